This design comes from an exercise in tuning for small area on the open sky130 flow, not from production work.
Where RTL was checked, it was by simulation tests only, not by an equivalence proof against the original.
The runs stand in the order in which they began. Some may have run side by side, so a run need not build on the results above it, and the first need not be the original design.
The series may have gaps, and a smaller design here may also do less where the tests do not look.
For runs 3, 4 and 13, only the layout was checked, not whether the RTL still works.
Power figures rest on the tool's default switching activity, not on a simulated workload.

==> flow/design.v <==
module debounce(
	input wire clk,          
	input wire rst,
    input wire Btn,
    output reg Btn_pulse);
localparam INIT = 3'b000, WQ = 3'b001, SCEN_St = 3'b010, CCR = 3'b011, WFCR = 3'b100;
reg[2:0] state;
localparam max_i = 2000;  
reg[13:0] I;
always @(posedge clk)
begin
	if (rst) begin
		Btn_pulse <= 0;
		state <= INIT;
		I <= 0;
	end
	else begin
		case (state)
			INIT:
			begin
				if (Btn) state <= WQ;
				I <= 0;
			end
			WQ:
			begin
				if (!Btn) state <= INIT;
				else if (I == max_i) begin 
					state <= SCEN_St;
					Btn_pulse <= 1;
				end
				I <= I + 1;
			end
			SCEN_St:
			begin
				state <= CCR;
				Btn_pulse <= 0;
				I <= 0;
			end
			CCR:
			begin
				if (!Btn) state <= WFCR;
				I <= 0;
			end
			WFCR:
			begin
				if (Btn) state <= CCR;
				else if (I == max_i) state <= INIT;
				I <= I + 1;
			end
		endcase
	end
end
endmodule
`timescale 1 ns / 1 ps
module vga_timing (
                input  wire clk,
                input  wire rst,
                output wire [9:0] vcount,
                output wire vsync,  
                output wire [9:0] hcount,
                output wire hsync,
                output reg inDisplayArea   
        );
        localparam HOR_TOTAL_TIME = 799;
        localparam VER_TOTAL_TIME = 524;
        localparam HOR_BLANK_START = 639;
        localparam VER_BLANK_START = 479;
        localparam HOR_SYNC_START = 655;
        localparam VER_SYNC_START = 489;
        localparam HOR_SYNC_TIME = 96;
        localparam VER_SYNC_TIME = 2;
        reg [11:0] horizontal_counter;
        reg [11:0] vertical_counter;
        reg horizontal_sync;
        reg vertical_sync;
        reg [11:0] horizontal_counter_nxt;
        reg [11:0] vertical_counter_nxt;
        reg horizontal_sync_nxt ; 
        reg vertical_sync_nxt ;
        always @(posedge clk)
                if(rst)
                        inDisplayArea <= 1'b0;
                else
                        inDisplayArea <= (horizontal_counter < 640) && (vertical_counter < 480);
        always @(posedge clk) begin
                if(rst) begin
                        horizontal_sync    <=  1'b0;
                        vertical_sync      <=  1'b0;
                        vertical_counter   <=  12'b0;
                        horizontal_counter <=  12'b0;
                end else begin
                        horizontal_sync    <= horizontal_sync_nxt;
                        vertical_sync      <= vertical_sync_nxt;
                        horizontal_counter <= horizontal_counter_nxt;
                        vertical_counter   <= vertical_counter_nxt;
                end
        end
        always @* begin 
        if (horizontal_counter == HOR_TOTAL_TIME) begin
                horizontal_counter_nxt = 0;
                if (vertical_counter == VER_TOTAL_TIME)
                        vertical_counter_nxt = 0;
                else
                        vertical_counter_nxt = vertical_counter + 1;
                if (vertical_counter >= VER_SYNC_START && vertical_counter < (VER_SYNC_START + VER_SYNC_TIME))
                        vertical_sync_nxt  = 1'b1;
                else
                        vertical_sync_nxt  = 1'b0;
        end else begin
                horizontal_counter_nxt = horizontal_counter + 1;
                vertical_counter_nxt   = vertical_counter;
                vertical_sync_nxt      = vertical_sync;
        end
        if (horizontal_counter >= HOR_SYNC_START && horizontal_counter < (HOR_SYNC_START + HOR_SYNC_TIME ))
                horizontal_sync_nxt  = 1'b1;
        else
                horizontal_sync_nxt  = 1'b0;
        end
        assign   hcount = horizontal_counter;
        assign   vcount = vertical_counter;
        assign   hsync  = horizontal_sync;
        assign   vsync  = vertical_sync;
endmodule
`timescale 1ns / 1ps
module logic_unit( 
    clk, rst,
    board_input,
    board_out_addr,
    board_out_piece,
	 board_change_en_wire,
    BtnL,  
    BtnU,
    BtnR,
    BtnD,
    BtnC,
    cursor_addr,
    selected_addr,
    hilite_selected_square,
	 state, move_is_legal, is_in_initial_state
    );
input wire clk, rst;
input wire BtnL, BtnU, BtnR, BtnD, BtnC;
input wire [255:0] board_input;
wire [3:0] board[63:0];
genvar i;
generate for (i=0; i<64; i=i+1) begin: BOARD
	assign board[i] = board_input[i*4+3 : i*4];
end
endgenerate
output reg[5:0] board_out_addr;
output reg[3:0] board_out_piece;
reg board_change_enable;  
output wire board_change_en_wire;
assign board_change_en_wire = board_change_enable;
output reg[5:0] cursor_addr;
output reg[5:0] selected_addr;
output wire hilite_selected_square;
localparam INITIAL = 3'b000,
    PIECE_SEL = 3'b001, PIECE_MOVE= 3'b010,
    WRITE_NEW_PIECE = 3'b011, ERASE_OLD_PIECE = 3'b100;
output wire is_in_initial_state;
assign is_in_initial_state = (state == INITIAL);
wire[3:0] cursor_contents, selected_contents;
assign cursor_contents = board[cursor_addr];  
assign selected_contents = board[selected_addr];  
localparam PIECE_NONE   = 3'b000;
localparam PIECE_PAWN   = 3'b001;
localparam PIECE_KNIGHT = 3'b010;
localparam PIECE_BISHOP = 3'b011;
localparam PIECE_ROOK   = 3'b100;
localparam PIECE_QUEEN  = 3'b101;
localparam PIECE_KING   = 3'b110;
localparam COLOR_WHITE  = 0;
localparam COLOR_BLACK  = 1;
reg player_to_move;
output reg move_is_legal;  
reg move_is_legal_nxt;  
output reg[2:0] state;
assign hilite_selected_square = (state == PIECE_MOVE);
always @ (posedge clk) begin
    if (rst) begin
        state <= INITIAL;
        player_to_move <= COLOR_WHITE;
        cursor_addr <= 6'b110_100;  
        selected_addr <= 6'bXXXXXX;
        board_out_addr <= 6'b000000;
        board_out_piece <= 4'b0000;
        board_change_enable <= 0;
        move_is_legal <= 1'b0;
    end
    else begin
        move_is_legal <= move_is_legal_nxt;
        case (state)
            INITIAL :
            begin
                state <= PIECE_SEL;  
            end
            PIECE_SEL:
            begin
                if (BtnC 
                    && cursor_contents[3] == player_to_move
                    && cursor_contents[2:0] != PIECE_NONE) 
						  begin
                        state <= PIECE_MOVE;
								selected_addr <= cursor_addr;
						  end
            end
            PIECE_MOVE:
            begin
                if (BtnC) begin
                    if (      (cursor_contents[3] != player_to_move
                            || cursor_contents[2:0] == PIECE_NONE)
                            && move_is_legal)
                    begin
								state <= WRITE_NEW_PIECE; 
                        board_out_addr <= cursor_addr;
                        board_out_piece <= selected_contents;
                        board_change_enable <= 1;
                    end
                    else if (cursor_contents[3] == player_to_move
                        && cursor_contents[2:0] != PIECE_NONE)
                    begin
                        selected_addr <= cursor_addr;
                    end
						  else begin
								state <= PIECE_SEL;
						  end
					end
            end
            WRITE_NEW_PIECE:
            begin
                state <= ERASE_OLD_PIECE;
                board_change_enable <= 1;  
                board_out_addr <= selected_addr;
                board_out_piece <= 4'b0000;  
            end
            ERASE_OLD_PIECE:
            begin
                state <= PIECE_SEL;
                board_change_enable <= 0;
                board_out_addr <= 6'bXXXXXX;
                board_out_piece <= 4'bXXXX;
                player_to_move <= ~player_to_move;
            end
			endcase
		 if      (BtnL && cursor_addr[2:0] != 3'b000) cursor_addr <= cursor_addr - 6'b000_001;
		 else if (BtnR && cursor_addr[2:0] != 3'b111) cursor_addr <= cursor_addr + 6'b000_001;
		 else if (BtnU && cursor_addr[5:3] != 3'b000) cursor_addr <= cursor_addr - 6'b001_000;
		 else if (BtnD && cursor_addr[5:3] != 3'b111) cursor_addr <= cursor_addr + 6'b001_000;
    end
end
reg[3:0] h_delta;
reg[3:0] v_delta;
always @(*) begin
	if (cursor_addr[2:0] >= selected_addr[2:0]) h_delta = cursor_addr[2:0] - selected_addr[2:0];
	else													  h_delta = selected_addr[2:0] - cursor_addr[2:0];
	if (cursor_addr[5:3] >= selected_addr[5:3]) v_delta = cursor_addr[5:3] - selected_addr[5:3];
	else													  v_delta = selected_addr[5:3] - cursor_addr[5:3];
end
always @(*) begin
    move_is_legal_nxt = move_is_legal;
    if(selected_contents[2:0] == PIECE_PAWN)
        begin
            if (player_to_move == COLOR_WHITE) begin  
                if (v_delta == 2  
                    && h_delta == 0  
                    && selected_addr[5:3] == 3'b110  
                    && cursor_contents[2:0] == PIECE_NONE  
                    && board[selected_addr - 6'b001_000][2:0] == PIECE_NONE  
						  && cursor_addr[5:3] < selected_addr[5:3] )
                    move_is_legal_nxt = 1;  
                else if(v_delta == 1  
                    && h_delta == 0
                    && cursor_contents[2:0] == PIECE_NONE
						  && cursor_addr[5:3] < selected_addr[5:3] )
                    move_is_legal_nxt = 1;
                else if(v_delta == 1
                    && (h_delta == 1)  
                    && cursor_contents[3] == COLOR_BLACK  
                    && cursor_contents[2:0] != PIECE_NONE  
						  && cursor_addr[5:3] < selected_addr[5:3] )
                    move_is_legal_nxt = 1;
                else move_is_legal_nxt = 0;
            end
            else if (player_to_move == COLOR_BLACK) begin
                if (v_delta == 2  
                    && h_delta == 0  
                    && selected_addr[5:3] == 3'b001  
                    && cursor_contents[2:0] == PIECE_NONE  
                    && board[selected_addr + 6'b001_000][2:0] == PIECE_NONE  
						  && cursor_addr[5:3] > selected_addr[5:3] )
                    move_is_legal_nxt = 1;  
                else if(v_delta == 1  
                    && h_delta == 0
                    && cursor_contents[2:0] == PIECE_NONE
						  && cursor_addr[5:3] > selected_addr[5:3] )
                    move_is_legal_nxt = 1;
                else if(v_delta == 1
                    && (h_delta==1)  
                    && cursor_contents[3] == COLOR_WHITE  
                    && cursor_contents[2:0] != PIECE_NONE  
						  && cursor_addr[5:3] > selected_addr[5:3] )
                    move_is_legal_nxt = 1;
                else move_is_legal_nxt = 0;
            end
        end
    else if(selected_contents[2:0] == PIECE_ROOK)
        begin
            move_is_legal_nxt = (h_delta==0 || v_delta==0);
        end
    else if(selected_contents[2:0] == PIECE_QUEEN)
        begin
            move_is_legal_nxt =
                (  h_delta==0 || v_delta==0   
                || h_delta == v_delta );      
        end
    else if(selected_contents[2:0] == PIECE_KING)
        begin
            move_is_legal_nxt =
                ( h_delta == 0 || h_delta == 1)
				 && ( v_delta == 0 || v_delta == 1);
        end
    else if(selected_contents[2:0] == PIECE_BISHOP)
        begin
            move_is_legal_nxt =
                (  h_delta == v_delta );
        end
    else if(selected_contents[2:0] == PIECE_KNIGHT)
        begin
            move_is_legal_nxt =
                (   h_delta==2 && v_delta==1 
                ||  v_delta==2 && h_delta==1 );
        end
	 else move_is_legal_nxt = 0;
end 
endmodule
`timescale 1ns / 1ps
module display_unit(
    input wire clk,
	input wire rst,
	input wire [255:0] board_in,
	input wire [5:0] cursor_addr,
	input wire [5:0] select_addr,
	input wire select_en,
	output wire hsync,
	output wire vsync,
	output wire [2:0] r,
	output wire [2:0] g,
	output wire [1:0] b
    );
reg [7:0] output_color;
wire inDisplayArea;
wire[3:0] board[63:0];
genvar i;
generate for (i=0; i<64; i=i+1) begin: REWIRE_BOARD
	assign board[i] = board_in[i*4+3 : i*4];
end
endgenerate
wire [9:0] CounterX;
wire [9:0] CounterY;
vga_timing syncgen(.clk(clk), .rst(rst),
	.hsync(hsync), 
	.vsync(vsync), 
	.inDisplayArea(inDisplayArea), 
	.hcount(CounterX), 
	.vcount(CounterY));
localparam PIECE_NONE   = 3'b000;
localparam PIECE_PAWN   = 3'b001;
localparam PIECE_KNIGHT = 3'b010;
localparam PIECE_BISHOP = 3'b011;
localparam PIECE_ROOK   = 3'b100;
localparam PIECE_QUEEN  = 3'b101;
localparam PIECE_KING   = 3'b110;
localparam COLOR_WHITE  = 0;
localparam COLOR_BLACK  = 1;
reg [0:7] pawnArt [0:7];
reg [0:7] bishopArt [0:7];
reg [0:7] knightArt [0:7];
reg [0:7] queenArt [0:7];
reg [0:7] kingArt [0:7];
reg [0:7] rookArt [0:7];
initial $readmemb("_pawn_art.mem", 	pawnArt);
initial $readmemb("_bishop_art.mem",bishopArt);
initial $readmemb("_knight_art.mem",knightArt);
initial $readmemb("_queen_art.mem", queenArt);
initial $readmemb("_king_art.mem", 	kingArt);
initial $readmemb("_rook_art.mem", 	rookArt);
localparam RGB_OUTSIDE = 8'b000_000_00;   
localparam RGB_DARK_SQ = 8'b101_000_00;   
localparam RGB_LIGHT_SQ = 8'b111_110_10;  
localparam RGB_BLACK_PIECE = 8'b001_001_01;  
localparam RGB_WHITE_PIECE = 8'b111_111_11;  
localparam RGB_CURSOR = 8'b000_000_11;  
localparam RGB_SELECTED = 8'b111_000_00;  
reg [2:0] counter_row;  
reg [2:0] counter_col;
reg [6:0] square_x;  
reg [6:0] square_y;
reg [4:0] art_x;  
reg [4:0] art_y; 
wire in_square_border;
wire in_board;
wire dark_square;  
always @(CounterX) begin
	if 	    (CounterX <= 170) begin counter_col <= 0; square_x <= CounterX - 120; end
	else if (CounterX <= 220) begin counter_col <= 1; square_x <= CounterX - 170; end
	else if (CounterX <= 270) begin counter_col <= 2; square_x <= CounterX - 220; end
	else if (CounterX <= 320) begin counter_col <= 3; square_x <= CounterX - 270; end
	else if (CounterX <= 370) begin counter_col <= 4; square_x <= CounterX - 320; end
	else if (CounterX <= 420) begin counter_col <= 5; square_x <= CounterX - 370; end
	else if (CounterX <= 470) begin counter_col <= 6; square_x <= CounterX - 420; end
	else 				      begin counter_col <= 7; square_x <= CounterX - 470; end
end
always @(CounterY) begin
	if 	    (CounterY <=  90) begin counter_row <= 0; square_y <= CounterY - 40; end
	else if (CounterY <= 140) begin counter_row <= 1; square_y <= CounterY - 90; end
	else if (CounterY <= 190) begin counter_row <= 2; square_y <= CounterY - 140; end
	else if (CounterY <= 240) begin counter_row <= 3; square_y <= CounterY - 190; end
	else if (CounterY <= 290) begin counter_row <= 4; square_y <= CounterY - 240; end
	else if (CounterY <= 340) begin counter_row <= 5; square_y <= CounterY - 290; end
	else if (CounterY <= 390) begin counter_row <= 6; square_y <= CounterY - 340; end
	else 					  begin counter_row <= 7; square_y <= CounterY - 390; end
end
always @(square_x) begin
	if 	    (square_x <= 10) art_x <= 0;
	else if (square_x <= 15) art_x <= 1;
	else if (square_x <= 20) art_x <= 2;
	else if (square_x <= 25) art_x <= 3;
	else if (square_x <= 30) art_x <= 4;
	else if (square_x <= 35) art_x <= 5;
	else if (square_x <= 40) art_x <= 6;
	else 				     art_x <= 7;	
end
always @(square_y) begin
	if 	    (square_y <= 10) art_y <= 0;
	else if (square_y <= 15) art_y <= 1;
	else if (square_y <= 20) art_y <= 2;
	else if (square_y <= 25) art_y <= 3;
	else if (square_y <= 30) art_y <= 4;
	else if (square_y <= 35) art_y <= 5;
	else if (square_y <= 40) art_y <= 6;
	else 				     art_y <= 7;	
end
assign in_square_border = (   square_x <= 5 
						   || square_x >= 45
						   || square_y <= 5 
						   || square_y >= 45	);
assign in_board = (CounterX >= 120 && CounterX < 520)
					 &&(CounterY >= 40  && CounterY < 440);
assign dark_square = counter_row[0] ^ counter_col[0];  
always @(posedge clk) begin
	if (!in_board) output_color <= RGB_OUTSIDE;
	else begin
		if (in_square_border) begin
			if (cursor_addr == { counter_row, counter_col }) 
				output_color <= RGB_CURSOR;
			else if (in_square_border && select_addr == { counter_row, counter_col } && select_en)
				output_color <= RGB_SELECTED;
			else if (dark_square) 
				output_color <= RGB_DARK_SQ;
			else
				output_color <= RGB_LIGHT_SQ;
		end
		else begin
			case (board[{counter_row, counter_col}][2:0])
				PIECE_NONE  : begin
					if (dark_square) 
						output_color <= RGB_DARK_SQ;
					else
						output_color <= RGB_LIGHT_SQ;
				end
				PIECE_PAWN  : begin
					if (pawnArt[art_y][art_x]) begin
						if(board[{counter_row, counter_col}][3] == COLOR_BLACK)
							output_color <= RGB_BLACK_PIECE;
						else
							output_color <= RGB_WHITE_PIECE;
					end
					else begin
						if (dark_square) 
							output_color <= RGB_DARK_SQ;
						else
							output_color <= RGB_LIGHT_SQ;
					end
				end
				PIECE_KNIGHT: begin
					if (knightArt[art_y][art_x]) begin
						if(board[{counter_row, counter_col}][3] == COLOR_BLACK)
							output_color <= RGB_BLACK_PIECE;
						else
							output_color <= RGB_WHITE_PIECE;
					end
					else begin
						if (dark_square) 
							output_color <= RGB_DARK_SQ;
						else
							output_color <= RGB_LIGHT_SQ;
					end
				end
				PIECE_BISHOP: begin
					if (bishopArt[art_y][art_x]) begin
						if(board[{counter_row, counter_col}][3] == COLOR_BLACK)
							output_color <= RGB_BLACK_PIECE;
						else
							output_color <= RGB_WHITE_PIECE;
					end
					else begin
						if (dark_square) 
							output_color <= RGB_DARK_SQ;
						else
							output_color <= RGB_LIGHT_SQ;
					end
				end
				PIECE_ROOK  : begin
					if (rookArt[art_y][art_x]) begin
						if(board[{counter_row, counter_col}][3] == COLOR_BLACK)
							output_color <= RGB_BLACK_PIECE;
						else
							output_color <= RGB_WHITE_PIECE;
					end
					else begin
						if (dark_square) 
							output_color <= RGB_DARK_SQ;
						else
							output_color <= RGB_LIGHT_SQ;
					end
				end
				PIECE_QUEEN : begin
					if (queenArt[art_y][art_x]) begin
						if(board[{counter_row, counter_col}][3] == COLOR_BLACK)
							output_color <= RGB_BLACK_PIECE;
						else
							output_color <= RGB_WHITE_PIECE;
					end
					else begin
						if (dark_square) 
							output_color <= RGB_DARK_SQ;
						else
							output_color <= RGB_LIGHT_SQ;
					end
				end
				PIECE_KING  : begin
					if (kingArt[art_y][art_x]) begin
						if(board[{counter_row, counter_col}][3] == COLOR_BLACK)
							output_color <= RGB_BLACK_PIECE;
						else
							output_color <= RGB_WHITE_PIECE;
					end
					else begin
						if (dark_square) 
							output_color <= RGB_DARK_SQ;
						else
							output_color <= RGB_LIGHT_SQ;
					end
				end
				default: output_color <= RGB_OUTSIDE;
			endcase
		end
	end
end
assign r = {output_color[7] & inDisplayArea,output_color[6] & inDisplayArea,output_color[5] & inDisplayArea};
assign g = {output_color[4] & inDisplayArea,output_color[3] & inDisplayArea,output_color[2] & inDisplayArea};
assign b = {output_color[1] & inDisplayArea,output_color[0] & inDisplayArea};
endmodule
`timescale 1ns / 1ps
module chess(
      	input wire clk,
		input wire rst,  
		input wire [4:0] btn,
		output wire vga_hsync,
		output wire vga_vsync, 
		output wire [2:0] vga_r,
		output wire [2:0] vga_g,
		output wire [1:0] vga_b
    );
wire clk_25MHz = clk;
wire Reset = rst;
genvar i;
wire [4:0] Btn_pulse;
generate for (i = 0;i < 5;i = i + 1) begin
	debounce u_debounce(
	.clk(clk_25MHz), .rst(Reset),
	.Btn(btn[i]), .Btn_pulse(Btn_pulse[i]));
end
endgenerate
reg [3:0] board[63:0];
wire [255:0] passable_board;
generate for (i=0; i<64; i=i+1) begin: BOARD
	assign passable_board[i*4+3 : i*4] = board[i];
end
endgenerate
wire[5:0] board_change_addr;
wire[3:0] board_change_piece;
wire[5:0] cursor_addr;
wire[5:0] selected_piece_addr;
wire hilite_selected_square;
wire board_change_en_wire;
wire is_in_initial_state;
logic_unit u_logic_unit (
	.clk(clk_25MHz), 
	.rst(Reset),
	.board_input(passable_board),
	.board_out_addr(board_change_addr),
	.board_out_piece(board_change_piece),
	.board_change_en_wire(board_change_en_wire),
	.cursor_addr(cursor_addr),
	.selected_addr(selected_piece_addr),
	.hilite_selected_square(hilite_selected_square),
	.BtnU(Btn_pulse[1]), .BtnL(Btn_pulse[2]), .BtnC(Btn_pulse[0]),
	.BtnR(Btn_pulse[3]), .BtnD(Btn_pulse[4]),
	.state(), .move_is_legal(), .is_in_initial_state(is_in_initial_state)
	);
always @(posedge clk_25MHz)
begin 
	if (Reset != 1) begin 
		if (board_change_en_wire == 1)  
		begin
			board[board_change_addr] <= board_change_piece;
		end
	end
	if (is_in_initial_state)
	begin
		board[6'b111_000] <= { 1'b0, 3'b100 };
		board[6'b111_001] <= { 1'b0, 3'b010 };
		board[6'b111_010] <= { 1'b0, 3'b011 };
		board[6'b111_011] <= { 1'b0, 3'b101 };
		board[6'b111_100] <= { 1'b0, 3'b110 };
		board[6'b111_101] <= { 1'b0, 3'b011 };
		board[6'b111_110] <= { 1'b0, 3'b010 };
		board[6'b111_111] <= { 1'b0, 3'b100 };
		board[6'b110_000] <= { 1'b0, 3'b001 };
		board[6'b110_001] <= { 1'b0, 3'b001 };
		board[6'b110_010] <= { 1'b0, 3'b001 };
		board[6'b110_011] <= { 1'b0, 3'b001 };
		board[6'b110_100] <= { 1'b0, 3'b001 };
		board[6'b110_101] <= { 1'b0, 3'b001 };
		board[6'b110_110] <= { 1'b0, 3'b001 };
		board[6'b110_111] <= { 1'b0, 3'b001 };
		board[6'b101_000] <= { 1'b0, 3'b000 };
		board[6'b101_001] <= { 1'b0, 3'b000 };
		board[6'b101_010] <= { 1'b0, 3'b000 };
		board[6'b101_011] <= { 1'b0, 3'b000 };
		board[6'b101_100] <= { 1'b0, 3'b000 };
		board[6'b101_101] <= { 1'b0, 3'b000 };
		board[6'b101_110] <= { 1'b0, 3'b000 };
		board[6'b101_111] <= { 1'b0, 3'b000 };
		board[6'b100_000] <= { 1'b0, 3'b000 };
		board[6'b100_001] <= { 1'b0, 3'b000 };
		board[6'b100_010] <= { 1'b0, 3'b000 };
		board[6'b100_011] <= { 1'b0, 3'b000 };
		board[6'b100_100] <= { 1'b0, 3'b000 };
		board[6'b100_101] <= { 1'b0, 3'b000 };
		board[6'b100_110] <= { 1'b0, 3'b000 };
		board[6'b100_111] <= { 1'b0, 3'b000 };
		board[6'b011_000] <= { 1'b0, 3'b000 };
		board[6'b011_001] <= { 1'b0, 3'b000 };
		board[6'b011_010] <= { 1'b0, 3'b000 };
		board[6'b011_011] <= { 1'b0, 3'b000 };
		board[6'b011_100] <= { 1'b0, 3'b000 };
		board[6'b011_101] <= { 1'b0, 3'b000 };
		board[6'b011_110] <= { 1'b0, 3'b000 };
		board[6'b011_111] <= { 1'b0, 3'b000 };
		board[6'b010_000] <= { 1'b0, 3'b000 };
		board[6'b010_001] <= { 1'b0, 3'b000 };
		board[6'b010_010] <= { 1'b0, 3'b000 };
		board[6'b010_011] <= { 1'b0, 3'b000 };
		board[6'b010_100] <= { 1'b0, 3'b000 };
		board[6'b010_101] <= { 1'b0, 3'b000 };
		board[6'b010_110] <= { 1'b0, 3'b000 };
		board[6'b010_111] <= { 1'b0, 3'b000 };
		board[6'b001_000] <= { 1'b1, 3'b001 };
		board[6'b001_001] <= { 1'b1, 3'b001 };
		board[6'b001_010] <= { 1'b1, 3'b001 };
		board[6'b001_011] <= { 1'b1, 3'b001 };
		board[6'b001_100] <= { 1'b1, 3'b001 };
		board[6'b001_101] <= { 1'b1, 3'b001 };
		board[6'b001_110] <= { 1'b1, 3'b001 };
		board[6'b001_111] <= { 1'b1, 3'b001 };
		board[6'b000_000] <= { 1'b1, 3'b100 };
		board[6'b000_001] <= { 1'b1, 3'b010 };
		board[6'b000_010] <= { 1'b1, 3'b011 };
		board[6'b000_011] <= { 1'b1, 3'b101 };
		board[6'b000_100] <= { 1'b1, 3'b110 };
		board[6'b000_101] <= { 1'b1, 3'b011 };
		board[6'b000_110] <= { 1'b1, 3'b010 };
		board[6'b000_111] <= { 1'b1, 3'b100 };
	end
end
display_unit u_display_unit (
	.clk(clk_25MHz), 
	.rst(Reset),
	.hsync(vga_hsync),  
	.vsync(vga_vsync),
	.r(vga_r),
	.g(vga_g),
	.b(vga_b),
	.board_in(passable_board),  
	.cursor_addr(cursor_addr),  
	.select_addr(selected_piece_addr),  
	.select_en(hilite_selected_square));  
endmodule
==> flow/_bishop_art.mem <==
00000000
00011000
00111100
00111100
00011000
00011000
00111100
11100111
==> flow/_king_art.mem <==
00011000
01111110
00011000
00011000
00111100
01111110
01111110
00111100
==> flow/_knight_art.mem <==
00011000
01111100
11111110
11101111
00000111
00011111
00111111
01111110
==> flow/_pawn_art.mem <==
00000000
00000000
00000000
00000000
00011000
00111100
01111110
01111110
==> flow/_queen_art.mem <==
00000000
01010101
01010101
01010101
01010101
01111111
01111111
01111111
==> flow/_rook_art.mem <==
00000000
01011010
01111110
00111100
00011000
00011000
00111100
01111110
==> flow/run.sh <==
#!/bin/bash
# synth_recipe.tcl (not shown) runs the flow's synth.tcl, then flattens the netlist and writes it again
# the make line also repeats each setting of config.mk as NAME=value (left out here)
make -C /OpenROAD-flow-scripts/flow DESIGN_CONFIG=/design/flow/config.mk WORK_HOME=/design/flow/orfs CLKGATE_MAP_FILE= SYNTH_SCRIPT=/design/flow/synth_recipe.tcl finish
==> flow/config.mk <==
export PLATFORM = sky130hd
export DESIGN_NAME = chess
export DESIGN_NICKNAME = chess
export VERILOG_FILES = /design/flow/design.v
export SDC_FILE = /design/flow/constraint.sdc
export NUM_CORES = 4
export LEC_CHECK = 0
export CAP_MARGIN = 20
export CELL_PAD_IN_SITES_DETAIL_PLACEMENT = 2
export CELL_PAD_IN_SITES_GLOBAL_PLACEMENT = 4
export CORE_MARGIN = 2
export CORE_UTILIZATION = 20
export PLACE_DENSITY = 0.3
export SLEW_MARGIN = 20
==> flow/constraint.sdc <==
create_clock -name core_clock -period 40.0 [get_ports {clk}]
set_input_delay 8.0000 -clock core_clock [delete_from_list [all_inputs] [get_ports {clk}]]
set_output_delay 8.0000 -clock core_clock [all_outputs]
set_load 0.01 [all_outputs]
==> results by group, run 1 <==
STA
  – Hold slack: 0.477 ns
  – Final min period: 10.11 ns
  – Setup violations, final: 0
  – Final Hold Fails: 0
  – Crit share post-route: 25.3%
  – Slew margin rel.: 17.7%
  – Slew Limit Fails: 0
  – RSZ-0062 raised after global routing: false
  – Setup TNS Final: 0 ns
  – Least-Margin Pin Slew: 1.23 ns
  – Fmax: 0.0990 GHz
  – Final clock skew: 0.0246 ns

Worst setup path
  – Reg-to-reg slack, setup: 32.91 ns
  – Crit path launch type: primary input
  – Critical Path AT: 10.61 ns
  – Crit-path max FO: 30
  – CP endpoint kind: register
  – Worst EP required: 40.51 ns
  – Setup CP Type: primary input to register

Die
  – Core area: 150000 µm²
  – Io pins: 17
  – Die Wd: 394 µm
  – Die H: 394 µm
  – Initial core utilization: 20.2%
  – Row count: 142
  – DIE AREA: 155000 µm²

Routing
  – Post-DRT Antenna Nets: 0
  – WL final: 246 mm
  – Via count: 37100
  – Remaining DRCs: 0
  – Drt wl/cell: 39.9 µm
  – Initial drt markers: 4243
  – Vias per cell: 6.02
  – Total iterations of the first detailed-routing run: 10

Hold path
  – Hold WC Path Type: register to register

Flow run
  – Max-Cap Viols: 0

Clock tree
  – CTS Hold Bufs: 0
  – Clock Path Buffers: 3
  – Clock sink count: 408
  – CTS buffer count: 56
  – Post-cts repair resize count: 0
  – Root buf cell: clkbuf_16
  – H-tree depth: 2
  – Worst-Skew Late Latency: 0.69 ns
  – # Post-CTS Setup Buffers: 0
  – Worst-path clk slew: 0.06 ns
  – TritonCTS clock tree: built

Global routing
  – Initial antenna violation count: 36
  – Gr usage total: 30.5%
  – Vias in the first global route: 37200
  – First-pass GRT wire length: 333 mm
  – Grt ovf: 0
  – Largest net degree at the start of global routing: 144

Layout
  – Share of layout cells above drive strength 1: 11.1%
  – Final Util: 23.7%
  – Final nets: 4180
  – Area delta synth->final: 17.5%

Outcome
  – Outcome: timing/DRC/antenna clean

Synth
  – Dominant synthesized flop cell: dfxtp_1
  – Cell variety after synth: 115
  – Post-synth ARST share: 0%
  – Top cells by count, synth: 521 x nand2_1, 402 x dfxtp_1, 360 x nor2_1, 341 x a21oi_1, 333 x nand3_1
  – Synth area leaders: dfxtp_1 27%, nand2_1 6.4%, a21oi_1 5.6%
  – Register area share after synthesis: 27.1%
  – Number of flops mapped to enable cells by yosys: 6
  – Synth area leader: dfxtp_1
  – Syn. warnings: 5
  – FF+latch count, synth: 408
  – Gate Count Post-Synth: 4135
  – Count leader, synth: nand2_1
  – Synth Net Count: 4224
  – Mean Syn Cell Area: 7.34 µm²
  – Share of the synthesized area in the top cell type: 26.5%
  – Synth Cell Area: 30300 µm²

Pwr
  – P_sw: 270 µW
  – Clock Power Share: 54.1%
  – Sw Ratio: 26.2%
  – Sequential share of power: 40.3%
  – PD cells: 28.8 nW/µm²
  – Pint: 759 µW
  – Leakage: 0.0119 µW
  – Maximum vdd drop: 0.0331 mV
  – Gate power share: 5.7%

Placed design
  – Post-DP HPWL: 181 mm
  – GPL Wtd Cong: 1.05
  – PortBufs: 16
power groups by stage:
stage / clock (µW) / combinational [µW] / sequential [µW]
finish: 556 / 58.2 / 414
global placement: 0 / 55.7 / 423
detailed placement: 0 / 57.4 / 423
floorplan: 0 / 36.4 / 420
global route: 590 / 62.4 / 415
CTS: 577 / 57.7 / 414
worst max-delay path, stage by stage:
cell and delay (ns):
buf_4 0.20, nor3b_1 0.55, nor3b_2 0.71, buf_4 0.55, nand2_1 0.24, nand2_1 0.14
a21oi_1 0.09
kinds of logic after synthesis:
group | synth area share (%)
flops | 27.1
xor+xnor | 3.52
fa+ha+maj | 3.56
mux | 4.73
compound gates | 28.9
buf+inv | 5.59
simple gates | 26.6
through the flow:
| step | instances | cell area [µm²] | power (µW) | setup slack (ns) |
|---|---|---|---|---|
| 6_report | 6161 | 35700 | 1030 | 29.89 |
| 5_1_grt | 6154 | 35700 | 1070 | 29.74 |
| 4_1_cts | 6153 | 35600 | 1050 | 29.98 |
| 3_5_place_dp | 6048 | 33600 | 481 | 29.27 |
| 3_3_place_gp | 6048 | 33600 | 479 | 29.48 |
| 2_1_floorplan | 4135 | 30300 | 457 | 30.57 |
path summary, 6_finish.rpt:
check,cells past startpoint,startpoint,to
setup reg to reg,21,u_display_unit.syncgen.vertical_counter[4],u_display_unit.output_color[4]
setup / recovery,7,rst,board[36][2]
hold reg to reg,2,genblk1[1].u_debounce.Btn_pulse,genblk1[1].u_debounce.Btn_pulse
hold / removal,2,genblk1[1].u_debounce.Btn_pulse,genblk1[1].u_debounce.Btn_pulse
cell type report:
cell class	instances	area [µm²]
fill	17600	115000
multi-input combinational	3303	20700
sequential	408	8240
tap	2016	2520
timing repair buffer	239	1850
clock buffer	83	1690
clock inverter	22	329
inverter	83	312
antenna	7	17.5
sequential cells by signal, summed over array words and instances (netlist names):
name and cells:
u_logic_unit.board_out_piece 4, genblk1.u_debounce.state 15, u_logic_unit.move_is_legal 1, genblk1.u_debounce.I 70, board 256, u_logic_unit.board_out_addr 6
u_logic_unit.selected_addr 6, genblk1.u_debounce.Btn_pulse 5, u_display_unit.syncgen.horizontal_counter 12, u_display_unit.syncgen.horizontal_sync 1, u_logic_unit.cursor_addr 6, u_logic_unit.state 3
u_display_unit.syncgen.vertical_counter 12, u_display_unit.syncgen.inDisplayArea 1, u_display_unit.syncgen.vertical_sync 1, u_logic_unit.board_change_enable 1, u_display_unit.output_color 7, u_logic_unit.player_to_move 1
layer usage:
metal  up-vias  track usage (%)  part of all wire, %
li1      15400                -                    -
met1     19400             41.0                   44
met2      1828             45.6                   42
met3       486             7.64                  8.3
met4        26             13.5                  5.3
met5         -            0.985                 0.15
layout by cell type (no fill, tap or decap), drive strengths merged, types with 18 or more instances in the layout:
master   synthesis  routed
nor3            65      65
o22ai           25      25
nor2b           19      19
buf             92     223
a211oi          52      52
a22o            41      41
and2            29      29
clkbuf         249      84
inv             80      80
mux2i          112     112
nand2          521     521
nand3          333     333
a32oi           19      19
nand2b          32      32
a22oi          130     130
nor4            29      29
and3            52      52
o21ai          261     261
a221oi          68      68
o211ai          29      29
a31oi           63      63
nor2           362     362
a222oi          44      44
dfxtp          402     402
mux2            18      18
xnor2           65      65
a21oi          343     343
ha              76      76
xor2            57      57
o2111ai         19      19
or3             26      26
nand4           92      92
==> run 2, diff against run 1 <==
==> flow/design.v (replaced) <==
module debounce(
    input  wire clk,
    input  wire rst,
    input  wire btn,
    output reg  pulse,       
    output wire pulse_next   
);
    localparam [10:0] TERM = 11'b100_1110_1001;
    reg        a;
    reg [10:0] s;
    wire x    = btn ^ a;           
    wire idle = (s == 11'd0);
    wire term = (s == TERM);
    wire adv  = x & ~term;         
    wire fin  = x & term;          
    assign pulse_next = fin & ~a & ~rst;
    always @(posedge clk) begin
        if (rst) begin
            a     <= 1'b0;
            pulse <= 1'b0;
            s     <= 11'd0;
        end else begin
            pulse <= fin & ~a;
            if (fin) a <= ~a;
            s <= adv ? {s[9:0], (s[10] ^ s[8]) | (idle & ~pulse)} : 11'd0;
        end
    end
endmodule
module chess(
    input  wire       clk,
    input  wire       rst,
    input  wire [4:0] btn,
    output wire       vga_hsync,
    output wire       vga_vsync,
    output wire [2:0] vga_r,
    output wire [2:0] vga_g,
    output wire [1:0] vga_b
);
    genvar i;
    wire [4:0] bp;
    wire [4:0] bnext;
    generate for (i = 0; i < 5; i = i + 1) begin : DB
        debounce u_db(.clk(clk), .rst(rst), .btn(btn[i]),
                      .pulse(bp[i]), .pulse_next(bnext[i]));
    end endgenerate
    wire btn_c = bp[0], btn_u = bp[1], btn_l = bp[2], btn_r = bp[3], btn_d = bp[4];
    wire steal = bp[0] | bnext[0];
    reg [2:0] hb;  reg [3:0] ha;  reg [3:0] hk;
    reg [2:0] vb;  reg [3:0] va;  reg [3:0] vk;
    wire hb4  = (hb == 3'd4);
    wire hend = (hk == 4'd13) & (ha == 4'd4) & (hb == 3'd3);    
    wire vb4  = (vb == 3'd4);
    wire vwrap = (vk == 4'd10) & (va == 4'd3) & vb4;           
    always @(posedge clk) begin
        if (rst) begin
            hb <= 3'd4; ha <= 4'd4; hk <= 4'd13;
            vb <= 3'd4; va <= 4'd5; vk <= 4'd9;
        end else begin
            hb <= hb4 ? 3'd0 : hb + 3'd1;
            if (hb4) begin
                ha <= (ha == 4'd9) ? 4'd0 : ha + 4'd1;
                if (ha == 4'd8) hk <= hk + 4'd1;
            end
            if (hend) begin
                if (vwrap) begin
                    vb <= 3'd0; va <= 4'd9; vk <= 4'd0;
                end else begin
                    vb <= vb4 ? 3'd0 : vb + 3'd1;
                    if (vb4) begin
                        va <= (va == 4'd9) ? 4'd0 : va + 4'd1;
                        if (va == 4'd8) vk <= vk + 4'd1;
                    end
                end
            end
        end
    end
    assign vga_hsync = ((hk == 4'd10) & (ha >= 4'd6) & (ha <= 4'd8))
                     | (hk == 4'd11)
                     | ((hk == 4'd12) & ((ha == 4'd9) | (ha <= 4'd4) | ((ha == 4'd5) & (hb == 3'd0))));
    assign vga_vsync = ((vk == 4'd8) & (va == 4'd8) & vb4)
                     | ((vk == 4'd9) & (va == 4'd9) & (vb == 3'd0));
    wire hpre = (hk == 4'd15) & (ha == 4'd8) & hb4;    
    wire vpre = vwrap;                                 
    wire in_x = (~hk[3] & ~((hk == 4'd7) & (ha == 4'd8) & hb4)) | hpre;
    wire in_y = (~vk[3] & ~((vk == 4'd7) & (va == 4'd8) & vb4)) | vpre;
    wire [2:0] col = hpre ? 3'd0 : hk[2:0];
    wire [2:0] row = vpre ? 3'd0 : vk[2:0];
    wire bord = ha[3] | ((ha == 4'd7) & hb4) | hpre
              | va[3] | ((va == 4'd7) & vb4) | vpre;
    wire [2:0] art_x = ha[2:0];
    wire [2:0] art_y = va[2:0];
    localparam S_SEL = 2'd0, S_MOVE = 2'd1, S_WRITE = 2'd2, S_ERASE = 2'd3;
    reg [1:0] state;
    reg       player;
    reg [5:0] cursor;
    reg [5:0] sel;
    reg [2:0] sel_type;
    reg [5:0] cprev;
    reg       legal;
    function [3:0] init_sq(input integer k);
        begin
            case (k / 8)
                0: init_sq = {1'b1, (k%8 == 0 || k%8 == 7) ? 3'd4 :
                                    (k%8 == 1 || k%8 == 6) ? 3'd2 :
                                    (k%8 == 2 || k%8 == 5) ? 3'd3 :
                                    (k%8 == 3) ? 3'd5 : 3'd6};
                1: init_sq = 4'b1001;
                6: init_sq = 4'b0001;
                7: init_sq = {1'b0, (k%8 == 0 || k%8 == 7) ? 3'd4 :
                                    (k%8 == 1 || k%8 == 6) ? 3'd2 :
                                    (k%8 == 2 || k%8 == 5) ? 3'd3 :
                                    (k%8 == 3) ? 3'd5 : 3'd6};
                default: init_sq = 4'b0000;
            endcase
        end
    endfunction
    reg [255:0] bq;
    wire       wen = state[1];
    wire [5:0] wa  = state[0] ? sel : cprev;
    wire [3:0] wd  = state[0] ? 4'b0000 : {player, sel_type};
    wire [7:0] rsel, csel;
    generate for (i = 0; i < 8; i = i + 1) begin : DEC
        assign rsel[i] = rst | (wen & (wa[5:3] == i));
        assign csel[i] = rst | (wen & (wa[2:0] == i));
    end endgenerate
    generate for (i = 0; i < 64; i = i + 1) begin : SQ
        always @(posedge clk)
            if (rsel[i/8] & csel[i%8])
                bq[4*i +: 4] <= rst ? init_sq(i) : wd;
    end endgenerate
    wire [5:0] ra = steal ? cursor : {row, col};
    wire [3:0] port = bq[{ra, 2'b00} +: 4];
    reg [3:0] dcopy;
    always @(posedge clk)
        if (!steal) dcopy <= port;
    wire [3:0] dsq = steal ? dcopy : port;
    wire c_occ   = |port[2:0];
    wire c_col   = port[3];
    wire c_own   = c_occ & (c_col == player);
    wire c_opp   = c_occ & (c_col != player);
    wire c_empty = ~c_occ;
    wire [7:0] empty2, empty5;
    generate for (i = 0; i < 8; i = i + 1) begin : PASS
        assign empty2[i] = ~|bq[4*(16+i) +: 3];
        assign empty5[i] = ~|bq[4*(40+i) +: 3];
    end endgenerate
    wire pass_empty = player ? empty2[sel[2:0]] : empty5[sel[2:0]];
    wire [2:0] cc = cursor[2:0], cr = cursor[5:3];
    wire [2:0] sc = sel[2:0],    sr = sel[5:3];
    wire [2:0] dh = (cc >= sc) ? cc - sc : sc - cc;
    wire [2:0] dv = (cr >= sr) ? cr - sr : sr - cr;
    wire fwd  = player ? (cr > sr) : (cr < sr);
    wire home = player ? (sr == 3'd1) : (sr == 3'd6);
    wire h0 = (dh == 3'd0), h1 = (dh == 3'd1), h2 = (dh == 3'd2);
    wire v0 = (dv == 3'd0), v1 = (dv == 3'd1), v2 = (dv == 3'd2);
    reg legal_n;
    always @(*) begin
        case (sel_type)
            3'd1: legal_n = fwd & ((v1 & h0 & c_empty) | (v1 & h1 & c_opp)
                                 | (v2 & h0 & home & c_empty & pass_empty));
            3'd2: legal_n = (h2 & v1) | (h1 & v2);
            3'd3: legal_n = (dh == dv);
            3'd4: legal_n = h0 | v0;
            3'd5: legal_n = h0 | v0 | (dh == dv);
            3'd6: legal_n = (h0 | h1) & (v0 | v1);
            default: legal_n = 1'b0;
        endcase
    end
    always @(posedge clk) begin
        legal <= legal_n;
        cprev <= cursor;
        if (rst) begin
            state  <= S_SEL;
            player <= 1'b0;
            cursor <= 6'd52;
        end else begin
            case (state)
                S_SEL:
                    if (btn_c & c_own) begin
                        state    <= S_MOVE;
                        sel      <= cursor;
                        sel_type <= port[2:0];
                    end
                S_MOVE:
                    if (btn_c) begin
                        if (~c_own & legal)
                            state <= S_WRITE;
                        else if (c_own) begin
                            sel      <= cursor;
                            sel_type <= port[2:0];
                        end else
                            state <= S_SEL;
                    end
                S_WRITE: state <= S_ERASE;
                S_ERASE: begin
                    state  <= S_SEL;
                    player <= ~player;
                end
            endcase
            if      (btn_l && cc != 3'd0) cursor <= cursor - 6'd1;
            else if (btn_r && cc != 3'd7) cursor <= cursor + 6'd1;
            else if (btn_u && cr != 3'd0) cursor <= cursor - 6'd8;
            else if (btn_d && cr != 3'd7) cursor <= cursor + 6'd8;
        end
    end
    localparam [63:0] ART_PAWN   = {8'b00000000, 8'b00000000, 8'b00000000, 8'b00000000,
                                    8'b00011000, 8'b00111100, 8'b01111110, 8'b01111110};
    localparam [63:0] ART_KNIGHT = {8'b00011000, 8'b01111100, 8'b11111110, 8'b11101111,
                                    8'b00000111, 8'b00011111, 8'b00111111, 8'b01111110};
    localparam [63:0] ART_BISHOP = {8'b00000000, 8'b00011000, 8'b00111100, 8'b00111100,
                                    8'b00011000, 8'b00011000, 8'b00111100, 8'b11100111};
    localparam [63:0] ART_ROOK   = {8'b00000000, 8'b01011010, 8'b01111110, 8'b00111100,
                                    8'b00011000, 8'b00011000, 8'b00111100, 8'b01111110};
    localparam [63:0] ART_QUEEN  = {8'b00000000, 8'b01010101, 8'b01010101, 8'b01010101,
                                    8'b01010101, 8'b01111111, 8'b01111111, 8'b01111111};
    localparam [63:0] ART_KING   = {8'b00011000, 8'b01111110, 8'b00011000, 8'b00011000,
                                    8'b00111100, 8'b01111110, 8'b01111110, 8'b00111100};
    wire [5:0] art_i = 6'd63 - {art_y, art_x};
    reg art;
    always @(*) begin
        case (dsq[2:0])
            3'd1: art = ART_PAWN[art_i];
            3'd2: art = ART_KNIGHT[art_i];
            3'd3: art = ART_BISHOP[art_i];
            3'd4: art = ART_ROOK[art_i];
            3'd5: art = ART_QUEEN[art_i];
            3'd6: art = ART_KING[art_i];
            default: art = 1'b0;
        endcase
    end
    wire [5:0] sq = {row, col};
    wire is_cur = (cursor == sq);
    wire is_sel = (state == S_MOVE) & (sel == sq);
    wire dark   = row[0] ^ col[0];
    reg [2:0] code;
    always @(posedge clk) begin
        if (rst | ~(in_x & in_y))
            code <= 3'b000;
        else if (bord)
            code <= is_cur ? 3'b001 : is_sel ? 3'b010 : dark ? 3'b100 : 3'b110;
        else if (art)
            code <= dsq[3] ? 3'b101 : 3'b011;
        else
            code <= dark ? 3'b100 : 3'b110;
    end
    assign vga_r = {code[1] | (code[2] & ~code[0]), code[1], code[2] | code[1]};
    assign vga_g = {code[1] & (code[2] | code[0]), code[1] & (code[2] | code[0]),
                    code[0] & (code[2] | code[1])};
    assign vga_b = {code[2] ? code[1] : code[0], code[0]};
endmodule
removed: flow/_bishop_art.mem
removed: flow/_king_art.mem
removed: flow/_knight_art.mem
removed: flow/_pawn_art.mem
removed: flow/_queen_art.mem
removed: flow/_rook_art.mem
==> results by group, run 2 <==
Outcome
  – Outcome: timing/DRC/antenna clean

Clock tree
  – Post-cts repair resize count: 0
  – Clock sink count: 375
  – Clock Path Buffers: 3
  – CTS Hold Bufs: 0
  – H-tree depth: 2
  – # Post-CTS Setup Buffers: 0
  – Root buf cell: clkbuf_16
  – Worst-Skew Late Latency: 0.62 ns
  – TritonCTS clock tree: built
  – Worst-path clk slew: 0.06 ns
  – CTS buffer count: 51

Synth
  – Mean Syn Cell Area: 11.0 µm²
  – Number of flops mapped to enable cells by yosys: 265
  – Count leader, synth: edfxtp_1
  – Synth area leader: edfxtp_1
  – FF+latch count, synth: 375
  – Synth area leaders: edfxtp_1 45%, dfxtp_1 12%, nand2_1 4.3%
  – Post-synth ARST share: 0%
  – Top cells by count, synth: 265 x edfxtp_1, 202 x nand2_1, 124 x nor2_1, 110 x dfxtp_1, 87 x a21oi_1
  – Cell variety after synth: 87
  – Dominant synthesized flop cell: edfxtp_1
  – Gate Count Post-Synth: 1610
  – Synth Net Count: 1649
  – Register area share after synthesis: 57.2%
  – Synth Cell Area: 17800 µm²
  – Syn. warnings: 2
  – Share of the synthesized area in the top cell type: 44.8%

STA
  – Final min period: 15.20 ns
  – Final clock skew: 0.0391 ns
  – Final Hold Fails: 0
  – Fmax: 0.0658 GHz
  – Least-Margin Pin Slew: 1.14 ns
  – Setup TNS Final: 0 ns
  – Crit share post-route: 38.0%
  – RSZ-0062 raised after global routing: false
  – Slew Limit Fails: 0
  – Slew margin rel.: 23.4%
  – Setup violations, final: 0

Worst setup path
  – Crit-path max FO: 55
  – Critical Path AT: 15.67 ns
  – CP endpoint kind: register
  – Crit path launch type: primary input
  – Setup CP Type: primary input to register
  – Worst EP required: 40.47 ns

Flow run
  – Max-Cap Viols: 0

Pwr
  – PD cells: 45.8 nW/µm²
  – Maximum vdd drop: 0.0268 mV
  – Leakage: 0.00719 µW

Placed design
  – PortBufs: 16
  – Area of placed instances: 19300 µm²
  – Post-DP HPWL: 54.9 mm
  – GPL Wtd Cong: 0.722

Layout
  – Design Area, Final: 20900 µm²
  – Final nets: 1659
  – Most frequent cells in the layout: 265 x edfxtp_1, 202 x nand2_1, 124 x nor2_1, 109 x dfxtp_1, 77 x a21oi_1
  – Number of fill cells: 9712
  – Max FFs per register: 256
  – Share of layout cells above drive strength 1: 10.0%
  – Most flops, register: bq
  – Largest registers: bq (256), DB.u_db.s (55)
  – Most common cell after layout, fill and taps aside: edfxtp_1
  – Area delta synth->final: 17.9%

Routing
  – Total iterations of the first detailed-routing run: 5
  – Via count: 13300
  – WL final: 79.2 mm
  – Initial drt markers: 725
  – Vias per cell: 4.70
  – Remaining DRCs: 0
  – Drt wl/cell: 28.0 µm
  – Post-DRT Antenna Nets: 0

Global routing
  – Initial antenna violation count: 1
  – Gr usage total: 17.5%
  – Grt ovf: 0
  – Largest net degree at the start of global routing: 69
  – First-pass GRT wire length: 114 mm
  – Vias in the first global route: 14500

Die
  – Initial core utilization: 20.1%
  – Row count: 109
  – Core area: 88200 µm²
  – Die Wd: 302 µm
  – DIE AREA: 91200 µm²
  – Io pins: 17
  – Die H: 302 µm

Hold path
  – Hold WC Path Type: register to register
[run 2: changes by cell type in the layout (fill, tap and decap cells not counted), sizes merged, moves of 77 or more]
cell | before | now
nand2 | 521 | 202
nand3 | 333 | 38
dfxtp | 402 | 110
edfxtp | 6 | 265
a21oi | 343 | 87
nor2 | 362 | 124
o21ai | 261 | 33
buf | 223 | 38
a22oi | 130 | 28
mux2i | 112 | 35
[run 2: report_power, final]
part           switching (µW)  internal (µW)  leakage, µW  total [µW]
combinational            48.0           16.4      0.00299        64.4
sequential               5.80            427      0.00340         433
clock                     189            272     0.000804         461
total                     243            716      0.00719         959
[run 2: path summary, 6_finish.rpt]
path,from,endpoint,slack [ns],cells past startpoint
setup reg to reg,hk[2],code[1],32.09,19
hold / removal,DB[4].u_db.s[1],DB[4].u_db.s[2],0.45,1
hold reg to reg,DB[4].u_db.s[1],DB[4].u_db.s[2],0.45,1
setup / recovery,rst,code[1],24.80,21
[run 2: critical path, cell delays in order]
cell,delay [ns]
buf_2,0.56
nor3b_2,0.23
a41oi_4,0.25
buf_4,0.45
mux2_4,0.48
buf_4,0.64
nand2_1,0.12
a31oi_1,0.23
o22ai_1,0.10
o21ai_0,0.88
o31a_1,0.75
clkinv_1,0.70
ha_1,0.56
nand2_1,0.10
mux2i_1,0.07
o21ai_0,0.18
o211ai_1,0.12
a2111o_1,0.44
a221oi_2,0.38
mux2i_1,0.23
a21oi_1,0.08
[run 2: layout make-up]
cell class | count | area [µm²] | share of cell area [%]
inverter | 42 | 158 | 0.753
timing repair buffer | 53 | 433 | 2.07
multi-input combinational | 1097 | 7070 | 33.8
clock buffer | 64 | 1360 | 6.48
sequential | 375 | 10200 | 48.5
clock inverter | 27 | 293 | 1.40
antenna | 3 | 7.51 | 0.0359
tap | 1165 | 1460 | 6.96
[run 2: cells by family (layout without fill, tap and decap cells)]
family                   Yosys count  in the layout  synth area share (%)
AND/OR/NAND/NOR                  611            611                  17.1
flip-flops                       375            375                  57.2
AO/OA/AOI/OAI                    359            359                  14.3
buffers and inverters            138            186                  3.41
multiplexers                      55             55                  3.49
XOR/XNOR                          39             39                  1.92
adder cells (fa/ha/maj)           33             33                  2.52
other                              0              3                     0
[run 2: routing by layer]
metal	share of wire [%]	vias up	global-route usage, %
met3	2.1	82	1.77
met2	45	156	28.2
li1	-	6098	-
met1	50	6958	25.2
met5	0	-	0
met4	2.1	0	3.94
[run 2: through the flow]
stage,total power (µW),setup WS (ns),cells,hold WS (ns),utilization (%)
6_report,959,24.80,2826,0.449,23.7
5_1_grt,999,24.18,2823,0.485,23.7
2_1_floorplan,478,27.71,1610,0.363,-
3_5_place_dp,508,24.17,2732,0.443,21.8
3_3_place_gp,509,24.18,2732,0.439,21.8
4_1_cts,978,24.77,2823,0.457,23.7
==> run 3, diff against run 2 <==
==> flow/design.v (replaced) <==
module debounce(
    input  wire clk,
    input  wire rst,
    input  wire btn,
    output reg  pulse,         
    output wire pulse_next,    
    output wire pulse_next2    
);
    localparam [10:0] TERM  = 11'b100_1110_1001;    
    localparam [10:0] TERM1 = 11'b110_0111_0100;    
    localparam [10:0] INV   = 11'b010_1010_1010;
    reg        a;
    reg [10:0] f;
    wire [10:0] s = f ^ INV;
    wire x    = btn ^ a;           
    wire idle = (s == 11'd0);
    wire term = (s == TERM);
    wire adv  = x & ~term;         
    wire fin  = x & term;          
    assign pulse_next  = ~a & term;
    assign pulse_next2 = ~a & (s == TERM1);
    wire [10:0] sn = adv ? {s[9:0], (s[10] ^ s[8]) | (idle & ~pulse)} : 11'd0;
    always @(posedge clk) begin
        if (rst) begin
            a     <= 1'b0;
            pulse <= 1'b0;
            f     <= INV;
        end else begin
            pulse <= fin & ~a;
            if (fin) a <= ~a;
            f <= sn ^ INV;
        end
    end
endmodule
module chess(
    input  wire       clk,
    input  wire       rst,
    input  wire [4:0] btn,
    output wire       vga_hsync,
    output wire       vga_vsync,
    output wire [2:0] vga_r,
    output wire [2:0] vga_g,
    output wire [1:0] vga_b
);
    genvar i;
    localparam [2:0] P_PAWN = 3'd6, P_KNIGHT = 3'd1, P_BISHOP = 3'd7,
                     P_ROOK = 3'd2, P_QUEEN  = 3'd3,  P_KING   = 3'd5;
    wire [4:0] bp, bn1, bn2;
    generate for (i = 0; i < 5; i = i + 1) begin : DB
        debounce u_db(.clk(clk), .rst(rst), .btn(btn[i]), .pulse(bp[i]),
                      .pulse_next(bn1[i]), .pulse_next2(bn2[i]));
    end endgenerate
    wire btn_c = bp[0], btn_u = bp[1], btn_l = bp[2], btn_r = bp[3], btn_d = bp[4];
    wire rd_pass = bn2[0];                  
    wire rd_cur  = bn1[0] | bp[0];          
    wire steal   = rd_pass | rd_cur;
    reg [2:0] hb;  reg [3:0] ha;  reg [3:0] hk;
    reg [2:0] vb;  reg [3:0] va;  reg [3:0] vk;
    wire hb4 = hb[2] & ~hb[1];
    wire hb3 = hb[2] & hb[1];
    wire hb0 = ~(hb[2] | hb[0]);
    wire vb4 = vb[2] & ~vb[1];
    wire vb0 = ~(vb[2] | vb[0]);
    wire hend  = (hk == 4'd13) & (ha == 4'd4) & hb3;      
    wire vwrap = (vk == 4'd10) & (va == 4'd3) & vb4;      
    always @(posedge clk) begin
        if (rst) begin
            hb <= 3'b100; ha <= 4'd4; hk <= 4'd13;
            vb <= 3'b100; va <= 4'd5; vk <= 4'd9;
        end else begin
            hb <= {hb[1:0], ~(hb[2] | hb[1])};
            if (hb4) begin
                ha <= (ha == 4'd9) ? 4'd0 : ha + 4'd1;
                if (ha == 4'd8) hk <= hk + 4'd1;
            end
            if (hend) begin
                if (vwrap) begin
                    vb <= 3'b000; va <= 4'd9; vk <= 4'd0;
                end else begin
                    vb <= {vb[1:0], ~(vb[2] | vb[1])};
                    if (vb4) begin
                        va <= (va == 4'd9) ? 4'd0 : va + 4'd1;
                        if (va == 4'd8) vk <= vk + 4'd1;
                    end
                end
            end
        end
    end
    assign vga_hsync = ((hk == 4'd10) & (ha >= 4'd6) & (ha <= 4'd8))
                     | (hk == 4'd11)
                     | ((hk == 4'd12) & ((ha == 4'd9) | (ha <= 4'd4) | ((ha == 4'd5) & hb0)));
    assign vga_vsync = ((vk == 4'd8) & (va == 4'd8) & vb4)
                     | ((vk == 4'd9) & (va == 4'd9) & vb0);
    wire hpre = (hk == 4'd15) & (ha == 4'd8) & hb4;     
    wire vpre = vwrap;                                  
    wire in_x = (~hk[3] & ~((hk == 4'd7) & (ha == 4'd8) & hb4)) | hpre;
    wire in_y = (~vk[3] & ~((vk == 4'd7) & (va == 4'd8) & vb4)) | vpre;
    wire [2:0] col = hpre ? 3'd0 : hk[2:0];
    wire [2:0] row = vpre ? 3'd0 : vk[2:0];
    wire bord = ha[3] | ((ha == 4'd7) & hb4) | hpre
              | va[3] | ((va == 4'd7) & vb4) | vpre;
    localparam S_SEL = 2'd0, S_MOVE = 2'd1, S_WRITE = 2'd2, S_ERASE = 2'd3;
    reg [1:0] state;
    reg       player;
    reg [2:0] cr, cc;           
    reg [5:0] sel;
    reg [2:0] sel_type;
    reg [5:0] cprev;            
    reg       legal;
    reg       pass_empty;
    wire [5:0] cursor = {cr, cc};
    function [2:0] back_rank(input integer c);
        back_rank = (c == 0 || c == 7) ? P_ROOK :
                    (c == 1 || c == 6) ? P_KNIGHT :
                    (c == 2 || c == 5) ? P_BISHOP :
                    (c == 3) ? P_QUEEN : P_KING;
    endfunction
    function [3:0] init_sq(input integer k);
        case (k / 8)
            0: init_sq = {1'b1, back_rank(k % 8)};
            1: init_sq = {1'b1, P_PAWN};
            6: init_sq = {1'b0, P_PAWN};
            7: init_sq = {1'b0, back_rank(k % 8)};
            default: init_sq = 4'b0000;
        endcase
    endfunction
    reg [255:0] bq;
    wire       wen = state[1];
    wire [5:0] wa  = state[0] ? sel : cprev;
    wire [3:0] wd  = state[0] ? 4'b0000 : {player, sel_type};
    wire [7:0] rsel, csel;
    generate for (i = 0; i < 8; i = i + 1) begin : DEC
        assign rsel[i] = rst | (wen & (wa[5:3] == i));
        assign csel[i] = rst | (wen & (wa[2:0] == i));
    end endgenerate
    generate for (i = 0; i < 64; i = i + 1) begin : SQ
        always @(posedge clk)
            if (rsel[i/8] & csel[i%8])
                bq[4*i +: 4] <= rst ? init_sq(i) : wd;
    end endgenerate
    wire [5:0] ra = rd_pass ? {player ? 3'd2 : 3'd5, sel[2:0]} :
                    rd_cur  ? cursor : {row, col};
    wire [3:0] port = bq[{ra, 2'b00} +: 4];
    reg [3:0] dcopy;
    always @(posedge clk)
        if (!steal) dcopy <= port;
    wire [3:0] dsq = steal ? dcopy : port;
    wire c_occ   = |port[2:0];
    wire c_own   = c_occ & (port[3] == player);
    wire c_opp   = c_occ & (port[3] != player);
    wire c_empty = ~c_occ;
    wire [2:0] sc = sel[2:0], sr = sel[5:3];
    wire [2:0] dh = (cc >= sc) ? cc - sc : sc - cc;
    wire [2:0] dv = (cr >= sr) ? cr - sr : sr - cr;
    wire fwd  = player ? (cr > sr) : (cr < sr);
    wire home = player ? (sr == 3'd1) : (sr == 3'd6);
    wire h0 = (dh == 3'd0), h1 = (dh == 3'd1), h2 = (dh == 3'd2);
    wire v0 = (dv == 3'd0), v1 = (dv == 3'd1), v2 = (dv == 3'd2);
    reg legal_n;
    always @(*) begin
        case (sel_type)
            P_PAWN:   legal_n = fwd & ((v1 & h0 & c_empty) | (v1 & h1 & c_opp)
                                     | (v2 & h0 & home & c_empty & pass_empty));
            P_KNIGHT: legal_n = (h2 & v1) | (h1 & v2);
            P_BISHOP: legal_n = (dh == dv);
            P_ROOK:   legal_n = h0 | v0;
            P_QUEEN:  legal_n = h0 | v0 | (dh == dv);
            P_KING:   legal_n = (h0 | h1) & (v0 | v1);
            default:  legal_n = 1'b0;
        endcase
    end
    always @(posedge clk) begin
        legal <= legal_n;
        cprev <= cursor;
        if (rd_pass) pass_empty <= ~|port[2:0];
        if (rst) begin
            state  <= S_SEL;
            player <= 1'b0;
            cr     <= 3'd6;
            cc     <= 3'd4;
        end else begin
            case (state)
                S_SEL:
                    if (btn_c & c_own) begin
                        state    <= S_MOVE;
                        sel      <= cursor;
                        sel_type <= port[2:0];
                    end
                S_MOVE:
                    if (btn_c) begin
                        if (~c_own & legal)
                            state <= S_WRITE;
                        else if (c_own) begin
                            sel      <= cursor;
                            sel_type <= port[2:0];
                        end else
                            state <= S_SEL;
                    end
                S_WRITE: state <= S_ERASE;
                S_ERASE: begin
                    state  <= S_SEL;
                    player <= ~player;
                end
            endcase
            if      (btn_l && cc != 3'd0) cc <= cc - 3'd1;
            else if (btn_r && cc != 3'd7) cc <= cc + 3'd1;
            else if (btn_u && cr != 3'd0) cr <= cr - 3'd1;
            else if (btn_d && cr != 3'd7) cr <= cr + 3'd1;
        end
    end
    reg art;
    always @(*) begin
        case ({dsq[2:0], va[2:0], ha[2:0]})
            9'd67: art = 1'b1;
            9'd68: art = 1'b1;
            9'd73: art = 1'b1;
            9'd74: art = 1'b1;
            9'd75: art = 1'b1;
            9'd76: art = 1'b1;
            9'd77: art = 1'b1;
            9'd80: art = 1'b1;
            9'd81: art = 1'b1;
            9'd82: art = 1'b1;
            9'd83: art = 1'b1;
            9'd84: art = 1'b1;
            9'd85: art = 1'b1;
            9'd86: art = 1'b1;
            9'd88: art = 1'b1;
            9'd89: art = 1'b1;
            9'd90: art = 1'b1;
            9'd92: art = 1'b1;
            9'd93: art = 1'b1;
            9'd94: art = 1'b1;
            9'd95: art = 1'b1;
            9'd101: art = 1'b1;
            9'd102: art = 1'b1;
            9'd103: art = 1'b1;
            9'd107: art = 1'b1;
            9'd108: art = 1'b1;
            9'd109: art = 1'b1;
            9'd110: art = 1'b1;
            9'd111: art = 1'b1;
            9'd114: art = 1'b1;
            9'd115: art = 1'b1;
            9'd116: art = 1'b1;
            9'd117: art = 1'b1;
            9'd118: art = 1'b1;
            9'd119: art = 1'b1;
            9'd121: art = 1'b1;
            9'd122: art = 1'b1;
            9'd123: art = 1'b1;
            9'd124: art = 1'b1;
            9'd125: art = 1'b1;
            9'd126: art = 1'b1;
            9'd137: art = 1'b1;
            9'd139: art = 1'b1;
            9'd140: art = 1'b1;
            9'd142: art = 1'b1;
            9'd145: art = 1'b1;
            9'd146: art = 1'b1;
            9'd147: art = 1'b1;
            9'd148: art = 1'b1;
            9'd149: art = 1'b1;
            9'd150: art = 1'b1;
            9'd154: art = 1'b1;
            9'd155: art = 1'b1;
            9'd156: art = 1'b1;
            9'd157: art = 1'b1;
            9'd163: art = 1'b1;
            9'd164: art = 1'b1;
            9'd171: art = 1'b1;
            9'd172: art = 1'b1;
            9'd178: art = 1'b1;
            9'd179: art = 1'b1;
            9'd180: art = 1'b1;
            9'd181: art = 1'b1;
            9'd185: art = 1'b1;
            9'd186: art = 1'b1;
            9'd187: art = 1'b1;
            9'd188: art = 1'b1;
            9'd189: art = 1'b1;
            9'd190: art = 1'b1;
            9'd201: art = 1'b1;
            9'd203: art = 1'b1;
            9'd205: art = 1'b1;
            9'd207: art = 1'b1;
            9'd209: art = 1'b1;
            9'd211: art = 1'b1;
            9'd213: art = 1'b1;
            9'd215: art = 1'b1;
            9'd217: art = 1'b1;
            9'd219: art = 1'b1;
            9'd221: art = 1'b1;
            9'd223: art = 1'b1;
            9'd225: art = 1'b1;
            9'd227: art = 1'b1;
            9'd229: art = 1'b1;
            9'd231: art = 1'b1;
            9'd233: art = 1'b1;
            9'd234: art = 1'b1;
            9'd235: art = 1'b1;
            9'd236: art = 1'b1;
            9'd237: art = 1'b1;
            9'd238: art = 1'b1;
            9'd239: art = 1'b1;
            9'd241: art = 1'b1;
            9'd242: art = 1'b1;
            9'd243: art = 1'b1;
            9'd244: art = 1'b1;
            9'd245: art = 1'b1;
            9'd246: art = 1'b1;
            9'd247: art = 1'b1;
            9'd249: art = 1'b1;
            9'd250: art = 1'b1;
            9'd251: art = 1'b1;
            9'd252: art = 1'b1;
            9'd253: art = 1'b1;
            9'd254: art = 1'b1;
            9'd255: art = 1'b1;
            9'd323: art = 1'b1;
            9'd324: art = 1'b1;
            9'd329: art = 1'b1;
            9'd330: art = 1'b1;
            9'd331: art = 1'b1;
            9'd332: art = 1'b1;
            9'd333: art = 1'b1;
            9'd334: art = 1'b1;
            9'd339: art = 1'b1;
            9'd340: art = 1'b1;
            9'd347: art = 1'b1;
            9'd348: art = 1'b1;
            9'd354: art = 1'b1;
            9'd355: art = 1'b1;
            9'd356: art = 1'b1;
            9'd357: art = 1'b1;
            9'd361: art = 1'b1;
            9'd362: art = 1'b1;
            9'd363: art = 1'b1;
            9'd364: art = 1'b1;
            9'd365: art = 1'b1;
            9'd366: art = 1'b1;
            9'd369: art = 1'b1;
            9'd370: art = 1'b1;
            9'd371: art = 1'b1;
            9'd372: art = 1'b1;
            9'd373: art = 1'b1;
            9'd374: art = 1'b1;
            9'd378: art = 1'b1;
            9'd379: art = 1'b1;
            9'd380: art = 1'b1;
            9'd381: art = 1'b1;
            9'd419: art = 1'b1;
            9'd420: art = 1'b1;
            9'd426: art = 1'b1;
            9'd427: art = 1'b1;
            9'd428: art = 1'b1;
            9'd429: art = 1'b1;
            9'd433: art = 1'b1;
            9'd434: art = 1'b1;
            9'd435: art = 1'b1;
            9'd436: art = 1'b1;
            9'd437: art = 1'b1;
            9'd438: art = 1'b1;
            9'd441: art = 1'b1;
            9'd442: art = 1'b1;
            9'd443: art = 1'b1;
            9'd444: art = 1'b1;
            9'd445: art = 1'b1;
            9'd446: art = 1'b1;
            9'd459: art = 1'b1;
            9'd460: art = 1'b1;
            9'd466: art = 1'b1;
            9'd467: art = 1'b1;
            9'd468: art = 1'b1;
            9'd469: art = 1'b1;
            9'd474: art = 1'b1;
            9'd475: art = 1'b1;
            9'd476: art = 1'b1;
            9'd477: art = 1'b1;
            9'd483: art = 1'b1;
            9'd484: art = 1'b1;
            9'd491: art = 1'b1;
            9'd492: art = 1'b1;
            9'd498: art = 1'b1;
            9'd499: art = 1'b1;
            9'd500: art = 1'b1;
            9'd501: art = 1'b1;
            9'd504: art = 1'b1;
            9'd505: art = 1'b1;
            9'd506: art = 1'b1;
            9'd509: art = 1'b1;
            9'd510: art = 1'b1;
            9'd511: art = 1'b1;
            default: art = 1'b0;
        endcase
    end
    wire is_cur = (cursor == {row, col});
    wire is_sel = (state == S_MOVE) & (sel == {row, col});
    wire dark   = row[0] ^ col[0];
    reg [2:0] code;
    always @(posedge clk) begin
        if (rst | ~(in_x & in_y))
            code <= 3'b000;
        else if (bord)
            code <= is_cur ? 3'b001 : is_sel ? 3'b010 : dark ? 3'b100 : 3'b110;
        else if (art)
            code <= dsq[3] ? 3'b101 : 3'b011;
        else
            code <= dark ? 3'b100 : 3'b110;
    end
    assign vga_r = {code[1] | (code[2] & ~code[0]), code[1], code[2] | code[1]};
    assign vga_g = {code[1] & (code[2] | code[0]), code[1] & (code[2] | code[0]),
                    code[0] & (code[2] | code[1])};
    assign vga_b = {code[2] ? code[1] : code[0], code[0]};
endmodule
==> flow/config.mk (replaced) <==
export PLATFORM = sky130hd
export DESIGN_NAME = chess
export DESIGN_NICKNAME = chess
export VERILOG_FILES = /design/flow/design.v
export SDC_FILE = /design/flow/constraint.sdc
export NUM_CORES = 4
export LEC_CHECK = 0
export CAP_MARGIN = 20
export CELL_PAD_IN_SITES_DETAIL_PLACEMENT = 0
export CELL_PAD_IN_SITES_GLOBAL_PLACEMENT = 0
export CORE_MARGIN = 2
export CORE_UTILIZATION = 50
export PLACE_DENSITY = 0.6
export SLEW_MARGIN = 20
==> results by group, run 3 <==
Global routing
  – Grt ovf: 0
  – Gr usage total: 28.2%
  – First-pass GRT wire length: 76.5 mm
  – Largest net degree at the start of global routing: 66
  – Initial antenna violation count: 0
  – Vias in the first global route: 12100

Die
  – Row count: 68
  – DIE AREA: 36400 µm²
  – Initial core utilization: 50.6%
  – Io pins: 17
  – Die H: 191 µm
  – Die Wd: 191 µm
  – Core area: 34500 µm²

Synth
  – Dominant synthesized flop cell: edfxtp_1
  – Cell variety after synth: 91
  – Number of flops mapped to enable cells by yosys: 266
  – Syn. warnings: 2
  – FF+latch count, synth: 376
  – Synth area leaders: edfxtp_1 46%, dfxtp_1 13%, nor2_1 3.3%
  – Gate Count Post-Synth: 1538
  – Synth Net Count: 1574
  – Register area share after synthesis: 58.4%
  – Count leader, synth: edfxtp_1
  – Synth Cell Area: 17400 µm²
  – Top cells by count, synth: 266 x edfxtp_1, 155 x nor2_1, 134 x nand2_1, 110 x dfxtp_1, 59 x a21oi_1
  – Share of the synthesized area in the top cell type: 45.8%
  – Synth area leader: edfxtp_1
  – Mean Syn Cell Area: 11.3 µm²
  – Post-synth ARST share: 0%

Routing
  – WL final: 51.3 mm
  – Total iterations of the first detailed-routing run: 6
  – Post-DRT Antenna Nets: 0
  – Vias per cell: 6.40
  – Via count: 12900
  – Drt wl/cell: 25.4 µm
  – Initial drt markers: 1210
  – Remaining DRCs: 0

Pwr
  – PD cells: 43.2 nW/µm²
  – Maximum vdd drop: 0.0300 mV
  – Leakage: 0.00683 µW

Layout
  – Final nets: 1565
  – Design Area, Final: 19200 µm²
  – Most frequent cells in the layout: 266 x edfxtp_1, 155 x nor2_1, 134 x nand2_1, 110 x dfxtp_1, 58 x nand3_1
  – Largest registers: bq (256), DB.u_db.f (55)
  – Share of layout cells above drive strength 1: 9.10%
  – Most common cell after layout, fill and taps aside: edfxtp_1
  – Most flops, register: bq
  – Area delta synth->final: 10.2%
  – Max FFs per register: 256
  – Post-route insts no fill: 2016
  – Antenna fix cells: 0

Worst setup path
  – Worst r2r dst: sel[4]
  – Reg-to-reg slack, setup: 33.62 ns
  – FF-to-FF Start: DB[0].u_db.f[8]
  – Cell count of the worst reg-to-reg path: 14
  – Crit path launch type: register
  – Critical Path AT: 2.81 ns
  – Setup CP Type: register to primary output
  – Crit-path max FO: 12
  – Worst EP required: 32.00 ns
  – CP endpoint kind: primary output

STA
  – Final clock skew: 0.0185 ns
  – Final min period: 10.81 ns
  – Setup TNS Final: 0 ns
  – RSZ-0062 raised after global routing: false
  – Least-Margin Pin Slew: 1.17 ns
  – Slew Limit Fails: 0
  – Crit share post-route: 27.0%
  – Setup violations, final: 0
  – Fmax: 0.0925 GHz
  – Slew margin rel.: 21.8%
  – Final Hold Fails: 0

Flow run
  – Max-Cap Viols: 0

Clock tree
  – Post-cts repair resize count: 0
  – H-tree depth: 2
  – Clock Path Buffers: 3
  – TritonCTS clock tree: built
  – Worst-Skew Late Latency: 0.57 ns
  – Clock sink count: 376
  – Root buf cell: clkbuf_16
  – # Post-CTS Setup Buffers: 0
  – Worst-path clk slew: 0.06 ns
  – CTS buffer count: 40
  – CTS Hold Bufs: 0

Hold path
  – WHS Path Cells: 1
  – Hold WC Path Type: register to register
  – Hold path startpoint: DB[2].u_db.f[4]
  – Hold Path Sink: DB[2].u_db.f[5]

Placed design
  – Dpl cells: 1942
  – GPL Wtd Cong: 0.890
  – Post-DP HPWL: 33.5 mm
  – Area of placed instances: 17900 µm²
  – PortBufs: 16

Outcome
  – Outcome: timing/DRC/antenna clean
run 3: worst max path at each step:
stage / endpoint / slack (ns) / startpoint / depth (start not counted)
2_1_floorplan: sel[0] / 30.25 / rst / 3
3_3_place_gp: vga_hsync / 29.82 / ha[2] / 8
3_5_place_dp: vga_hsync / 29.80 / ha[2] / 8
4_1_cts: vga_hsync / 29.18 / ha[2] / 8
5_1_grt: vga_hsync / 28.98 / ha[2] / 8
6_report: vga_hsync / 29.19 / ha[2] / 8
run 3: report_power, final:
part / internal [µW] / switching [µW] / leakage (µW)
registers: 427 / 4.63 / 0.00340
logic: 9.33 / 22.2 / 0.00280
clock network: 210 / 158 / 0.000640
total: 646 / 185 / 0.00683
run 3: stage by stage:
| step | hold slack, ns | total power, µW | utilization (%) | setup slack (ns) |
|---|---|---|---|---|
| finish | 0.377 | 831 | 55.8 | 29.19 |
| global route | 0.386 | 855 | 55.8 | 28.98 |
| CTS | 0.384 | 835 | 55.8 | 29.18 |
| detailed placement | 0.370 | 471 | 52.0 | 29.80 |
| global placement | 0.364 | 470 | 52.0 | 29.82 |
| floorplan | 0.358 | 459 | - | 30.25 |
run 3: worst max-delay path, cell delays in order, from the launching register on:
cell	delay [ns]
dfxtp_1	0.56
inv_1	0.24
ha_1	0.26
nand3b_1	0.15
o21ai_0	0.15
a21oi_1	0.17
o22ai_1	0.08
and2_1	0.17
clkdlybuf4s50_1	0.47
run 3: layer usage:
layer,global-route usage [%],vias up,wire length [µm]
met3,6.83,128,4900
met2,41.9,632,22300
met4,10.0,0,1760
met5,0,-,0
li1,-,5807,-
met1,40.4,6343,22300
run 3: area by class of cell:
type	count	area [µm²]
fill	3011	15200
sequential	376	10200
multi-input combinational	1028	6660
clock buffer	48	1090
tap	455	569
timing repair buffer	40	335
clock inverter	26	211
inverter	43	163
run 3: logic make-up (layout without fill, tap and decap cells):
family                   count (synthesis)  after routing  synth area share [%]
AND/OR/NAND/NOR                        557            557                  15.8
flip-flops                             376            376                  58.4
AO/OA/AOI/OAI                          358            358                  15.1
buffers and inverters                  134            157                  3.62
multiplexers                            51             51                  3.08
XOR/XNOR                                33             33                  1.66
adder cells (fa/ha/maj)                 29             29                  2.34
==> run 4, diff against run 3 <==
--- a/flow/config.mk
+++ b/flow/config.mk
@@ -11,4 +11,5 @@
 export CORE_MARGIN = 2
 export CORE_UTILIZATION = 50
+export CTS_BUF_LIST = sky130_fd_sc_hd__clkbuf_4
 export PLACE_DENSITY = 0.6
 export SLEW_MARGIN = 20
==> results by group, run 4 <==
Outcome
  – Outcome: timing/DRC/antenna clean

Die
  – Row count: 68
  – Die Wd: 191 µm
  – Core area: 34500 µm²
  – Io pins: 17
  – Die H: 191 µm
  – Initial core utilization: 50.6%
  – DIE AREA: 36400 µm²

STA
  – Hold slack: 0.377 ns
  – Crit share post-route: 27.6%
  – Fmax: 0.0907 GHz
  – Setup TNS Final: 0 ns
  – Setup violations, final: 0
  – Least-Margin Pin Slew: 1.16 ns
  – Slew Limit Fails: 0
  – RSZ-0062 raised after global routing: false
  – Final min period: 11.02 ns
  – Slack of the critical path: 28.98 ns
  – Slew margin rel.: 22.8%
  – Final Hold Fails: 0
  – Final clock skew: 0.0629 ns

Routing
  – WL final: 51.6 mm
  – Total iterations of the first detailed-routing run: 9
  – Via count: 13300
  – Drt wl/cell: 24.4 µm
  – Vias per cell: 6.29
  – Initial drt markers: 1525
  – Remaining DRCs: 0
  – Post-DRT Antenna Nets: 0

Worst setup path
  – Critical Path AT: 3.02 ns
  – Setup crit start: ha[2]
  – Worst r2r dst: sel[3]
  – Crit path launch type: register
  – Worst path cell trace: inv_1, ha_1, nand3b_1, o21ai_0, a21oi_1, o22ai_1, and2_1, clkdlybuf4s50_1
  – Crit path largest cell delay: 0.56 ns
  – CP endpoint kind: primary output
  – Worst setup endpoint: vga_hsync
  – Cell at the slowest stage of the critical path: dfxtp_1
  – Setup CP Type: register to primary output
  – Cell count of the worst reg-to-reg path: 14
  – FF-to-FF Start: DB[0].u_db.f[8]
  – Worst EP required: 32.00 ns
  – Reg-to-reg slack, setup: 33.51 ns
  – Crit-path max FO: 12

Synth
  – Top cells by count, synth: 266 x edfxtp_1, 155 x nor2_1, 134 x nand2_1, 110 x dfxtp_1, 59 x a21oi_1
  – Syn. warnings: 2
  – Synth area leaders: edfxtp_1 46%, dfxtp_1 13%, nor2_1 3.3%
  – Gate Count Post-Synth: 1538
  – Synth area leader: edfxtp_1
  – Number of flops mapped to enable cells by yosys: 266
  – Dominant synthesized flop cell: edfxtp_1
  – Synth Net Count: 1574
  – Share of the synthesized area in the top cell type: 45.8%
  – Synth Cell Area: 17400 µm²
  – Post-synth ARST share: 0%
  – Register area share after synthesis: 58.4%
  – FF+latch count, synth: 376
  – Mean Syn Cell Area: 11.3 µm²
  – Cell variety after synth: 91
  – Count leader, synth: edfxtp_1

Clock tree
  – CTS buffer count: 97
  – TritonCTS clock tree: built
  – Post-cts repair resize count: 0
  – H-tree depth: 3
  – Root buf cell: clkbuf_4
  – # Post-CTS Setup Buffers: 0
  – Worst-Skew Late Latency: 0.83 ns
  – CTS Hold Bufs: 0
  – Clock sink count: 376
  – Clock Path Buffers: 3
  – Worst-path clk slew: 0.06 ns

Placed design
  – Post-DP HPWL: 33.5 mm
  – Dpl cells: 1942
  – PortBufs: 16
  – Pre-CTS setup slack: 29.80 ns
  – GPL Wtd Cong: 0.890

Pwr
  – PD cells: 41.7 nW/µm²
  – Leakage: 0.00693 µW
  – Maximum vdd drop: 0.0247 mV

Layout
  – Most common cell after layout, fill and taps aside: edfxtp_1
  – Share of layout cells above drive strength 1: 13.2%
  – Area delta synth->final: 10.1%
  – Most frequent cells in the layout: 266 x edfxtp_1, 155 x nor2_1, 134 x nand2_1, 131 x clkbuf_4, 110 x dfxtp_1
  – Final nets: 1622
  – Post-route insts no fill: 2119
  – Final Util: 55.7%
  – Most flops, register: bq
  – Largest registers: bq (256), DB.u_db.f (55)
  – Max FFs per register: 256

Flow run
  – Max-Cap Viols: 0

Global routing
  – Grt ovf: 0
  – Largest net degree at the start of global routing: 66
  – First-pass GRT wire length: 77.1 mm
  – Vias in the first global route: 12600
  – Initial antenna violation count: 1
  – Gr usage total: 28.6%

Hold path
  – Hold WC Path Type: register to register
run 4: cell counts after synthesis:
No cell type changed its count.
run 4: where the power goes:
group,switching [µW],internal [µW],leakage [µW]
logic,22.2,9.33,0.00280
clock network,160,179,0.000740
registers,4.63,427,0.00340
total,186,615,0.00693
run 4: cell families after synthesis:
logic type	Yosys count	share of synthesized area, %
AO/OA/AOI/OAI	358	15.1
XOR/XNOR	33	1.66
adder cells (fa/ha/maj)	29	2.34
buffers and inverters	134	3.62
flip-flops	376	58.4
multiplexers	51	3.08
AND/OR/NAND/NOR	557	15.8
run 4: per-stage QoR:
stage                     power (µW)  area (µm²)
after global routing             830       19200
final                            801       19200
after detailed placement         471       17900
after floorplan                  459       17400
after global placement           470       17900
after CTS                        807       19200
run 4: worst min-delay path by stage:
stage | startpoint | to | slack, ns | cells past startpoint
3_3_place_gp | DB[2].u_db.f[2] | DB[2].u_db.f[3] | 0.36 | 1
3_5_place_dp | DB[1].u_db.f[4] | DB[1].u_db.f[5] | 0.37 | 1
2_1_floorplan | DB[1].u_db.f[4] | DB[1].u_db.f[5] | 0.36 | 1
4_1_cts | DB[1].u_db.f[2] | DB[1].u_db.f[3] | 0.38 | 1
5_1_grt | DB[1].u_db.f[2] | DB[1].u_db.f[3] | 0.39 | 1
6_report | DB[1].u_db.f[2] | DB[1].u_db.f[3] | 0.38 | 1
run 4: worst max-delay path: cells and delay by family (launching register included):
| family | cells | cell delay, ns |
|---|---|---|
| buffers and inverters | 2 | 0.71 |
| flip-flops | 1 | 0.56 |
| AO/OA/AOI/OAI | 3 | 0.41 |
| AND/OR/NAND/NOR | 2 | 0.32 |
| adder cells (fa/ha/maj) | 1 | 0.26 |
run 4: area by class of cell:
type,instances,area (µm²)
clock buffer,131,983
timing repair buffer,40,335
fill,3039,15300
tap,455,569
clock inverter,45,287
inverter,43,163
sequential,376,10200
antenna,1,2.50
multi-input combinational,1028,6660
run 4: metal layers:
layer	vias to the layer above	wire length (µm)	global-route usage [%]
met4	0	2100	13.2
li1	5987	-	-
met3	154	5320	7.58
met1	6507	22200	40.1
met2	689	22000	41.4
met5	-	0	0
==> run 5, diff against run 4 <==
--- a/flow/design.v
+++ b/flow/design.v
@@ -44,6 +44,6 @@
 );
     genvar i;
-    localparam [2:0] P_PAWN = 3'd6, P_KNIGHT = 3'd1, P_BISHOP = 3'd7,
-                     P_ROOK = 3'd2, P_QUEEN  = 3'd3,  P_KING   = 3'd5;
+    localparam [2:0] P_PAWN = 3'd1, P_KNIGHT = 3'd2, P_BISHOP = 3'd3,
+                     P_ROOK = 3'd4, P_QUEEN  = 3'd5,  P_KING   = 3'd6;
     wire [4:0] bp, bn1, bn2;
     generate for (i = 0; i < 5; i = i + 1) begin : DB
@@ -101,5 +101,6 @@
               | va[3] | ((va == 4'd7) & vb4) | vpre;
     localparam S_SEL = 2'd0, S_MOVE = 2'd1, S_WRITE = 2'd2, S_ERASE = 2'd3;
-    reg [1:0] state;
+    reg       st_hi, st_lo;     
+    wire [1:0] state = {st_hi, st_lo};
     reg       player;
     reg [2:0] cr, cc;           
@@ -141,5 +142,14 @@
     wire [5:0] ra = rd_pass ? {player ? 3'd2 : 3'd5, sel[2:0]} :
                     rd_cur  ? cursor : {row, col};
-    wire [3:0] port = bq[{ra, 2'b00} +: 4];
+    reg [31:0] prow;                       
+    always @(*) begin
+        case (ra[5:3])
+            3'd0: prow = bq[31:0];    3'd1: prow = bq[63:32];
+            3'd2: prow = bq[95:64];   3'd3: prow = bq[127:96];
+            3'd4: prow = bq[159:128]; 3'd5: prow = bq[191:160];
+            3'd6: prow = bq[223:192]; default: prow = bq[255:224];
+        endcase
+    end
+    wire [3:0] port = prow[{ra[2:0], 2'b00} +: 4];
     reg [3:0] dcopy;
     always @(posedge clk)
@@ -175,5 +185,5 @@
         if (rd_pass) pass_empty <= ~|port[2:0];
         if (rst) begin
-            state  <= S_SEL;
+            {st_hi, st_lo} <= S_SEL;
             player <= 1'b0;
             cr     <= 3'd6;
@@ -183,5 +193,5 @@
                 S_SEL:
                     if (btn_c & c_own) begin
-                        state    <= S_MOVE;
+                        {st_hi, st_lo} <= S_MOVE;
                         sel      <= cursor;
                         sel_type <= port[2:0];
@@ -190,14 +200,14 @@
                     if (btn_c) begin
                         if (~c_own & legal)
-                            state <= S_WRITE;
+                            {st_hi, st_lo} <= S_WRITE;
                         else if (c_own) begin
                             sel      <= cursor;
                             sel_type <= port[2:0];
                         end else
-                            state <= S_SEL;
+                            {st_hi, st_lo} <= S_SEL;
                     end
-                S_WRITE: state <= S_ERASE;
+                S_WRITE: {st_hi, st_lo} <= S_ERASE;
                 S_ERASE: begin
-                    state  <= S_SEL;
+                    {st_hi, st_lo} <= S_SEL;
                     player <= ~player;
                 end
@@ -212,33 +222,11 @@
     always @(*) begin
         case ({dsq[2:0], va[2:0], ha[2:0]})
-            9'd67: art = 1'b1;
-            9'd68: art = 1'b1;
-            9'd73: art = 1'b1;
-            9'd74: art = 1'b1;
-            9'd75: art = 1'b1;
-            9'd76: art = 1'b1;
-            9'd77: art = 1'b1;
-            9'd80: art = 1'b1;
-            9'd81: art = 1'b1;
-            9'd82: art = 1'b1;
-            9'd83: art = 1'b1;
-            9'd84: art = 1'b1;
-            9'd85: art = 1'b1;
-            9'd86: art = 1'b1;
-            9'd88: art = 1'b1;
-            9'd89: art = 1'b1;
-            9'd90: art = 1'b1;
-            9'd92: art = 1'b1;
-            9'd93: art = 1'b1;
-            9'd94: art = 1'b1;
-            9'd95: art = 1'b1;
-            9'd101: art = 1'b1;
-            9'd102: art = 1'b1;
-            9'd103: art = 1'b1;
+            9'd99: art = 1'b1;
+            9'd100: art = 1'b1;
+            9'd106: art = 1'b1;
             9'd107: art = 1'b1;
             9'd108: art = 1'b1;
             9'd109: art = 1'b1;
-            9'd110: art = 1'b1;
-            9'd111: art = 1'b1;
+            9'd113: art = 1'b1;
             9'd114: art = 1'b1;
             9'd115: art = 1'b1;
@@ -246,5 +234,4 @@
             9'd117: art = 1'b1;
             9'd118: art = 1'b1;
-            9'd119: art = 1'b1;
             9'd121: art = 1'b1;
             9'd122: art = 1'b1;
@@ -253,8 +240,12 @@
             9'd125: art = 1'b1;
             9'd126: art = 1'b1;
+            9'd131: art = 1'b1;
+            9'd132: art = 1'b1;
             9'd137: art = 1'b1;
+            9'd138: art = 1'b1;
             9'd139: art = 1'b1;
             9'd140: art = 1'b1;
-            9'd142: art = 1'b1;
+            9'd141: art = 1'b1;
+            9'd144: art = 1'b1;
             9'd145: art = 1'b1;
             9'd146: art = 1'b1;
@@ -263,16 +254,25 @@
             9'd149: art = 1'b1;
             9'd150: art = 1'b1;
+            9'd152: art = 1'b1;
+            9'd153: art = 1'b1;
             9'd154: art = 1'b1;
-            9'd155: art = 1'b1;
             9'd156: art = 1'b1;
             9'd157: art = 1'b1;
-            9'd163: art = 1'b1;
-            9'd164: art = 1'b1;
+            9'd158: art = 1'b1;
+            9'd159: art = 1'b1;
+            9'd165: art = 1'b1;
+            9'd166: art = 1'b1;
+            9'd167: art = 1'b1;
             9'd171: art = 1'b1;
             9'd172: art = 1'b1;
+            9'd173: art = 1'b1;
+            9'd174: art = 1'b1;
+            9'd175: art = 1'b1;
             9'd178: art = 1'b1;
             9'd179: art = 1'b1;
             9'd180: art = 1'b1;
             9'd181: art = 1'b1;
+            9'd182: art = 1'b1;
+            9'd183: art = 1'b1;
             9'd185: art = 1'b1;
             9'd186: art = 1'b1;
@@ -281,57 +281,72 @@
             9'd189: art = 1'b1;
             9'd190: art = 1'b1;
-            9'd201: art = 1'b1;
             9'd203: art = 1'b1;
-            9'd205: art = 1'b1;
-            9'd207: art = 1'b1;
-            9'd209: art = 1'b1;
+            9'd204: art = 1'b1;
+            9'd210: art = 1'b1;
             9'd211: art = 1'b1;
+            9'd212: art = 1'b1;
             9'd213: art = 1'b1;
-            9'd215: art = 1'b1;
-            9'd217: art = 1'b1;
+            9'd218: art = 1'b1;
             9'd219: art = 1'b1;
+            9'd220: art = 1'b1;
             9'd221: art = 1'b1;
-            9'd223: art = 1'b1;
-            9'd225: art = 1'b1;
             9'd227: art = 1'b1;
-            9'd229: art = 1'b1;
-            9'd231: art = 1'b1;
-            9'd233: art = 1'b1;
-            9'd234: art = 1'b1;
+            9'd228: art = 1'b1;
             9'd235: art = 1'b1;
             9'd236: art = 1'b1;
-            9'd237: art = 1'b1;
-            9'd238: art = 1'b1;
-            9'd239: art = 1'b1;
-            9'd241: art = 1'b1;
             9'd242: art = 1'b1;
             9'd243: art = 1'b1;
             9'd244: art = 1'b1;
             9'd245: art = 1'b1;
-            9'd246: art = 1'b1;
-            9'd247: art = 1'b1;
+            9'd248: art = 1'b1;
             9'd249: art = 1'b1;
             9'd250: art = 1'b1;
-            9'd251: art = 1'b1;
-            9'd252: art = 1'b1;
             9'd253: art = 1'b1;
             9'd254: art = 1'b1;
             9'd255: art = 1'b1;
-            9'd323: art = 1'b1;
-            9'd324: art = 1'b1;
+            9'd265: art = 1'b1;
+            9'd267: art = 1'b1;
+            9'd268: art = 1'b1;
+            9'd270: art = 1'b1;
+            9'd273: art = 1'b1;
+            9'd274: art = 1'b1;
+            9'd275: art = 1'b1;
+            9'd276: art = 1'b1;
+            9'd277: art = 1'b1;
+            9'd278: art = 1'b1;
+            9'd282: art = 1'b1;
+            9'd283: art = 1'b1;
+            9'd284: art = 1'b1;
+            9'd285: art = 1'b1;
+            9'd291: art = 1'b1;
+            9'd292: art = 1'b1;
+            9'd299: art = 1'b1;
+            9'd300: art = 1'b1;
+            9'd306: art = 1'b1;
+            9'd307: art = 1'b1;
+            9'd308: art = 1'b1;
+            9'd309: art = 1'b1;
+            9'd313: art = 1'b1;
+            9'd314: art = 1'b1;
+            9'd315: art = 1'b1;
+            9'd316: art = 1'b1;
+            9'd317: art = 1'b1;
+            9'd318: art = 1'b1;
             9'd329: art = 1'b1;
-            9'd330: art = 1'b1;
             9'd331: art = 1'b1;
-            9'd332: art = 1'b1;
             9'd333: art = 1'b1;
-            9'd334: art = 1'b1;
+            9'd335: art = 1'b1;
+            9'd337: art = 1'b1;
             9'd339: art = 1'b1;
-            9'd340: art = 1'b1;
+            9'd341: art = 1'b1;
+            9'd343: art = 1'b1;
+            9'd345: art = 1'b1;
             9'd347: art = 1'b1;
-            9'd348: art = 1'b1;
-            9'd354: art = 1'b1;
+            9'd349: art = 1'b1;
+            9'd351: art = 1'b1;
+            9'd353: art = 1'b1;
             9'd355: art = 1'b1;
-            9'd356: art = 1'b1;
             9'd357: art = 1'b1;
+            9'd359: art = 1'b1;
             9'd361: art = 1'b1;
             9'd362: art = 1'b1;
@@ -340,4 +355,5 @@
             9'd365: art = 1'b1;
             9'd366: art = 1'b1;
+            9'd367: art = 1'b1;
             9'd369: art = 1'b1;
             9'd370: art = 1'b1;
@@ -346,14 +362,34 @@
             9'd373: art = 1'b1;
             9'd374: art = 1'b1;
+            9'd375: art = 1'b1;
+            9'd377: art = 1'b1;
             9'd378: art = 1'b1;
             9'd379: art = 1'b1;
             9'd380: art = 1'b1;
             9'd381: art = 1'b1;
+            9'd382: art = 1'b1;
+            9'd383: art = 1'b1;
+            9'd387: art = 1'b1;
+            9'd388: art = 1'b1;
+            9'd393: art = 1'b1;
+            9'd394: art = 1'b1;
+            9'd395: art = 1'b1;
+            9'd396: art = 1'b1;
+            9'd397: art = 1'b1;
+            9'd398: art = 1'b1;
+            9'd403: art = 1'b1;
+            9'd404: art = 1'b1;
+            9'd411: art = 1'b1;
+            9'd412: art = 1'b1;
+            9'd418: art = 1'b1;
             9'd419: art = 1'b1;
             9'd420: art = 1'b1;
+            9'd421: art = 1'b1;
+            9'd425: art = 1'b1;
             9'd426: art = 1'b1;
             9'd427: art = 1'b1;
             9'd428: art = 1'b1;
             9'd429: art = 1'b1;
+            9'd430: art = 1'b1;
             9'd433: art = 1'b1;
             9'd434: art = 1'b1;
@@ -362,34 +398,8 @@
             9'd437: art = 1'b1;
             9'd438: art = 1'b1;
-            9'd441: art = 1'b1;
             9'd442: art = 1'b1;
             9'd443: art = 1'b1;
             9'd444: art = 1'b1;
             9'd445: art = 1'b1;
-            9'd446: art = 1'b1;
-            9'd459: art = 1'b1;
-            9'd460: art = 1'b1;
-            9'd466: art = 1'b1;
-            9'd467: art = 1'b1;
-            9'd468: art = 1'b1;
-            9'd469: art = 1'b1;
-            9'd474: art = 1'b1;
-            9'd475: art = 1'b1;
-            9'd476: art = 1'b1;
-            9'd477: art = 1'b1;
-            9'd483: art = 1'b1;
-            9'd484: art = 1'b1;
-            9'd491: art = 1'b1;
-            9'd492: art = 1'b1;
-            9'd498: art = 1'b1;
-            9'd499: art = 1'b1;
-            9'd500: art = 1'b1;
-            9'd501: art = 1'b1;
-            9'd504: art = 1'b1;
-            9'd505: art = 1'b1;
-            9'd506: art = 1'b1;
-            9'd509: art = 1'b1;
-            9'd510: art = 1'b1;
-            9'd511: art = 1'b1;
             default: art = 1'b0;
         endcase
==> flow/flow/run.sh (new file) <==
#!/bin/bash
# Layout flow: the standard ORFS flow (standard.sh) with two changes.
#  1. Synthesis maps the logic with an area-oriented ABC script
#     (flow/abc_area.script: no buffering or gate upsizing; the resizer
#     repairs slew and capacitance after placement). Everything else in
#     synthesis, flip-flop mapping and naming included, is the standard one.
#  2. Clock tree synthesis uses small clock buffers and no dummy loads.
# Each make step writes its tool's full log under orfs/logs/; the make
# output goes to flow_make.log in this folder.
set -euo pipefail
W=$PWD
rm -rf "$W/scripts_area"
cp -r "$FLOW_HOME/scripts" "$W/scripts_area"
cp "$W/flow/abc_area.script" "$W/scripts_area/abc_speed.script"
CTS="-sink_clustering_enable -repair_clock_nets -dont_use_dummy_load -buf_list {sky130_fd_sc_hd__clkbuf_16} -sink_clustering_size 30 -sink_clustering_max_diameter 80"
bash standard.sh "SCRIPTS_DIR=$W/scripts_area" "CTS_ARGS=$CTS" "BUFFER_PORTS_ARGS=-inputs -outputs -buffer_cell sky130_fd_sc_hd__buf_1" finish > "$W/flow_make.log" 2>&1
==> flow/flow/abc_area.script (new file) <==
&get -n
&st
&dch -f
&nf -R 1000
&st
&dch -f
&nf -R 1000
&st
&dch -f
&nf -R 1000
&put
==> flow/standard.sh (new file) <==
#!/bin/bash
# synth_recipe.tcl (not shown) runs the flow's synth.tcl, then flattens the netlist and writes it again
# the make line also repeats each setting of config.mk as NAME=value (left out here)
make -C /OpenROAD-flow-scripts/flow DESIGN_CONFIG=/design/flow/config.mk WORK_HOME=/design/flow/orfs CLKGATE_MAP_FILE= SYNTH_SCRIPT=/design/flow/synth_recipe.tcl "${@:-finish}"
--- a/flow/config.mk
+++ b/flow/config.mk
@@ -11,5 +11,4 @@
 export CORE_MARGIN = 2
 export CORE_UTILIZATION = 50
-export CTS_BUF_LIST = sky130_fd_sc_hd__clkbuf_4
 export PLACE_DENSITY = 0.6
 export SLEW_MARGIN = 20
removed: flow/run.sh
==> results by group, run 5 <==
Outcome
  – Outcome: timing/DRC/antenna clean

Worst setup path
  – Crit-path max FO: 15
  – Setup CP Type: register to primary output
  – Cell at the slowest stage of the critical path: dfxtp_1
  – Critical Path AT: 2.38 ns
  – Worst EP required: 32.00 ns
  – Crit path launch type: register
  – Worst path cell trace: nor2b_1, nand3b_1, nor4b_1, a31oi_1, nor2_1, buf_1
  – CP endpoint kind: primary output
  – Crit path largest cell delay: 0.62 ns
  – Cell count of the worst reg-to-reg path: 22

Layout
  – Most flops, register: bq
  – Number of fill cells: 2622
  – Max FFs per register: 256
  – Post-route insts no fill: 1669
  – Most frequent cells in the layout: 266 x edfxtp_1, 169 x nor2_1, 110 x dfxtp_1, 102 x nand2_1, 65 x a21oi_1
  – Area delta synth->final: 7.61%
  – Antenna fix cells: 0
  – Share of layout cells above drive strength 1: 4.16%
  – Final nets: 1315
  – Most common cell after layout, fill and taps aside: edfxtp_1
  – Largest registers: bq (256), DB.u_db.f (55)

Pwr
  – Clock Power Share: 27.4%
  – Sequential share of power: 65.2%
  – Gate power share: 7.4%
  – Leakage: 0.00551 µW
  – PD cells: 41.7 nW/µm²
  – Maximum vdd drop: 0.0360 mV
  – P_sw: 159 µW
  – Pint: 530 µW
  – Sw Ratio: 23.1%

Clock tree
  – TritonCTS clock tree: built
  – Post-cts repair resize count: 0
  – Worst-Skew Late Latency: 0.53 ns
  – CTS Hold Bufs: 0
  – Clock Path Buffers: 3
  – CTS buffer count: 17
  – H-tree depth: 1
  – Root buf cell: clkbuf_16
  – Clock sink count: 376
  – # Post-CTS Setup Buffers: 0
  – Worst-path clk slew: 0.10 ns

Die
  – Die H: 179 µm
  – Initial core utilization: 50.5%
  – Core area: 30300 µm²
  – Die Wd: 179 µm
  – DIE AREA: 32100 µm²
  – Io pins: 17
  – Row count: 64

Placed design
  – Dpl cells: 1652
  – GPL Wtd Cong: 0.810
  – Post-DP HPWL: 24.4 mm
  – PortBufs: 16

Synth
  – FF+latch count, synth: 376
  – Synth area leader: edfxtp_1
  – Top cells by count, synth: 266 x edfxtp_1, 176 x nor2_1, 110 x dfxtp_1, 102 x nand2_1, 71 x a21oi_1
  – Register area share after synthesis: 66.5%
  – Number of flops mapped to enable cells by yosys: 266
  – Dominant synthesized flop cell: edfxtp_1
  – Synth Area in Compound Gates: 14.2%
  – Post-synthesis mux area share: 1.00%
  – Share of the synthesized area in the top cell type: 52.1%
  – Adder-Cell Fraction of Synth Area: 2.99%
  – Post-synth ARST share: 0%
  – Syn. warnings: 2
  – Synth Cell Area: 15300 µm²
  – Synth Net Count: 1266
  – Largest family of logic cells by synthesized area: compound AO/OA/AOI/OAI gates
  – Synth area leaders: edfxtp_1 52%, dfxtp_1 14%, nor2_1 4.3%
  – Count leader, synth: edfxtp_1
  – Cell variety after synth: 58
  – Mean Syn Cell Area: 12.5 µm²
  – Synth Area in XOR/XNOR: 1.43%
  – Post-synthesis simple-gate area fraction: 12.9%
  – Gate Count Post-Synth: 1226

Routing
  – Vias per cell: 6.17
  – Post-DRT Antenna Nets: 0
  – Initial drt markers: 1098
  – Via count: 10300
  – WL final: 38.0 mm
  – Total iterations of the first detailed-routing run: 6
  – Drt wl/cell: 22.8 µm
  – Remaining DRCs: 0

STA
  – Final min period: 10.38 ns
  – Setup TNS Final: 0 ns
  – Slew Limit Fails: 0
  – Crit share post-route: 26.0%
  – Least-Margin Pin Slew: 1.02 ns
  – Final Hold Fails: 0
  – Setup violations, final: 0
  – Final clock skew: 0.0401 ns
  – RSZ-0062 raised after global routing: false
  – Slew margin rel.: 31.0%
  – Fmax: 0.0963 GHz

Global routing
  – Vias in the first global route: 10100
  – Gr usage total: 24.3%
  – First-pass GRT wire length: 58.7 mm
  – Initial antenna violation count: 0
  – Grt ovf: 0
  – Largest net degree at the start of global routing: 57

Hold path
  – Hold WC Path Type: register to register
  – WHS Path Cells: 1

Flow run
  – Max-Cap Viols: 0
[run 5: cell count changes in the layout (fill, tap and decap cells not counted), sizes merged, moves of 27 or more]
cell	before	now
clkbuf	131	18
and3	55	6
inv	42	0
a22oi	3	41
a211oi	44	8
nand2	136	102
a222oi	1	30
mux2i	41	12
nand3	58	31
[run 5: cell type report]
cell class	count	area, µm²	area share [%]
Clock buffer	17	425	2.58
Inverter	33	124	0.751
Multi-Input combinational cell	814	5070	30.7
Sequential cell	376	10200	61.8
Tap cell	396	495	3.00
Timing Repair Buffer	33	189	1.15
[run 5: path summary, 6_finish.rpt]
| check | to | slack (ns) | start |
|---|---|---|---|
| setup / recovery | vga_vsync | 29.62 | va[0] |
| hold reg to reg | DB[2].u_db.f[3] | 0.40 | DB[2].u_db.f[2] |
| setup reg to reg | st_lo | 34.03 | DB[0].u_db.f[5] |
| hold / removal | DB[2].u_db.f[3] | 0.40 | DB[2].u_db.f[2] |
[run 5: cell families (layout without fill, tap and decap cells)]
| logic type | Yosys count | in the layout |
|---|---|---|
| mux | 15 | 15 |
| xor+xnor | 25 | 25 |
| flops | 376 | 376 |
| fa+ha+maj | 33 | 33 |
| compound gates | 313 | 313 |
| buf+inv | 36 | 83 |
| simple gates | 428 | 428 |
[run 5: worst max-delay path: cells and delay by family (launching register included)]
family	cells	cell delay (ns)
buffers and inverters	1	0.17
AND/OR/NAND/NOR	4	1.03
flip-flops	1	0.62
AO/OA/AOI/OAI	1	0.07
[run 5: per-stage QoR]
stage               instance area [µm²]  setup WS [ns]  power (µW)  hold WS, ns  util (%)
global route                      16500          29.45         713        0.419      54.3
global placement                  16100          29.88         508        0.378      52.9
floorplan                         15300          30.22         486        0.366         -
finish                            16500          29.62         688        0.402      54.3
detailed placement                16100          29.82         508        0.379      52.9
CTS                               16500          29.62         693        0.404      54.3
[run 5: power by group through the flow]
stage / registers, µW / clock network, µW / logic, µW
floorplan: 454 / 0 / 31.9
global placement: 458 / 0 / 50.3
detailed placement: 458 / 0 / 50.6
CTS: 449 / 193 / 50.7
global route: 451 / 206 / 56.3
finish: 449 / 189 / 50.8
[run 5: per-layer routing]
metal | vias up | track usage (%) | share of wire, %
met2 | 347 | 41.4 | 49
met3 | 60 | 2.84 | 5.8
met5 | - | 0 | 0
met4 | 0 | 6.92 | 3.3
met1 | 5054 | 33.1 | 42
li1 | 4836 | - | -
==> run 6, diff against run 5 <==
--- a/flow/flow/run.sh
+++ b/flow/flow/run.sh
@@ -13,4 +13,4 @@
 cp -r "$FLOW_HOME/scripts" "$W/scripts_area"
 cp "$W/flow/abc_area.script" "$W/scripts_area/abc_speed.script"
-CTS="-sink_clustering_enable -repair_clock_nets -dont_use_dummy_load -buf_list {sky130_fd_sc_hd__clkbuf_16} -sink_clustering_size 30 -sink_clustering_max_diameter 80"
+CTS="-sink_clustering_enable -repair_clock_nets -dont_use_dummy_load -buf_list {sky130_fd_sc_hd__clkbuf_8} -sink_clustering_size 20 -sink_clustering_max_diameter 60"
 bash standard.sh "SCRIPTS_DIR=$W/scripts_area" "CTS_ARGS=$CTS" "BUFFER_PORTS_ARGS=-inputs -outputs -buffer_cell sky130_fd_sc_hd__buf_1" finish > "$W/flow_make.log" 2>&1
--- a/flow/config.mk
+++ b/flow/config.mk
@@ -10,5 +10,5 @@
 export CELL_PAD_IN_SITES_GLOBAL_PLACEMENT = 0
 export CORE_MARGIN = 2
-export CORE_UTILIZATION = 50
-export PLACE_DENSITY = 0.6
+export CORE_UTILIZATION = 65
+export PLACE_DENSITY = 0.75
 export SLEW_MARGIN = 20
==> results by group, run 6 <==
Worst setup path
  – Worst EP required: 32.00 ns
  – Crit path launch type: register
  – CP endpoint kind: primary output
  – FF-to-FF Start: DB[0].u_db.f[5]
  – Crit-path max FO: 15
  – Top delay family on crit path: simple AND/OR/NAND/NOR gates
  – Crit path largest cell delay: 0.63 ns
  – CP Depth: 6
  – Setup crit start: va[0]
  – Cell at the slowest stage of the critical path: dfxtp_1
  – Crit path buffers/inverters: 1
  – Critical Path AT: 2.45 ns
  – Worst path cell trace: nor2b_1, nand3b_1, nor4b_1, a31oi_1, nor2_1, buf_1
  – Setup CP Type: register to primary output
  – Cell count of the worst reg-to-reg path: 22

Clock tree
  – H-tree depth: 1
  – # Post-CTS Setup Buffers: 0
  – CTS Hold Bufs: 0
  – Worst-path clk slew: 0.11 ns
  – Clock Path Buffers: 3
  – Root buf cell: clkbuf_8
  – TritonCTS clock tree: built
  – Post-cts repair resize count: 0
  – CTS buffer count: 27
  – Clock sink count: 376
  – Worst-Skew Late Latency: 0.58 ns

Global routing
  – Gr usage total: 29.3%
  – Initial antenna violation count: 0
  – Grt ovf: 0
  – Largest net degree at the start of global routing: 57
  – Vias in the first global route: 10200
  – First-pass GRT wire length: 55.3 mm

STA
  – Setup TNS Final: 0 ns
  – Final clock skew: 0.0504 ns
  – Slew Limit Fails: 0
  – RSZ-0062 raised after global routing: false
  – Final Hold Fails: 0
  – Slew margin rel.: 22.7%
  – Final min period: 10.45 ns
  – Crit share post-route: 26.1%
  – Fmax: 0.0957 GHz
  – Least-Margin Pin Slew: 1.16 ns
  – Hold slack: 0.367 ns
  – Setup violations, final: 0
  – Slack of the critical path: 29.55 ns

Routing
  – WL met2: 17.2 mm
  – Metal-1 WL: 14.1 mm
  – Max Used Layer: met4
  – WL final: 35.7 mm
  – Vias per cell: 6.58
  – Initial drt markers: 1202
  – WL met3: 2.96 mm
  – Drt wl/cell: 22.3 µm
  – Post-DRT Antenna Nets: 0
  – Total iterations of the first detailed-routing run: 6
  – Remaining DRCs: 0
  – Via count: 10600

Synth
  – Top cells by count, synth: 266 x edfxtp_1, 176 x nor2_1, 110 x dfxtp_1, 102 x nand2_1, 71 x a21oi_1
  – Register area share after synthesis: 66.5%
  – Synth area leader: edfxtp_1
  – Post-synthesis mux area share: 1.00%
  – Syn. warnings: 2
  – Dominant synthesized flop cell: edfxtp_1
  – Cell variety after synth: 58
  – Mean Syn Cell Area: 12.5 µm²
  – Number of flops mapped to enable cells by yosys: 266
  – Count leader, synth: edfxtp_1
  – Adder-Cell Fraction of Synth Area: 2.99%
  – Largest family of logic cells by synthesized area: compound AO/OA/AOI/OAI gates
  – Synth area leaders: edfxtp_1 52%, dfxtp_1 14%, nor2_1 4.3%
  – Synth Area in Compound Gates: 14.2%
  – Post-synth ARST share: 0%
  – Synth Cell Area: 15300 µm²
  – Synth Net Count: 1266
  – FF+latch count, synth: 376
  – Post-synthesis simple-gate area fraction: 12.9%
  – Gate Count Post-Synth: 1226
  – Share of the synthesized area in the top cell type: 52.1%
  – Synth Area in XOR/XNOR: 1.43%

Layout
  – Area delta synth->final: 6.66%
  – Most common cell after layout, fill and taps aside: edfxtp_1
  – Most frequent cells in the layout: 266 x edfxtp_1, 169 x nor2_1, 110 x dfxtp_1, 102 x nand2_1, 68 x a21oi_1
  – Largest registers: bq (256), DB.u_db.f (55)
  – Share of layout cells above drive strength 1: 4.82%
  – Most flops, register: bq
  – Final nets: 1328
  – Max FFs per register: 256
  – Post-route insts no fill: 1606

Placed design
  – GPL Wtd Cong: 0.858
  – Post-DP HPWL: 23.0 mm
  – PortBufs: 16
  – Dpl cells: 1578
  – Pre-CTS setup slack: 29.93 ns

Hold path
  – WHS Path Cells: 1
  – Hold WC Path Type: register to register
  – Hold path startpoint: DB[0].u_db.f[8]

Pwr
  – Leakage: 0.00551 µW
  – PD cells: 40.9 nW/µm²
  – Maximum vdd drop: 0.0286 mV

Die
  – Die Wd: 158 µm
  – Die H: 158 µm
  – Initial core utilization: 65.7%
  – Core area: 23300 µm²
  – Io pins: 17
  – DIE AREA: 24800 µm²
  – Row count: 56

Flow run
  – Max-Cap Viols: 0

Outcome
  – Outcome: timing/DRC/antenna clean
[run 6: logic make-up after synthesis]
logic type / after synthesis
XOR/XNOR: 25
multiplexers: 15
AO/OA/AOI/OAI: 313
AND/OR/NAND/NOR: 428
flip-flops: 376
adder cells (fa/ha/maj): 33
buffers and inverters: 36
[run 6: through the flow]
step / power [µW] / util, % / instance area (µm²)
CTS: 670 / 70.0 / 16300
detailed placement: 507 / 68.5 / 16000
global route: 691 / 70.1 / 16300
finish: 669 / 70.1 / 16300
global placement: 506 / 68.4 / 16000
floorplan: 486 / - / 15300
[run 6: layout make-up]
type	instances	area [µm²]
fill	1679	6980
clock buffer	27	372
multi-input combinational	814	5050
timing repair buffer	36	211
antenna	1	2.50
sequential	376	10200
tap	319	399
inverter	33	124
[run 6: final timing paths]
| check | endpoint | slack [ns] |
|---|---|---|
| min | DB[0].u_db.f[9] | 0.37 |
| min reg2reg | DB[0].u_db.f[9] | 0.37 |
| max | vga_vsync | 29.55 |
| max reg2reg | st_lo | 33.98 |
[run 6: per-layer routing]
layer	vias up	GRT usage (%)
met2	514	48.8
met5	-	0
met4	0	12.2
met1	5074	38.7
li1	4871	-
met3	101	4.71
[run 6: where the power goes]
| group | internal [µW] | total, µW | switching (µW) |
|---|---|---|---|
| clock network | 60.2 | 169 | 109 |
| registers | 440 | 449 | 8.70 |
| logic | 12.7 | 50.5 | 37.8 |
| total | 513 | 669 | 156 |
==> run 7, diff against run 6 <==
--- a/flow/flow/run.sh
+++ b/flow/flow/run.sh
@@ -13,4 +13,4 @@
 cp -r "$FLOW_HOME/scripts" "$W/scripts_area"
 cp "$W/flow/abc_area.script" "$W/scripts_area/abc_speed.script"
-CTS="-sink_clustering_enable -repair_clock_nets -dont_use_dummy_load -buf_list {sky130_fd_sc_hd__clkbuf_8} -sink_clustering_size 20 -sink_clustering_max_diameter 60"
+CTS="-sink_clustering_enable -repair_clock_nets -dont_use_dummy_load -buf_list {sky130_fd_sc_hd__clkbuf_16} -sink_clustering_size 30 -sink_clustering_max_diameter 50"
 bash standard.sh "SCRIPTS_DIR=$W/scripts_area" "CTS_ARGS=$CTS" "BUFFER_PORTS_ARGS=-inputs -outputs -buffer_cell sky130_fd_sc_hd__buf_1" finish > "$W/flow_make.log" 2>&1
==> results by group, run 7 <==
Clock tree
  – Clock sink count: 376
  – # Post-CTS Setup Buffers: 0
  – CTS Hold Bufs: 0
  – Root buf cell: clkbuf_16
  – CTS buffer count: 36
  – TritonCTS clock tree: built
  – Clock Path Buffers: 3
  – H-tree depth: 2
  – Worst-path clk slew: 0.06 ns
  – Worst-Skew Late Latency: 0.52 ns
  – Post-cts repair resize count: 0

STA
  – Slew Limit Fails: 0
  – Setup violations, final: 0
  – Final clock skew: 0.0457 ns
  – Slew margin rel.: 28.0%
  – Final min period: 10.34 ns
  – RSZ-0062 raised after global routing: false
  – Crit share post-route: 25.8%
  – Setup TNS Final: 0 ns
  – Least-Margin Pin Slew: 1.08 ns
  – Final Hold Fails: 0
  – Fmax: 0.0967 GHz

Global routing
  – Largest net degree at the start of global routing: 57
  – Met2 GRT Util: 49.0%
  – First-pass GRT wire length: 55.8 mm
  – Gr usage total: 29.7%
  – Met1 Use GR: 39.0%
  – Vias in the first global route: 10200
  – Grt ovf: 0
  – Global route hottest layer: met2
  – Initial antenna violation count: 0
  – Met3 GRT Util: 5.40%

Synth
  – Synth area leaders: edfxtp_1 52%, dfxtp_1 14%, nor2_1 4.3%
  – Post-synth ARST share: 0%
  – Top cells by count, synth: 266 x edfxtp_1, 176 x nor2_1, 110 x dfxtp_1, 102 x nand2_1, 71 x a21oi_1
  – Synth area leader: edfxtp_1
  – FF+latch count, synth: 376
  – Register area share after synthesis: 66.5%
  – Share of the synthesized area in the top cell type: 52.1%
  – Cell variety after synth: 58
  – Count leader, synth: edfxtp_1
  – Synth Net Count: 1266
  – Gate Count Post-Synth: 1226
  – Syn. warnings: 2
  – Synth Cell Area: 15300 µm²
  – Number of flops mapped to enable cells by yosys: 266
  – Mean Syn Cell Area: 12.5 µm²
  – Dominant synthesized flop cell: edfxtp_1

Worst setup path
  – Crit-path max FO: 15
  – Crit path largest cell delay: 0.62 ns
  – CP endpoint kind: primary output
  – Critical Path AT: 2.34 ns
  – Crit path launch type: register
  – Cell at the slowest stage of the critical path: dfxtp_1
  – Setup CP Type: register to primary output
  – Worst EP required: 32.00 ns
  – Top delay family on crit path: simple AND/OR/NAND/NOR gates
  – Crit path buffers/inverters: 1
  – Worst path cell trace: nor2b_1, nand3b_1, nor4b_1, a31oi_1, nor2_1, buf_1

Die
  – Initial core utilization: 65.7%
  – Die Wd: 158 µm
  – DIE AREA: 24800 µm²
  – Core area: 23300 µm²
  – Io pins: 17
  – Row count: 56
  – Die H: 158 µm

Routing
  – Drt wl/cell: 22.3 µm
  – Initial drt markers: 1341
  – Remaining DRCs: 0
  – Post-DRT Antenna Nets: 0
  – WL final: 36.1 mm
  – Vias per cell: 6.57
  – Via count: 10600
  – Total iterations of the first detailed-routing run: 7

Pwr
  – Maximum vdd drop: 0.0439 mV
  – PD cells: 46.4 nW/µm²
  – Leakage: 0.00576 µW
  – Design Power: 783 µW

Flow run
  – Max-Cap Viols: 0

Layout
  – Max FFs per register: 256
  – Most common cell after layout, fill and taps aside: edfxtp_1
  – Final nets: 1337
  – Share of layout cells above drive strength 1: 5.48%
  – Most frequent cells in the layout: 266 x edfxtp_1, 169 x nor2_1, 110 x dfxtp_1, 102 x nand2_1, 68 x a21oi_1
  – Most flops, register: bq
  – Area delta synth->final: 10.1%
  – Largest registers: bq (256), DB.u_db.f (55)
  – Number of fill cells: 1618

Outcome
  – Outcome: timing/DRC/antenna clean

Hold path
  – Hold WC Path Type: register to register

Placed design
  – Post-DP HPWL: 23.0 mm
  – PortBufs: 16
  – GPL Wtd Cong: 0.858
[run 7: area by class of cell]
class / instances / area, µm² / area share, %
flip-flops and latches: 376 / 10200 / 60.4
clock buffers: 36 / 901 / 5.34
multi-input cells: 814 / 5050 / 29.9
diodes: 1 / 2.50 / 0.0148
inverters: 33 / 124 / 0.734
repair buffers: 36 / 211 / 1.25
well taps: 319 / 399 / 2.36
[run 7: through the flow]
| step | utilization [%] | hold WS [ns] | instances | worst slack [ns] | area [µm²] |
|---|---|---|---|---|---|
| floorplan | - | 0.366 | 1226 | 30.22 | 15300 |
| global route | 72.3 | 0.382 | 1614 | 29.46 | 16900 |
| detailed placement | 68.5 | 0.382 | 1578 | 29.93 | 16000 |
| finish | 72.3 | 0.371 | 1615 | 29.66 | 16900 |
| global placement | 68.4 | 0.370 | 1578 | 29.93 | 16000 |
| CTS | 72.3 | 0.371 | 1614 | 29.67 | 16900 |
[run 7: cell families after synthesis]
group / share of synthesized area, %
multiplexers: 1.00
flip-flops: 66.5
XOR/XNOR: 1.43
AO/OA/AOI/OAI: 14.2
adder cells (fa/ha/maj): 2.99
buffers and inverters: 0.955
AND/OR/NAND/NOR: 12.9
[run 7: metal layers]
metal,part of all wire (%),up-vias
met1,39,5074
li1,-,4895
met2,48,545
met5,0,-
met3,9.0,96
met4,3.7,0
[run 7: power by group]
group	internal [µW]	switching (µW)
sequential	441	8.79
clock	158	125
combinational	12.7	37.8
total	611	172
[run 7: final timing paths]
| path | cells after the start | end | slack, ns | startpoint |
|---|---|---|---|---|
| hold / removal | 1 | DB[3].u_db.f[3] | 0.37 | DB[3].u_db.f[2] |
| setup / recovery | 6 | vga_vsync | 29.66 | va[0] |
| hold reg to reg | 1 | DB[3].u_db.f[3] | 0.37 | DB[3].u_db.f[2] |
| setup reg to reg | 22 | st_lo | 34.00 | DB[0].u_db.f[5] |
[run 7: worst reg2reg max path, stage by stage, from the launching register on]
cell and delay, ns:
dfxtp_1 0.34, nor2_1 0.13, nand3_1 0.11, nor3_1 0.23, nand4b_1 0.55, o211ai_1 0.51
o21ai_0 0.36, nand2_1 0.21, nor2_2 0.04, buf_4 0.27, a222oi_1 0.45, nand3_1 0.16
a211oi_1 0.28, a21oi_1 0.07, o22ai_1 0.17, o21ai_0 0.32, nor3_1 0.55, nand2b_1 0.25
clkinv_1 0.11, a211oi_1 0.40, o21ai_0 0.15, o21ai_0 0.11, nor2_1 0.06
==> run 8, diff against run 7 <==
--- a/flow/flow/run.sh
+++ b/flow/flow/run.sh
@@ -13,4 +13,4 @@
 cp -r "$FLOW_HOME/scripts" "$W/scripts_area"
 cp "$W/flow/abc_area.script" "$W/scripts_area/abc_speed.script"
-CTS="-sink_clustering_enable -repair_clock_nets -dont_use_dummy_load -buf_list {sky130_fd_sc_hd__clkbuf_16} -sink_clustering_size 30 -sink_clustering_max_diameter 50"
+CTS="-sink_clustering_enable -repair_clock_nets -dont_use_dummy_load -buf_list {sky130_fd_sc_hd__clkbuf_8} -sink_clustering_size 20 -sink_clustering_max_diameter 60"
 bash standard.sh "SCRIPTS_DIR=$W/scripts_area" "CTS_ARGS=$CTS" "BUFFER_PORTS_ARGS=-inputs -outputs -buffer_cell sky130_fd_sc_hd__buf_1" finish > "$W/flow_make.log" 2>&1
==> flow/flow/abc_area.script (replaced) <==
&get -n
&st
&deepsyn -T 60
&st
&dch -f
&nf -R 1000
&st
&dch -f
&nf -R 1000
&st
&dch -f
&nf -R 1000
&put
==> results by group, run 8 <==
Synth
  – FF+latch count, synth: 376
  – Post-synthesis simple-gate area fraction: 13.1%
  – Adder-Cell Fraction of Synth Area: 3.02%
  – Gate Count Post-Synth: 1217
  – Synth Cell Area: 15200 µm²
  – Synth Area in XOR/XNOR: 1.38%
  – Top cells by count, synth: 266 x edfxtp_1, 168 x nor2_1, 127 x nand2_1, 110 x dfxtp_1, 86 x a21oi_1
  – Syn. warnings: 2
  – Dominant synthesized flop cell: edfxtp_1
  – Register area share after synthesis: 67.1%
  – Post-synth ARST share: 0%
  – Share of the synthesized area in the top cell type: 52.6%
  – Cell variety after synth: 55
  – Synth Area in Compound Gates: 13.6%
  – Count leader, synth: edfxtp_1
  – Synth area leader: edfxtp_1
  – Mean Syn Cell Area: 12.5 µm²
  – Synth area leaders: edfxtp_1 53%, dfxtp_1 15%, nor2_1 4.2%
  – Synth Net Count: 1257
  – Number of flops mapped to enable cells by yosys: 266
  – Post-synthesis mux area share: 0.684%
  – Largest family of logic cells by synthesized area: compound AO/OA/AOI/OAI gates

Die
  – DIE AREA: 24600 µm²
  – Core area: 22800 µm²
  – Io pins: 17
  – Die Wd: 157 µm
  – Initial core utilization: 66.7%
  – Die H: 157 µm
  – Row count: 55

Worst setup path
  – Worst r2r dst: code[1]
  – Setup CP Type: register to primary output
  – Worst EP required: 32.00 ns
  – Crit path buffers/inverters: 2
  – Cell count of the worst reg-to-reg path: 26
  – Top delay family on crit path: flip-flops
  – Reg-to-reg slack, setup: 33.76 ns
  – Crit path launch type: register
  – Crit-path max FO: 8
  – FF-to-FF Start: vk[0]
  – Critical Path AT: 2.18 ns
  – Crit path largest cell delay: 0.50 ns
  – Cell at the slowest stage of the critical path: dfxtp_1
  – CP endpoint kind: primary output
  – Setup crit start: ha[2]
  – Worst path cell trace: clkinv_1, ha_1, nand3b_1, o21ai_0, a21oi_1, o32ai_1, buf_1

Pwr
  – Pint: 491 µW
  – Gate power share: 4.4%
  – Maximum vdd drop: 0.0265 mV
  – Sw Ratio: 21.4%
  – Sequential share of power: 69.1%
  – Design Power: 625 µW
  – Leakage: 0.00560 µW
  – P_sw: 134 µW
  – Clock Power Share: 26.4%
  – PD cells: 38.6 nW/µm²

STA
  – Slew Limit Fails: 0
  – Crit share post-route: 25.4%
  – RSZ-0062 raised after global routing: false
  – Setup violations, final: 0
  – Least-Margin Pin Slew: 1.10 ns
  – Setup TNS Final: 0 ns
  – Final Hold Fails: 0
  – Fmax: 0.0983 GHz
  – Slew margin rel.: 26.6%
  – Final min period: 10.18 ns
  – Final clock skew: 0.0728 ns
  – Hold slack: 0.379 ns

Routing
  – Remaining DRCs: 0
  – Via count: 10400
  – Post-DRT Antenna Nets: 0
  – Total iterations of the first detailed-routing run: 7
  – Initial drt markers: 1186
  – WL final: 36.1 mm
  – Drt wl/cell: 22.7 µm
  – Vias per cell: 6.52

Global routing
  – Initial antenna violation count: 0
  – Largest net degree at the start of global routing: 59
  – Vias in the first global route: 9939
  – Gr usage total: 29.9%
  – Grt ovf: 0
  – First-pass GRT wire length: 55.3 mm

Clock tree
  – CTS Hold Bufs: 0
  – # Post-CTS Setup Buffers: 0
  – Root buf cell: clkbuf_8
  – Clock sink count: 376
  – CTS buffer count: 25
  – Worst-path clk slew: 0.11 ns
  – Clock Path Buffers: 3
  – H-tree depth: 1
  – TritonCTS clock tree: built
  – Post-cts repair resize count: 0
  – Worst-Skew Late Latency: 0.59 ns

Layout
  – Sequential cell area: 10200 µm²
  – Area delta synth->final: 6.53%
  – Number of fill cells: 1640
  – Design Area, Final: 16200 µm²
  – Share of layout cells above drive strength 1: 4.78%
  – Most frequent cells in the layout: 266 x edfxtp_1, 163 x nor2_1, 127 x nand2_1, 110 x dfxtp_1, 85 x a21oi_1
  – Max FFs per register: 256
  – Multi-input logic area: 4890 µm²
  – Most flops, register: bq
  – Most common cell after layout, fill and taps aside: edfxtp_1
  – Antenna fix cells: 0
  – Largest registers: bq (256), DB.u_db.f (55)
  – Final nets: 1318

Flow run
  – Max-Cap Viols: 0

Placed design
  – GPL Wtd Cong: 0.876
  – PortBufs: 16
  – Area of placed instances: 15800 µm²
  – Post-DP HPWL: 23.5 mm

Hold path
  – Hold WC Path Type: register to register
  – WHS Path Cells: 1
  – Hold path startpoint: DB[1].u_db.f[4]
  – Hold Path Sink: DB[1].u_db.f[5]

Outcome
  – Outcome: timing/DRC/antenna clean
-- run 8: power by group through the flow --
stage / Clock (µW) / Combinational (µW) / Sequential (µW)
final: 165 / 27.7 / 432
after global routing: 181 / 30.4 / 433
after CTS: 167 / 27.2 / 432
after detailed placement: 0 / 27.1 / 441
after global placement: 0 / 26.3 / 441
after floorplan: 0 / 17.7 / 439
-- run 8: per-stage QoR --
step,utilization [%],instances,setup WS [ns]
after floorplan,-,1217,29.95
final,71.0,1589,29.82
after detailed placement,69.4,1563,29.48
after global routing,71.0,1589,29.69
after global placement,69.4,1562,29.51
after CTS,70.9,1588,29.78
-- run 8: worst register-to-register path, stage by stage, from the launching register on --
cell      delay [ns]
dfxtp_1         0.49
clkinv_1        0.17
ha_1            0.22
nor3b_1         0.13
nor2_1          0.08
nor3_1          0.09
nand2b_1        0.24
nand2_1         0.23
o21ai_0         0.64
and2_0          0.22
buf_4           0.28
nor2b_2         0.59
buf_4           0.33
a22oi_1         0.11
nand2_1         0.10
a221oi_1        0.05
nand2_1         0.10
nand2_1         0.05
a21oi_1         0.28
a211oi_1        0.17
o21ai_0         0.59
nor4_1          0.14
a311oi_1        0.39
a31o_1          0.22
a21oi_1         0.04
nor2_1          0.09
nor2_1          0.05
-- run 8: final cells by class --
type                            instances  share of cell area [%]
Clock buffer                           25                    2.13
Inverter                               37                   0.859
Multi-Input combinational cell        801                    30.2
Sequential cell                       376                    63.0
Tap cell                              313                    2.42
Timing Repair Buffer                   37                    1.38
-- run 8: how the worst max path moves through the flow --
stage / to / slack [ns] / depth (start not counted)
6_report: vga_hsync / 29.82 / 7
5_1_grt: vga_hsync / 29.69 / 7
4_1_cts: vga_hsync / 29.78 / 7
3_5_place_dp: bq[23] / 29.48 / 6
3_3_place_gp: bq[23] / 29.51 / 6
2_1_floorplan: bq[0] / 29.95 / 1
-- run 8: layer usage --
metal / up-vias / part of all wire [%] / global-route usage [%]
met5: - / 0 / 0
li1: 4774 / - / -
met3: 83 / 9.0 / 5.29
met1: 4969 / 40 / 40.7
met2: 530 / 47 / 48.5
met4: 0 / 3.6 / 11.4
-- run 8: cells by family after synthesis --
kind of cell,Yosys count
xor gates and xnor gates,24
and+or+nand+nor,441
adders and majority gates,33
AOI/OAI and AO/OA,293
DFF,376
muxes,10
buffers and inverters,40
==> run 9, diff against run 8 <==
--- a/flow/flow/run.sh
+++ b/flow/flow/run.sh
@@ -13,4 +13,4 @@
 cp -r "$FLOW_HOME/scripts" "$W/scripts_area"
 cp "$W/flow/abc_area.script" "$W/scripts_area/abc_speed.script"
-CTS="-sink_clustering_enable -repair_clock_nets -dont_use_dummy_load -buf_list {sky130_fd_sc_hd__clkbuf_8} -sink_clustering_size 20 -sink_clustering_max_diameter 60"
+CTS="-sink_clustering_enable -repair_clock_nets -dont_use_dummy_load -buf_list {sky130_fd_sc_hd__clkbuf_8} -sink_clustering_size 16 -sink_clustering_max_diameter 50"
 bash standard.sh "SCRIPTS_DIR=$W/scripts_area" "CTS_ARGS=$CTS" "BUFFER_PORTS_ARGS=-inputs -outputs -buffer_cell sky130_fd_sc_hd__buf_1" finish > "$W/flow_make.log" 2>&1
==> results by group, run 9 <==
STA
  – RSZ-0062 raised after global routing: false
  – Slew margin rel.: 25.5%
  – Final min period: 10.20 ns
  – Final clock skew: 0.0778 ns
  – Final Hold Fails: 0
  – Least-Margin Pin Slew: 1.12 ns
  – Fmax: 0.0981 GHz
  – Setup violations, final: 0
  – Hold slack: 0.378 ns
  – Setup TNS Final: 0 ns
  – Crit share post-route: 25.5%
  – Slew Limit Fails: 0

Routing
  – Initial drt markers: 1316
  – Via count: 10400
  – Vias per cell: 6.53
  – Post-DRT Antenna Nets: 0
  – Total iterations of the first detailed-routing run: 10
  – WL final: 36.2 mm
  – Drt wl/cell: 22.7 µm
  – Remaining DRCs: 0

Clock tree
  – Root buf cell: clkbuf_8
  – TritonCTS clock tree: built
  – Worst-Skew Late Latency: 0.63 ns
  – # Post-CTS Setup Buffers: 0
  – CTS Hold Bufs: 0
  – Clock sink count: 376
  – CTS buffer count: 31
  – H-tree depth: 1
  – Post-cts repair resize count: 0
  – Worst-path clk slew: 0.10 ns
  – Clock Path Buffers: 3

Placed design
  – Post-DP HPWL: 23.5 mm
  – PortBufs: 16
  – GPL Wtd Cong: 0.876

Die
  – DIE AREA: 24600 µm²
  – Die Wd: 157 µm
  – Initial core utilization: 66.7%
  – Die H: 157 µm
  – Core area: 22800 µm²
  – Row count: 55
  – Io pins: 17

Synth
  – Dominant synthesized flop cell: edfxtp_1
  – Register area share after synthesis: 67.1%
  – Synth area leaders: edfxtp_1 53%, dfxtp_1 15%, nor2_1 4.2%
  – Synth Cell Area: 15200 µm²
  – Post-synth ARST share: 0%
  – Cell variety after synth: 55
  – Synth Net Count: 1257
  – Gate Count Post-Synth: 1217
  – Synth area leader: edfxtp_1
  – Top cells by count, synth: 266 x edfxtp_1, 168 x nor2_1, 127 x nand2_1, 110 x dfxtp_1, 86 x a21oi_1
  – Syn. warnings: 2
  – Mean Syn Cell Area: 12.5 µm²
  – Share of the synthesized area in the top cell type: 52.6%
  – FF+latch count, synth: 376
  – Number of flops mapped to enable cells by yosys: 266
  – Count leader, synth: edfxtp_1

Worst setup path
  – Setup CP Type: register to primary output
  – Worst EP required: 32.00 ns
  – Critical Path AT: 2.20 ns
  – Crit path launch type: register
  – CP endpoint kind: primary output
  – Crit-path max FO: 8

Layout
  – Largest registers: bq (256), DB.u_db.f (55)
  – Antenna fix cells: 0
  – Most frequent cells in the layout: 266 x edfxtp_1, 163 x nor2_1, 127 x nand2_1, 110 x dfxtp_1, 85 x a21oi_1
  – Most flops, register: bq
  – Share of layout cells above drive strength 1: 5.15%
  – Most common cell after layout, fill and taps aside: edfxtp_1
  – Final nets: 1323
  – Area delta synth->final: 7.00%
  – Max FFs per register: 256

Global routing
  – Largest net degree at the start of global routing: 59
  – Initial antenna violation count: 0
  – Gr usage total: 30.0%
  – Vias in the first global route: 9991
  – Grt ovf: 0
  – First-pass GRT wire length: 55.5 mm

Pwr
  – Maximum vdd drop: 0.0299 mV
  – Leakage: 0.00563 µW
  – PD cells: 39.4 nW/µm²
  – Design Power: 641 µW

Outcome
  – Outcome: timing/DRC/antenna clean

Hold path
  – Hold WC Path Type: register to register

Flow run
  – Max-Cap Viols: 0
==> run 9: layout make-up <==
class / instances / area [µm²]
flip-flops and latches: 376 / 10200
fillers: 1633 / 6530
multi-input cells: 801 / 4890
clock buffers: 31 / 427
well taps: 313 / 392
repair buffers: 36 / 211
inverters: 37 / 139
==> run 9: stage by stage <==
step / cell area [µm²] / std cells / utilization [%] / setup WS, ns
6_report: 16200 / 1594 / 71.3 / 29.80
5_1_grt: 16200 / 1594 / 71.3 / 29.67
4_1_cts: 16200 / 1594 / 71.3 / 29.76
3_5_place_dp: 15800 / 1563 / 69.4 / 29.48
3_3_place_gp: 15800 / 1562 / 69.4 / 29.51
2_1_floorplan: 15200 / 1217 / - / 29.95
==> run 9: cell families after synthesis <==
group	count (synthesis)	share of synthesized area, %
AND/OR/NAND/NOR	441	13.1
flip-flops	376	67.1
AO/OA/AOI/OAI	293	13.6
buffers and inverters	40	1.06
adder cells (fa/ha/maj)	33	3.02
XOR/XNOR	24	1.38
multiplexers	10	0.684
==> run 9: routing by layer <==
layer / wire length, µm / vias up / global-route usage (%) / share of wire, %
met4: 1290 / 0 / 9.65 / 3.6
li1: - / 4779 / - / -
met2: 17200 / 552 / 49.2 / 47
met1: 14400 / 4981 / 40.8 / 40
met5: 0 / - / 0 / 0
met3: 3380 / 100 / 5.65 / 9.3
==> run 9: final timing paths <==
kind / slack (ns) / cells past startpoint / end / start
setup / recovery: 29.80 / 7 / vga_hsync / ha[2]
hold / removal: 0.38 / 1 / DB[1].u_db.f[5] / DB[1].u_db.f[4]
setup reg to reg: 33.72 / 21 / st_hi / DB[0].u_db.f[10]
hold reg to reg: 0.38 / 1 / DB[1].u_db.f[5] / DB[1].u_db.f[4]
==> run 9: critical path, stage by stage, from the launching register on <==
cell and delay, ns:
dfxtp_1 0.50, clkinv_1 0.22, ha_1 0.24, nand3b_1 0.10
o21ai_0 0.12, a21oi_1 0.16, o32ai_1 0.12, buf_1 0.16
==> run 9: where the power goes <==
group / total (µW) / leakage, µW / internal (µW) / switching, µW
logic: 27.6 / 0.00198 / 7.61 / 20.0
registers: 432 / 0.00344 / 427 / 4.77
clock network: 181 / 0.000223 / 68.8 / 113
total: 641 / 0.00563 / 504 / 137
==> run 10, diff against run 9 <==
--- a/flow/flow/run.sh
+++ b/flow/flow/run.sh
@@ -2,8 +2,12 @@
 # Layout flow: the standard ORFS flow (standard.sh) with two changes.
 #  1. Synthesis maps the logic with an area-oriented ABC script
-#     (flow/abc_area.script: no buffering or gate upsizing; the resizer
-#     repairs slew and capacitance after placement). Everything else in
-#     synthesis, flip-flop mapping and naming included, is the standard one.
-#  2. Clock tree synthesis uses small clock buffers and no dummy loads.
+#     (flow/abc_area.script: AIG restructuring with &deepsyn, then area
+#     mapping with relaxed delay; no buffering or gate upsizing, the
+#     resizer repairs slew and capacitance after placement). Everything
+#     else in synthesis, flip-flop mapping and naming included, is the
+#     standard one.
+#  2. Clock tree synthesis uses clkbuf_8 buffers in clusters of at most 16
+#     flip-flops, and no dummy loads.
+#  3. The port buffers are buf_1.
 # Each make step writes its tool's full log under orfs/logs/; the make
 # output goes to flow_make.log in this folder.
==> results by group, run 10 <==
STA
  – Slew Limit Fails: 0
  – Crit share post-route: 25.5%
  – Least-Margin Pin Slew: 1.12 ns
  – Setup TNS Final: 0 ns
  – Setup violations, final: 0
  – Fmax: 0.0981 GHz
  – Slew margin rel.: 25.5%
  – Final Hold Fails: 0
  – RSZ-0062 raised after global routing: false
  – Final min period: 10.20 ns
  – Final clock skew: 0.0778 ns

Routing
  – Vias per cell: 6.53
  – Post-DRT Antenna Nets: 0
  – Via count: 10400
  – Remaining DRCs: 0
  – Drt wl/cell: 22.7 µm
  – WL final: 36.2 mm
  – Initial drt markers: 1316
  – Total iterations of the first detailed-routing run: 10

Die
  – DIE AREA: 24600 µm²
  – Initial core utilization: 66.7%
  – Die H: 157 µm
  – Io pins: 17
  – Row count: 55
  – Die Wd: 157 µm
  – Core area: 22800 µm²

Layout
  – Most frequent cells in the layout: 266 x edfxtp_1, 163 x nor2_1, 127 x nand2_1, 110 x dfxtp_1, 85 x a21oi_1
  – Antenna fix cells: 0
  – Area delta synth->final: 7.00%
  – Most common cell after layout, fill and taps aside: edfxtp_1
  – Share of layout cells above drive strength 1: 5.15%
  – Final nets: 1323
  – Largest registers: bq (256), DB.u_db.f (55)
  – Number of fill cells: 1633
  – Most flops, register: bq
  – Max FFs per register: 256

Synth
  – FF+latch count, synth: 376
  – Synth area leaders: edfxtp_1 53%, dfxtp_1 15%, nor2_1 4.2%
  – Post-synthesis mux area share: 0.684%
  – Register area share after synthesis: 67.1%
  – Synth Cell Area: 15200 µm²
  – Adder-Cell Fraction of Synth Area: 3.02%
  – Post-synthesis simple-gate area fraction: 13.1%
  – Dominant synthesized flop cell: edfxtp_1
  – Largest family of logic cells by synthesized area: compound AO/OA/AOI/OAI gates
  – Post-synth ARST share: 0%
  – Share of the synthesized area in the top cell type: 52.6%
  – Synth Area in XOR/XNOR: 1.38%
  – Synth area leader: edfxtp_1
  – Gate Count Post-Synth: 1217
  – Mean Syn Cell Area: 12.5 µm²
  – Number of flops mapped to enable cells by yosys: 266
  – Synth Area in Compound Gates: 13.6%
  – Cell variety after synth: 55
  – Count leader, synth: edfxtp_1
  – Syn. warnings: 2
  – Top cells by count, synth: 266 x edfxtp_1, 168 x nor2_1, 127 x nand2_1, 110 x dfxtp_1, 86 x a21oi_1
  – Synth Net Count: 1257

Worst setup path
  – Cell count of the worst reg-to-reg path: 21
  – Worst r2r dst: st_hi
  – Setup CP Type: register to primary output
  – FF-to-FF Start: DB[0].u_db.f[10]
  – CP endpoint kind: primary output
  – Crit-path max FO: 8
  – Reg-to-reg slack, setup: 33.72 ns
  – Worst EP required: 32.00 ns
  – Critical Path AT: 2.20 ns
  – Crit path launch type: register

Global routing
  – Vias in the first global route: 9991
  – Initial antenna violation count: 0
  – First-pass GRT wire length: 55.5 mm
  – Largest net degree at the start of global routing: 59
  – Grt ovf: 0
  – Gr usage total: 30.0%

Hold path
  – Hold Path Sink: DB[1].u_db.f[5]
  – Hold WC Path Type: register to register
  – WHS Path Cells: 1
  – Hold path startpoint: DB[1].u_db.f[4]

Clock tree
  – CTS Hold Bufs: 0
  – Root buf cell: clkbuf_8
  – Worst-path clk slew: 0.10 ns
  – H-tree depth: 1
  – # Post-CTS Setup Buffers: 0
  – Post-cts repair resize count: 0
  – CTS buffer count: 31
  – TritonCTS clock tree: built
  – Clock sink count: 376
  – Worst-Skew Late Latency: 0.63 ns
  – Clock Path Buffers: 3

Placed design
  – GPL Wtd Cong: 0.876
  – Post-DP HPWL: 23.5 mm
  – PortBufs: 16

Pwr
  – Leakage: 0.00563 µW
  – Maximum vdd drop: 0.0299 mV
  – Design Power: 641 µW
  – PD cells: 39.4 nW/µm²

Flow run
  – Max-Cap Viols: 0

Outcome
  – Outcome: timing/DRC/antenna clean
-- run 10: cell counts after synthesis --
No cell type changed its count.
-- run 10: worst max-delay path by stage --
stage | startpoint | to | slack [ns]
5_1_grt | ha[2] | vga_hsync | 29.67
6_report | ha[2] | vga_hsync | 29.80
4_1_cts | ha[2] | vga_hsync | 29.76
2_1_floorplan | rst | bq[0] | 29.95
3_5_place_dp | rst | bq[23] | 29.48
3_3_place_gp | rst | bq[23] | 29.51
-- run 10: area by class of cell --
type / count / area (µm²) / share of cell area, %
sequential: 376 / 10200 / 62.7
multi-input combinational: 801 / 4890 / 30.1
clock buffer: 31 / 427 / 2.63
tap: 313 / 392 / 2.41
timing repair buffer: 36 / 211 / 1.30
inverter: 37 / 139 / 0.855
-- run 10: metrics by stage --
step / setup slack (ns) / instance area [µm²] / hold WS (ns) / std cells / util, %
finish: 29.80 / 16200 / 0.378 / 1594 / 71.3
global route: 29.67 / 16200 / 0.398 / 1594 / 71.3
CTS: 29.76 / 16200 / 0.383 / 1594 / 71.3
detailed placement: 29.48 / 15800 / 0.364 / 1563 / 69.4
global placement: 29.51 / 15800 / 0.363 / 1562 / 69.4
floorplan: 29.95 / 15200 / 0.358 / 1217 / -
-- run 10: logic make-up (layout without fill, tap and decap cells) --
group / count (synthesis) / in the layout
compound gates: 293 / 293
xor+xnor: 24 / 24
fa+ha+maj: 33 / 33
buf+inv: 40 / 104
flops: 376 / 376
mux: 10 / 10
simple gates: 441 / 441
-- run 10: worst max-delay path: stages (launching register included) --
cell and delay, ns:
dfxtp_1 0.50, clkinv_1 0.22, ha_1 0.24, nand3b_1 0.10, o21ai_0 0.12, a21oi_1 0.16, o32ai_1 0.12, buf_1 0.16
-- run 10: routing by layer --
| metal | vias to the layer above | global-route usage (%) | wire length, µm |
|---|---|---|---|
| met5 | - | 0 | 0 |
| met4 | 0 | 9.65 | 1290 |
| met3 | 100 | 5.65 | 3380 |
| met2 | 552 | 49.2 | 17200 |
| met1 | 4981 | 40.8 | 14400 |
| li1 | 4779 | - | - |
-- run 10: where the power goes --
group	internal, µW	total [µW]	switching, µW
clock	68.8	181	113
sequential	427	432	4.77
combinational	7.61	27.6	20.0
==> run 11, diff against run 10 <==
--- a/flow/flow/run.sh
+++ b/flow/flow/run.sh
@@ -1,4 +1,4 @@
 #!/bin/bash
-# Layout flow: the standard ORFS flow (standard.sh) with two changes.
+# Layout flow: the standard ORFS flow (standard.sh) with three changes.
 #  1. Synthesis maps the logic with an area-oriented ABC script
 #     (flow/abc_area.script: AIG restructuring with &deepsyn, then area
--- a/flow/config.mk
+++ b/flow/config.mk
@@ -10,5 +10,5 @@
 export CELL_PAD_IN_SITES_GLOBAL_PLACEMENT = 0
 export CORE_MARGIN = 2
-export CORE_UTILIZATION = 65
-export PLACE_DENSITY = 0.75
+export CORE_UTILIZATION = 75
+export PLACE_DENSITY = 0.85
 export SLEW_MARGIN = 20
==> results by group, run 11 <==
Die
  – Die Wd: 146 µm
  – DIE AREA: 21400 µm²
  – Die H: 146 µm
  – Initial core utilization: 75.8%
  – Io pins: 17
  – Core area: 20000 µm²
  – Row count: 52

Pwr
  – PD cells: 39.2 nW/µm²
  – Maximum vdd drop: 0.0389 mV
  – Leakage: 0.00560 µW

Worst setup path
  – Crit-path max FO: 8
  – FF-to-FF Start: vk[0]
  – Top delay family on crit path: flip-flops
  – Worst path cell trace: clkinv_1, ha_1, nand3b_1, o21ai_0, a21oi_1, o32ai_1, buf_1
  – Reg-to-reg slack, setup: 33.52 ns
  – CP endpoint kind: primary output
  – Critical Path AT: 2.21 ns
  – Crit path largest cell delay: 0.50 ns
  – Cell at the slowest stage of the critical path: dfxtp_1
  – Setup CP Type: register to primary output
  – Cell count of the worst reg-to-reg path: 22
  – Crit path buffers/inverters: 2
  – Crit path launch type: register
  – Worst EP required: 32.00 ns
  – Worst r2r dst: st_hi

Global routing
  – Gr usage total: 33.1%
  – Grt ovf: 0
  – Largest net degree at the start of global routing: 59
  – Vias in the first global route: 10100
  – Initial antenna violation count: 0
  – First-pass GRT wire length: 54.8 mm

Layout
  – Design Area, Final: 16100 µm²
  – Most flops, register: bq
  – Post-route insts no fill: 1545
  – Sequential cell area: 10200 µm²
  – Most frequent cells in the layout: 266 x edfxtp_1, 163 x nor2_1, 127 x nand2_1, 110 x dfxtp_1, 85 x a21oi_1
  – Max FFs per register: 256
  – Most common cell after layout, fill and taps aside: edfxtp_1
  – Area delta synth->final: 6.28%
  – Largest registers: bq (256), DB.u_db.f (55)
  – Number of fill cells: 1239
  – Antenna fix cells: 0
  – Final nets: 1317
  – Multi-input logic area: 4890 µm²
  – Share of layout cells above drive strength 1: 4.55%

Routing
  – Remaining DRCs: 0
  – Drt wl/cell: 22.8 µm
  – WL final: 35.2 mm
  – Vias per cell: 6.83
  – Post-DRT Antenna Nets: 0
  – Initial drt markers: 1199
  – Total iterations of the first detailed-routing run: 9
  – Via count: 10600

Synth
  – Cell variety after synth: 55
  – Post-synth ARST share: 0%
  – Top cells by count, synth: 266 x edfxtp_1, 168 x nor2_1, 127 x nand2_1, 110 x dfxtp_1, 86 x a21oi_1
  – Syn. warnings: 2
  – FF+latch count, synth: 376
  – Gate Count Post-Synth: 1217
  – Register area share after synthesis: 67.1%
  – Number of flops mapped to enable cells by yosys: 266
  – Synth area leaders: edfxtp_1 53%, dfxtp_1 15%, nor2_1 4.2%
  – Mean Syn Cell Area: 12.5 µm²
  – Count leader, synth: edfxtp_1
  – Dominant synthesized flop cell: edfxtp_1
  – Share of the synthesized area in the top cell type: 52.6%
  – Synth area leader: edfxtp_1
  – Synth Net Count: 1257
  – Synth Cell Area: 15200 µm²

Placed design
  – Area of placed instances: 15700 µm²
  – PortBufs: 16
  – Dpl cells: 1516
  – Post-DP HPWL: 22.9 mm
  – GPL Wtd Cong: 0.927

Hold path
  – Hold path startpoint: DB[1].u_db.f[2]
  – Hold Path Sink: DB[1].u_db.f[3]
  – WHS Path Cells: 1
  – Hold WC Path Type: register to register

STA
  – Crit share post-route: 25.5%
  – Fmax: 0.0979 GHz
  – Final clock skew: 0.0312 ns
  – Final Hold Fails: 0
  – Final min period: 10.21 ns
  – RSZ-0062 raised after global routing: false
  – Setup TNS Final: 0 ns
  – Least-Margin Pin Slew: 1.25 ns
  – Slew margin rel.: 16.8%
  – Slew Limit Fails: 0
  – Setup violations, final: 0

Clock tree
  – # Post-CTS Setup Buffers: 0
  – CTS buffer count: 29
  – Worst-Skew Late Latency: 0.59 ns
  – Post-cts repair resize count: 0
  – CTS Hold Bufs: 0
  – Root buf cell: clkbuf_8
  – Clock Path Buffers: 3
  – Clock sink count: 376
  – H-tree depth: 1
  – Worst-path clk slew: 0.09 ns
  – TritonCTS clock tree: built

Flow run
  – Max-Cap Viols: 0

Outcome
  – Outcome: timing/DRC/antenna clean
run 11: changes by cell type in the layout (fill, tap and decap cells not counted), sizes merged:
cell,previous run,this run
buf,35,31
clkbuf,32,30
run 11: cells by family (layout without fill, tap and decap cells):
logic type	Yosys count	count (layout)	synth area share, %
compound gates	293	293	13.6
buf+inv	40	98	1.06
mux	10	10	0.684
xor+xnor	24	24	1.38
simple gates	441	441	13.1
fa+ha+maj	33	33	3.02
flops	376	376	67.1
run 11: report_power, final:
| part | switching (µW) | total (µW) | internal (µW) | leakage, µW |
|---|---|---|---|---|
| combinational | 19.8 | 27.3 | 7.50 | 0.00196 |
| sequential | 4.77 | 432 | 427 | 0.00344 |
| clock | 109 | 173 | 64.6 | 0.000209 |
| total | 133 | 633 | 499 | 0.00560 |
run 11: worst max path at each step:
| stage | start | end | cells after the start |
|---|---|---|---|
| after floorplan | rst | bq[0] | 1 |
| after global routing | ha[2] | vga_hsync | 7 |
| after CTS | ha[2] | vga_hsync | 7 |
| after global placement | rst | bq[39] | 6 |
| final | ha[2] | vga_hsync | 7 |
| after detailed placement | rst | bq[35] | 6 |
run 11: per-stage QoR:
stage,total power (µW),utilization [%],hold WS [ns],worst slack (ns)
6_report,633,80.5,0.384,29.79
4_1_cts,632,80.5,0.389,29.77
3_5_place_dp,467,78.5,0.365,29.61
3_3_place_gp,466,78.5,0.361,29.70
5_1_grt,648,80.5,0.398,29.66
2_1_floorplan,457,-,0.358,29.95
run 11: final cells by class:
type                       count  share of cell area [%]
multi-input combinational    801                    30.3
inverter                      37                   0.861
clock buffer                  29                    2.47
tap                          270                    2.09
sequential                   376                    63.1
timing repair buffer          32                    1.12
run 11: layer usage:
layer	share of wire, %	wire [µm]	track usage (%)
met5	0	0	0
met4	4.2	1490	13.4
met3	12	4280	6.84
met2	48	16800	53.8
met1	36	12600	44.6
==> run 12, diff against run 11 <==
--- a/flow/config.mk
+++ b/flow/config.mk
@@ -11,4 +11,5 @@
 export CORE_MARGIN = 2
 export CORE_UTILIZATION = 75
+export GPL_TIMING_DRIVEN = 0
 export PLACE_DENSITY = 0.85
 export SLEW_MARGIN = 20
==> results by group, run 12 <==
Pwr
  – PD cells: 38.8 nW/µm²
  – Gate power share: 4.5%
  – Clock Power Share: 27.7%
  – Pint: 500 µW
  – Design Power: 638 µW
  – P_sw: 138 µW
  – Maximum vdd drop: 0.0385 mV
  – Sequential share of power: 67.7%
  – Sw Ratio: 21.6%
  – Leakage: 0.00568 µW

Global routing
  – Initial antenna violation count: 0
  – Grt ovf: 0
  – Gr usage total: 35.2%
  – Vias in the first global route: 10600
  – First-pass GRT wire length: 57.9 mm
  – Largest net degree at the start of global routing: 47

Layout
  – Most frequent cells in the layout: 266 x edfxtp_1, 163 x nor2_1, 127 x nand2_1, 110 x dfxtp_1, 79 x a21oi_1
  – Most common cell after layout, fill and taps aside: edfxtp_1
  – Design Area, Final: 16400 µm²
  – Sequential cell area: 10200 µm²
  – Final nets: 1323
  – Most flops, register: bq
  – Share of layout cells above drive strength 1: 5.78%
  – Number of fill cells: 1157
  – Multi-input logic area: 4960 µm²
  – Max FFs per register: 256
  – Antenna fix cells: 0
  – Largest registers: bq (256), DB.u_db.f (55)
  – Area delta synth->final: 8.16%

Synth
  – Post-synth ARST share: 0%
  – Number of flops mapped to enable cells by yosys: 266
  – Gate Count Post-Synth: 1217
  – Share of the synthesized area in the top cell type: 52.6%
  – Register area share after synthesis: 67.1%
  – Mean Syn Cell Area: 12.5 µm²
  – Synth Net Count: 1257
  – Synth area leader: edfxtp_1
  – Syn. warnings: 2
  – FF+latch count, synth: 376
  – Count leader, synth: edfxtp_1
  – Cell variety after synth: 55
  – Dominant synthesized flop cell: edfxtp_1
  – Synth area leaders: edfxtp_1 53%, dfxtp_1 15%, nor2_1 4.2%
  – Top cells by count, synth: 266 x edfxtp_1, 168 x nor2_1, 127 x nand2_1, 110 x dfxtp_1, 86 x a21oi_1
  – Synth Cell Area: 15200 µm²

Placed design
  – Area of placed instances: 16000 µm²
  – GPL Wtd Cong: 0.905
  – PortBufs: 16
  – Post-DP HPWL: 25.3 mm

Clock tree
  – Clock Path Buffers: 3
  – CTS Hold Bufs: 0
  – Clock sink count: 376
  – H-tree depth: 1
  – Post-cts repair resize count: 0
  – TritonCTS clock tree: built
  – CTS buffer count: 29
  – Root buf cell: clkbuf_8
  – Worst-path clk slew: 0.09 ns
  – Worst-Skew Late Latency: 0.60 ns
  – # Post-CTS Setup Buffers: 0

Worst setup path
  – Crit path buffers/inverters: 2
  – Crit path largest cell delay: 0.49 ns
  – Crit-path max FO: 8
  – Setup CP Type: register to primary output
  – Crit path launch type: register
  – Worst EP required: 32.00 ns
  – Worst path cell trace: clkinv_1, ha_1, nand3b_1, o21ai_0, a21oi_1, o32ai_1, buf_1
  – Cell at the slowest stage of the critical path: dfxtp_1
  – CP endpoint kind: primary output
  – Critical Path AT: 2.22 ns
  – Top delay family on crit path: flip-flops

Routing
  – WL final: 37.4 mm
  – Remaining DRCs: 0
  – Via count: 10900
  – Vias per cell: 7.00
  – Post-DRT Antenna Nets: 0
  – Initial drt markers: 1442
  – Total iterations of the first detailed-routing run: 12
  – Drt wl/cell: 24.1 µm

STA
  – Final min period: 10.22 ns
  – Crit share post-route: 25.6%
  – Least-Margin Pin Slew: 1.24 ns
  – Slew Limit Fails: 0
  – Setup TNS Final: 0 ns
  – Final clock skew: 0.0349 ns
  – Setup violations, final: 0
  – Fmax: 0.0978 GHz
  – RSZ-0062 raised after global routing: false
  – Final Hold Fails: 0
  – Slew margin rel.: 17.6%

Die
  – Io pins: 17
  – Row count: 52
  – Die Wd: 146 µm
  – DIE AREA: 21400 µm²
  – Core area: 20000 µm²
  – Initial core utilization: 75.8%
  – Die H: 146 µm

Hold path
  – Hold WC Path Type: register to register

Outcome
  – Outcome: timing/DRC/antenna clean

Flow run
  – Max-Cap Viols: 0
-- run 12: layout make-up --
class                      instances  share of cell area, %
buffer                             3                  0.137
tap                              270                   2.06
multi-input combinational        801                   30.2
sequential                       376                   62.0
inverter                          37                  0.846
clock buffer                      29                   2.43
timing repair buffer              35                   2.29
-- run 12: power groups by stage --
stage / clock network [µW] / logic [µW] / registers [µW]
after floorplan: 0 / 17.7 / 439
after global placement: 0 / 25.9 / 440
after global routing: 189 / 31.2 / 433
after CTS: 175 / 28.3 / 432
final: 177 / 29.0 / 432
after detailed placement: 0 / 28.1 / 441
-- run 12: per-stage QoR --
stage               utilization [%]  hold slack [ns]  setup slack, ns  cells
detailed placement             79.9            0.366            29.34   1522
global placement               77.8            0.362            26.48   1503
CTS                            81.9            0.383            29.75   1551
floorplan                         -            0.358            29.95   1217
finish                         82.0            0.384            29.78   1551
global route                   82.0            0.384            29.59   1551
-- run 12: worst paths after layout --
kind                                        end  slack (ns)  cells after the start        startpoint
worst max-delay path                  vga_hsync       29.78                      7             ha[2]
worst min-delay path            DB[1].u_db.f[5]        0.38                      1   DB[1].u_db.f[4]
worst max register to register           sel[1]       33.44                     18  DB[0].u_db.f[10]
worst min register to register  DB[1].u_db.f[5]        0.38                      1   DB[1].u_db.f[4]
-- run 12: kinds of logic after synthesis --
family,count (synthesis),share of synthesized area (%)
AOI/OAI and AO/OA,293,13.6
DFF,376,67.1
adders and majority gates,33,3.02
muxes,10,0.684
buffers and inverters,40,1.06
and+or+nand+nor,441,13.1
xor gates and xnor gates,24,1.38
-- run 12: metal layers --
metal  track usage [%]  share of wire [%]
met1              45.1                 36
met2              58.4                 48
met3              7.63                 11
met4              16.0                4.9
met5                 0                  0
==> run 13, diff against run 12 <==
--- a/flow/design.v
+++ b/flow/design.v
@@ -161,15 +161,18 @@
     wire c_empty = ~c_occ;
     wire [2:0] sc = sel[2:0], sr = sel[5:3];
-    wire [2:0] dh = (cc >= sc) ? cc - sc : sc - cc;
-    wire [2:0] dv = (cr >= sr) ? cr - sr : sr - cr;
-    wire fwd  = player ? (cr > sr) : (cr < sr);
+    wire [3:0] ddh = {1'b0, cc} - {1'b0, sc};       
+    wire [3:0] ddv = {1'b0, cr} - {1'b0, sr};       
+    wire [2:0] dh = ddh[3] ? -ddh[2:0] : ddh[2:0];
+    wire [2:0] dv = ddv[3] ? -ddv[2:0] : ddv[2:0];
     wire home = player ? (sr == 3'd1) : (sr == 3'd6);
-    wire h0 = (dh == 3'd0), h1 = (dh == 3'd1), h2 = (dh == 3'd2);
-    wire v0 = (dv == 3'd0), v1 = (dv == 3'd1), v2 = (dv == 3'd2);
+    wire h0 = (ddh == 4'd0), h1 = (dh == 3'd1), h2 = (dh == 3'd2);
+    wire v0 = (ddv == 4'd0), v1 = (dv == 3'd1), v2 = (dv == 3'd2);
+    wire f1 = (ddv == (player ? 4'd1 : 4'hf));      
+    wire f2 = (ddv == (player ? 4'd2 : 4'he));      
     reg legal_n;
     always @(*) begin
         case (sel_type)
-            P_PAWN:   legal_n = fwd & ((v1 & h0 & c_empty) | (v1 & h1 & c_opp)
-                                     | (v2 & h0 & home & c_empty & pass_empty));
+            P_PAWN:   legal_n = (f1 & ((h0 & c_empty) | (h1 & c_opp)))
+                                     | (f2 & h0 & home & c_empty & pass_empty);
             P_KNIGHT: legal_n = (h2 & v1) | (h1 & v2);
             P_BISHOP: legal_n = (dh == dv);
--- a/flow/config.mk
+++ b/flow/config.mk
@@ -11,5 +11,4 @@
 export CORE_MARGIN = 2
 export CORE_UTILIZATION = 75
-export GPL_TIMING_DRIVEN = 0
 export PLACE_DENSITY = 0.85
 export SLEW_MARGIN = 20
==> results by group, run 13 <==
Outcome
  – Outcome: timing/DRC/antenna clean

STA
  – Setup TNS Final: 0 ns
  – Least-Margin Pin Slew: 1.14 ns
  – Slew margin rel.: 23.8%
  – Final min period: 10.30 ns
  – Setup violations, final: 0
  – Slew Limit Fails: 0
  – RSZ-0062 raised after global routing: false
  – Final Hold Fails: 0
  – Final clock skew: 0.0661 ns
  – Crit share post-route: 25.7%
  – Fmax: 0.0971 GHz

Synth
  – Syn. warnings: 2
  – Register area share after synthesis: 67.2%
  – Dominant synthesized flop cell: edfxtp_1
  – Cell variety after synth: 60
  – Post-synth ARST share: 0%
  – Share of the synthesized area in the top cell type: 52.7%
  – Top cells by count, synth: 266 x edfxtp_1, 173 x nor2_1, 110 x dfxtp_1, 96 x nand2_1, 73 x a21oi_1
  – Synth Net Count: 1241
  – Mean Syn Cell Area: 12.6 µm²
  – Synth Cell Area: 15200 µm²
  – Count leader, synth: edfxtp_1
  – Synth area leaders: edfxtp_1 53%, dfxtp_1 15%, nor2_1 4.3%
  – Gate Count Post-Synth: 1202
  – Number of flops mapped to enable cells by yosys: 266
  – Synth area leader: edfxtp_1
  – FF+latch count, synth: 376

Global routing
  – Largest net degree at the start of global routing: 68
  – Grt ovf: 0
  – Gr usage total: 34.4%
  – First-pass GRT wire length: 56.3 mm
  – Initial antenna violation count: 0
  – Vias in the first global route: 10300

Clock tree
  – H-tree depth: 1
  – Worst-path clk slew: 0.09 ns
  – # Post-CTS Setup Buffers: 0
  – Worst-Skew Late Latency: 0.63 ns
  – CTS buffer count: 31
  – TritonCTS clock tree: built
  – Clock sink count: 376
  – Clock Path Buffers: 3
  – CTS Hold Bufs: 0
  – Post-cts repair resize count: 0
  – Root buf cell: clkbuf_8

Placed design
  – Post-DP HPWL: 23.3 mm
  – GPL Wtd Cong: 0.886
  – PortBufs: 16
  – Dpl cells: 1507

Layout
  – Area delta synth->final: 6.63%
  – Share of layout cells above drive strength 1: 5.05%
  – Most flops, register: bq
  – Most frequent cells in the layout: 266 x edfxtp_1, 170 x nor2_1, 110 x dfxtp_1, 96 x nand2_1, 71 x a21oi_1
  – Final nets: 1309
  – Antenna fix cells: 0
  – Largest registers: bq (256), DB.u_db.f (55)
  – Max FFs per register: 256
  – Post-route insts no fill: 1538
  – Most common cell after layout, fill and taps aside: edfxtp_1

Die
  – Core area: 20000 µm²
  – Initial core utilization: 75.7%
  – Die Wd: 146 µm
  – DIE AREA: 21400 µm²
  – Die H: 146 µm
  – Io pins: 17
  – Row count: 52

Hold path
  – Hold WC Path Type: register to register
  – Hold path startpoint: DB[2].u_db.f[2]

Worst setup path
  – Critical Path AT: 2.30 ns
  – Cell at the slowest stage of the critical path: dfxtp_1
  – Worst path cell trace: clkinv_1, ha_1, nand3b_1, o21ai_0, a211o_1, nand2_1, a21oi_1, buf_1
  – Crit-path max FO: 8
  – Worst EP required: 32.00 ns
  – Setup crit start: ha[2]
  – FF-to-FF Start: DB[0].u_db.f[10]
  – Crit path largest cell delay: 0.51 ns
  – CP endpoint kind: primary output
  – Setup CP Type: register to primary output
  – Crit path launch type: register

Routing
  – Remaining DRCs: 0
  – Vias per cell: 6.96
  – Drt wl/cell: 23.6 µm
  – WL final: 36.3 mm
  – Initial drt markers: 1624
  – Post-DRT Antenna Nets: 0
  – Via count: 10700
  – Total iterations of the first detailed-routing run: 9

Flow run
  – Max-Cap Viols: 0

Pwr
  – P_sw: 138 µW
  – Maximum vdd drop: 0.0404 mV
  – Pint: 504 µW
  – Gate power share: 4.3%
  – Leakage: 0.00562 µW
  – Clock Power Share: 28.2%
  – Sw Ratio: 21.4%
  – Sequential share of power: 67.5%
  – PD cells: 39.7 nW/µm²
run 13: cell types whose count changed in the layout (fill, tap and decap cells not counted), moves of 7 or more:
cell and change:
nor2_1 +7, a222oi_1 +7, nand2_1 -31, buf_4 +15
a221oi_1 -13, a21oi_1 -8
run 13: cell type report:
type	count	area (µm²)
fillers	1174	3870
repair buffers	38	226
flip-flops and latches	376	10200
inverters	32	120
clock buffers	31	427
well taps	270	338
multi-input cells	791	4870
run 13: routing by layer:
layer,wire length [µm],share of wire [%],GRT usage [%]
met5,0,0,0
met3,4740,13,8.09
met1,13100,36,47.1
met4,1430,4.0,14.1
met2,17000,47,54.2
run 13: logic make-up (layout without fill, tap and decap cells):
group,after synthesis,count (layout),synth area share [%]
compound gates,293,293,13.9
fa+ha+maj,32,32,2.84
mux,4,4,0.264
simple gates,438,438,13.5
xor+xnor,24,24,1.39
buf+inv,35,101,0.941
flops,376,376,67.2
run 13: worst max-delay path, delay by kind of cell (launching register included):
kind                       cells  cell delay, ns
buffers and inverters          2            0.36
AOI/OAI and AO/OA              3            0.43
DFF                            1            0.51
adders and majority gates      1            0.25
and+or+nand+nor                2            0.16
run 13: per-stage QoR:
stage | worst slack (ns) | utilization (%) | cell area (µm²) | hold WS [ns] | power [µW]
after floorplan | 30.10 | - | 15200 | 0.358 | 457
after global placement | 29.74 | 78.5 | 15700 | 0.363 | 467
after detailed placement | 29.66 | 78.5 | 15700 | 0.369 | 468
after CTS | 29.69 | 80.6 | 16200 | 0.390 | 640
after global routing | 29.53 | 80.7 | 16200 | 0.406 | 658
final | 29.70 | 80.7 | 16200 | 0.385 | 642
run 13: power by group through the flow:
stage          logic, µW  clock network, µW  registers, µW
6_report            27.5                181            433
2_1_floorplan       17.6                  0            439
5_1_grt             30.2                194            434
3_3_place_gp        25.7                  0            441
4_1_cts             26.9                180            433
3_5_place_dp        26.8                  0            441
run 13: final timing paths:
| check | to | slack, ns | depth (start not counted) |
|---|---|---|---|
| max | vga_hsync | 29.70 | 8 |
| min | DB[2].u_db.f[3] | 0.38 | 1 |
| max reg2reg | code[1] | 33.85 | 24 |
| min reg2reg | DB[2].u_db.f[3] | 0.38 | 1 |
==> run 14, diff against run 13 <==
--- a/flow/design.v
+++ b/flow/design.v
@@ -161,18 +161,15 @@
     wire c_empty = ~c_occ;
     wire [2:0] sc = sel[2:0], sr = sel[5:3];
-    wire [3:0] ddh = {1'b0, cc} - {1'b0, sc};       
-    wire [3:0] ddv = {1'b0, cr} - {1'b0, sr};       
-    wire [2:0] dh = ddh[3] ? -ddh[2:0] : ddh[2:0];
-    wire [2:0] dv = ddv[3] ? -ddv[2:0] : ddv[2:0];
+    wire [2:0] dh = (cc >= sc) ? cc - sc : sc - cc;
+    wire [2:0] dv = (cr >= sr) ? cr - sr : sr - cr;
+    wire fwd  = player ? (cr > sr) : (cr < sr);
     wire home = player ? (sr == 3'd1) : (sr == 3'd6);
-    wire h0 = (ddh == 4'd0), h1 = (dh == 3'd1), h2 = (dh == 3'd2);
-    wire v0 = (ddv == 4'd0), v1 = (dv == 3'd1), v2 = (dv == 3'd2);
-    wire f1 = (ddv == (player ? 4'd1 : 4'hf));      
-    wire f2 = (ddv == (player ? 4'd2 : 4'he));      
+    wire h0 = (dh == 3'd0), h1 = (dh == 3'd1), h2 = (dh == 3'd2);
+    wire v0 = (dv == 3'd0), v1 = (dv == 3'd1), v2 = (dv == 3'd2);
     reg legal_n;
     always @(*) begin
         case (sel_type)
-            P_PAWN:   legal_n = (f1 & ((h0 & c_empty) | (h1 & c_opp)))
-                                     | (f2 & h0 & home & c_empty & pass_empty);
+            P_PAWN:   legal_n = fwd & ((v1 & h0 & c_empty) | (v1 & h1 & c_opp)
+                                     | (v2 & h0 & home & c_empty & pass_empty));
             P_KNIGHT: legal_n = (h2 & v1) | (h1 & v2);
             P_BISHOP: legal_n = (dh == dv);
--- a/flow/flow/run.sh
+++ b/flow/flow/run.sh
@@ -7,5 +7,5 @@
 #     else in synthesis, flip-flop mapping and naming included, is the
 #     standard one.
-#  2. Clock tree synthesis uses clkbuf_8 buffers in clusters of at most 16
+#  2. Clock tree synthesis uses clkbuf_8 buffers in clusters of at most 18
 #     flip-flops, and no dummy loads.
 #  3. The port buffers are buf_1.
@@ -17,4 +17,4 @@
 cp -r "$FLOW_HOME/scripts" "$W/scripts_area"
 cp "$W/flow/abc_area.script" "$W/scripts_area/abc_speed.script"
-CTS="-sink_clustering_enable -repair_clock_nets -dont_use_dummy_load -buf_list {sky130_fd_sc_hd__clkbuf_8} -sink_clustering_size 16 -sink_clustering_max_diameter 50"
+CTS="-sink_clustering_enable -repair_clock_nets -dont_use_dummy_load -buf_list {sky130_fd_sc_hd__clkbuf_8} -sink_clustering_size 18 -sink_clustering_max_diameter 55"
 bash standard.sh "SCRIPTS_DIR=$W/scripts_area" "CTS_ARGS=$CTS" "BUFFER_PORTS_ARGS=-inputs -outputs -buffer_cell sky130_fd_sc_hd__buf_1" finish > "$W/flow_make.log" 2>&1
==> results by group, run 14 <==
Worst setup path
  – FF-to-FF Start: vk[0]
  – Cell at the slowest stage of the critical path: dfxtp_1
  – Crit-path max FO: 8
  – Setup crit start: ha[2]
  – Worst EP required: 32.00 ns
  – Worst path cell trace: clkinv_1, ha_1, nand3b_1, o21ai_0, a21oi_1, o32ai_1, buf_1
  – Worst setup endpoint: vga_hsync
  – Reg-to-reg slack, setup: 33.23 ns
  – Worst r2r dst: st_lo
  – Critical Path AT: 2.22 ns
  – Crit path largest cell delay: 0.50 ns
  – Setup CP Type: register to primary output
  – Crit path launch type: register
  – CP endpoint kind: primary output
  – Cell count of the worst reg-to-reg path: 22

Routing
  – Total iterations of the first detailed-routing run: 8
  – Via count: 10500
  – Initial drt markers: 1262
  – Remaining DRCs: 0
  – WL final: 35.1 mm
  – Vias per cell: 6.83
  – Post-DRT Antenna Nets: 0
  – Drt wl/cell: 22.7 µm

Synth
  – Mean Syn Cell Area: 12.5 µm²
  – Synth area leader: edfxtp_1
  – Syn. warnings: 2
  – Top cells by count, synth: 266 x edfxtp_1, 168 x nor2_1, 127 x nand2_1, 110 x dfxtp_1, 86 x a21oi_1
  – Synth Cell Area: 15200 µm²
  – Count leader, synth: edfxtp_1
  – Gate Count Post-Synth: 1217
  – Share of the synthesized area in the top cell type: 52.6%
  – Synth Net Count: 1257
  – FF+latch count, synth: 376
  – Number of flops mapped to enable cells by yosys: 266
  – Synth area leaders: edfxtp_1 53%, dfxtp_1 15%, nor2_1 4.2%
  – Register area share after synthesis: 67.1%
  – Post-synth ARST share: 0%
  – Cell variety after synth: 55
  – Dominant synthesized flop cell: edfxtp_1

STA
  – Final min period: 10.23 ns
  – Setup TNS Final: 0 ns
  – Crit share post-route: 25.6%
  – Fmax: 0.0978 GHz
  – Setup violations, final: 0
  – Slew margin rel.: 18.3%
  – Final clock skew: 0.0326 ns
  – Hold slack: 0.383 ns
  – RSZ-0062 raised after global routing: false
  – Slew Limit Fails: 0
  – Least-Margin Pin Slew: 1.23 ns
  – Final Hold Fails: 0

Pwr
  – Sequential share of power: 68.8%
  – Gate power share: 4.3%
  – Sw Ratio: 21.2%
  – P_sw: 133 µW
  – PD cells: 39.0 nW/µm²
  – Pint: 495 µW
  – Leakage: 0.00558 µW
  – Clock Power Share: 26.9%
  – Maximum vdd drop: 0.0392 mV

Placed design
  – Post-DP HPWL: 22.9 mm
  – Area of placed instances: 15700 µm²
  – PortBufs: 16
  – GPL Wtd Cong: 0.927

Clock tree
  – Worst-Skew Late Latency: 0.59 ns
  – Clock Path Buffers: 3
  – Clock sink count: 376
  – Worst-path clk slew: 0.10 ns
  – Root buf cell: clkbuf_8
  – H-tree depth: 1
  – CTS buffer count: 27
  – # Post-CTS Setup Buffers: 0
  – CTS Hold Bufs: 0
  – Post-cts repair resize count: 0
  – TritonCTS clock tree: built

Die
  – Die H: 146 µm
  – Row count: 52
  – DIE AREA: 21400 µm²
  – Io pins: 17
  – Core area: 20000 µm²
  – Initial core utilization: 75.8%
  – Die Wd: 146 µm

Layout
  – Largest registers: bq (256), DB.u_db.f (55)
  – Number of fill cells: 1257
  – Antenna fix cells: 0
  – Most common cell after layout, fill and taps aside: edfxtp_1
  – Most flops, register: bq
  – Most frequent cells in the layout: 266 x edfxtp_1, 163 x nor2_1, 127 x nand2_1, 110 x dfxtp_1, 85 x a21oi_1
  – Final nets: 1315
  – Max FFs per register: 256
  – Share of layout cells above drive strength 1: 4.40%
  – Design Area, Final: 16100 µm²
  – Area delta synth->final: 6.10%

Global routing
  – First-pass GRT wire length: 54.5 mm
  – Grt ovf: 0
  – Largest net degree at the start of global routing: 59
  – Vias in the first global route: 10000
  – Gr usage total: 32.9%
  – Initial antenna violation count: 0

Outcome
  – Outcome: timing/DRC/antenna clean

Hold path
  – Hold WC Path Type: register to register

Flow run
  – Max-Cap Viols: 0
-- run 14: worst min-delay path by stage --
| stage | startpoint | endpoint | slack, ns | cells past startpoint |
|---|---|---|---|---|
| final | DB[2].u_db.f[4] | DB[2].u_db.f[5] | 0.38 | 1 |
| after global routing | DB[4].u_db.f[4] | DB[4].u_db.f[5] | 0.40 | 1 |
| after CTS | DB[2].u_db.f[2] | DB[2].u_db.f[3] | 0.39 | 1 |
| after detailed placement | DB[4].u_db.f[4] | DB[4].u_db.f[5] | 0.36 | 1 |
| after global placement | DB[4].u_db.f[2] | DB[4].u_db.f[3] | 0.36 | 1 |
| after floorplan | DB[2].u_db.f[4] | DB[2].u_db.f[5] | 0.36 | 1 |
-- run 14: area by class of cell --
| cell class | instances | area, µm² | area share (%) |
|---|---|---|---|
| flip-flops and latches | 376 | 10200 | 63.2 |
| multi-input cells | 801 | 4890 | 30.4 |
| clock buffers | 27 | 372 | 2.31 |
| well taps | 270 | 338 | 2.10 |
| repair buffers | 32 | 181 | 1.13 |
| inverters | 37 | 139 | 0.862 |
-- run 14: layer usage --
metal  vias to the layer above  global-route usage (%)  routed length (µm)
li1                       4753                       -                   -
met1                      4987                    45.9               12800
met2                       700                    53.1               16500
met3                       106                    6.13                4350
met4                         0                    11.9                1350
met5                         -                       0                   0
-- run 14: logic make-up after synthesis --
family	Yosys count	share of synthesized area (%)
mux	10	0.684
buf+inv	40	1.06
flops	376	67.1
compound gates	293	13.6
simple gates	441	13.1
fa+ha+maj	33	3.02
xor+xnor	24	1.38
-- run 14: stage by stage --
| stage | cells | util, % | setup slack, ns | total power (µW) |
|---|---|---|---|---|
| after floorplan | 1217 | - | 29.95 | 457 |
| after global placement | 1515 | 78.5 | 29.70 | 466 |
| after detailed placement | 1516 | 78.5 | 29.61 | 467 |
| after CTS | 1543 | 80.3 | 29.77 | 627 |
| after global routing | 1543 | 80.4 | 29.67 | 644 |
| final | 1543 | 80.4 | 29.78 | 628 |
-- run 14: power by group through the flow --
stage	Clock (µW)	Sequential (µW)	Combinational [µW]
6_report	169	432	27.3
5_1_grt	181	433	29.8
4_1_cts	168	432	26.7
3_5_place_dp	0	441	26.6
3_3_place_gp	0	441	25.4
2_1_floorplan	0	439	17.7
-- run 14: critical path, delay by kind of cell, from the launching register on --
kind	cells	cell delay, ns
flip-flops	1	0.50
buffers and inverters	2	0.39
adder cells (fa/ha/maj)	1	0.25
AO/OA/AOI/OAI	3	0.38
AND/OR/NAND/NOR	1	0.10

==> static timing again, ports no longer ideal <==
The results above use ideal ports. As a check the final layouts listed here were re-extracted and re-timed, cells and wires unchanged. Step 1: set_driving_cell puts a clkbuf_16 on clk and a buf_2 on each other input, an assumption about the parent block. Step 2 adds t to the input delays and takes it off the output delays; t is the mean of the earliest and latest rising clock arrival at the registers after step 1. Input paths then give back, and output paths get back, about the clock's delay inside the block. Three values: no drivers, after step 1, after step 2; two values: the first two.
| run | t (ns) | setup slack, ns | worst setup path after step 2 | worst data-port slew with drivers (ns) |
|---|---|---|---|---|
| run 1 | 0.764 | 29.894 / 29.950 / 29.186 | input to register | 0.11 |
| run 2 | 0.659 | 24.799 / 24.838 / 24.179 | input to register | 0.04 |
| run 3 | 0.609 | 29.193 / 29.139 / 29.748 | register to output | 0.03 |
| run 4 | 0.844 | 28.977 / 28.928 / 29.772 | register to output | 0.03 |
| run 5 | 0.559 | 29.620 / 29.571 / 29.873 | input to register | 0.03 |
| run 6 | 0.614 | 29.548 / 29.502 / 29.933 | input to register | 0.05 |
| run 7 | 0.552 | 29.663 / 29.612 / 29.900 | input to register | 0.05 |
| run 8 | 0.599 | 29.824 / 29.781 / 29.523 | input to register | 0.07 |
| run 9 | 0.631 | 29.805 / 29.764 / 29.397 | input to register | 0.07 |
| run 10 | 0.631 | 29.805 / 29.764 / 29.397 | input to register | 0.07 |
| run 11 | 0.615 | 29.789 / 29.748 / 29.500 | input to register | 0.03 |
| run 12 | 0.629 | 29.777 / 29.734 / 29.580 | input to register | 0.03 |
| run 13 | 0.638 | 29.700 / 29.654 / 29.822 | input to register | 0.03 |
| run 14 | 0.611 | 29.775 / 29.735 / 29.541 | input to register | 0.03 |
After both steps every run listed still meets setup and hold. The setup slack of run 1, which loses most, moves by +0.056 ns with the drivers and by -0.708 ns with both steps.
